Source: an optimization exercise on an open RTL-to-GDS flow (aim: small area). Production flows keep margins and buffers that such runs may drop.
Where RTL was checked, it was by simulation tests only, not by an equivalence proof against the original.
Order is by start time. A run may have started before the one above it ended, and the first run may already hold edits.
The series may have gaps, and a smaller design here may also do less where the tests do not look.
The RTL of runs 2, 7 and 10 was laid out without a check of its function.
The clock cells of runs 7 to 22 come from the design's own scripts or RTL, not from TritonCTS.
The flow treats the clock pin as an ideal source. Dropping or thinning the clock tree relies on that and would not hold on a real chip.

`flow/design.v`:
```
`timescale 1ns / 1ps
module button_debounce (
    input clk,        
    input rst,        
    input button_in,  
    output reg button_out  
);
    parameter integer DEBOUNCE_TIME = 200; 
    reg [19:0] counter;
    reg button_state;
    always @(posedge clk or posedge rst) begin
        if (rst) begin
            counter <= 0;
            button_state <= 0;
            button_out <= 0;
        end else begin
            if (button_in != button_state) begin
                counter <= counter + 1;
                if (counter >= DEBOUNCE_TIME) begin
                    button_state <= button_in;
                    button_out <= button_in;
                    counter <= 0;
                end
            end else begin
                counter <= 0;
            end
        end
    end
endmodule
`timescale 1ns / 1ps
module operatorremainder(
    input [35:0] n,
    output reg is_multiple
);
	parameter DIVISOR = 20000;
	reg [35:0] temp;
	reg [35:0] quotient;
	reg [35:0] remainder;
	integer i;
	always @(*) begin
        temp = n;
        quotient = 0;
        remainder = 0;
        for (i = 35; i >= 0; i = i - 1) begin
            quotient = (quotient << 1) | (temp[i] ? 1'b1 : 1'b0);
            if (quotient >= DIVISOR) begin
                quotient = quotient - DIVISOR;
                remainder = (remainder << 1) | 1'b1;
            end else begin
                remainder = (remainder << 1);
            end
        end
        is_multiple = (quotient == 0);
    end
endmodule
`timescale 1ns / 1ps
module ClockTest(
	input clk,
	input rst,
	input btn,
	output reg [6:0] seg,  
	output reg [3:0] an,
	output reg buttons_pressed, 
	output reg buttons_released 
);
	wire is_divisible;  
   reg [7:0] counter;  
   reg [35:0] cnt;	 
   wire buttons_out;
	reg buttons_out_prev;
   wire [6:0] segments [15:0];  
	reg [3:0] ones;  
   reg [3:0] tens;  
	reg [3:0] s_ones;  
	reg [3:0] s_tens;  
   reg [6:0] refresh_counter;  
   reg refresh_flag;	 
   reg [7:0] clk_display;  
      assign segments[0] = 7'b1000000;   
      assign segments[1] = 7'b1111001;   
      assign segments[2] = 7'b0100100;   
      assign segments[3] = 7'b0110000;   
      assign segments[4] = 7'b0011001;   
      assign segments[5] = 7'b0010010;   
      assign segments[6] = 7'b0000010;   
      assign segments[7] = 7'b1111000;   
      assign segments[8] = 7'b0000000;   
      assign segments[9] = 7'b0010000;   
      assign segments[10] = 7'b0001000;  
      assign segments[11] = 7'b0000011;  
      assign segments[12] = 7'b1000110;  
      assign segments[13] = 7'b0100001;  
      assign segments[14] = 7'b0000110;  
      assign segments[15] = 7'b0001110;  
   button_debounce debounce (
		.clk(clk),
		.rst(rst),
		.button_in(btn),
		.button_out(buttons_out)
   );
   operatorremainder remainder (
        .n(cnt),
        .is_multiple(is_divisible)
    );
   always @ (posedge clk or posedge rst) begin
      if (rst) begin  
         cnt <= 0;
         counter <= 0;
			ones <= 0;
			tens <= 0;
			s_ones <= 0;
			s_tens <= 0;
			clk_display <= 0;
			buttons_out_prev <= 0;
			buttons_pressed <= 0;
			buttons_released <= 0;
      end else begin
			if(cnt == 1_200_000 -1) begin 
				cnt <= 0;
				ones <= 0;
				tens <= 0;
				s_ones <= 0;
				s_tens <= 0;
				clk_display <= 0;
			end else begin
			if (is_divisible) begin 
				if(clk_display == 60) begin
					s_ones <= 0;
					s_tens <= 0;
				end else begin
					clk_display <= clk_display+1;
					if(s_ones == 9) begin
						s_ones <= 0;
						s_tens <= s_tens + 1;
					end else begin
						s_ones <= s_ones + 1;
					end
				end
			end
			buttons_out_prev <= buttons_out;
			buttons_pressed <= (buttons_out & ~buttons_out_prev);	  
			buttons_released <= (~buttons_out & buttons_out_prev);  
			if (buttons_pressed) begin
				if (ones == 9) begin
					ones <= 0;
					if (tens == 9) begin
						tens <= 0;
					end else begin
						tens <= tens + 1;
					end
				end else begin
				ones <= ones + 1;
				end
			end
			cnt <= cnt + 1;
         end   
      end
   end
	always @(posedge clk or posedge rst) begin
		if (rst) begin
			refresh_counter <= 0;
			refresh_flag <= 0;
		end else begin
		refresh_counter <= refresh_counter + 1;
		if (refresh_counter == 250) begin   
			refresh_counter <= 0;
			refresh_flag <= ~refresh_flag;
		end
		end
	end
	always @(posedge clk or posedge rst) begin
		if (rst) begin
			seg <= 7'b1111111;
			an <= 4'b1111;
		end else
		case (refresh_counter[6:5])
			2'b00: begin
				seg <= segments[ones];
				an <= 4'b1110; 
			end
			2'b01: begin
				seg <= segments[tens];
				an <= 4'b1101; 
			end
				2'b10: begin
				seg <= segments[s_ones];
				an <= 4'b1011; 
			end
				2'b11: begin
				seg <= segments[s_tens];
				an <= 4'b0111; 
			end
		endcase
end
endmodule
```
`flow/constraint.sdc`:
```
create_clock -name core_clock -period 50.0 [get_ports {clk}]
set_input_delay 10.0000 -clock core_clock [delete_from_list [all_inputs] [get_ports {clk}]]
set_output_delay 10.0000 -clock core_clock [all_outputs]
set_load 0.01 [all_outputs]
```
`flow/run.sh`:
```
#!/bin/bash
# synth_recipe.tcl (not shown) runs the flow's synth.tcl, then flattens the netlist and writes it again
# the make line also repeats each setting of config.mk as NAME=value (left out here)
make -C /OpenROAD-flow-scripts/flow DESIGN_CONFIG=/design/flow/config.mk WORK_HOME=/design/flow/orfs CLKGATE_MAP_FILE= SYNTH_SCRIPT=/design/flow/synth_recipe.tcl finish
```
`flow/config.mk`:
```
export PLATFORM = sky130hd
export DESIGN_NAME = ClockTest
export DESIGN_NICKNAME = ClockTest
export VERILOG_FILES = /design/flow/design.v
export SDC_FILE = /design/flow/constraint.sdc
export NUM_CORES = 4
export LEC_CHECK = 0
export CAP_MARGIN = 20
export CORE_MARGIN = 2
export CORE_UTILIZATION = 40
export SLEW_MARGIN = 20
```
==> results of run 1 <==
logic make-up (layout without fill, tap and decap cells):
group,count (synthesis),count (layout)
and+or+nand+nor,1822,1822
xor gates and xnor gates,428,428
AOI/OAI and AO/OA,1394,1394
DFF,102,102
other,1,12
adders and majority gates,37,37
buffers and inverters,349,179
muxes,136,136
placed cells by master (no fill, tap or decap), types with 93 or more instances in the layout:
master	count
nor3_1	147
mux2i_1	93
inv_1	95
nand2_1	389
xor2_1	111
a21oi_1	228
nand3_1	200
o21ai_0	148
nor2_1	348
xnor2_1	309
a31oi_1	112
stage by stage:
stage,worst slack [ns],cell area (sq um)
2_1_floorplan,14.47,30200
3_3_place_gp,6.94,30700
3_5_place_dp,6.21,30700
4_1_cts,6.14,31000
5_1_grt,2.40,31000
6_report,5.17,31000
worst max-delay path by stage:
stage	endpoint	cells after the start	startpoint
global route	clk_display[5]	118	cnt[28]
CTS	s_tens[3]	119	cnt[28]
finish	s_tens[3]	117	cnt[28]
floorplan	s_tens[3]	156	cnt[29]
detailed placement	s_tens[3]	119	cnt[28]
global placement	clk_display[5]	117	cnt[28]
area by class of cell:
type | instances | area (sq um) | share of cell area [%]
Tap cell | 969 | 1210 | 3.91
Clock inverter | 7 | 86.3 | 0.278
Clock buffer | 9 | 225 | 0.726
Multi-Input combinational cell | 3829 | 26100 | 84.0
Timing Repair Buffer | 55 | 450 | 1.45
Inverter | 108 | 408 | 1.32
Sequential cell | 102 | 2570 | 8.27
metal layers:
layer	up-vias	wire length (microns)	GRT usage, %
met5	-	0	0
li1	16300	-	-
met2	1489	47200	41.5
met1	16100	49400	37.1
met3	171	6780	2.38
met4	0	2050	5.09
sequential cells by signal (all words and copies together) (netlist names):
name	cells
buttons_pressed	1
ones	4
debounce.counter	20
tens	4
an	4
s_ones	4
refresh_counter	7
cnt	36
buttons_released	1
seg	7
clk_display	8
s_tens	4
debounce.button_out	1
buttons_out_prev	1
==> impl_metrics.tcl, run 1 <==
set metrics [dict create \
    hold_start "refresh_counter[4]" \
    path_max_fanout 26 \
    yosys.area_share.adder_pct 1.53 \
    grt_pass1_wl_microns 169000 \
    end_kind "register" \
    antenna_found_initial 0 \
    vias 34100 \
    synth_top_family_by_area "compound AO/OA/AOI/OAI gates" \
    cap_viol_max_count 0 \
    crit_path_start_kind "register" \
    die_h_microns 278 \
    synth_cells 4269 \
    synth_most_common_cell "nand2_1" \
    ys_types 147 \
    r2r_setup_slack_ns 5.17 \
    crit_top_cell "xnor2_1" \
    finalNetCount 4144 \
    timing.final.crit_share_pct 89.7 \
    ys_warn_count 3 \
    critPathRequiredTime_ns 50.29 \
    core_region_area_sq_um 74400 \
    netlist_top_cells_count "nand2_1, nor2_1, xnor2_1" \
    cts_max_path_buffers 2 \
    post_cts_resized 0 \
    finalClockSkew_ns 0.0117 \
    port_buffers 15 \
    drc 0 \
    setup_viol 0 \
    cp_num_buf_inv 5 \
    wl_microns 105000 \
    worst_ep_arrival_time_ns 45.12 \
    vias_per_cell 6.71 \
    yosys.area_share.simple_pct 32.5 \
    routedWlPerCell_microns 20.8 \
    min_to "refresh_counter[4]" \
    synthArstFlopShare_pct 100 \
    fillers 7829 \
    synth_compound_area_share_pct 34.8 \
    syn_area_sq_um 30100 \
    synth_edf_count 0 \
    synth-xor-area-share_pct 12.7 \
    root_buffer "clkbuf_16" \
    final_antenna_net_count 0 \
    cts.sinks 102 \
    boundaryPins 16 \
    relSlewSlack_pct 27.2 \
    first_global_vias 30500 \
    r2r_cells 117 \
    worst_r2r_endpoint "s_tens[3]" \
    first_pass_iters 8 \
    maxSlewViolCount 0 \
    fp.dieW_microns 278 \
    dp_cells 5063 \
    tightest_slew_ns 1.08 \
    grt_usage_pct 25.7 \
    path_class "register to register" \
    crit_slowest_cell "a2111oi_0" \
    drt_iter0_drc 3745 \
    grt_max_degree 73 \
    cts_tree "yes" \
    gp_congestion 0.966 \
    yosysTopAreaCell "xnor2_1" \
    dieArea_sq_um 77500 \
    synth_seq_cells 102 \
    h-tree-depth 3 \
    synth_top_area_share_pct 8.99 \
    rsz0062_at_grt "no" \
    drive_gt1_share_pct 7.30 \
    post_cts_buffers 0 \
    totalNegativeSetupSlack_ns 0 \
    cts_buffers 9 \
    ys.flop_type "dfrtp_1" \
    grt.overflow.total 0 \
    syn2layout_area_growth_pct 2.99 \
    status "finished clean" \
    fin_cells 5079 \
    seq_area_frac_synth_pct 8.52 \
    fmax_ghz 0.0223 \
    num_rows 100 \
    synth_mux_area_share_pct 4.76 \
    insertion_delay_ns 0.37 \
    clkTransAtPathRegs_ns 0.08 \
    hold_ws_ns 0.477 \
    min_period_ns 44.83 \
    cp_top_family "compound AO/OA/AOI/OAI gates" \
    start_util_pct 40.4 \
    hold_buffers 0 \
    rr_startpoint "cnt[28]" \
    fin_util_pct 41.7 \
    synth.avg_cell_area_sq_um 7.05 \
    min_path_cells 1 \
    hold_viol_final 0 \
    diodes 0 \
    min_path_type "register to register" \
    synthTopCellsByArea "xnor2_1, dfrtp_1, nand2_1" \
    hpwl_microns 82500 \
    slowest_delay_ns 0.92 \
]
Power of run 1 is not shown: the default activity estimate is doubtful for this run.
==> run 2: changes to the inputs <==
==> flow/design.v (replaced) <==
`timescale 1ns / 1ps
module button_debounce (
    input clk,
    input rst,
    input button_in,
    output reg button_out
);
    localparam [7:0] D0 = 8'd4;
    reg [7:0] counter;
    wire differ = button_in ^ button_out;
    wire full = ~|(counter & 8'hf5);
    always @(posedge clk or posedge rst) begin
        if (rst) begin
            counter <= D0;
            button_out <= 0;
        end else begin
            if (differ & full)
                button_out <= button_in;
            if (differ & ~full)
                counter <= {counter[6:0], counter[7] ^ counter[2]};
            else
                counter <= D0;
        end
    end
endmodule
`timescale 1ns / 1ps
module ClockTest(
	input clk,
	input rst,
	input btn,
	output [6:0] seg,
	output [3:0] an,
	output buttons_pressed,
	output buttons_released
);
	localparam [9:0] J0 = 10'd638;          
	reg [6:0] rl;
	reg [9:0] j;
	reg       tick;                         
	reg [3:0] s_ones;
	reg [2:0] s_tens;
	reg [3:0] ones;
	reg [3:0] tens;
	reg       prev;                         
	reg       pulse;                        
	reg [3:0] dg;                           
	wire btn_lvl;
	button_debounce debounce (
		.clk(clk),
		.rst(rst),
		.button_in(btn),
		.button_out(btn_lvl)
	);
	wire [6:0] rc = {rl[6] ^ (&rl[5:0]), rl[5] ^ (&rl[4:0]), rl[4] ^ (&rl[3:0]),
	                 rl[3] ^ (&rl[2:0]), rl[2] ^ (&rl[1:0]), rl[1] ^ rl[0], ~rl[0]};
	function [3:0] bcd_inc;
		input [3:0] d;
		bcd_inc = {(d[3] & ~d[0]) | (d[2] & d[1] & d[0]),
		           d[2] ^ (d[1] & d[0]),
		           d[1] ^ (d[0] & ~d[3]),
		           ~d[0]};
	endfunction
	wire j_last = (j & 10'b1100011111) == 10'b0100011101;
	wire sec_last = j_last & (rl[4:0] == 5'd30);
	wire min_last = sec_last & s_tens[2] & s_tens[1];
	assign buttons_pressed  = pulse & prev;
	assign buttons_released = pulse & ~prev;
	always @(posedge clk or posedge rst) begin
		if (rst) begin
			rl <= 7'h7f;
			j <= J0;
			tick <= 1'b1;
		end else begin
			rl <= rc;
			j <= {j[8:2], j[1] | j_last, j[0], j[9] ^ j[6]};
			tick <= sec_last;
		end
	end
	always @(posedge clk or posedge rst) begin
		if (rst) begin
			s_ones <= 0;
			s_tens <= 0;
			ones <= 0;
			tens <= 0;
			prev <= 0;
			pulse <= 0;
		end else if (min_last) begin
			s_ones <= 0;
			s_tens <= 0;
			ones <= 0;
			tens <= 0;
		end else begin
			if (tick) begin
				s_ones <= bcd_inc(s_ones);
				if (s_ones[3] & s_ones[0])
					s_tens <= {s_tens[2] ^ (s_tens[1] & s_tens[0]), s_tens[1] ^ s_tens[0], ~s_tens[0]};
			end
			if (buttons_pressed) begin
				ones <= bcd_inc(ones);
				if (ones[3] & ones[0])
					tens <= bcd_inc(tens);
			end
			prev <= btn_lvl;
			pulse <= btn_lvl ^ prev;
		end
	end
	always @(posedge clk or posedge rst) begin
		if (rst)
			dg <= 4'b1111;
		else
			case (rc[6:5])
				2'b00: dg <= ones;
				2'b01: dg <= tens;
				2'b10: dg <= s_ones;
				2'b11: dg <= {1'b0, s_tens};
			endcase
	end
	wire blank = dg[3] & dg[2];
	assign an = blank ? 4'b1111 : ~(4'b0001 << rl[6:5]);
	reg [6:0] pat;
	always @(*) begin
		case (dg)
			4'd0: pat = 7'b1000000;
			4'd1: pat = 7'b1111001;
			4'd2: pat = 7'b0100100;
			4'd3: pat = 7'b0110000;
			4'd4: pat = 7'b0011001;
			4'd5: pat = 7'b0010010;
			4'd6: pat = 7'b0000010;
			4'd7: pat = 7'b1111000;
			4'd8: pat = 7'b0000000;
			4'd9: pat = 7'b0010000;
			default: pat = 7'b1111111;
		endcase
	end
	assign seg = pat;
endmodule
==> impl_metrics.tcl, run 2 <==
set metrics [dict create \
    end_kind "output port" \
    ys_warn_count 2 \
    largest_register_ffs 10 \
    clkTransAtPathRegs_ns 0.09 \
    synthArstFlopShare_pct 100 \
    hold_buffers 0 \
    synthTopCellsByArea "dfrtp_1, dfstp_2, ha_1" \
    rr_startpoint "rl[1]" \
    ys_types 33 \
    gp_congestion 0.835 \
    crit_path_start_kind "register" \
    fin_area_sq_um 2480 \
    diodes 0 \
    drive_gt1_share_pct 19.3 \
    antenna_found_initial 0 \
    synth_top_area_share_pct 32.5 \
    post_cts_buffers 0 \
    fmax_ghz 0.0818 \
    cts_max_path_buffers 2 \
    h-tree-depth 2 \
    hpwl_microns 2570 \
    yosysTopAreaCell "dfrtp_1" \
    path_class "register to output port" \
    first_global_vias 1389 \
    post_cts_resized 0 \
    ys.flop_type "dfrtp_1" \
    mostFrequentLayoutCells "dfrtp_1, nor2_1, dfstp_2" \
    fp.dieW_microns 77.4 \
    worst_ep_arrival_time_ns 2.22 \
    fin_cells 272 \
    rsz0062_at_grt "no" \
    syn2layout_area_growth_pct 15.2 \
    synth_most_common_cell "dfrtp_1" \
    tightest_slew_ns 0.612 \
    synth_seq_cells 48 \
    totalNegativeSetupSlack_ns 0 \
    core_region_area_sq_um 5140 \
    grt_pass1_wl_microns 6270 \
    num_rows 26 \
    seq_area_frac_synth_pct 56.8 \
    insertion_delay_ns 0.30 \
    path_max_fanout 6 \
    hold_start "j[5]" \
    routedWlPerCell_microns 12.8 \
    r2r_cells 5 \
    syn_area_sq_um 2160 \
    largest_register "j" \
    vias 1338 \
    netlist_top_cells_count "dfrtp_1, nor2_1, dfstp_2" \
    cap_viol_max_count 0 \
    die_h_microns 77.4 \
    synth.avg_cell_area_sq_um 11.8 \
    min_path_cells 0 \
    root_buffer "clkbuf_8" \
    first_pass_iters 4 \
    relSlewSlack_pct 59.2 \
    grt_usage_pct 13.0 \
    grt.overflow.total 0 \
    critPathRequiredTime_ns 40.00 \
    placed_cell_area_sq_um 2380 \
    start_util_pct 42.0 \
    synth_cells 183 \
    setup_viol 0 \
    min_path_type "register to register" \
    cts_tree "yes" \
    layout_commonest_cell "dfrtp_1" \
    finalClockSkew_ns 0.00804 \
    hold_viol_final 0 \
    cts_buffers 5 \
    drc 0 \
    r2r_setup_slack_ns 47.96 \
    status "finished clean" \
    min_to "j[6]" \
    min_period_ns 12.22 \
    vias_per_cell 4.92 \
    finalNetCount 214 \
    maxSlewViolCount 0 \
    cts.sinks 48 \
    fillers 482 \
    wl_microns 3490 \
    boundaryPins 16 \
    worst_r2r_endpoint "pulse" \
    top_regs "j (10), debounce.counter (8), rl (7)" \
    final_antenna_net_count 0 \
    port_buffers 15 \
    drt_iter0_drc 69 \
    fin_util_pct 48.3 \
    grt_max_degree 49 \
    timing.final.crit_share_pct 24.4 \
    synth_edf_count 0 \
    dieArea_sq_um 6000 \
    dp_cells 264 \
]
[run 2: worst max-delay path: stages, from the launching register on]
cell and delay (ns):
dfstp_2 0.56, inv_1 0.11, ha_1 0.19, or2_2 0.26, a21oi_1 0.22, a31oi_1 0.09, clkdlybuf4s50_1 0.50
[run 2: cell type report]
class	count	area [sq um]	share of cell area [%]
clock buffer	6	93.8	3.78
clock inverter	2	15.0	0.604
inverter	9	33.8	1.36
multi-input combinational	121	871	35.0
sequential	48	1230	49.3
tap	70	87.6	3.52
timing repair buffer	16	158	6.34
[run 2: logic make-up after synthesis]
kind of cell,share of synthesized area (%)
simple gates,16.1
flops,56.8
compound gates,4.29
xor+xnor,7.60
buf+inv,2.78
mux,6.55
fa+ha+maj,5.80
[run 2: metal layers]
metal	vias to the layer above	part of all wire (%)	GRT usage, %
li1	648	-	-
met1	664	47	16.9
met2	20	49	21.5
met3	6	2.3	3.14
met4	0	1.5	4.29
met5	-	0	0
[run 2: worst max path at each step]
stage          startpoint  endpoint  slack [ns]  depth (start not counted)
2_1_floorplan       dg[1]    seg[0]       38.69                          5
3_3_place_gp        dg[1]    seg[0]       38.23                          6
3_5_place_dp        dg[1]    seg[3]       38.11                          6
4_1_cts             dg[1]    seg[3]       37.78                          6
5_1_grt             dg[1]    seg[3]       37.67                          6
6_report            dg[1]    seg[3]       37.78                          6
[run 2: per-stage QoR]
stage                     hold WS [ns]  setup slack, ns
after detailed placement         0.346            38.11
after global routing             0.366            37.67
final                            0.362            37.78
after floorplan                  0.331            38.69
after CTS                        0.361            37.78
after global placement           0.335            38.23
Power of run 2 is not shown: the default activity estimate is doubtful for this run.
==> run 3: changes to the inputs <==
--- a/flow/design.v
+++ b/flow/design.v
@@ -33,17 +33,17 @@
 	output buttons_pressed,
 	output buttons_released
 );
-	localparam [9:0] J0 = 10'd638;          
+	localparam [9:0] J624 = 10'd317;        
 	reg [6:0] rl;
 	reg [9:0] j;
-	reg       tick;                         
+	reg       tick_d;                       
+	reg       press_d;                      
 	reg [3:0] s_ones;
 	reg [2:0] s_tens;
 	reg [3:0] ones;
 	reg [3:0] tens;
 	reg       prev;                         
 	reg       pulse;                        
-	reg [3:0] dg;                           
 	wire btn_lvl;
 	button_debounce debounce (
 		.clk(clk),
@@ -53,6 +53,15 @@
 	);
 	wire [6:0] rc = {rl[6] ^ (&rl[5:0]), rl[5] ^ (&rl[4:0]), rl[4] ^ (&rl[3:0]),
 	                 rl[3] ^ (&rl[2:0]), rl[2] ^ (&rl[1:0]), rl[1] ^ rl[0], ~rl[0]};
+	wire j_624 = (j & 10'b1100011111) == 10'b0100011101;
+	wire j_623 = (j & 10'b0110111111) == 10'b0010011110;
+	wire sec_first = j_624 & (&rl[4:0]);
+	wire sec_last = j_623 & (rl[4:0] == 5'd30);
+	wire sec60 = s_tens[2] & s_tens[1];
+	wire min_last = sec_last & sec60;
+	wire min_last_d = sec_first & sec60;
+	assign buttons_pressed  = pulse & prev;
+	assign buttons_released = pulse & ~prev;
 	function [3:0] bcd_inc;
 		input [3:0] d;
 		bcd_inc = {(d[3] & ~d[0]) | (d[2] & d[1] & d[0]),
@@ -60,63 +69,63 @@
 		           d[1] ^ (d[0] & ~d[3]),
 		           ~d[0]};
 	endfunction
-	wire j_last = (j & 10'b1100011111) == 10'b0100011101;
-	wire sec_last = j_last & (rl[4:0] == 5'd30);
-	wire min_last = sec_last & s_tens[2] & s_tens[1];
-	assign buttons_pressed  = pulse & prev;
-	assign buttons_released = pulse & ~prev;
 	always @(posedge clk or posedge rst) begin
 		if (rst) begin
 			rl <= 7'h7f;
-			j <= J0;
-			tick <= 1'b1;
+			j <= J624;
+			tick_d <= 1'b0;
+			press_d <= 1'b0;
 		end else begin
 			rl <= rc;
-			j <= {j[8:2], j[1] | j_last, j[0], j[9] ^ j[6]};
-			tick <= sec_last;
+			j <= {j[8:2], j[1] | j_624, j[0], j[9] ^ j[6]};
+			tick_d <= sec_first;
+			press_d <= buttons_pressed;
 		end
 	end
 	always @(posedge clk or posedge rst) begin
 		if (rst) begin
 			s_ones <= 0;
-			s_tens <= 0;
+			s_tens <= 3'd7;
 			ones <= 0;
 			tens <= 0;
-			prev <= 0;
-			pulse <= 0;
-		end else if (min_last) begin
+		end else if (min_last_d) begin
 			s_ones <= 0;
 			s_tens <= 0;
 			ones <= 0;
 			tens <= 0;
 		end else begin
-			if (tick) begin
+			if (tick_d) begin
 				s_ones <= bcd_inc(s_ones);
 				if (s_ones[3] & s_ones[0])
 					s_tens <= {s_tens[2] ^ (s_tens[1] & s_tens[0]), s_tens[1] ^ s_tens[0], ~s_tens[0]};
 			end
-			if (buttons_pressed) begin
+			if (press_d) begin
 				ones <= bcd_inc(ones);
 				if (ones[3] & ones[0])
 					tens <= bcd_inc(tens);
 			end
+		end
+	end
+	always @(posedge clk or posedge rst) begin
+		if (rst) begin
+			prev <= 0;
+			pulse <= 0;
+		end else if (!min_last) begin
 			prev <= btn_lvl;
 			pulse <= btn_lvl ^ prev;
 		end
 	end
-	always @(posedge clk or posedge rst) begin
-		if (rst)
-			dg <= 4'b1111;
-		else
-			case (rc[6:5])
-				2'b00: dg <= ones;
-				2'b01: dg <= tens;
-				2'b10: dg <= s_ones;
-				2'b11: dg <= {1'b0, s_tens};
-			endcase
+	reg [3:0] dg;
+	always @(*) begin
+		case (rl[6:5])
+			2'b00: dg = ones;
+			2'b01: dg = tens;
+			2'b10: dg = s_ones;
+			2'b11: dg = {&s_tens, s_tens};
+		endcase
 	end
-	wire blank = dg[3] & dg[2];
-	assign an = blank ? 4'b1111 : ~(4'b0001 << rl[6:5]);
+	wire blank = &s_tens;
+	assign an = {~(rl[6] & rl[5] & ~blank), ~(rl[6] & ~rl[5]), ~(~rl[6] & rl[5]), ~(~rl[6] & ~rl[5])};
 	reg [6:0] pat;
 	always @(*) begin
 		case (dg)
==> impl_metrics.tcl, run 3 <==
set metrics [dict create \
    status "finished clean" \
    timing.final.crit_share_pct 25.5 \
    slowest_delay_ns 0.65 \
    end_kind "output port" \
    dp_cells 255 \
    synth_most_common_cell "dfrtp_1" \
    path_max_fanout 10 \
    maxSlewViolCount 0 \
    port_buffers 15 \
    gp_congestion 0.790 \
    seq_area_frac_synth_pct 55.1 \
    synthArstFlopShare_pct 100 \
    final_antenna_net_count 0 \
    ys_types 35 \
    hold_buffers 0 \
    antenna_found_initial 0 \
    rsz0062_at_grt "no" \
    r2r_setup_slack_ns 47.85 \
    cap_viol_max_count 0 \
    min_path_type "register to register" \
    setup_viol 0 \
    ys.flop_type "dfrtp_1" \
    insertion_delay_ns 0.29 \
    hold_start "j[4]" \
    synth_mux_area_share_pct 8.59 \
    finalNetCount 204 \
    fp.dieW_microns 76.1 \
    syn_area_sq_um 2080 \
    relSlewSlack_pct 48.4 \
    synth_compound_area_share_pct 3.85 \
    ys_warn_count 2 \
    synth.avg_cell_area_sq_um 11.8 \
    placed_cell_area_sq_um 2310 \
    busiest_layer "met2" \
    critPathRequiredTime_ns 40.00 \
    drive_gt1_share_pct 18.7 \
    top_regs "j (10), debounce.counter (8), rl (7)" \
    dieArea_sq_um 5800 \
    core_region_area_sq_um 5070 \
    num_rows 26 \
    fin_area_sq_um 2420 \
    worst_ep_arrival_time_ns 2.75 \
    r2r_cells 6 \
    fin_util_pct 47.7 \
    h-tree-depth 2 \
    clkTransAtPathRegs_ns 0.08 \
    crit_slowest_cell "dfstp_2" \
    cts.sinks 45 \
    fin_cells 263 \
    vias_per_cell 4.89 \
    post_cts_resized 0 \
    rr_startpoint "rl[0]" \
    synth_top_family_by_area "simple AND/OR/NAND/NOR gates" \
    diodes 0 \
    cp_num_buf_inv 1 \
    grt.overflow.total 0 \
    finalClockSkew_ns 0.00631 \
    cts_max_path_buffers 2 \
    grt_pass1_wl_microns 6240 \
    first_pass_iters 4 \
    synthTopCellsByArea "dfrtp_1, dfstp_2, ha_1" \
    synth_cells 176 \
    tightest_slew_ns 0.768 \
    synth-xor-area-share_pct 6.31 \
    cp_cell_sequence "mux4_2 -> or4b_4 -> nand3_1 -> clkdlybuf4s50_1" \
    boundaryPins 16 \
    cp_top_family "simple AND/OR/NAND/NOR gates" \
    synth_seq_cells 45 \
    use_met2_pct 22.3 \
    post_cts_buffers 0 \
    yosysTopAreaCell "dfrtp_1" \
    grt_use_met3_pct 3.55 \
    first_global_vias 1276 \
    worst_r2r_endpoint "s_ones[1]" \
    grt_max_degree 46 \
    die_h_microns 76.1 \
    syn2layout_area_growth_pct 16.3 \
    synth_edf_count 0 \
    start_util_pct 41.0 \
    fillers 483 \
    routedWlPerCell_microns 13.7 \
    met1_usage_pct 17.9 \
    min_to "j[5]" \
    crit_path_start_kind "register" \
    mostFrequentLayoutCells "dfrtp_1, dfstp_2, clkdlybuf4s50_1" \
    grt_usage_pct 13.6 \
    drt_iter0_drc 55 \
    layout_commonest_cell "dfrtp_1" \
    fmax_ghz 0.0784 \
    yosys.area_share.adder_pct 5.41 \
    cts_tree "yes" \
    synth_top_area_share_pct 33.7 \
    wl_microns 3610 \
    totalNegativeSetupSlack_ns 0 \
    largest_register_ffs 10 \
    min_period_ns 12.75 \
    drc 0 \
    hpwl_microns 2650 \
    largest_register "j" \
    hold_viol_final 0 \
    yosys.area_share.simple_pct 17.2 \
    cts_buffers 5 \
    netlist_top_cells_count "dfrtp_1, dfstp_2, nor2_1" \
    vias 1286 \
    path_class "register to output port" \
    root_buffer "clkbuf_8" \
    min_path_cells 0 \
]
## run 3: area by class of cell
type,count,area (sq um),share of cell area (%)
Sequential cell,45,1150,47.4
Multi-Input combinational cell,114,876,36.2
Timing Repair Buffer,16,158,6.51
Tap cell,70,87.6,3.62
Clock buffer,7,86.3,3.56
Inverter,10,37.5,1.55
Clock inverter,1,30.0,1.24
## run 3: logic make-up (layout without fill, tap and decap cells)
logic type,count (synthesis),count (layout)
AOI/OAI and AO/OA,14,14
buffers and inverters,17,34
adders and majority gates,9,9
and+or+nand+nor,64,64
xor gates and xnor gates,15,15
muxes,12,12
DFF,45,45
## run 3: worst max path at each step
stage               start      to  slack [ns]  depth (start not counted)
floorplan           rl[5]  seg[1]       38.12                          5
global placement    rl[5]  seg[3]       37.61                          4
detailed placement  rl[5]  seg[3]       37.56                          4
CTS                 rl[5]  seg[3]       37.23                          4
global route        rl[5]  seg[3]       37.15                          4
finish              rl[5]  seg[3]       37.25                          4
## run 3: worst reg2reg max path: cells and delay by family (launching register included)
family	cells	cell delay, ns
simple gates	3	1.02
flops	1	0.54
fa+ha+maj	2	0.34
buf+inv	1	0.10
## run 3: layer usage
layer	wire length, microns	part of all wire (%)
met4	47	1.3
met5	0	0
met2	1770	49
met3	125	3.5
met1	1670	46
## run 3: stage by stage
| stage | setup slack, ns | hold WS [ns] |
|---|---|---|
| floorplan | 38.12 | 0.354 |
| global placement | 37.61 | 0.358 |
| detailed placement | 37.56 | 0.360 |
| CTS | 37.23 | 0.369 |
| global route | 37.15 | 0.375 |
| finish | 37.25 | 0.368 |
Power of run 3 is not shown: the default activity estimate is doubtful for this run.
==> run 4: changes to the inputs <==
==> flow/flow/run.sh (new file) <==
#!/bin/bash
# The standard layout (standard.sh, which runs the standard synthesis
# unchanged), with two changes to how the layout is built:
#  - port buffers are the smallest buffer cell, buf_1, instead of the flow's
#    default pick (every input and output port still gets its own buffer);
#  - clock tree synthesis inserts no dummy loads.
set -euo pipefail
export BUFFER_PORTS_ARGS="-buffer_cell sky130_fd_sc_hd__buf_1"
export CTS_ARGS="-sink_clustering_enable -repair_clock_nets -dont_use_dummy_load"
bash standard.sh finish > orfs_make.log 2>&1
==> flow/standard.sh (new file) <==
#!/bin/bash
# synth_recipe.tcl (not shown) runs the flow's synth.tcl, then flattens the netlist and writes it again
# the make line also repeats each setting of config.mk as NAME=value (left out here)
make -C /OpenROAD-flow-scripts/flow DESIGN_CONFIG=/design/flow/config.mk WORK_HOME=/design/flow/orfs CLKGATE_MAP_FILE= SYNTH_SCRIPT=/design/flow/synth_recipe.tcl "${@:-finish}"
removed: flow/run.sh
==> impl_metrics.tcl, run 4 <==
set metrics [dict create \
    status "finished clean" \
    regArea_sq_um 1150 \
    path_class "register to output port" \
    synthArstFlopShare_pct 100 \
    path_max_fanout 10 \
    ys_types 35 \
    synth_top_area_share_pct 33.7 \
    rr_startpoint "rl[0]" \
    post_cts_buffers 0 \
    r2r_cells 7 \
    cts_buffers 5 \
    finalNetCount 205 \
    tightest_slew_ns 0.533 \
    routedWlPerCell_microns 13.1 \
    mostFrequentLayoutCells "dfrtp_1, dfstp_2, buf_1" \
    boundaryPins 16 \
    cap_viol_max_count 0 \
    cp_num_buf_inv 1 \
    maxSlewViolCount 0 \
    timing.final.crit_share_pct 24.7 \
    first_pass_iters 4 \
    rsz0062_at_grt "no" \
    slowest_delay_ns 0.65 \
    cp.depth 4 \
    vias_per_cell 4.95 \
    h-tree-depth 2 \
    r2r_setup_slack_ns 48.17 \
    dieArea_sq_um 5800 \
    seq_area_frac_synth_pct 55.1 \
    cts_tree "yes" \
    synth_edf_count 0 \
    grt_max_degree 46 \
    largest_register_ffs 10 \
    syn2layout_area_growth_pct 9.50 \
    synth_most_common_cell "dfrtp_1" \
    top_regs "j (10), debounce.counter (8), rl (7)" \
    wl_microns 3420 \
    critPathCapture "seg[0]" \
    fp.dieW_microns 76.1 \
    crit_path_start_kind "register" \
    synth_seq_cells 45 \
    clkTransAtPathRegs_ns 0.08 \
    totalNegativeSetupSlack_ns 0 \
    port_buffers 15 \
    root_buffer "clkbuf_8" \
    worst_r2r_endpoint "tens[2]" \
    cts.sinks 45 \
    die_h_microns 76.1 \
    cp_cell_sequence "mux4_2 -> or4b_4 -> nand3_1 -> buf_1" \
    fillers 503 \
    fmax_ghz 0.0809 \
    first_global_vias 1269 \
    hold_viol_final 0 \
    drive_gt1_share_pct 18.3 \
    insertion_delay_ns 0.29 \
    synthTopCellsByArea "dfrtp_1, dfstp_2, ha_1" \
    placed_cell_area_sq_um 2210 \
    hold_buffers 0 \
    ys_warn_count 2 \
    diodes 0 \
    finalClockSkew_ns 0.0159 \
    syn_area_sq_um 2080 \
    min_path_type "register to register" \
    end_kind "output port" \
    grt_pass1_wl_microns 5980 \
    gp_congestion 0.753 \
    post_cts_resized 0 \
    setup_viol 0 \
    cts_max_path_buffers 2 \
    synth.avg_cell_area_sq_um 11.8 \
    antenna_found_initial 0 \
    yosysTopAreaCell "dfrtp_1" \
    hpwl_microns 2550 \
    dp_cells 256 \
    relSlewSlack_pct 64.5 \
    grt_usage_pct 13.1 \
    layout_commonest_cell "dfrtp_1" \
    start_util_pct 41.0 \
    core_region_area_sq_um 5070 \
    worst_ep_arrival_time_ns 2.36 \
    crit_slowest_cell "dfstp_2" \
    cp_top_family "flip-flops" \
    netlist_top_cells_count "dfrtp_1, dfstp_2, nor2_1" \
    final_antenna_net_count 0 \
    largest_register "j" \
    multi_input_area_sq_um 867 \
    grt.overflow.total 0 \
    drc 0 \
    num_rows 26 \
    ys.flop_type "dfrtp_1" \
    synth_cells 176 \
    min_period_ns 12.36 \
    crit_start "rl[5]" \
    drt_iter0_drc 39 \
    critPathRequiredTime_ns 40.00 \
    vias 1291 \
    fin_cells 261 \
    fin_area_sq_um 2280 \
]
run 4: per-stage QoR:
step	worst slack [ns]	util (%)	hold slack [ns]
6_report	37.64	44.9	0.367
5_1_grt	37.52	44.9	0.373
4_1_cts	37.62	44.9	0.368
3_5_place_dp	37.96	43.6	0.356
3_3_place_gp	37.99	43.6	0.358
2_1_floorplan	38.12	-	0.354
run 4: area by class of cell:
| class | count | area share (%) |
|---|---|---|
| multi-input cells | 114 | 38.0 |
| flip-flops and latches | 45 | 50.3 |
| inverters | 10 | 1.65 |
| repair buffers | 17 | 3.13 |
| clock buffers | 5 | 3.02 |
| well taps | 70 | 3.84 |
run 4: cell families (layout without fill, tap and decap cells):
group | Yosys count | after routing | share of synthesized area [%]
simple gates | 64 | 64 | 17.2
compound gates | 14 | 14 | 3.85
fa+ha+maj | 9 | 9 | 5.41
xor+xnor | 15 | 15 | 6.31
flops | 45 | 45 | 55.1
buf+inv | 17 | 32 | 3.55
mux | 12 | 12 | 8.59
run 4: metal layers:
layer	track usage, %	share of wire (%)	up-vias
met5	0	0	-
met4	4.91	1.6	0
met3	3.67	4.1	6
met2	21.4	48	28
met1	16.8	46	631
li1	-	-	626
run 4: how the worst min path moves through the flow:
stage | slack (ns) | cells past startpoint | from | to
final | 0.37 | 0 | j[2] | j[3]
after global routing | 0.37 | 0 | j[2] | j[3]
after CTS | 0.37 | 0 | j[2] | j[3]
after detailed placement | 0.36 | 0 | j[2] | j[3]
after global placement | 0.36 | 0 | j[3] | j[4]
after floorplan | 0.35 | 0 | j[4] | j[5]
run 4: worst register-to-register path, cell delays in order, from the launching register on:
cell and delay, ns:
dfstp_2 0.53, ha_1 0.16, and3_1 0.18, ha_1 0.21
inv_1 0.08, nor4_2 0.25, buf_4 0.24, a21oi_1 0.07
Power of run 4 is not shown: the default activity estimate is doubtful for this run.
==> run 5: changes to the inputs <==
==> flow/flow/run.sh (replaced) <==
#!/bin/bash
# The standard layout (standard.sh, which runs the standard synthesis
# unchanged), with these changes to how the layout is built:
#  - after the standard synthesis, its combinational logic is mapped again
#    with Yosys/ABC for area (resynth.tcl); every flip-flop is kept as the
#    standard synthesis made it (same instance, name and cell type);
#  - port buffers are the smallest buffer cell, buf_1 (every input and output
#    port still gets its own buffer);
#  - clock tree synthesis inserts no dummy loads.
# Each tool's full output goes to a log file of its own in this folder.
set -euo pipefail
here=$(pwd)
res=$here/orfs/results/$FLOW_PLATFORM/ClockTest/base
lib=$FLOW_HOME/platforms/$FLOW_PLATFORM/lib/sky130_fd_sc_hd__tt_025C_1v80.lib
export BUFFER_PORTS_ARGS="-buffer_cell sky130_fd_sc_hd__buf_1"
export CTS_ARGS="-sink_clustering_enable -repair_clock_nets -dont_use_dummy_load"

bash standard.sh synth > log_1_standard_synth.log 2>&1

cp $res/1_2_yosys.v $here/standard_synth.v
python3 flow/mkmodels.py $lib $here/cell_models.v > log_2_mkmodels.log 2>&1
# the platform's DONT_USE_CELLS
args=""
for c in $(cat flow/dont_use.txt); do args="$args -dont_use $c"; done
yosys=$FLOW_HOME/../tools/install/yosys/bin/yosys
LIB_FILE=$lib MODELS_V=$here/cell_models.v IN_V=$here/standard_synth.v OUT_V=$here/resynth.v \
  TOP=$FLOW_TOP ABC_SCRIPT=$here/flow/resynth.abc DONT_USE_ARGS="$args" \
  $yosys -c flow/resynth.tcl > log_3_resynth.log 2>&1

cp $here/resynth.v $res/1_2_yosys.v
rm -f $res/1_synth.odb $res/1_synth.sdc
bash standard.sh finish > log_4_standard_finish.log 2>&1
==> flow/flow/dont_use.txt (new file) <==
sky130_fd_sc_hd__probe_p_8
sky130_fd_sc_hd__probec_p_8
sky130_fd_sc_hd__lpflow_bleeder_1
sky130_fd_sc_hd__lpflow_clkbufkapwr_1
sky130_fd_sc_hd__lpflow_clkbufkapwr_16
sky130_fd_sc_hd__lpflow_clkbufkapwr_2
sky130_fd_sc_hd__lpflow_clkbufkapwr_4
sky130_fd_sc_hd__lpflow_clkbufkapwr_8
sky130_fd_sc_hd__lpflow_clkinvkapwr_1
sky130_fd_sc_hd__lpflow_clkinvkapwr_16
sky130_fd_sc_hd__lpflow_clkinvkapwr_2
sky130_fd_sc_hd__lpflow_clkinvkapwr_4
sky130_fd_sc_hd__lpflow_clkinvkapwr_8
sky130_fd_sc_hd__lpflow_decapkapwr_12
sky130_fd_sc_hd__lpflow_decapkapwr_3
sky130_fd_sc_hd__lpflow_decapkapwr_4
sky130_fd_sc_hd__lpflow_decapkapwr_6
sky130_fd_sc_hd__lpflow_decapkapwr_8
sky130_fd_sc_hd__lpflow_inputiso0n_1
sky130_fd_sc_hd__lpflow_inputiso0p_1
sky130_fd_sc_hd__lpflow_inputiso1n_1
sky130_fd_sc_hd__lpflow_inputiso1p_1
sky130_fd_sc_hd__lpflow_inputisolatch_1
sky130_fd_sc_hd__lpflow_isobufsrc_1
sky130_fd_sc_hd__lpflow_isobufsrc_16
sky130_fd_sc_hd__lpflow_isobufsrc_2
sky130_fd_sc_hd__lpflow_isobufsrc_4
sky130_fd_sc_hd__lpflow_isobufsrc_8
sky130_fd_sc_hd__lpflow_isobufsrckapwr_16
sky130_fd_sc_hd__lpflow_lsbuf_lh_hl_isowell_tap_1
sky130_fd_sc_hd__lpflow_lsbuf_lh_hl_isowell_tap_2
sky130_fd_sc_hd__lpflow_lsbuf_lh_hl_isowell_tap_4
sky130_fd_sc_hd__lpflow_lsbuf_lh_isowell_4
sky130_fd_sc_hd__lpflow_lsbuf_lh_isowell_tap_1
sky130_fd_sc_hd__lpflow_lsbuf_lh_isowell_tap_2
sky130_fd_sc_hd__lpflow_lsbuf_lh_isowell_tap_4
==> flow/flow/mkmodels.py (new file) <==
# Write Verilog models of the combinational cells of a liberty file (one assign per output pin).
import re, sys
lib = open(sys.argv[1]).read()
out = []
cells = [(m.group(1), m.end()) for m in re.finditer(r'\n\s*cell\s*\(\s*"?([A-Za-z0-9_]+)"?\s*\)\s*\{', lib)]
for i, (name, start) in enumerate(cells):
    end = cells[i + 1][1] if i + 1 < len(cells) else len(lib)
    body = lib[start:end]
    if re.search(r'\b(ff|latch|statetable)\s*\(', body):
        continue
    pins = []
    for pm in re.finditer(r'\n\s*pin\s*\(\s*"?([A-Za-z0-9_]+)"?\s*\)\s*\{', body):
        seg = body[pm.end():pm.end() + 3000]
        d = re.search(r'direction\s*:\s*"?(\w+)"?', seg)
        f = re.search(r'\bfunction\s*:\s*"([^"]*)"', seg.split('timing')[0].split('internal_power')[0])
        pins.append((pm.group(1), d.group(1) if d else None, f.group(1) if f else None))
    outs = [p for p in pins if p[1] == 'output']
    ins = [p for p in pins if p[1] == 'input']
    if not outs or any(p[2] is None for p in outs):
        continue
    ports = [p[0] for p in ins] + [p[0] for p in outs]
    out.append(f"module {name}({', '.join(ports)});")
    for p in ins: out.append(f"  input {p[0]};")
    for p in outs:
        expr = p[2].replace('!', '~').replace('+', '|').replace('*', '&')
        out.append(f"  output {p[0]};\n  assign {p[0]} = {expr};")
    out.append("endmodule")
open(sys.argv[2], 'w').write("\n".join(out) + "\n")
==> flow/flow/resynth.abc (new file) <==
&get -n
&deepsyn -T 30
&st
&dch -f
&nf -a -R 1000
&put
==> flow/flow/resynth.tcl (new file) <==
# Re-map the combinational logic of the standard synthesis's netlist for area.
# Flip-flops stay as they are: the same instances, names and cell types.
set lib $::env(LIB_FILE)
yosys read_liberty -lib $lib
yosys read_verilog -overwrite $::env(MODELS_V)
yosys read_verilog $::env(IN_V)
yosys hierarchy -top $::env(TOP)
yosys setattr -set keep 1 t:sky130_fd_sc_hd__df*
yosys flatten
yosys read_liberty -lib -overwrite $lib
yosys opt
yosys techmap
yosys opt
yosys stat
yosys abc -script $::env(ABC_SCRIPT) -liberty $lib {*}$::env(DONT_USE_ARGS)
yosys opt_clean -purge
yosys hilomap -singleton -hicell sky130_fd_sc_hd__conb_1 HI -locell sky130_fd_sc_hd__conb_1 LO
yosys insbuf -buf sky130_fd_sc_hd__buf_4 A X
yosys check
yosys stat -liberty $lib
yosys write_verilog -noattr -nohex -nodec $::env(OUT_V)
==> impl_metrics.tcl, run 5 <==
set metrics [dict create \
    status "finished clean" \
    crit_path_start_kind "register" \
    rr_startpoint "rl[0]" \
    cp_cell_sequence "mux4_2 -> nor2_1 -> xor2_1 -> o21ai_0 -> clkinv_1 -> buf_1" \
    cts_tree "yes" \
    h-tree-depth 2 \
    worst_r2r_endpoint "tens[2]" \
    path_max_fanout 9 \
    drc 0 \
    core_region_area_sq_um 4720 \
    crit_start "rl[5]" \
    syn_area_sq_um 1960 \
    totalNegativeSetupSlack_ns 0 \
    hpwl_microns 2370 \
    largest_register "j" \
    finalNetCount 197 \
    gp_congestion 0.857 \
    diodes 0 \
    layout_commonest_cell "dfrtp_1" \
    post_cts_buffers 0 \
    ys_warn_count 2 \
    first_pass_iters 4 \
    boundaryPins 16 \
    min_period_ns 12.36 \
    grt_usage_pct 14.0 \
    maxSlewViolCount 0 \
    drt_iter0_drc 96 \
    cts.sinks 45 \
    rsz0062_at_grt "no" \
    setup_viol 0 \
    num_rows 25 \
    grt_pass1_wl_microns 5830 \
    synth_cells 181 \
    hold_buffers 0 \
    clkTransAtPathRegs_ns 0.08 \
    start_util_pct 41.5 \
    first_global_vias 1267 \
    syn2layout_area_growth_pct 7.54 \
    drive_gt1_share_pct 14.1 \
    tightest_slew_ns 0.555 \
    dp_cells 254 \
    end_kind "output port" \
    root_buffer "clkbuf_8" \
    top_regs "j (10), debounce.counter (8), rl (7)" \
    antenna_found_initial 0 \
    grt.overflow.total 0 \
    port_buffers 15 \
    relSlewSlack_pct 63.0 \
    critPathRequiredTime_ns 40.00 \
    dieArea_sq_um 5470 \
    min_path_type "register to register" \
    post_cts_resized 0 \
    cts_buffers 5 \
    fp.dieW_microns 74.0 \
    slowest_delay_ns 0.63 \
    crit_slowest_cell "dfstp_2" \
    cts_max_path_buffers 2 \
    vias 1268 \
    cap_viol_max_count 0 \
    die_h_microns 74.0 \
    timing.final.crit_share_pct 24.7 \
    insertion_delay_ns 0.30 \
    mostFrequentLayoutCells "dfrtp_1, nor2_1, dfstp_2" \
    wl_microns 3330 \
    critPathCapture "seg[0]" \
    worst_ep_arrival_time_ns 2.36 \
    fmax_ghz 0.0809 \
    largest_register_ffs 10 \
    grt_max_degree 46 \
    hold_viol_final 0 \
    synth.avg_cell_area_sq_um 10.8 \
    finalClockSkew_ns 0.0222 \
    final_antenna_net_count 0 \
    r2r_cells 6 \
    r2r_setup_slack_ns 48.20 \
    hold_start "j[4]" \
    path_class "register to output port" \
    vias_per_cell 4.90 \
    fin_cells 259 \
    routedWlPerCell_microns 12.8 \
]
-- run 5: area by class of cell --
type	instances	area, sq um
fill	438	2620
tap	67	83.8
sequential	45	1150
timing repair buffer	17	71.3
clock buffer	5	68.8
inverter	9	33.8
multi-input combinational	116	702
-- run 5: layer usage --
metal / track usage (%) / up-vias / share of wire [%]
li1: - / 623 / -
met1: 18.5 / 611 / 46
met2: 21.7 / 29 / 47
met3: 4.20 / 5 / 4.8
met4: 6.06 / 0 / 1.8
met5: 0 / - / 0
-- run 5: worst max-delay path, delay by kind of cell, from the launching register on --
family          cells  cell delay [ns]
mux                 1             0.55
buf+inv             2             0.25
simple gates        1             0.22
flops               1             0.63
xor+xnor            1             0.11
compound gates      1             0.30
-- run 5: worst min path at each step --
stage / to / cells after the start / slack (ns)
4_1_cts: j[5] / 0 / 0.37
3_3_place_gp: j[4] / 0 / 0.36
6_report: j[5] / 0 / 0.37
2_1_floorplan: j[4] / 0 / 0.35
3_5_place_dp: j[3] / 0 / 0.36
5_1_grt: j[5] / 0 / 0.37
-- run 5: per-stage QoR --
stage / cell area, sq um / hold slack, ns / utilization, % / worst slack, ns
floorplan: 1960 / 0.351 / - / 38.08
global placement: 2040 / 0.356 / 43.2 / 38.06
detailed placement: 2040 / 0.356 / 43.2 / 37.96
CTS: 2110 / 0.369 / 44.6 / 37.64
global route: 2110 / 0.375 / 44.6 / 37.47
finish: 2110 / 0.367 / 44.6 / 37.64
Power of run 5 is not shown: the default activity estimate is doubtful for this run.
==> run 6: changes to the inputs <==
==> flow/flow/run.sh (replaced) <==
#!/bin/bash
# The standard layout (standard.sh), with these changes to how the layout
# is built:
#  - the standard synthesis runs unchanged first; then the design is
#    synthesized again for area (rtlsynth.tcl: same passes skipped, flattened
#    and renamed the same way, but its own ABC scripts and no adder cells),
#    and the smallest of a few ABC scripts' netlists replaces the standard
#    one, once regnames.py has checked that its flip-flops are the standard
#    synthesis's (same registers, same cell types) and given them the standard
#    names.  If that check fails, the standard netlist is kept;
#  - port buffers are the smallest buffer cell, buf_1 (every input and output
#    port still gets its own buffer);
#  - clock tree synthesis inserts no dummy loads.
# Each tool's full output goes to a log file of its own in this folder.
set -euo pipefail
here=$(pwd)
res=$here/orfs/results/$FLOW_PLATFORM/ClockTest/base
lib=$FLOW_HOME/platforms/$FLOW_PLATFORM/lib/sky130_fd_sc_hd__tt_025C_1v80.lib
yosys=$FLOW_HOME/../tools/install/yosys/bin/yosys
export BUFFER_PORTS_ARGS="-buffer_cell sky130_fd_sc_hd__buf_1"
export CTS_ARGS="-sink_clustering_enable -repair_clock_nets -dont_use_dummy_load"

bash standard.sh synth > log_1_standard_synth.log 2>&1
cp $res/1_2_yosys.v $here/standard_synth.v

# the platform's DONT_USE_CELLS
args=""
for c in $(cat flow/dont_use.txt); do args="$args -dont_use $c"; done
for k in 1 2 3; do
  LIB_FILE=$lib DESIGN_V=$FLOW_DESIGN OUT_V=$here/synth_$k.v TOP=$FLOW_TOP \
    ABC_SCRIPT=$here/flow/abc_$k.abc DONT_USE_ARGS="$args" \
    $yosys -c flow/rtlsynth.tcl > log_2_synth_$k.log 2>&1 &
done
wait || true

best=""
best_area=""
for k in 1 2 3; do
  if python3 flow/regnames.py $here/standard_synth.v $here/synth_$k.v $here/synth_${k}_named.v > log_3_regnames_$k.log 2>&1; then
    a=$(sed -n "s/.*Chip area for module.*: //p" $here/synth_$k.v.stat | tail -1)
    echo "script $k: area $a" >> log_3_choice.log
    if [[ -n "$a" ]] && { [[ -z "$best_area" ]] || python3 -c "import sys; sys.exit(0 if $a < $best_area else 1)"; }; then
      best=$k; best_area=$a
    fi
  fi
done
if [[ -n "$best" ]]; then
  echo "using script $best" >> log_3_choice.log
  cp $here/synth_${best}_named.v $res/1_2_yosys.v
  rm -f $res/1_synth.odb $res/1_synth.sdc
else
  echo "keeping the standard netlist" >> log_3_choice.log
fi
bash standard.sh finish > log_4_standard_finish.log 2>&1
==> flow/flow/abc_1.abc (new file) <==
&get -n
&deepsyn -T 30
&st
&dch -f
&nf -a -R 1000
&put
==> flow/flow/abc_2.abc (new file) <==
&get -n
&st
&synch2
&dc2
&deepsyn -T 30
&st
&dch -f
&nf -a -R 1000
&put
==> flow/flow/abc_3.abc (new file) <==
&get -n
&deepsyn -T 120
&st
&dch -f
&nf -a -R 1000
&put
==> flow/flow/regnames.py (new file) <==
# Give the flip-flops of a netlist the instance names the standard synthesis gave the
# same registers, pairing them by the net on their Q pin, and check that both netlists
# have the same registers in the same cell types.
# usage: regnames.py standard.v mine.v out.v ; exits 1 if they cannot be paired.
import re, sys

INST = re.compile(r'^\s*(sky130_fd_sc_hd__df\w+)\s+(\\\S+|\S+)\s*\((.*?)\);', re.M | re.S)
PIN = re.compile(r'\.(\w+)\s*\(\s*(\\\S+\s|[^()\s]+(?:\s*\[\s*\d+\s*\])?)\s*\)')

def flops(text):
    out = {}
    for m in INST.finditer(text):
        pins = {p: re.sub(r'[\\\s]', '', n) for p, n in PIN.findall(m.group(3))}
        out[m.group(2)] = (m.group(1), pins.get('Q'), m.start(2), m.end(2))
    return out

std = open(sys.argv[1]).read()
mine = open(sys.argv[2]).read()
fs, fm = flops(std), flops(mine)
by_q = {}
for name, (cell, q, _, _) in fs.items():
    if q is None or q in by_q:
        sys.exit(f"standard netlist: flip-flop {name} has no unique Q net")
    by_q[q] = (name, cell)
if len(fs) != len(fm):
    sys.exit(f"{len(fs)} flip-flops in the standard netlist, {len(fm)} in the new one")
edits = []
used = set()
for name, (cell, q, a, b) in fm.items():
    if q not in by_q:
        sys.exit(f"new netlist: flip-flop {name} drives {q}, which no standard flip-flop drives")
    sname, scell = by_q[q]
    if scell != cell:
        sys.exit(f"register {q}: cell {cell}, standard synthesis has {scell}")
    used.add(sname)
    edits.append((a, b, sname))
if len(used) != len(fs):
    sys.exit("registers do not pair one to one")
existing = set(re.findall(r'^\s*\w+\s+(\\\S+|\S+)\s*\(', mine, re.M))
for a, b, sname in sorted(edits, reverse=True):
    mine = mine[:a] + sname + ' ' + mine[b:]
open(sys.argv[3], 'w').write(mine)
print(f"paired {len(edits)} flip-flops")
==> flow/flow/rtlsynth.tcl (new file) <==
# Synthesis of the design for area: like the standard synthesis (no fsm or share
# passes, design flattened, function-call nets renamed) but with its own ABC
# script and no extraction of half/full adder cells.  regnames.py then checks
# that the flip-flops match the standard synthesis's and gives them its names.
set lib $::env(LIB_FILE)
yosys read_liberty -lib $lib
yosys read_verilog -sv $::env(DESIGN_V)
yosys synth -top $::env(TOP) -flatten -nofsm -noshare
yosys opt -purge
yosys dfflibmap -liberty $lib {*}$::env(DONT_USE_ARGS)
yosys opt
yosys setundef -zero
yosys abc -script $::env(ABC_SCRIPT) -liberty $lib {*}$::env(DONT_USE_ARGS)
yosys splitnets
yosys opt_clean -purge
yosys hilomap -singleton -hicell sky130_fd_sc_hd__conb_1 HI -locell sky130_fd_sc_hd__conb_1 LO
yosys insbuf -buf sky130_fd_sc_hd__buf_4 A X
# left out here: hide names made inside functions
yosys check
yosys tee -o $::env(OUT_V).stat stat -liberty $lib
yosys write_verilog -noattr -nohex -nodec $::env(OUT_V)
removed: flow/flow/mkmodels.py
removed: flow/flow/resynth.abc
removed: flow/flow/resynth.tcl
==> impl_metrics.tcl, run 6 <==
set metrics [dict create \
    status "finished clean" \
    drive_gt1_share_pct 14.4 \
    first_global_vias 1186 \
    core_region_area_sq_um 4410 \
    synth_cells 160 \
    first_pass_iters 4 \
    largest_register "j" \
    syn_area_sq_um 1850 \
    fmax_ghz 0.0794 \
    routedWlPerCell_microns 13.6 \
    port_buffers 15 \
    antenna_found_initial 0 \
    finalNetCount 186 \
    start_util_pct 41.9 \
    slowest_delay_ns 0.63 \
    grt.overflow.total 0 \
    dieArea_sq_um 5190 \
    timing.final.crit_share_pct 25.2 \
    hold_buffers 0 \
    relSlewSlack_pct 63.3 \
    cp_num_buf_inv 1 \
    min_to "j[4]" \
    ys_warn_count 2 \
    crit_slowest_cell "dfstp_2" \
    path_max_fanout 8 \
    fillers 418 \
    layout_commonest_cell "dfrtp_1" \
    root_buffer "clkbuf_8" \
    insertion_delay_ns 0.29 \
    fp.dieW_microns 72.0 \
    rsz0062_at_grt "no" \
    diodes 0 \
    synth.avg_cell_area_sq_um 11.6 \
    hold_start "j[3]" \
    grt_max_degree 46 \
    regArea_sq_um 1150 \
    tightest_slew_ns 0.550 \
    post_cts_buffers 0 \
    grt_usage_pct 13.9 \
    hold_viol_final 0 \
    grt_pass1_wl_microns 5490 \
    boundaryPins 16 \
    num_rows 24 \
    worst_ep_arrival_time_ns 2.60 \
    largest_register_ffs 10 \
    worst_r2r_endpoint "s_tens[2]" \
    cap_viol_max_count 0 \
    cts_tree "yes" \
    multi_input_area_sq_um 684 \
    cp_top_family "flip-flops" \
    final_antenna_net_count 0 \
    hpwl_microns 2250 \
    top_regs "j (10), debounce.counter (8), rl (7)" \
    finalClockSkew_ns 0.0110 \
    min_period_ns 12.60 \
    end_kind "output port" \
    post_cts_resized 0 \
    setup_viol 0 \
    rr_startpoint "rl[0]" \
    cts.sinks 45 \
    r2r_cells 7 \
    vias_per_cell 5.28 \
    maxSlewViolCount 0 \
    syn2layout_area_growth_pct 10.7 \
    gp_congestion 0.799 \
    totalNegativeSetupSlack_ns 0 \
    h-tree-depth 2 \
    drc 0 \
    cts_max_path_buffers 2 \
    r2r_setup_slack_ns 47.93 \
    mostFrequentLayoutCells "dfrtp_1, nor2_1, dfstp_2" \
    critPathRequiredTime_ns 40.00 \
    vias 1230 \
    min_path_type "register to register" \
    wl_microns 3170 \
    min_path_cells 0 \
    cts_buffers 5 \
    die_h_microns 72.0 \
    drt_iter0_drc 35 \
    crit_path_start_kind "register" \
    clkTransAtPathRegs_ns 0.08 \
    path_class "register to output port" \
    cp_cell_sequence "mux4_2 -> nor2_1 -> xnor2_1 -> o21ai_0 -> nand2_1 -> o22ai_1 -> buf_1" \
]
run 6: stage by stage:
step / cell area, sq um / instances / worst slack (ns) / hold WS [ns] / util, %
4_1_cts: 2050 / 233 / 37.40 / 0.377 / 46.4
3_5_place_dp: 1980 / 228 / 37.74 / 0.368 / 44.8
6_report: 2050 / 233 / 37.40 / 0.378 / 46.4
3_3_place_gp: 1980 / 228 / 37.88 / 0.364 / 44.8
5_1_grt: 2050 / 233 / 37.21 / 0.383 / 46.4
2_1_floorplan: 1850 / 160 / 37.90 / 0.355 / -
run 6: final cells by class:
class / count / share of cell area, %
Clock buffer: 5 / 3.36
Tap cell: 52 / 3.18
Sequential cell: 45 / 56.0
Multi-Input combinational cell: 110 / 33.4
Inverter: 5 / 0.916
Timing Repair Buffer: 16 / 3.12
run 6: worst max path at each step:
stage | depth (start not counted) | start | end | slack, ns
after global placement | 7 | rl[6] | seg[1] | 37.88
after CTS | 7 | rl[6] | seg[1] | 37.40
after floorplan | 6 | rl[6] | seg[1] | 37.90
final | 7 | rl[6] | seg[1] | 37.40
after global routing | 7 | rl[6] | seg[1] | 37.21
after detailed placement | 7 | rl[6] | seg[1] | 37.74
run 6: worst reg2reg max path, stage by stage (launching register included):
cell and delay [ns]:
dfstp_2 0.56, and3_1 0.23, nand3_1 0.16, nor3_1 0.24, and3_1 0.53, a21oi_1 0.11, nand2_1 0.09, o21ai_0 0.07
run 6: per-layer routing:
metal / track usage [%] / vias up / share of wire, % / wire [microns]
met1: 18.1 / 602 / 48 / 1530
met5: 0 / - / 0 / 0
li1: - / 596 / - / -
met3: 3.33 / 7 / 4.5 / 144
met2: 20.7 / 25 / 45 / 1420
met4: 9.64 / 0 / 2.6 / 81
Power of run 6 is not shown: the default activity estimate is doubtful for this run.
==> run 7: changes to the inputs <==
--- a/flow/design.v
+++ b/flow/design.v
@@ -73,32 +73,29 @@
 		if (rst) begin
 			rl <= 7'h7f;
 			j <= J624;
-			tick_d <= 1'b0;
-			press_d <= 1'b0;
 		end else begin
 			rl <= rc;
 			j <= {j[8:2], j[1] | j_624, j[0], j[9] ^ j[6]};
-			tick_d <= sec_first;
-			press_d <= buttons_pressed;
 		end
 	end
 	always @(posedge clk or posedge rst) begin
-		if (rst) begin
+		if (rst)
+			s_tens <= 3'd7;
+		else if (min_last_d)
+			s_tens <= 0;
+		else if (tick_d & s_ones[3] & s_ones[0])
+			s_tens <= {s_tens[2] ^ (s_tens[1] & s_tens[0]), s_tens[1] ^ s_tens[0], ~s_tens[0]};
+	end
+	always @(posedge clk) begin
+		tick_d <= sec_first;
+		press_d <= buttons_pressed;
+		if (min_last_d) begin
 			s_ones <= 0;
-			s_tens <= 3'd7;
-			ones <= 0;
-			tens <= 0;
-		end else if (min_last_d) begin
-			s_ones <= 0;
-			s_tens <= 0;
 			ones <= 0;
 			tens <= 0;
 		end else begin
-			if (tick_d) begin
+			if (tick_d)
 				s_ones <= bcd_inc(s_ones);
-				if (s_ones[3] & s_ones[0])
-					s_tens <= {s_tens[2] ^ (s_tens[1] & s_tens[0]), s_tens[1] ^ s_tens[0], ~s_tens[0]};
-			end
 			if (press_d) begin
 				ones <= bcd_inc(ones);
 				if (ones[3] & ones[0])
--- a/flow/flow/run.sh
+++ b/flow/flow/run.sh
@@ -10,7 +10,9 @@
 #    names.  If that check fails, the standard netlist is kept;
 #  - port buffers are the smallest buffer cell, buf_1 (every input and output
 #    port still gets its own buffer);
-#  - clock tree synthesis inserts no dummy loads.
+#  - the clock tree is a small two-level tree built by clock_tree.tcl (a root
+#    buffer driving three leaf buffers, each driving a third of the
+#    flip-flops) in place of clock_tree_synthesis.
 # Each tool's full output goes to a log file of its own in this folder.
 set -euo pipefail
 here=$(pwd)
@@ -18,7 +20,7 @@
 lib=$FLOW_HOME/platforms/$FLOW_PLATFORM/lib/sky130_fd_sc_hd__tt_025C_1v80.lib
 yosys=$FLOW_HOME/../tools/install/yosys/bin/yosys
 export BUFFER_PORTS_ARGS="-buffer_cell sky130_fd_sc_hd__buf_1"
-export CTS_ARGS="-sink_clustering_enable -repair_clock_nets -dont_use_dummy_load"
+export PRE_CTS_TCL=$here/flow/clock_tree.tcl
 
 bash standard.sh synth > log_1_standard_synth.log 2>&1
 cp $res/1_2_yosys.v $here/standard_synth.v
==> flow/flow/clock_tree.tcl (new file) <==
# PRE_CTS_TCL hook: build a small two-level clock tree by hand in place of
# clock_tree_synthesis.  The clock's flip-flops are split by position into
# NLEAF groups of about equal size; each group gets a leaf clock buffer at its
# centre, and one root buffer at the centre of all flip-flops drives the leaf
# buffers, so the clock port drives a single cell.  Every flip-flop is two
# buffers from the clock port.
set leaf_cell sky130_fd_sc_hd__clkbuf_8
set root_cell sky130_fd_sc_hd__clkbuf_2
set nleaf 3
set block [ord::get_db_block]
set clk_net [$block findNet clk]
set sinks {}
foreach it [$clk_net getITerms] {
  if { [$it isInputSignal] } {
    set inst [$it getInst]
    set bb [$inst getBBox]
    set x [expr {([$bb xMin] + [$bb xMax]) / 2}]
    set y [expr {([$bb yMin] + [$bb yMax]) / 2}]
    lappend sinks [list $x $y "[$inst getName]/[[$it getMTerm] getName]"]
  }
}
set n [llength $sinks]
set dbu [$block getDbUnitsPerMicron]
# split into vertical strips of about equal count
set sinks [lsort -integer -index 0 $sinks]
set ax 0; set ay 0
foreach s $sinks { set ax [expr {$ax + [lindex $s 0]}]; set ay [expr {$ay + [lindex $s 1]}] }
set ax [expr {double($ax) / $n / $dbu}]; set ay [expr {double($ay) / $n / $dbu}]
for {set k 0} {$k < $nleaf} {incr k} {
  set lo [expr {($k * $n) / $nleaf}]
  set hi [expr {(($k + 1) * $n) / $nleaf - 1}]
  set grp [lrange $sinks $lo $hi]
  set sx 0; set sy 0; set pins {}
  foreach s $grp {
    set sx [expr {$sx + [lindex $s 0]}]; set sy [expr {$sy + [lindex $s 1]}]
    lappend pins [get_pins [lindex $s 2]]
  }
  set m [llength $grp]
  set cx [expr {double($sx) / $m / $dbu}]; set cy [expr {double($sy) / $m / $dbu}]
  insert_buffer -buffer_cell $leaf_cell -net clk -load_pins $pins \
    -location [list $cx $cy] -buffer_name clkbuf_leaf_$k -net_name clknet_leaf_$k
  puts "clock tree: leaf $k, $m flip-flops, buffer at ($cx, $cy)"
}
insert_buffer -buffer_cell $root_cell -net clk -location [list $ax $ay] \
  -buffer_name clkbuf_root -net_name clknet_root
puts "clock tree: root buffer at ($ax, $ay)"
foreach net [list clknet_root clknet_leaf_0 clknet_leaf_1 clknet_leaf_2] {
  set dn [$block findNet $net]
  if { $dn != "NULL" } { $dn setSigType CLOCK }
}
# the tree is built; nothing is left for clock_tree_synthesis to do
proc clock_tree_synthesis { args } {
  puts "clock_tree_synthesis skipped: the clock tree was built by clock_tree.tcl"
}
==> impl_metrics.tcl, run 7 <==
set metrics [dict create \
    status "finished clean" \
    hold_viol_final 0 \
    insertion_delay_ns 0.33 \
    crit_slowest_cell "dfstp_2" \
    largest_register "j" \
    rsz0062_at_grt "no" \
    maxSlewViolCount 0 \
    rr_startpoint "rl[1]" \
    routedWlPerCell_microns 13.8 \
    grt_usage_pct 13.5 \
    vias_per_cell 5.33 \
    post_cts_resized 0 \
    vias 1284 \
    path_class "register to output port" \
    core_region_area_sq_um 4320 \
    ys_warn_count 2 \
    drive_gt1_share_pct 13.2 \
    relSlewSlack_pct 53.1 \
    grt_pass1_wl_microns 5680 \
    min_period_ns 12.63 \
    crit_top_cell "nor2_1" \
    dp_slack_ns 37.76 \
    finalNetCount 194 \
    first_pass_iters 4 \
    setup_viol 0 \
    post_cts_buffers 0 \
    min_path_cells 0 \
    setup_ws_ns 37.37 \
    grt_max_degree 32 \
    hold_start "j[3]" \
    layout_commonest_cell "nor2_1" \
    timing.final.crit_share_pct 25.3 \
    crit_path_start_kind "register" \
    synth_cells 169 \
    slowest_delay_ns 0.60 \
    top_regs "j (10), debounce.counter (8), rl (7)" \
    drc 0 \
    critPathRequiredTime_ns 40.00 \
    totalNegativeSetupSlack_ns 0 \
    end_kind "output port" \
    num_rows 24 \
    drt_iter0_drc 112 \
    wl_microns 3320 \
    mostFrequentLayoutCells "nor2_1, dfstp_2, buf_1" \
    path_max_fanout 7 \
    syn_area_sq_um 1790 \
    cp_cell_sequence "nand2b_1 -> o22ai_1 -> nor3_1 -> or2_0 -> nor2b_1 -> nor2_1 -> nor2_1 -> a22o_1 -> buf_1" \
    boundaryPins 16 \
    first_global_vias 1191 \
    clkTransAtPathRegs_ns 0.10 \
    final_antenna_net_count 0 \
    die_h_microns 70.9 \
    crit_start "rl[5]" \
    grt.overflow.total 0 \
    dieArea_sq_um 5030 \
    hpwl_microns 2490 \
    finalClockSkew_ns 0.0118 \
    fmax_ghz 0.0792 \
    synth.avg_cell_area_sq_um 10.6 \
    gp_congestion 0.876 \
    diodes 0 \
    largest_register_ffs 10 \
    r2r_cells 6 \
    start_util_pct 41.4 \
    r2r_setup_slack_ns 47.81 \
    cap_viol_max_count 0 \
    min_path_type "register to register" \
    hold_buffers 0 \
    tightest_slew_ns 0.697 \
    fp.dieW_microns 70.9 \
    antenna_found_initial 0 \
    port_buffers 15 \
    worst_ep_arrival_time_ns 2.63 \
    syn2layout_area_growth_pct 9.99 \
    hold_ws_ns 0.372 \
]
[run 7: changes by cell type in the layout (fill, tap and decap cells not counted), sizes merged, moves of 3 or more]
cell   previous run  this run
dfrtp            28        14
dfxtp             0        14
nor2             17        21
nor2b             1         4
[run 7: final cells by class, without the clock buffers]
cell class | instances | area [sq um]
Inverter | 5 | 18.8
Fill cell | 417 | 2350
Sequential cell | 45 | 1080
Timing Repair Buffer | 16 | 61.3
Multi-Input combinational cell | 119 | 701
Tap cell | 52 | 65.1
[run 7: layer usage]
layer | up-vias | track usage [%] | part of all wire (%)
li1 | 623 | - | -
met1 | 625 | 17.7 | 44
met4 | 0 | 1.05 | 0.60
met2 | 34 | 25.1 | 51
met5 | - | 0 | 0
met3 | 2 | 1.42 | 4.8
[run 7: final timing paths]
path / to
min reg2reg: j[4]
max in group asynchronous: j[6]
max reg2reg: tens[2]
max: seg[1]
min in group asynchronous: debounce.button_out
min: j[4]
[run 7: stage by stage]
step	utilization [%]	cell area (sq um)	std cells
finish	45.5	1970	241
global placement	44.4	1920	236
CTS	45.5	1970	241
global route	45.5	1970	241
detailed placement	44.5	1920	237
floorplan	-	1790	169
[run 7: worst max-delay path: cells and delay by family, from the launching register on]
family | cells | cell delay, ns
AOI/OAI and AO/OA | 2 | 0.29
and+or+nand+nor | 6 | 1.28
DFF | 1 | 0.60
buffers and inverters | 1 | 0.12
Power of run 7 is not shown: the default activity estimate is doubtful for this run.
==> run 8: changes to the inputs <==
--- a/flow/design.v
+++ b/flow/design.v
@@ -34,7 +34,8 @@
 	output buttons_released
 );
 	localparam [9:0] J624 = 10'd317;        
-	reg [6:0] rl;
+	reg [4:0] u;
+	reg [1:0] g;
 	reg [9:0] j;
 	reg       tick_d;                       
 	reg       press_d;                      
@@ -51,12 +52,14 @@
 		.button_in(btn),
 		.button_out(btn_lvl)
 	);
-	wire [6:0] rc = {rl[6] ^ (&rl[5:0]), rl[5] ^ (&rl[4:0]), rl[4] ^ (&rl[3:0]),
-	                 rl[3] ^ (&rl[2:0]), rl[2] ^ (&rl[1:0]), rl[1] ^ rl[0], ~rl[0]};
+	wire u_low0 = ~|u[3:0];
+	wire u_31 = u_low0 & ~u[4];             
+	wire u_30 = u_low0 & u[4];              
+	wire [1:0] sel = {g[1], g[1] ^ g[0]};   
 	wire j_624 = (j & 10'b1100011111) == 10'b0100011101;
 	wire j_623 = (j & 10'b0110111111) == 10'b0010011110;
-	wire sec_first = j_624 & (&rl[4:0]);
-	wire sec_last = j_623 & (rl[4:0] == 5'd30);
+	wire sec_first = j_624 & u_31;
+	wire sec_last = j_623 & u_30;
 	wire sec60 = s_tens[2] & s_tens[1];
 	wire min_last = sec_last & sec60;
 	wire min_last_d = sec_first & sec60;
@@ -71,10 +74,13 @@
 	endfunction
 	always @(posedge clk or posedge rst) begin
 		if (rst) begin
-			rl <= 7'h7f;
+			u <= 5'b00000;
+			g <= 2'b10;
 			j <= J624;
 		end else begin
-			rl <= rc;
+			u <= {u[3:0], u[4] ^ u[2] ^ u_low0};
+			if (u_31)
+				g <= {g[0], ~g[1]};
 			j <= {j[8:2], j[1] | j_624, j[0], j[9] ^ j[6]};
 		end
 	end
@@ -114,7 +120,7 @@
 	end
 	reg [3:0] dg;
 	always @(*) begin
-		case (rl[6:5])
+		case (sel)
 			2'b00: dg = ones;
 			2'b01: dg = tens;
 			2'b10: dg = s_ones;
@@ -122,7 +128,7 @@
 		endcase
 	end
 	wire blank = &s_tens;
-	assign an = {~(rl[6] & rl[5] & ~blank), ~(rl[6] & ~rl[5]), ~(~rl[6] & rl[5]), ~(~rl[6] & ~rl[5])};
+	assign an = {~(sel[1] & sel[0] & ~blank), ~(sel[1] & ~sel[0]), ~(~sel[1] & sel[0]), ~(~sel[1] & ~sel[0])};
 	reg [6:0] pat;
 	always @(*) begin
 		case (dg)
==> impl_metrics.tcl, run 8 <==
set metrics [dict create \
    grt_usage_pct 13.2 \
    critPathCapture "seg[0]" \
    first_pass_iters 4 \
    status "finished clean" \
    drive_gt1_share_pct 11.5 \
    fin_util_pct 44.9 \
    final_antenna_net_count 0 \
    relSlewSlack_pct 58.0 \
    timing.final.crit_share_pct 24.7 \
    slowest_delay_ns 0.58 \
    min_period_ns 12.36 \
    r2r_cells 8 \
    rsz0062_at_grt "no" \
    syn2layout_area_growth_pct 9.76 \
    wl_microns 3050 \
    hold_ws_ns 0.370 \
    fmax_ghz 0.0809 \
    hpwl_microns 2230 \
    port_buffers 15 \
    hold_buffers 0 \
    worst_r2r_endpoint "s_tens[2]" \
    critPathRequiredTime_ns 40.00 \
    setup_viol 0 \
    grt_max_degree 32 \
    end_kind "output port" \
    diodes 0 \
    num_rows 24 \
    die_h_microns 70.0 \
    drc 0 \
    start_util_pct 40.9 \
    worst_ep_arrival_time_ns 2.36 \
    maxSlewViolCount 0 \
    top_regs "j (10), debounce.counter (8), u (5)" \
    post_cts_buffers 0 \
    syn_area_sq_um 1740 \
    path_max_fanout 9 \
    mostFrequentLayoutCells "nor2_1, dfrtp_1, buf_1" \
    grt_pass1_wl_microns 5510 \
    crit_path_start_kind "register" \
    grt.overflow.total 0 \
    largest_register_ffs 10 \
    crit_start "g[0]" \
    post_cts_resized 0 \
    boundaryPins 16 \
    ys_warn_count 2 \
    finalNetCount 179 \
    crit_slowest_cell "mux4_2" \
    path_class "register to output port" \
    hold_viol_final 0 \
    antenna_found_initial 0 \
    dp_slack_ns 38.01 \
    synth_cells 155 \
    vias_per_cell 5.15 \
    vias 1163 \
    first_global_vias 1193 \
    gp_congestion 0.800 \
    synth.avg_cell_area_sq_um 11.3 \
    drt_iter0_drc 66 \
    rr_startpoint "u[1]" \
    largest_register "j" \
    tightest_slew_ns 0.627 \
    finalClockSkew_ns 0.0105 \
    dieArea_sq_um 4900 \
    insertion_delay_ns 0.34 \
    core_region_area_sq_um 4260 \
    routedWlPerCell_microns 13.5 \
    fp.dieW_microns 70.0 \
    totalNegativeSetupSlack_ns 0 \
    layout_commonest_cell "nor2_1" \
    cp_cell_sequence "mux4_2 -> nor2_1 -> xnor2_1 -> o21ai_0 -> clkinv_1 -> buf_1" \
    r2r_setup_slack_ns 47.77 \
    cap_viol_max_count 0 \
    min_path_type "register to register" \
    setup_ws_ns 37.64 \
    clkTransAtPathRegs_ns 0.10 \
]
run 8: layout make-up, without the clock buffers:
type | count | area, sq um
Tap cell | 52 | 65.1
Inverter | 2 | 7.51
Timing Repair Buffer | 15 | 56.3
Multi-Input combinational cell | 108 | 669
Sequential cell | 45 | 1070
Fill cell | 408 | 2350
run 8: worst min path at each step:
stage	slack (ns)	startpoint	endpoint	depth (start not counted)
after floorplan	0.35	j[4]	j[5]	0
after global placement	0.36	j[2]	j[3]	0
after detailed placement	0.36	j[2]	j[3]	0
after CTS	0.36	j[2]	j[3]	0
after global routing	0.38	j[2]	j[3]	0
final	0.37	j[2]	j[3]	0
run 8: per-layer routing:
layer,share of wire (%),wire (microns),track usage [%],vias up
li1,-,-,-,576
met3,2.5,77,1.44,2
met1,46,1420,17.2,579
met4,0.82,25,1.28,0
met2,50,1530,24.6,6
met5,0,0,0,-
run 8: critical path, delay by kind of cell (launching register included):
kind / cells / cell delay, ns
mux: 1 / 0.58
compound gates: 1 / 0.32
flops: 1 / 0.53
xor+xnor: 1 / 0.11
simple gates: 1 / 0.23
buf+inv: 2 / 0.25
run 8: through the flow:
stage | std cells | area, sq um
floorplan | 155 | 1740
global placement | 222 | 1870
detailed placement | 222 | 1870
CTS | 226 | 1910
global route | 226 | 1910
finish | 226 | 1910
Power of run 8 is not shown: the default activity estimate is doubtful for this run.
==> run 9: changes to the inputs <==
--- a/flow/flow/run.sh
+++ b/flow/flow/run.sh
@@ -11,7 +11,7 @@
 #  - port buffers are the smallest buffer cell, buf_1 (every input and output
 #    port still gets its own buffer);
 #  - the clock tree is a small two-level tree built by clock_tree.tcl (a root
-#    buffer driving three leaf buffers, each driving a third of the
+#    buffer driving four leaf buffers, each driving a quarter of the
 #    flip-flops) in place of clock_tree_synthesis.
 # Each tool's full output goes to a log file of its own in this folder.
 set -euo pipefail
--- a/flow/flow/clock_tree.tcl
+++ b/flow/flow/clock_tree.tcl
@@ -4,9 +4,9 @@
 # centre, and one root buffer at the centre of all flip-flops drives the leaf
 # buffers, so the clock port drives a single cell.  Every flip-flop is two
 # buffers from the clock port.
-set leaf_cell sky130_fd_sc_hd__clkbuf_8
+set leaf_cell sky130_fd_sc_hd__clkbuf_4
 set root_cell sky130_fd_sc_hd__clkbuf_2
-set nleaf 3
+set nleaf 4
 set block [ord::get_db_block]
 set clk_net [$block findNet clk]
 set sinks {}
@@ -44,7 +44,7 @@
 insert_buffer -buffer_cell $root_cell -net clk -location [list $ax $ay] \
   -buffer_name clkbuf_root -net_name clknet_root
 puts "clock tree: root buffer at ($ax, $ay)"
-foreach net [list clknet_root clknet_leaf_0 clknet_leaf_1 clknet_leaf_2] {
+foreach net [list clknet_root clknet_leaf_0 clknet_leaf_1 clknet_leaf_2 clknet_leaf_3 clknet_leaf_4 clknet_leaf_5] {
   set dn [$block findNet $net]
   if { $dn != "NULL" } { $dn setSigType CLOCK }
 }
==> impl_metrics.tcl, run 9 <==
set metrics [dict create \
    antenna_found_initial 0 \
    busiest_layer "met2" \
    maxSlewViolCount 0 \
    timing.final.crit_share_pct 24.7 \
    routedWlPerCell_microns 13.5 \
    wl_microns 3050 \
    top_regs "j (10), debounce.counter (8), u (5)" \
    insertion_delay_ns 0.34 \
    vias 1179 \
    totalNegativeSetupSlack_ns 0 \
    synth_cells 155 \
    rsz0062_at_grt "no" \
    gp_congestion 0.800 \
    hold_viol_final 0 \
    grt_usage_pct 13.2 \
    syn_area_sq_um 1740 \
    hold_buffers 0 \
    post_cts_resized 0 \
    die_h_microns 70.0 \
    met1_usage_pct 16.5 \
    dieArea_sq_um 4900 \
    cap_viol_max_count 0 \
    finalNetCount 180 \
    largest_register "j" \
    mostFrequentLayoutCells "nor2_1, dfrtp_1, buf_1" \
    fmax_ghz 0.0809 \
    clkTransAtPathRegs_ns 0.11 \
    diodes 0 \
    fin_area_sq_um 1900 \
    grt.overflow.total 0 \
    boundaryPins 16 \
    grt_use_met3_pct 1.44 \
    relSlewSlack_pct 58.5 \
    grt_max_degree 32 \
    hold_ws_ns 0.371 \
    setup_viol 0 \
    fp.dieW_microns 70.0 \
    start_util_pct 40.9 \
    first_pass_iters 4 \
    worst_ep_arrival_time_ns 2.36 \
    first_global_vias 1211 \
    vias_per_cell 5.19 \
    ys_warn_count 2 \
    min_path_type "register to register" \
    final_antenna_net_count 0 \
    tightest_slew_ns 0.619 \
    min_period_ns 12.36 \
    path_max_fanout 9 \
    end_kind "output port" \
    grt_pass1_wl_microns 5480 \
    core_region_area_sq_um 4260 \
    hpwl_microns 2230 \
    critPathRequiredTime_ns 40.00 \
    drive_gt1_share_pct 12.0 \
    path_class "register to output port" \
    use_met2_pct 25.2 \
    crit_path_start_kind "register" \
    drt_iter0_drc 69 \
    status "finished clean" \
    layout_commonest_cell "nor2_1" \
    largest_register_ffs 10 \
    placed_cell_area_sq_um 1870 \
    post_cts_buffers 0 \
    synth.avg_cell_area_sq_um 11.3 \
    port_buffers 15 \
    syn2layout_area_growth_pct 9.11 \
    finalClockSkew_ns 0.0222 \
    num_rows 24 \
    fillers 417 \
    drc 0 \
]
run 9: path summary, 6_finish.rpt:
path | start | endpoint | slack, ns | depth (start not counted)
setup / recovery | g[0] | seg[0] | 37.64 | 6
hold / removal | j[2] | j[3] | 0.37 | 0
setup reg to reg | u[1] | s_tens[2] | 47.79 | 8
hold reg to reg | j[2] | j[3] | 0.37 | 0
max in group asynchronous | rst | u[1] | 39.90 | 2
min in group asynchronous | rst | debounce.counter[5] | 9.69 | 2
run 9: through the flow:
| stage | util [%] | worst slack [ns] | std cells |
|---|---|---|---|
| final | 44.6 | 37.64 | 227 |
| after global routing | 44.6 | 37.40 | 227 |
| after CTS | 44.6 | 38.02 | 227 |
| after detailed placement | 43.8 | 38.01 | 222 |
| after global placement | 43.8 | 38.12 | 222 |
| after floorplan | - | 38.17 | 155 |
run 9: area by class of cell, without the clock buffers:
class	instances	area, sq um	share of cell area, %
sequential	45	1070	56.2
multi-input combinational	108	669	35.2
timing repair buffer	15	56.3	2.96
tap	52	65.1	3.42
inverter	2	7.51	0.394
run 9: layer usage:
| metal | vias up | share of wire [%] |
|---|---|---|
| met3 | 2 | 2.2 |
| met2 | 6 | 51 |
| met5 | - | 0 |
| met4 | 0 | 0.82 |
| met1 | 595 | 46 |
| li1 | 576 | - |
run 9: worst max-delay path, cell delays in order (launching register included):
cell      delay (ns)
dfrtp_1         0.54
mux4_2          0.58
nor2_1          0.23
xnor2_1         0.11
o21ai_0         0.32
clkinv_1        0.11
buf_1           0.14
Power of run 9 is not shown: the default activity estimate is doubtful for this run.
==> run 10: changes to the inputs <==
--- a/flow/design.v
+++ b/flow/design.v
@@ -6,20 +6,22 @@
     output reg button_out
 );
     localparam [7:0] D0 = 8'd4;
-    reg [7:0] counter;
+    localparam [7:0] P = 8'h55;
+    reg [7:0] cs;
+    wire [7:0] counter = cs ^ P;
     wire differ = button_in ^ button_out;
     wire full = ~|(counter & 8'hf5);
     always @(posedge clk or posedge rst) begin
         if (rst) begin
-            counter <= D0;
+            cs <= D0 ^ P;
             button_out <= 0;
         end else begin
             if (differ & full)
                 button_out <= button_in;
             if (differ & ~full)
-                counter <= {counter[6:0], counter[7] ^ counter[2]};
+                cs <= {counter[6:0], counter[7] ^ counter[2]} ^ P;
             else
-                counter <= D0;
+                cs <= D0 ^ P;
         end
     end
 endmodule
--- a/flow/flow/run.sh
+++ b/flow/flow/run.sh
@@ -11,7 +11,7 @@
 #  - port buffers are the smallest buffer cell, buf_1 (every input and output
 #    port still gets its own buffer);
 #  - the clock tree is a small two-level tree built by clock_tree.tcl (a root
-#    buffer driving four leaf buffers, each driving a quarter of the
+#    buffer driving three leaf buffers, each driving a third of the
 #    flip-flops) in place of clock_tree_synthesis.
 # Each tool's full output goes to a log file of its own in this folder.
 set -euo pipefail
--- a/flow/flow/clock_tree.tcl
+++ b/flow/flow/clock_tree.tcl
@@ -4,9 +4,9 @@
 # centre, and one root buffer at the centre of all flip-flops drives the leaf
 # buffers, so the clock port drives a single cell.  Every flip-flop is two
 # buffers from the clock port.
-set leaf_cell sky130_fd_sc_hd__clkbuf_4
+set leaf_cell sky130_fd_sc_hd__clkbuf_8
 set root_cell sky130_fd_sc_hd__clkbuf_2
-set nleaf 4
+set nleaf 3
 set block [ord::get_db_block]
 set clk_net [$block findNet clk]
 set sinks {}
@@ -44,7 +44,7 @@
 insert_buffer -buffer_cell $root_cell -net clk -location [list $ax $ay] \
   -buffer_name clkbuf_root -net_name clknet_root
 puts "clock tree: root buffer at ($ax, $ay)"
-foreach net [list clknet_root clknet_leaf_0 clknet_leaf_1 clknet_leaf_2 clknet_leaf_3 clknet_leaf_4 clknet_leaf_5] {
+foreach net [list clknet_root clknet_leaf_0 clknet_leaf_1 clknet_leaf_2] {
   set dn [$block findNet $net]
   if { $dn != "NULL" } { $dn setSigType CLOCK }
 }
==> impl_metrics.tcl, run 10 <==
set metrics [dict create \
    hold_start "j[3]" \
    grt_max_degree 32 \
    fmax_ghz 0.0762 \
    worst_ep_arrival_time_ns 3.13 \
    path_max_fanout 6 \
    route.met3.wl_microns 150 \
    rsz0062_at_grt "no" \
    finalNetCount 191 \
    critPathRequiredTime_ns 40.00 \
    drive_gt1_share_pct 10.8 \
    first_global_vias 1164 \
    fillers 388 \
    vias_per_cell 5.17 \
    crit_path_start_kind "register" \
    boundaryPins 16 \
    relSlewSlack_pct 58.8 \
    first_pass_iters 4 \
    mostFrequentLayoutCells "nor2_1, dfrtp_1, buf_1" \
    num_rows 23 \
    r2r_setup_slack_ns 48.11 \
    wl_microns 3090 \
    rr_startpoint "u[1]" \
    port_buffers 15 \
    min_period_ns 13.13 \
    timing.final.crit_share_pct 26.3 \
    grt_pass1_wl_microns 5350 \
    dp_slack_ns 37.33 \
    hpwl_microns 2240 \
    start_util_pct 42.3 \
    r2r_cells 7 \
    insertion_delay_ns 0.34 \
    setup_ws_ns 36.87 \
    top_layer_used "met4" \
    grt_usage_pct 12.8 \
    met2_length_microns 1380 \
    dieArea_sq_um 4860 \
    synth.avg_cell_area_sq_um 10.4 \
    setup_viol 0 \
    post_cts_buffers 0 \
    totalNegativeSetupSlack_ns 0 \
    vias 1219 \
    diodes 0 \
    min_path_cells 0 \
    tightest_slew_ns 0.618 \
    dp_cells 232 \
    core_region_area_sq_um 4090 \
    largest_register_ffs 10 \
    drt_iter0_drc 82 \
    die_h_microns 69.7 \
    min_to "j[4]" \
    largest_register "j" \
    routedWlPerCell_microns 13.1 \
    top_regs "j (10), debounce.cs (8), u (5)" \
    gp_congestion 0.920 \
    hold_ws_ns 0.370 \
    status "finished clean" \
    crit_start "g[0]" \
    fin_cells 236 \
    layout_commonest_cell "nor2_1" \
    maxSlewViolCount 0 \
    syn_area_sq_um 1730 \
    final_antenna_net_count 0 \
    cap_viol_max_count 0 \
    end_kind "output port" \
    post_cts_resized 0 \
    syn2layout_area_growth_pct 10.4 \
    hold_viol_final 0 \
    hold_buffers 0 \
    synth_cells 166 \
    fp.dieW_microns 69.7 \
    min_path_type "register to register" \
    clkTransAtPathRegs_ns 0.10 \
    finalClockSkew_ns 0.0119 \
    path_class "register to output port" \
    grt.overflow.total 0 \
    ys_warn_count 2 \
    antenna_found_initial 0 \
    wl_met1_microns 1530 \
    worst_r2r_endpoint "s_tens[2]" \
    drc 0 \
]
==> run 10: changes by cell type in the layout (fill, tap and decap cells not counted), sizes merged, moves of 2 or more <==
cell,previous run,this run
and2,10,6
clkinv,1,3
dfrtp,20,18
dfstp,11,13
mux4,3,0
nand2,9,14
nand2b,4,6
nand3,5,3
nand3b,2,0
nor2,22,24
nor2b,3,1
nor3,10,14
o21ai,1,6
o22ai,1,6
==> run 10: layer usage <==
metal | global-route usage (%) | up-vias
met5 | 0 | -
met3 | 1.74 | 4
met2 | 22.5 | 27
met1 | 17.6 | 571
li1 | - | 617
met4 | 1.07 | 0
==> run 10: layout make-up, without the clock buffers <==
type | count | area (sq um) | share of cell area (%)
tap | 50 | 62.6 | 3.28
sequential | 45 | 1070 | 56.2
timing repair buffer | 16 | 63.8 | 3.35
multi-input combinational | 117 | 647 | 33.9
inverter | 4 | 15.0 | 0.787
==> run 10: how the worst max path moves through the flow <==
stage          slack [ns]      to
3_5_place_dp        37.33  seg[2]
4_1_cts             37.31  seg[2]
6_report            36.87  seg[2]
2_1_floorplan       37.50  seg[2]
3_3_place_gp        37.64  seg[2]
5_1_grt             36.59  seg[2]
==> run 10: through the flow <==
stage               utilization [%]  cell area (sq um)
floorplan                         -               1730
finish                         46.7               1910
detailed placement             45.5               1860
global route                   46.7               1910
CTS                            46.7               1910
global placement               45.5               1860
==> run 10: critical path, stage by stage, from the launching register on <==
cell and delay [ns]:
dfrtp_1 0.43, or2_0 0.32, o22ai_1 0.20, nor2_1 0.11, nor2_1 0.18, or2_0 0.21, nand2_1 0.09, o21ai_0 0.32
and2_0 0.22, clkinv_1 0.10, nor3_1 0.18, o21ai_0 0.13, and2_0 0.17, buf_1 0.12
Power of run 10 is not shown: the default activity estimate is doubtful for this run.
==> run 11: changes to the inputs <==
--- a/flow/design.v
+++ b/flow/design.v
@@ -6,22 +6,20 @@
     output reg button_out
 );
     localparam [7:0] D0 = 8'd4;
-    localparam [7:0] P = 8'h55;
-    reg [7:0] cs;
-    wire [7:0] counter = cs ^ P;
+    reg [7:0] counter;
     wire differ = button_in ^ button_out;
     wire full = ~|(counter & 8'hf5);
     always @(posedge clk or posedge rst) begin
         if (rst) begin
-            cs <= D0 ^ P;
+            counter <= D0;
             button_out <= 0;
         end else begin
             if (differ & full)
                 button_out <= button_in;
             if (differ & ~full)
-                cs <= {counter[6:0], counter[7] ^ counter[2]} ^ P;
+                counter <= {counter[6:0], counter[7] ^ counter[2]};
             else
-                cs <= D0 ^ P;
+                counter <= D0;
         end
     end
 endmodule
--- a/flow/flow/run.sh
+++ b/flow/flow/run.sh
@@ -11,7 +11,7 @@
 #  - port buffers are the smallest buffer cell, buf_1 (every input and output
 #    port still gets its own buffer);
 #  - the clock tree is a small two-level tree built by clock_tree.tcl (a root
-#    buffer driving three leaf buffers, each driving a third of the
+#    buffer driving four leaf buffers, each driving a quarter of the
 #    flip-flops) in place of clock_tree_synthesis.
 # Each tool's full output goes to a log file of its own in this folder.
 set -euo pipefail
==> flow/flow/clock_tree.tcl (replaced) <==
# PRE_CTS_TCL hook: build a small two-level clock tree by hand in place of
# clock_tree_synthesis.  The clock's flip-flops are split by position into
# a grid of NCOL x NROW groups of about equal size; each group gets a leaf clock buffer at its
# centre, and one root buffer at the centre of all flip-flops drives the leaf
# buffers, so the clock port drives a single cell.  Every flip-flop is two
# buffers from the clock port.
set leaf_cell sky130_fd_sc_hd__clkbuf_4
set root_cell sky130_fd_sc_hd__clkbuf_4
set ncol 2
set nrow 2
set block [ord::get_db_block]
set clk_net [$block findNet clk]
set sinks {}
foreach it [$clk_net getITerms] {
  if { [$it isInputSignal] } {
    set inst [$it getInst]
    set bb [$inst getBBox]
    set x [expr {([$bb xMin] + [$bb xMax]) / 2}]
    set y [expr {([$bb yMin] + [$bb yMax]) / 2}]
    lappend sinks [list $x $y "[$inst getName]/[[$it getMTerm] getName]"]
  }
}
set n [llength $sinks]
set dbu [$block getDbUnitsPerMicron]
set ax 0; set ay 0
foreach s $sinks { set ax [expr {$ax + [lindex $s 0]}]; set ay [expr {$ay + [lindex $s 1]}] }
set ax [expr {double($ax) / $n / $dbu}]; set ay [expr {double($ay) / $n / $dbu}]
# split into NCOL columns of about equal count by x, each column into NROW
# groups of about equal count by y
set groups {}
set sinks [lsort -integer -index 0 $sinks]
for {set c 0} {$c < $ncol} {incr c} {
  set col [lrange $sinks [expr {($c * $n) / $ncol}] [expr {(($c + 1) * $n) / $ncol - 1}]]
  set col [lsort -integer -index 1 $col]
  set m [llength $col]
  for {set r 0} {$r < $nrow} {incr r} {
    lappend groups [lrange $col [expr {($r * $m) / $nrow}] [expr {(($r + 1) * $m) / $nrow - 1}]]
  }
}
set k 0
foreach grp $groups {
  set sx 0; set sy 0; set pins {}
  foreach s $grp {
    set sx [expr {$sx + [lindex $s 0]}]; set sy [expr {$sy + [lindex $s 1]}]
    lappend pins [get_pins [lindex $s 2]]
  }
  set m [llength $grp]
  set cx [expr {double($sx) / $m / $dbu}]; set cy [expr {double($sy) / $m / $dbu}]
  insert_buffer -buffer_cell $leaf_cell -net clk -load_pins $pins \
    -location [list $cx $cy] -buffer_name clkbuf_leaf_$k -net_name clknet_leaf_$k
  puts "clock tree: leaf $k, $m flip-flops, buffer at ($cx, $cy)"
  incr k
}
insert_buffer -buffer_cell $root_cell -net clk -location [list $ax $ay] \
  -buffer_name clkbuf_root -net_name clknet_root
puts "clock tree: root buffer at ($ax, $ay)"
foreach net [list clknet_root clknet_leaf_0 clknet_leaf_1 clknet_leaf_2 clknet_leaf_3 clknet_leaf_4 clknet_leaf_5] {
  set dn [$block findNet $net]
  if { $dn != "NULL" } { $dn setSigType CLOCK }
}
# the tree is built; nothing is left for clock_tree_synthesis to do
proc clock_tree_synthesis { args } {
  puts "clock_tree_synthesis skipped: the clock tree was built by clock_tree.tcl"
}
==> impl_metrics.tcl, run 11 <==
set metrics [dict create \
    status "finished clean" \
    worst_r2r_endpoint "s_tens[2]" \
    drive_gt1_share_pct 12.0 \
    finalNetCount 180 \
    multi_input_area_sq_um 669 \
    min_path_type "register to register" \
    hold_viol_final 0 \
    min_period_ns 12.38 \
    post_cts_buffers 0 \
    fillers 411 \
    clkTransAtPathRegs_ns 0.12 \
    core_region_area_sq_um 4260 \
    first_pass_iters 4 \
    crit_path_start_kind "register" \
    regArea_sq_um 1070 \
    relSlewSlack_pct 58.9 \
    grt_usage_pct 13.2 \
    fp.dieW_microns 70.0 \
    final_antenna_net_count 0 \
    start_util_pct 40.9 \
    num_rows 24 \
    maxSlewViolCount 0 \
    grt_max_degree 32 \
    finalClockSkew_ns 0.0239 \
    diodes 0 \
    hold_buffers 0 \
    top_regs "j (10), debounce.counter (8), u (5)" \
    cp_cell_sequence "mux4_2 -> nor2_1 -> xnor2_1 -> o21ai_0 -> clkinv_1 -> buf_1" \
    crit_slowest_cell "mux4_2" \
    critPathRequiredTime_ns 40.00 \
    syn_area_sq_um 1740 \
    hpwl_microns 2230 \
    synth.avg_cell_area_sq_um 11.3 \
    antenna_found_initial 0 \
    synth_cells 155 \
    first_global_vias 1202 \
    mostFrequentLayoutCells "nor2_1, dfrtp_1, buf_1" \
    fmax_ghz 0.0808 \
    insertion_delay_ns 0.36 \
    die_h_microns 70.0 \
    gp_congestion 0.800 \
    port_buffers 15 \
    placed_cell_area_sq_um 1870 \
    rr_startpoint "u[1]" \
    fin_area_sq_um 1910 \
    vias 1170 \
    rsz0062_at_grt "no" \
    r2r_cells 8 \
    slowest_delay_ns 0.58 \
    boundaryPins 16 \
    worst_ep_arrival_time_ns 2.38 \
    path_class "register to output port" \
    ys_warn_count 2 \
    largest_register "j" \
    end_kind "output port" \
    grt.overflow.total 0 \
    post_cts_resized 0 \
    drt_iter0_drc 47 \
    layout_commonest_cell "nor2_1" \
    totalNegativeSetupSlack_ns 0 \
    timing.final.crit_share_pct 24.8 \
    syn2layout_area_growth_pct 9.25 \
    hold_start "j[2]" \
    cap_viol_max_count 0 \
    grt_pass1_wl_microns 5490 \
    routedWlPerCell_microns 13.3 \
    largest_register_ffs 10 \
    vias_per_cell 5.15 \
    min_path_cells 0 \
    drc 0 \
    tightest_slew_ns 0.614 \
    setup_viol 0 \
    path_max_fanout 9 \
    r2r_setup_slack_ns 47.79 \
    dieArea_sq_um 4900 \
    min_to "j[3]" \
    wl_microns 3030 \
]
## run 11: worst max path at each step
stage,cells past startpoint,start,end,slack (ns)
2_1_floorplan,6,g[0],seg[2],38.17
3_3_place_gp,6,g[0],seg[0],38.12
3_5_place_dp,6,g[0],seg[0],38.01
5_1_grt,6,g[0],seg[0],37.39
6_report,6,g[0],seg[0],37.62
4_1_cts,6,g[0],seg[0],38.02
## run 11: metal layers
layer	up-vias	GRT usage, %	share of wire (%)
met1	575	17.6	46
li1	580	-	-
met3	8	1.30	2.6
met4	0	2.35	2.2
met5	-	0	0
met2	7	23.6	49
## run 11: per-stage QoR
stage | hold slack, ns | util [%] | setup slack [ns] | std cells
4_1_cts | 0.359 | 44.6 | 38.02 | 227
5_1_grt | 0.382 | 44.7 | 37.39 | 227
3_5_place_dp | 0.358 | 43.8 | 38.01 | 222
6_report | 0.371 | 44.7 | 37.62 | 227
2_1_floorplan | 0.354 | - | 38.17 | 155
3_3_place_gp | 0.358 | 43.8 | 38.12 | 222
## run 11: critical path: cells and delay by family, from the launching register on
family	cells	cell delay [ns]
multiplexers	1	0.58
buffers and inverters	2	0.25
AO/OA/AOI/OAI	1	0.32
AND/OR/NAND/NOR	1	0.23
XOR/XNOR	1	0.11
flip-flops	1	0.54
## run 11: cell type report, without the clock buffers
cell class                 count  area share [%]
sequential                    45            56.1
multi-input combinational    108            35.1
tap                           52            3.41
timing repair buffer          15            2.95
inverter                       2           0.394
Power of run 11 is not shown: the default activity estimate is doubtful for this run.
==> run 12: changes to the inputs <==
--- a/flow/design.v
+++ b/flow/design.v
@@ -3,23 +3,27 @@
     input clk,
     input rst,
     input button_in,
-    output reg button_out
+    output reg button_out,
+    output toggle           
 );
     localparam [7:0] D0 = 8'd4;
-    reg [7:0] counter;
+    localparam [7:0] P = 8'h55;
+    reg [7:0] cs;
+    wire [7:0] counter = cs ^ P;
     wire differ = button_in ^ button_out;
     wire full = ~|(counter & 8'hf5);
+    assign toggle = differ & full;
     always @(posedge clk or posedge rst) begin
         if (rst) begin
-            counter <= D0;
+            cs <= D0 ^ P;
             button_out <= 0;
         end else begin
-            if (differ & full)
+            if (toggle)
                 button_out <= button_in;
             if (differ & ~full)
-                counter <= {counter[6:0], counter[7] ^ counter[2]};
+                cs <= {counter[6:0], counter[7] ^ counter[2]} ^ P;
             else
-                counter <= D0;
+                cs <= D0 ^ P;
         end
     end
 endmodule
@@ -43,14 +47,16 @@
 	reg [2:0] s_tens;
 	reg [3:0] ones;
 	reg [3:0] tens;
-	reg       prev;                         
+	reg       chg;                          
 	reg       pulse;                        
 	wire btn_lvl;
+	wire btn_toggle;
 	button_debounce debounce (
 		.clk(clk),
 		.rst(rst),
 		.button_in(btn),
-		.button_out(btn_lvl)
+		.button_out(btn_lvl),
+		.toggle(btn_toggle)
 	);
 	wire u_low0 = ~|u[3:0];
 	wire u_31 = u_low0 & ~u[4];             
@@ -63,8 +69,8 @@
 	wire sec60 = s_tens[2] & s_tens[1];
 	wire min_last = sec_last & sec60;
 	wire min_last_d = sec_first & sec60;
-	assign buttons_pressed  = pulse & prev;
-	assign buttons_released = pulse & ~prev;
+	assign buttons_pressed  = pulse & btn_lvl;
+	assign buttons_released = pulse & ~btn_lvl;
 	function [3:0] bcd_inc;
 		input [3:0] d;
 		bcd_inc = {(d[3] & ~d[0]) | (d[2] & d[1] & d[0]),
@@ -111,11 +117,12 @@
 	end
 	always @(posedge clk or posedge rst) begin
 		if (rst) begin
-			prev <= 0;
+			chg <= 0;
 			pulse <= 0;
-		end else if (!min_last) begin
-			prev <= btn_lvl;
-			pulse <= btn_lvl ^ prev;
+		end else begin
+			chg <= btn_toggle | (min_last & chg);
+			if (!min_last)
+				pulse <= chg;
 		end
 	end
 	reg [3:0] dg;
--- a/flow/flow/run.sh
+++ b/flow/flow/run.sh
@@ -11,7 +11,7 @@
 #  - port buffers are the smallest buffer cell, buf_1 (every input and output
 #    port still gets its own buffer);
 #  - the clock tree is a small two-level tree built by clock_tree.tcl (a root
-#    buffer driving four leaf buffers, each driving a quarter of the
+#    buffer driving three leaf buffers, each driving a third of the
 #    flip-flops) in place of clock_tree_synthesis.
 # Each tool's full output goes to a log file of its own in this folder.
 set -euo pipefail
@@ -28,7 +28,7 @@
 # the platform's DONT_USE_CELLS
 args=""
 for c in $(cat flow/dont_use.txt); do args="$args -dont_use $c"; done
-for k in 1 2 3; do
+for k in 1 2 3 4 5; do
   LIB_FILE=$lib DESIGN_V=$FLOW_DESIGN OUT_V=$here/synth_$k.v TOP=$FLOW_TOP \
     ABC_SCRIPT=$here/flow/abc_$k.abc DONT_USE_ARGS="$args" \
     $yosys -c flow/rtlsynth.tcl > log_2_synth_$k.log 2>&1 &
@@ -37,7 +37,7 @@
 
 best=""
 best_area=""
-for k in 1 2 3; do
+for k in 1 2 3 4 5; do
   if python3 flow/regnames.py $here/standard_synth.v $here/synth_$k.v $here/synth_${k}_named.v > log_3_regnames_$k.log 2>&1; then
     a=$(sed -n "s/.*Chip area for module.*: //p" $here/synth_$k.v.stat | tail -1)
     echo "script $k: area $a" >> log_3_choice.log
==> flow/flow/abc_4.abc (new file) <==
&get -n
&deepsyn -T 30 -S 2
&st
&dch -f
&nf -a -R 1000
&put
==> flow/flow/abc_5.abc (new file) <==
&get -n
&deepsyn -T 30 -S 3
&st
&dch -f
&nf -a -R 1000
&put
==> flow/flow/clock_tree.tcl (replaced) <==
# PRE_CTS_TCL hook: build a small two-level clock tree by hand in place of
# clock_tree_synthesis.  The clock's flip-flops are split by position into
# NLEAF groups of about equal size; each group gets a leaf clock buffer at its
# centre, and one root buffer at the centre of all flip-flops drives the leaf
# buffers, so the clock port drives a single cell.  Every flip-flop is two
# buffers from the clock port.
set leaf_cell sky130_fd_sc_hd__clkbuf_8
set root_cell sky130_fd_sc_hd__clkbuf_2
set nleaf 3
set block [ord::get_db_block]
set clk_net [$block findNet clk]
set sinks {}
foreach it [$clk_net getITerms] {
  if { [$it isInputSignal] } {
    set inst [$it getInst]
    set bb [$inst getBBox]
    set x [expr {([$bb xMin] + [$bb xMax]) / 2}]
    set y [expr {([$bb yMin] + [$bb yMax]) / 2}]
    lappend sinks [list $x $y "[$inst getName]/[[$it getMTerm] getName]"]
  }
}
set n [llength $sinks]
set dbu [$block getDbUnitsPerMicron]
# split into vertical strips of about equal count
set sinks [lsort -integer -index 0 $sinks]
set ax 0; set ay 0
foreach s $sinks { set ax [expr {$ax + [lindex $s 0]}]; set ay [expr {$ay + [lindex $s 1]}] }
set ax [expr {double($ax) / $n / $dbu}]; set ay [expr {double($ay) / $n / $dbu}]
for {set k 0} {$k < $nleaf} {incr k} {
  set lo [expr {($k * $n) / $nleaf}]
  set hi [expr {(($k + 1) * $n) / $nleaf - 1}]
  set grp [lrange $sinks $lo $hi]
  set sx 0; set sy 0; set pins {}
  foreach s $grp {
    set sx [expr {$sx + [lindex $s 0]}]; set sy [expr {$sy + [lindex $s 1]}]
    lappend pins [get_pins [lindex $s 2]]
  }
  set m [llength $grp]
  set cx [expr {double($sx) / $m / $dbu}]; set cy [expr {double($sy) / $m / $dbu}]
  insert_buffer -buffer_cell $leaf_cell -net clk -load_pins $pins \
    -location [list $cx $cy] -buffer_name clkbuf_leaf_$k -net_name clknet_leaf_$k
  puts "clock tree: leaf $k, $m flip-flops, buffer at ($cx, $cy)"
}
insert_buffer -buffer_cell $root_cell -net clk -location [list $ax $ay] \
  -buffer_name clkbuf_root -net_name clknet_root
puts "clock tree: root buffer at ($ax, $ay)"
foreach net [list clknet_root clknet_leaf_0 clknet_leaf_1 clknet_leaf_2] {
  set dn [$block findNet $net]
  if { $dn != "NULL" } { $dn setSigType CLOCK }
}
# the tree is built; nothing is left for clock_tree_synthesis to do
proc clock_tree_synthesis { args } {
  puts "clock_tree_synthesis skipped: the clock tree was built by clock_tree.tcl"
}
==> impl_metrics.tcl, run 12 <==
set metrics [dict create \
    status "finished clean" \
    drc 0 \
    largest_register "j" \
    boundaryPins 16 \
    grt.overflow.total 0 \
    first_global_vias 1168 \
    timing.final.crit_share_pct 25.1 \
    top_regs "j (10), debounce.cs (8), u (5)" \
    wl_microns 3090 \
    path_max_fanout 6 \
    min_period_ns 12.55 \
    grt_pass1_wl_microns 5440 \
    largest_register_ffs 10 \
    synth.avg_cell_area_sq_um 10.6 \
    core_region_area_sq_um 4090 \
    slowest_delay_ns 0.58 \
    gp_congestion 0.900 \
    relSlewSlack_pct 37.1 \
    mostFrequentLayoutCells "nor2_1, dfrtp_1, buf_1" \
    grt_max_degree 32 \
    antenna_found_initial 0 \
    first_pass_iters 4 \
    finalNetCount 187 \
    end_kind "output port" \
    ys_warn_count 2 \
    post_cts_buffers 0 \
    drt_iter0_drc 47 \
    worst_r2r_endpoint "s_tens[2]" \
    num_rows 23 \
    grt_usage_pct 13.0 \
    die_h_microns 69.8 \
    fmax_ghz 0.0797 \
    r2r_setup_slack_ns 47.51 \
    diodes 0 \
    syn_area_sq_um 1730 \
    maxSlewViolCount 0 \
    path_class "register to output port" \
    final_antenna_net_count 0 \
    rr_startpoint "j[4]" \
    layout_commonest_cell "nor2_1" \
    syn2layout_area_growth_pct 9.54 \
    multi_input_area_sq_um 647 \
    totalNegativeSetupSlack_ns 0 \
    cap_viol_max_count 0 \
    crit_path_start_kind "register" \
    clkTransAtPathRegs_ns 0.09 \
    vias_per_cell 5.23 \
    crit_slowest_cell "dfstp_2" \
    worst_ep_arrival_time_ns 2.55 \
    dieArea_sq_um 4870 \
    setup_viol 0 \
    min_path_cells 0 \
    r2r_cells 6 \
    drive_gt1_share_pct 9.89 \
    hpwl_microns 2300 \
    rsz0062_at_grt "no" \
    port_buffers 15 \
    fillers 407 \
    min_path_type "register to register" \
    hold_buffers 0 \
    hold_viol_final 0 \
    insertion_delay_ns 0.33 \
    fp.dieW_microns 69.8 \
    critPathRequiredTime_ns 40.00 \
    crit_top_cell "nor2_1" \
    hold_start "j[2]" \
    post_cts_resized 0 \
    regArea_sq_um 1070 \
    tightest_slew_ns 0.941 \
    min_to "j[3]" \
    routedWlPerCell_microns 13.3 \
    synth_cells 163 \
    start_util_pct 42.3 \
    cp_cell_sequence "or2_0 -> o22ai_1 -> nor2_1 -> nor2_1 -> xnor2_1 -> o2bb2ai_1 -> nand3_1 -> o21ai_0 -> buf_1" \
    vias 1213 \
    finalClockSkew_ns 0.00981 \
]
## run 12: cell type report, without the clock buffers
type / count / area share, %
inverters: 3 / 0.594
repair buffers: 15 / 2.97
well taps: 50 / 3.30
flip-flops and latches: 45 / 56.6
multi-input cells: 115 / 34.1
## run 12: worst max-delay path by stage
stage / startpoint / end / slack [ns] / cells past startpoint
2_1_floorplan: g[1] / seg[1] / 38.13 / 8
3_3_place_gp: g[1] / seg[1] / 38.05 / 9
3_5_place_dp: g[1] / seg[1] / 37.85 / 9
4_1_cts: g[1] / seg[1] / 37.84 / 9
5_1_grt: g[1] / seg[1] / 37.21 / 9
6_report: g[1] / seg[1] / 37.45 / 9
## run 12: per-layer routing
| layer | track usage (%) | vias to the layer above | part of all wire [%] |
|---|---|---|---|
| met4 | 0.641 | 0 | 0.49 |
| met3 | 1.89 | 2 | 6.0 |
| met5 | 0 | - | 0 |
| met2 | 22.5 | 38 | 47 |
| met1 | 18.1 | 568 | 46 |
| li1 | - | 605 | - |
## run 12: worst max-delay path: cells and delay by family (launching register included)
| family | cells | cell delay [ns] |
|---|---|---|
| buffers and inverters | 1 | 0.18 |
| and+or+nand+nor | 4 | 0.77 |
| AOI/OAI and AO/OA | 3 | 0.54 |
| DFF | 1 | 0.58 |
| xor gates and xnor gates | 1 | 0.15 |
## run 12: stage by stage
step,std cells,hold slack (ns),setup WS [ns],area [sq um],util [%]
5_1_grt,232,0.380,37.21,1900,46.4
2_1_floorplan,163,0.348,38.13,1730,-
4_1_cts,232,0.361,37.84,1900,46.4
3_5_place_dp,228,0.360,37.85,1850,45.3
3_3_place_gp,228,0.357,38.05,1850,45.3
6_report,232,0.372,37.45,1900,46.4
Power of run 12 is not shown: the default activity estimate is doubtful for this run.
==> run 13: changes to the inputs <==
--- a/flow/config.mk
+++ b/flow/config.mk
@@ -7,5 +7,5 @@
 export LEC_CHECK = 0
 export CAP_MARGIN = 20
 export CORE_MARGIN = 2
-export CORE_UTILIZATION = 40
+export CORE_UTILIZATION = 65
 export SLEW_MARGIN = 20
==> impl_metrics.tcl, run 13 <==
set metrics [dict create \
    status "finished clean" \
    r2r_cells 6 \
    vias 1230 \
    crit_path_start_kind "register" \
    cap_viol_max_count 0 \
    regArea_sq_um 1070 \
    core_region_area_sq_um 2500 \
    critPathRequiredTime_ns 40.00 \
    use_met2_pct 35.2 \
    cp_top_family "simple AND/OR/NAND/NOR gates" \
    fillers 185 \
    tightest_slew_ns 0.922 \
    grt_pass1_wl_microns 5260 \
    gp_congestion 0.871 \
    largest_register_ffs 10 \
    r2r_setup_slack_ns 47.50 \
    layout_commonest_cell "nor2_1" \
    start_util_pct 69.2 \
    clkTransAtPathRegs_ns 0.09 \
    num_rows 18 \
    boundaryPins 16 \
    syn2layout_area_growth_pct 8.10 \
    relSlewSlack_pct 38.3 \
    fmax_ghz 0.0803 \
    post_cts_buffers 0 \
    synth.avg_cell_area_sq_um 10.6 \
    min_path_cells 1 \
    rsz0062_at_grt "no" \
    totalNegativeSetupSlack_ns 0 \
    dp_slack_ns 37.93 \
    timing.final.crit_share_pct 24.9 \
    crit_slowest_cell "dfstp_2" \
    hpwl_microns 2140 \
    cp_cell_sequence "or2_0 -> o22ai_1 -> nor2_1 -> nor2_1 -> xnor2_1 -> o2bb2ai_1 -> nand3_1 -> o21ai_0 -> buf_1" \
    insertion_delay_ns 0.33 \
    multi_input_area_sq_um 647 \
    fin_util_pct 74.8 \
    worst_ep_arrival_time_ns 2.45 \
    crit_top_cell "nor2_1" \
    drc 0 \
    min_path_type "register to register" \
    path_class "register to output port" \
    setup_ws_ns 37.55 \
    finalNetCount 187 \
    final_antenna_net_count 0 \
    first_pass_iters 4 \
    hold_viol_final 0 \
    post_cts_resized 0 \
    port_buffers 15 \
    vias_per_cell 5.80 \
    grt_use_met3_pct 2.33 \
    hold_start "debounce.cs[3]" \
    grt_usage_pct 20.2 \
    min_to "debounce.cs[4]" \
    busiest_layer "met2" \
    grt_max_degree 32 \
    mostFrequentLayoutCells "nor2_1, dfrtp_1, buf_1" \
    finalClockSkew_ns 0.0106 \
    dieArea_sq_um 3090 \
    maxSlewViolCount 0 \
    ys_warn_count 2 \
    routedWlPerCell_microns 13.7 \
    antenna_found_initial 0 \
    worst_r2r_endpoint "s_tens[2]" \
    first_global_vias 1219 \
    largest_register "j" \
    fp.dieW_microns 55.6 \
    path_max_fanout 6 \
    cp_num_buf_inv 1 \
    syn_area_sq_um 1730 \
    met1_usage_pct 27.9 \
    setup_viol 0 \
    die_h_microns 55.6 \
    rr_startpoint "j[4]" \
    hold_buffers 0 \
    drt_iter0_drc 64 \
    synth_cells 163 \
    wl_microns 2910 \
    top_regs "j (10), debounce.cs (8), u (5)" \
    grt.overflow.total 0 \
    drive_gt1_share_pct 9.89 \
    end_kind "output port" \
    slowest_delay_ns 0.57 \
    diodes 0 \
    min_period_ns 12.45 \
]
==> run 13: cell type report, without the clock buffers <==
| class | count | area share, % |
|---|---|---|
| Inverter | 3 | 0.602 |
| Tap cell | 30 | 2.01 |
| Multi-Input combinational cell | 115 | 34.6 |
| Sequential cell | 45 | 57.3 |
| Timing Repair Buffer | 15 | 3.01 |
==> run 13: worst max-delay path by stage <==
stage / startpoint / end / slack, ns / cells after the start
final: g[1] / seg[1] / 37.55 / 9
after global routing: g[1] / seg[1] / 37.33 / 9
after CTS: g[1] / seg[1] / 37.92 / 9
after detailed placement: g[1] / seg[1] / 37.93 / 9
after global placement: g[1] / seg[1] / 38.08 / 9
after floorplan: g[1] / seg[1] / 38.13 / 8
==> run 13: per-layer routing <==
layer / share of wire (%) / routed length, microns / up-vias
met2: 50 / 1440 / 31
met5: 0 / 0 / -
li1: - / - / 601
met3: 5.1 / 147 / 6
met4: 1.1 / 32 / 0
met1: 44 / 1290 / 592
==> run 13: per-stage QoR <==
stage | cells | hold WS [ns] | area (sq um)
global route | 212 | 0.378 | 1870
finish | 212 | 0.368 | 1870
CTS | 212 | 0.359 | 1870
detailed placement | 208 | 0.357 | 1820
global placement | 208 | 0.356 | 1820
floorplan | 163 | 0.348 | 1730
Power of run 13 is not shown: the default activity estimate is doubtful for this run.
==> run 14: changes to the inputs <==
--- a/flow/flow/run.sh
+++ b/flow/flow/run.sh
@@ -10,9 +10,9 @@
 #    names.  If that check fails, the standard netlist is kept;
 #  - port buffers are the smallest buffer cell, buf_1 (every input and output
 #    port still gets its own buffer);
-#  - the clock tree is a small two-level tree built by clock_tree.tcl (a root
-#    buffer driving three leaf buffers, each driving a third of the
-#    flip-flops) in place of clock_tree_synthesis.
+#  - the clock tree is built by clock_tree.tcl in place of
+#    clock_tree_synthesis: four clock buffers, each driving the flip-flops of
+#    one quarter of the layout, driven by the clock port.
 # Each tool's full output goes to a log file of its own in this folder.
 set -euo pipefail
 here=$(pwd)
==> flow/flow/clock_tree.tcl (replaced) <==
set leaf_cell sky130_fd_sc_hd__clkbuf_4
set root_cell ""
set ncol 2
set nrow 2
set block [ord::get_db_block]
set clk_net [$block findNet clk]
set sinks {}
foreach it [$clk_net getITerms] {
  if { [$it isInputSignal] } {
    set inst [$it getInst]
    set bb [$inst getBBox]
    set x [expr {([$bb xMin] + [$bb xMax]) / 2}]
    set y [expr {([$bb yMin] + [$bb yMax]) / 2}]
    lappend sinks [list $x $y "[$inst getName]/[[$it getMTerm] getName]"]
  }
}
set n [llength $sinks]
set dbu [$block getDbUnitsPerMicron]
set ax 0; set ay 0
foreach s $sinks { set ax [expr {$ax + [lindex $s 0]}]; set ay [expr {$ay + [lindex $s 1]}] }
set ax [expr {double($ax) / $n / $dbu}]; set ay [expr {double($ay) / $n / $dbu}]
# split into NCOL columns of about equal count by x, each column into NROW
# groups of about equal count by y
set groups {}
set sinks [lsort -integer -index 0 $sinks]
for {set c 0} {$c < $ncol} {incr c} {
  set col [lrange $sinks [expr {($c * $n) / $ncol}] [expr {(($c + 1) * $n) / $ncol - 1}]]
  set col [lsort -integer -index 1 $col]
  set m [llength $col]
  for {set r 0} {$r < $nrow} {incr r} {
    lappend groups [lrange $col [expr {($r * $m) / $nrow}] [expr {(($r + 1) * $m) / $nrow - 1}]]
  }
}
set k 0
foreach grp $groups {
  set sx 0; set sy 0; set pins {}
  foreach s $grp {
    set sx [expr {$sx + [lindex $s 0]}]; set sy [expr {$sy + [lindex $s 1]}]
    lappend pins [get_pins [lindex $s 2]]
  }
  set m [llength $grp]
  set cx [expr {double($sx) / $m / $dbu}]; set cy [expr {double($sy) / $m / $dbu}]
  insert_buffer -buffer_cell $leaf_cell -net clk -load_pins $pins \
    -location [list $cx $cy] -buffer_name clkbuf_leaf_$k -net_name clknet_leaf_$k
  puts "clock tree: leaf $k, $m flip-flops, buffer at ($cx, $cy)"
  incr k
}
if { $root_cell != "" } {
  insert_buffer -buffer_cell $root_cell -net clk -location [list $ax $ay] \
    -buffer_name clkbuf_root -net_name clknet_root
  puts "clock tree: root buffer at ($ax, $ay)"
}
foreach net [list clknet_root clknet_leaf_0 clknet_leaf_1 clknet_leaf_2 clknet_leaf_3 clknet_leaf_4 clknet_leaf_5] {
  set dn [$block findNet $net]
  if { $dn != "NULL" } { $dn setSigType CLOCK }
}
# the tree is built; nothing is left for clock_tree_synthesis to do
proc clock_tree_synthesis { args } {
  puts "clock_tree_synthesis skipped: the clock tree was built by clock_tree.tcl"
}
--- a/flow/config.mk
+++ b/flow/config.mk
@@ -7,5 +7,5 @@
 export LEC_CHECK = 0
 export CAP_MARGIN = 20
 export CORE_MARGIN = 2
-export CORE_UTILIZATION = 65
+export CORE_UTILIZATION = 80
 export SLEW_MARGIN = 20
==> impl_metrics.tcl, run 14 <==
set metrics [dict create \
    crit_path_start_kind "register" \
    cp_cell_sequence "or2_0 -> o22ai_1 -> nor2_1 -> nor2_1 -> xnor2_1 -> o2bb2ai_1 -> nand3_1 -> o21ai_0 -> buf_1" \
    antenna_found_initial 0 \
    timing.final.crit_share_pct 24.9 \
    drc 0 \
    largest_register "j" \
    crit_top_cell "nor2_1" \
    vias_per_cell 6.34 \
    cap_viol_max_count 0 \
    totalNegativeSetupSlack_ns 0 \
    cp_num_buf_inv 1 \
    drive_gt1_share_pct 9.89 \
    critPathRequiredTime_ns 40.00 \
    min_period_ns 12.46 \
    diodes 0 \
    synth.avg_cell_area_sq_um 10.6 \
    vias 1326 \
    die_h_microns 50.5 \
    crit_slowest_cell "dfstp_2" \
    post_cts_resized 0 \
    core_region_area_sq_um 2000 \
    fillers 70 \
    num_rows 16 \
    largest_register_ffs 10 \
    rsz0062_at_grt "no" \
    fmax_ghz 0.0803 \
    grt_max_degree 32 \
    wl_microns 3750 \
    grt_usage_pct 32.6 \
    hold_ws_ns 0.374 \
    clkTransAtPathRegs_ns 0.10 \
    finalNetCount 187 \
    insertion_delay_ns 0.18 \
    cp_top_family "simple AND/OR/NAND/NOR gates" \
    final_antenna_net_count 0 \
    min_path_type "register to register" \
    end_kind "output port" \
    start_util_pct 86.4 \
    maxSlewViolCount 0 \
    path_max_fanout 6 \
    finalClockSkew_ns 0.0171 \
    dieArea_sq_um 2550 \
    synth_cells 163 \
    tightest_slew_ns 0.955 \
    layout_commonest_cell "nor2_1" \
    worst_ep_arrival_time_ns 2.46 \
    first_global_vias 1349 \
    status "finished clean" \
    boundaryPins 16 \
    hold_viol_final 0 \
    hpwl_microns 2600 \
    relSlewSlack_pct 36.1 \
    grt.overflow.total 0 \
    syn2layout_area_growth_pct 6.94 \
    mostFrequentLayoutCells "nor2_1, dfrtp_1, buf_1" \
    port_buffers 15 \
    post_cts_buffers 0 \
    drt_iter0_drc 76 \
    ys_warn_count 2 \
    gp_congestion 0.778 \
    first_pass_iters 4 \
    routedWlPerCell_microns 17.9 \
    setup_viol 0 \
    syn_area_sq_um 1730 \
    slowest_delay_ns 0.58 \
    path_class "register to output port" \
    hold_buffers 0 \
    top_regs "j (10), debounce.cs (8), u (5)" \
    grt_pass1_wl_microns 6180 \
    fp.dieW_microns 50.5 \
]
## run 14: per-layer routing
metal / GRT usage [%] / vias to the layer above / share of wire, %
li1: - / 609 / -
met1: 41.5 / 634 / 39
met2: 59.2 / 77 / 53
met3: 2.68 / 6 / 6.4
met4: 10.8 / 0 / 1.4
met5: 0 / - / 0
## run 14: worst paths after layout
check	startpoint	to	slack, ns	depth (start not counted)
worst min-delay path	j[4]	j[5]	0.37	0
min in group asynchronous	rst	g[0]	9.86	2
worst max-delay path	g[1]	seg[1]	37.54	9
max in group asynchronous	rst	u[0]	39.72	2
worst min register to register	j[4]	j[5]	0.37	0
worst max register to register	j[3]	s_tens[2]	47.39	6
## run 14: layout make-up, without the clock buffers
class,count,area [sq um],share of cell area (%)
multi-input cells,115,647,35.0
well taps,27,33.8,1.83
inverters,3,11.3,0.609
flip-flops and latches,45,1070,57.9
repair buffers,15,56.3,3.04
## run 14: worst reg2reg max path: stages, from the launching register on
cell and delay, ns:
dfstp_2 0.55, nand3_1 0.09, or3_1 0.40, or4_1 0.42, nor2_1 0.74, nor2_1 0.11
o22a_1 0.24
## run 14: per-stage QoR
stage               utilization [%]  std cells  setup slack [ns]  instance area, sq um
CTS                            92.4        209             37.81                  1850
global placement               90.9        205             38.08                  1820
floorplan                         -        163             38.13                  1730
global route                   92.4        209             37.34                  1850
detailed placement             90.9        205             37.82                  1820
finish                         92.4        209             37.54                  1850
Power of run 14 is not shown: the default activity estimate is doubtful for this run.
==> run 15: changes to the inputs <==
--- a/flow/config.mk
+++ b/flow/config.mk
@@ -7,5 +7,5 @@
 export LEC_CHECK = 0
 export CAP_MARGIN = 20
 export CORE_MARGIN = 2
-export CORE_UTILIZATION = 80
+export CORE_UTILIZATION = 65
 export SLEW_MARGIN = 20
==> impl_metrics.tcl, run 15 <==
set metrics [dict create \
    status "finished clean" \
    fillers 192 \
    regArea_sq_um 1070 \
    rsz0062_at_grt "no" \
    vias_per_cell 5.85 \
    min_path_type "register to register" \
    path_max_fanout 6 \
    fp.dieW_microns 55.6 \
    setup_viol 0 \
    cap_viol_max_count 0 \
    start_util_pct 69.2 \
    synth.avg_cell_area_sq_um 10.6 \
    hpwl_microns 2140 \
    post_cts_buffers 0 \
    port_buffers 15 \
    antenna_found_initial 0 \
    end_kind "output port" \
    first_pass_iters 4 \
    syn_area_sq_um 1730 \
    vias 1241 \
    grt_max_degree 32 \
    largest_register_ffs 10 \
    post_cts_resized 0 \
    ys_warn_count 2 \
    fmax_ghz 0.0813 \
    critPathRequiredTime_ns 40.00 \
    path_class "register to output port" \
    tightest_slew_ns 0.926 \
    timing.final.crit_share_pct 24.6 \
    hold_viol_final 0 \
    placed_cell_area_sq_um 1820 \
    layout_commonest_cell "nor2_1" \
    die_h_microns 55.6 \
    drt_iter0_drc 50 \
    gp_congestion 0.871 \
    top_regs "j (10), debounce.cs (8), u (5)" \
    routedWlPerCell_microns 13.9 \
    first_global_vias 1219 \
    dieArea_sq_um 3090 \
    synth_cells 163 \
    maxSlewViolCount 0 \
    clkTransAtPathRegs_ns 0.12 \
    boundaryPins 16 \
    grt_usage_pct 20.4 \
    mostFrequentLayoutCells "nor2_1, dfrtp_1, buf_1" \
    fin_area_sq_um 1850 \
    largest_register "j" \
    relSlewSlack_pct 38.0 \
    wl_microns 2940 \
    final_antenna_net_count 0 \
    drive_gt1_share_pct 9.89 \
    multi_input_area_sq_um 647 \
    num_rows 18 \
    syn2layout_area_growth_pct 7.16 \
    hold_buffers 0 \
    fin_cells 212 \
    insertion_delay_ns 0.18 \
    drc 0 \
    totalNegativeSetupSlack_ns 0 \
    worst_ep_arrival_time_ns 2.30 \
    diodes 0 \
    grt.overflow.total 0 \
    dp_cells 208 \
    core_region_area_sq_um 2500 \
    min_period_ns 12.30 \
    crit_path_start_kind "register" \
    grt_pass1_wl_microns 5280 \
    finalNetCount 187 \
    finalClockSkew_ns 0.0176 \
]
run 15: area by class of cell, without the clock buffers:
cell class	count	area share (%)
Inverter	3	0.607
Sequential cell	45	57.8
Multi-Input combinational cell	115	34.9
Timing Repair Buffer	15	3.04
Tap cell	30	2.02
run 15: metrics by stage:
| stage | utilization [%] | setup WS [ns] | hold WS [ns] |
|---|---|---|---|
| finish | 74.2 | 37.70 | 0.371 |
| detailed placement | 73.0 | 37.93 | 0.357 |
| floorplan | - | 38.13 | 0.348 |
| CTS | 74.2 | 37.92 | 0.359 |
| global route | 74.2 | 37.49 | 0.382 |
| global placement | 73.0 | 38.08 | 0.356 |
run 15: worst paths after layout:
| path | start | endpoint | slack [ns] | cells after the start |
|---|---|---|---|---|
| max in group asynchronous | rst | j[6] | 39.75 | 2 |
| worst max register to register | j[4] | s_tens[2] | 47.51 | 6 |
| min in group asynchronous | rst | debounce.cs[7] | 9.85 | 2 |
| worst max-delay path | g[1] | seg[1] | 37.70 | 9 |
| worst min-delay path | debounce.cs[3] | debounce.cs[4] | 0.37 | 1 |
| worst min register to register | debounce.cs[3] | debounce.cs[4] | 0.37 | 1 |
run 15: critical path, cell delays in order (launching register included):
cell	delay (ns)
dfstp_2	0.58
or2_0	0.24
o22ai_1	0.13
nor2_1	0.22
nor2_1	0.13
xnor2_1	0.15
o2bb2ai_1	0.29
nand3_1	0.12
o21ai_0	0.09
buf_1	0.17
run 15: layer usage:
layer,vias to the layer above,GRT usage [%],part of all wire (%)
li1,610,-,-
met3,7,2.56,4.8
met5,-,0,0
met4,0,4.53,1.7
met1,595,29.2,46
met2,29,34.0,48
Power of run 15 is not shown: the default activity estimate is doubtful for this run.
==> run 16: changes to the inputs <==
--- a/flow/config.mk
+++ b/flow/config.mk
@@ -7,5 +7,5 @@
 export LEC_CHECK = 0
 export CAP_MARGIN = 20
 export CORE_MARGIN = 2
-export CORE_UTILIZATION = 65
+export CORE_UTILIZATION = 40
 export SLEW_MARGIN = 20
==> impl_metrics.tcl, run 16 <==
set metrics [dict create \
    maxSlewViolCount 0 \
    rr_startpoint "j[4]" \
    crit_start "g[1]" \
    cp_cell_sequence "or2_0 -> o22ai_1 -> nor2_1 -> nor2_1 -> xnor2_1 -> o2bb2ai_1 -> nand3_1 -> o21ai_0 -> buf_1" \
    hpwl_microns 2300 \
    start_util_pct 42.3 \
    crit_path_start_kind "register" \
    min_period_ns 12.40 \
    top_regs "j (10), debounce.cs (8), u (5)" \
    clkTransAtPathRegs_ns 0.11 \
    boundaryPins 16 \
    dieArea_sq_um 4870 \
    min_path_cells 0 \
    rsz0062_at_grt "no" \
    syn_area_sq_um 1730 \
    synth.avg_cell_area_sq_um 10.6 \
    drc 0 \
    insertion_delay_ns 0.17 \
    status "finished clean" \
    post_cts_buffers 0 \
    grt.overflow.total 0 \
    drt_iter0_drc 46 \
    largest_register "j" \
    dp_cells 228 \
    final_antenna_net_count 0 \
    core_region_area_sq_um 4090 \
    gp_congestion 0.900 \
    grt_usage_pct 12.9 \
    fillers 401 \
    relSlewSlack_pct 36.3 \
    routedWlPerCell_microns 13.2 \
    hold_buffers 0 \
    path_class "register to output port" \
    drive_gt1_share_pct 9.89 \
    multi_input_area_sq_um 647 \
    crit_slowest_cell "dfstp_2" \
    r2r_cells 6 \
    regArea_sq_um 1070 \
    cp_num_buf_inv 1 \
    finalClockSkew_ns 0.0132 \
    fp.dieW_microns 69.8 \
    num_rows 23 \
    port_buffers 15 \
    setup_viol 0 \
    mostFrequentLayoutCells "nor2_1, dfrtp_1, buf_1" \
    fin_cells 232 \
    fmax_ghz 0.0807 \
    worst_ep_arrival_time_ns 2.40 \
    vias_per_cell 5.29 \
    wl_microns 3070 \
    synth_cells 163 \
    crit_top_cell "nor2_1" \
    layout_commonest_cell "nor2_1" \
    vias 1228 \
    antenna_found_initial 0 \
    grt_max_degree 32 \
    totalNegativeSetupSlack_ns 0 \
    finalNetCount 187 \
    hold_viol_final 0 \
    hold_start "j[2]" \
    timing.final.crit_share_pct 24.8 \
    path_max_fanout 6 \
    critPathRequiredTime_ns 40.00 \
    cap_viol_max_count 0 \
    syn2layout_area_growth_pct 8.60 \
    die_h_microns 69.8 \
    diodes 0 \
    end_kind "output port" \
    first_global_vias 1187 \
    min_path_type "register to register" \
    cp_top_family "simple AND/OR/NAND/NOR gates" \
    tightest_slew_ns 0.951 \
    slowest_delay_ns 0.58 \
    largest_register_ffs 10 \
    ys_warn_count 2 \
    grt_pass1_wl_microns 5430 \
    post_cts_resized 0 \
    cp.depth 9 \
    first_pass_iters 4 \
    fin_util_pct 46.0 \
]
[run 16: cell counts in the layout (fill, tap and decap cells not counted)]
No cell type changed its count.
[run 16: per-stage QoR]
step / hold slack [ns] / setup slack [ns] / instance area, sq um
global route: 0.387 / 37.39 / 1880
floorplan: 0.348 / 38.13 / 1730
CTS: 0.363 / 37.84 / 1880
global placement: 0.357 / 38.05 / 1850
finish: 0.376 / 37.60 / 1880
detailed placement: 0.360 / 37.85 / 1850
[run 16: path summary, 6_finish.rpt]
check / to / slack, ns
setup / recovery: seg[1] / 37.60
hold / removal: j[3] / 0.38
setup reg to reg: s_tens[2] / 47.50
hold reg to reg: j[3] / 0.38
min in group asynchronous: debounce.cs[7] / 9.86
max in group asynchronous: u[3] / 39.74
[run 16: final cells by class, without the clock buffers]
type	instances	share of cell area (%)
multi-input combinational	115	34.4
sequential	45	57.1
tap	50	3.33
timing repair buffer	15	3.00
inverter	3	0.599
[run 16: metal layers]
layer	GRT usage (%)	share of wire [%]	vias up
li1	-	-	606
met1	17.7	46	580
met2	22.1	47	39
met3	2.03	6.1	3
met4	1.28	1.2	0
met5	0	0	-
Power of run 16 is not shown: the default activity estimate is doubtful for this run.
==> run 17: changes to the inputs <==
--- a/flow/flow/run.sh
+++ b/flow/flow/run.sh
@@ -28,16 +28,18 @@
 # the platform's DONT_USE_CELLS
 args=""
 for c in $(cat flow/dont_use.txt); do args="$args -dont_use $c"; done
-for k in 1 2 3 4 5; do
-  LIB_FILE=$lib DESIGN_V=$FLOW_DESIGN OUT_V=$here/synth_$k.v TOP=$FLOW_TOP \
-    ABC_SCRIPT=$here/flow/abc_$k.abc DONT_USE_ARGS="$args" \
-    $yosys -c flow/rtlsynth.tcl > log_2_synth_$k.log 2>&1 &
+for batch in "1 2 3 4" "5 6 7 8"; do
+  for k in $batch; do
+    LIB_FILE=$lib DESIGN_V=$FLOW_DESIGN OUT_V=$here/synth_$k.v TOP=$FLOW_TOP \
+      ABC_SCRIPT=$here/flow/abc_$k.abc DONT_USE_ARGS="$args" \
+      $yosys -c flow/rtlsynth.tcl > log_2_synth_$k.log 2>&1 &
+  done
+  wait || true
 done
-wait || true
 
 best=""
 best_area=""
-for k in 1 2 3 4 5; do
+for k in 1 2 3 4 5 6 7 8; do
   if python3 flow/regnames.py $here/standard_synth.v $here/synth_$k.v $here/synth_${k}_named.v > log_3_regnames_$k.log 2>&1; then
     a=$(sed -n "s/.*Chip area for module.*: //p" $here/synth_$k.v.stat | tail -1)
     echo "script $k: area $a" >> log_3_choice.log
==> flow/flow/abc_6.abc (new file) <==
&get -n
&st
&synch2
&dc2
&deepsyn -T 30
&st
&dch -f
&nf -a -p -C 32 -F 8 -A 8 -R 1000
&put
==> flow/flow/abc_7.abc (new file) <==
&get -n
&st
&synch2
&dc2
&deepsyn -T 30 -S 1
&st
&dch -f
&nf -a -p -C 32 -F 8 -A 8 -R 1000
&put
==> flow/flow/abc_8.abc (new file) <==
&get -n
&st
&synch2
&dc2
&deepsyn -T 90 -S 5
&st
&dch -f
&nf -a -R 1000
&put
==> impl_metrics.tcl, run 17 <==
set metrics [dict create \
    hold_buffers 0 \
    min_path_type "register to register" \
    relSlewSlack_pct 59.3 \
    dieArea_sq_um 4850 \
    path_max_fanout 7 \
    rr_startpoint "u[1]" \
    first_global_vias 1193 \
    hold_viol_final 0 \
    r2r_setup_slack_ns 47.78 \
    cap_viol_max_count 0 \
    ys_warn_count 2 \
    routedWlPerCell_microns 13.2 \
    r2r_cells 5 \
    vias_per_cell 5.33 \
    post_cts_buffers 0 \
    end_kind "output port" \
    mostFrequentLayoutCells "nor2_1, dfrtp_1, buf_1" \
    crit_start "g[1]" \
    clkTransAtPathRegs_ns 0.11 \
    drc 0 \
    placed_cell_area_sq_um 1840 \
    die_h_microns 69.7 \
    grt_pass1_wl_microns 5320 \
    fmax_ghz 0.0804 \
    fillers 390 \
    largest_register_ffs 10 \
    syn_area_sq_um 1730 \
    wl_microns 3000 \
    tightest_slew_ns 0.609 \
    cp.depth 10 \
    antenna_found_initial 0 \
    layout_commonest_cell "nor2_1" \
    timing.final.crit_share_pct 24.9 \
    synth.avg_cell_area_sq_um 10.9 \
    maxSlewViolCount 0 \
    gp_congestion 0.936 \
    first_pass_iters 4 \
    num_rows 23 \
    rsz0062_at_grt "no" \
    totalNegativeSetupSlack_ns 0 \
    cp_top_family "simple AND/OR/NAND/NOR gates" \
    fp.dieW_microns 69.7 \
    final_antenna_net_count 0 \
    drt_iter0_drc 38 \
    worst_ep_arrival_time_ns 2.44 \
    path_class "register to output port" \
    min_path_cells 0 \
    critPathCapture "seg[1]" \
    grt_usage_pct 12.6 \
    setup_ws_ns 37.56 \
    syn2layout_area_growth_pct 8.63 \
    cp_num_buf_inv 1 \
    grt_max_degree 32 \
    synth_cells 158 \
    fin_area_sq_um 1870 \
    start_util_pct 42.2 \
    worst_r2r_endpoint "tens[2]" \
    fin_cells 227 \
    setup_viol 0 \
    crit_top_cell "or2_0" \
    dp_cells 223 \
    core_region_area_sq_um 4090 \
    vias 1210 \
    finalClockSkew_ns 0.0128 \
    finalNetCount 182 \
    drive_gt1_share_pct 10.7 \
    cp_cell_sequence "or2_0 -> o22ai_1 -> nor2_1 -> o21ai_0 -> nand2_1 -> and2_0 -> a21oi_1 -> or2_0 -> o32ai_1 -> buf_1" \
    slowest_delay_ns 0.59 \
    critPathRequiredTime_ns 40.00 \
    post_cts_resized 0 \
    crit_slowest_cell "dfstp_2" \
    crit_path_start_kind "register" \
    hpwl_microns 2260 \
    port_buffers 15 \
    diodes 0 \
    dp_slack_ns 37.79 \
    top_regs "j (10), debounce.cs (8), u (5)" \
    min_period_ns 12.44 \
    status "finished clean" \
    grt.overflow.total 0 \
    largest_register "j" \
    boundaryPins 16 \
    insertion_delay_ns 0.17 \
]
==> run 17: layout make-up, without the clock buffers <==
cell class                 instances  area [sq um]  share of cell area, %
sequential                        45          1070                   57.2
multi-input combinational        111           646                   34.4
tap                               50          62.6                   3.34
timing repair buffer              15          56.3                   3.00
inverter                           2          7.51                  0.401
==> run 17: worst min path at each step <==
stage               from    to  slack, ns
finish              j[4]  j[5]       0.37
global route        j[4]  j[5]       0.37
CTS                 j[3]  j[4]       0.36
detailed placement  j[3]  j[4]       0.36
global placement    u[3]  u[4]       0.35
floorplan           u[3]  u[4]       0.35
==> run 17: routing by layer <==
layer  part of all wire [%]  wire, microns  vias to the layer above  track usage [%]
met1                     47           1420                      591             17.0
met2                     47           1400                       25             21.8
met3                    4.0            120                        5             1.45
met5                      0              0                        -                0
met4                    1.8             54                        0             2.56
li1                       -              -                      589                -
==> run 17: per-stage QoR <==
stage	hold slack [ns]	util (%)
final	0.372	45.9
after global routing	0.368	45.9
after CTS	0.359	45.9
after detailed placement	0.359	45.1
after global placement	0.351	45.1
after floorplan	0.346	-
Power of run 17 is not shown: the default activity estimate is doubtful for this run.
==> run 18: changes to the inputs <==
==> flow/flow/abc_1.abc (replaced) <==
&get -n
&st
&synch2
&dc2
&deepsyn -T 30 -S 1
&st
&dch -f
&nf -a -p -C 32 -F 8 -A 8 -R 1000 -E 100
&put
strash
dch -f
amap
==> flow/flow/abc_2.abc (replaced) <==
&get -n
&st
&synch2
&dc2
&deepsyn -T 30 -S 2
&st
&dch -f
&nf -a -p -C 32 -F 8 -A 8 -R 1000 -E 100
&put
strash
dch -f
amap
==> flow/flow/abc_3.abc (replaced) <==
&get -n
&st
&synch2
&dc2
&deepsyn -T 30 -S 3
&st
&dch -f
&nf -a -p -C 32 -F 8 -A 8 -R 1000 -E 100
&put
strash
dch -f
amap
==> flow/flow/abc_4.abc (replaced) <==
&get -n
&st
&synch2
&dc2
&deepsyn -T 30 -S 1
&put
strash
dch -f
amap
==> flow/flow/abc_5.abc (replaced) <==
&get -n
&st
&synch2
&dc2
&deepsyn -T 30 -S 1
&st
&dch -f
&nf -a -p -C 32 -F 8 -A 8 -R 1000 -E 100
&put
strash
dch -f
amap
strash
dch -f
amap
==> flow/flow/abc_6.abc (replaced) <==
&get -n
&st
&synch2
&dc2
&deepsyn -T 30 -S 1
&st
&dch -f
&nf -a -p -C 32 -F 8 -A 8 -R 1000
&put
==> flow/flow/abc_7.abc (replaced) <==
&get -n
&st
&synch2
&dc2
&deepsyn -T 30
&st
&dch -f
&nf -a -R 1000
&put
==> flow/flow/abc_8.abc (replaced) <==
&get -n
&st
&synch2
&dc2
&deepsyn -T 60 -S 4
&st
&dch -f
&nf -a -p -C 32 -F 8 -A 8 -R 1000 -E 100
&put
strash
dch -f
amap
--- a/flow/flow/regnames.py
+++ b/flow/flow/regnames.py
@@ -36,8 +36,21 @@
     edits.append((a, b, sname))
 if len(used) != len(fs):
     sys.exit("registers do not pair one to one")
-existing = set(re.findall(r'^\s*\w+\s+(\\\S+|\S+)\s*\(', mine, re.M))
-for a, b, sname in sorted(edits, reverse=True):
-    mine = mine[:a] + sname + ' ' + mine[b:]
+# Other instances of the new netlist may already carry a name the standard
+# synthesis gave a flip-flop (both use Yosys's _NNN_ names); rename those first.
+ANY = re.compile(r'^(\s*sky130_fd_sc_hd__\w+\s+)(\\\S+|\S+)(\s*\()', re.M)
+taken = {m.group(2) for m in ANY.finditer(mine)}
+wanted = {sname for _, _, sname in edits}
+flop_spans = {(a, b) for a, b, _ in edits}
+renames = []
+k = 0
+for m in ANY.finditer(mine):
+    if m.group(2) in wanted and (m.start(2), m.end(2)) not in flop_spans:
+        while f"_comb{k}_" in taken:
+            k += 1
+        renames.append((m.start(2), m.end(2), f"_comb{k}_"))
+        taken.add(f"_comb{k}_")
+for a, b, name in sorted(edits + renames, reverse=True):
+    mine = mine[:a] + name + ' ' + mine[b:]
 open(sys.argv[3], 'w').write(mine)
-print(f"paired {len(edits)} flip-flops")
+print(f"paired {len(edits)} flip-flops, renamed {len(renames)} other instances")
==> impl_metrics.tcl, run 18 <==
set metrics [dict create \
    timing.final.crit_share_pct 25.4 \
    min_period_ns 12.71 \
    totalNegativeSetupSlack_ns 0 \
    path_class "register to output port" \
    worst_ep_arrival_time_ns 2.71 \
    crit_path_start_kind "register" \
    setup_viol 0 \
    fillers 376 \
    die_h_microns 69.3 \
    grt_max_degree 32 \
    num_rows 23 \
    first_pass_iters 4 \
    post_cts_resized 0 \
    relSlewSlack_pct 59.5 \
    insertion_delay_ns 0.18 \
    status "finished clean" \
    dp_cells 239 \
    drc 0 \
    maxSlewViolCount 0 \
    finalNetCount 198 \
    grt_usage_pct 12.9 \
    path_max_fanout 7 \
    port_buffers 15 \
    boundaryPins 16 \
    routedWlPerCell_microns 12.5 \
    fin_cells 243 \
    hpwl_microns 2270 \
    top_regs "j (10), debounce.cs (8), u (5)" \
    core_region_area_sq_um 4060 \
    finalClockSkew_ns 0.0166 \
    syn2layout_area_growth_pct 8.72 \
    ys_warn_count 2 \
    largest_register_ffs 10 \
    fmax_ghz 0.0787 \
    drive_gt1_share_pct 9.33 \
    rsz0062_at_grt "no" \
    drt_iter0_drc 39 \
    multi_input_area_sq_um 571 \
    hold_viol_final 0 \
    grt_pass1_wl_microns 5500 \
    gp_congestion 0.873 \
    dieArea_sq_um 4810 \
    grt.overflow.total 0 \
    tightest_slew_ns 0.607 \
    largest_register "j" \
    layout_commonest_cell "nor2_1" \
    final_antenna_net_count 0 \
    post_cts_buffers 0 \
    clkTransAtPathRegs_ns 0.11 \
    hold_buffers 0 \
    wl_microns 3050 \
    synth_cells 174 \
    start_util_pct 42.1 \
    fp.dieW_microns 69.3 \
    first_global_vias 1239 \
    diodes 0 \
    min_path_type "register to register" \
    synth.avg_cell_area_sq_um 9.81 \
    antenna_found_initial 0 \
    vias 1273 \
    mostFrequentLayoutCells "nor2_1, dfrtp_1, clkinv_1" \
    end_kind "output port" \
    critPathRequiredTime_ns 40.00 \
    vias_per_cell 5.24 \
    syn_area_sq_um 1710 \
    cap_viol_max_count 0 \
    regArea_sq_um 1070 \
]
run 18: cell count changes in the layout (fill, tap and decap cells not counted), sizes merged, moves of 3 or more:
cell / change
and2: -4
a211oi: +7
clkinv: +15
a21oi: -5
and3: -5
a222oi: +3
nor3b: -3
xnor2: -6
o21ai: +8
mux2: -3
nor2: +15
xor2: -3
run 18: path summary, 6_finish.rpt:
path	endpoint	start	depth (start not counted)	slack, ns
setup reg to reg	s_ones[2]	u[1]	7	47.64
max in group asynchronous	u[3]	rst	2	39.73
setup / recovery	seg[1]	g[1]	11	37.29
min in group asynchronous	debounce.cs[1]	rst	2	9.86
hold / removal	u[1]	u[0]	0	0.37
hold reg to reg	u[1]	u[0]	0	0.37
run 18: layout make-up, without the clock buffers:
cell class | count | area share (%)
repair buffers | 15 | 3.03
flip-flops and latches | 45 | 57.8
well taps | 50 | 3.37
inverters | 17 | 3.44
multi-input cells | 112 | 30.7
run 18: per-layer routing:
metal / routed length (microns) / vias up / GRT usage (%)
met5: 0 / - / 0
met2: 1370 / 43 / 21.3
met3: 159 / 4 / 1.45
met1: 1480 / 592 / 18.8
met4: 34 / 0 / 1.96
li1: - / 634 / -
run 18: stage by stage:
step	instance area [sq um]	util [%]	worst slack, ns	hold WS [ns]
global route	1860	45.7	36.98	0.379
floorplan	1710	-	37.82	0.354
detailed placement	1830	45.0	37.51	0.359
CTS	1860	45.7	37.52	0.359
finish	1860	45.7	37.29	0.371
global placement	1830	45.0	37.72	0.358
run 18: critical path, cell delays in order, from the launching register on:
cell      delay (ns)
dfstp_2         0.60
clkinv_1        0.17
nand2_1         0.09
o21ai_0         0.08
a222oi_1        0.44
nand2_1         0.20
nand2_1         0.13
o21ai_0         0.10
a21oi_1         0.24
clkinv_1        0.12
o31ai_1         0.21
buf_1           0.17
Power of run 18 is not shown: the default activity estimate is doubtful for this run.
==> run 19: changes to the inputs <==
--- a/flow/flow/run.sh
+++ b/flow/flow/run.sh
@@ -11,8 +11,8 @@
 #  - port buffers are the smallest buffer cell, buf_1 (every input and output
 #    port still gets its own buffer);
 #  - the clock tree is built by clock_tree.tcl in place of
-#    clock_tree_synthesis: four clock buffers, each driving the flip-flops of
-#    one quarter of the layout, driven by the clock port.
+#    clock_tree_synthesis: three clock buffers, each driving the flip-flops of
+#    one third of the layout (by x), driven by the clock port.
 # Each tool's full output goes to a log file of its own in this folder.
 set -euo pipefail
 here=$(pwd)
--- a/flow/flow/clock_tree.tcl
+++ b/flow/flow/clock_tree.tcl
@@ -1,7 +1,7 @@
-set leaf_cell sky130_fd_sc_hd__clkbuf_4
+set leaf_cell sky130_fd_sc_hd__clkbuf_8
 set root_cell ""
-set ncol 2
-set nrow 2
+set ncol 3
+set nrow 1
 set block [ord::get_db_block]
 set clk_net [$block findNet clk]
 set sinks {}
==> impl_metrics.tcl, run 19 <==
set metrics [dict create \
    grt_usage_pct 12.9 \
    rsz0062_at_grt "no" \
    layout_commonest_cell "nor2_1" \
    clkTransAtPathRegs_ns 0.10 \
    port_buffers 15 \
    top_layer_used "met4" \
    slowest_delay_ns 0.59 \
    vias_per_cell 5.17 \
    tightest_slew_ns 0.601 \
    boundaryPins 16 \
    grt_pass1_wl_microns 5500 \
    fillers 375 \
    r2r_cells 7 \
    insertion_delay_ns 0.16 \
    diodes 0 \
    first_global_vias 1236 \
    end_kind "output port" \
    top_regs "j (10), debounce.cs (8), u (5)" \
    dieArea_sq_um 4810 \
    syn2layout_area_growth_pct 9.38 \
    hold_start "j[4]" \
    crit_top_cell "nand2_1" \
    wl_met1_microns 1460 \
    post_cts_resized 0 \
    grt_max_degree 32 \
    start_util_pct 42.1 \
    vias 1252 \
    gp_congestion 0.873 \
    maxSlewViolCount 0 \
    hold_viol_final 0 \
    min_path_cells 0 \
    multi_input_area_sq_um 571 \
    wl_microns 3040 \
    antenna_found_initial 0 \
    synth_cells 174 \
    drive_gt1_share_pct 8.85 \
    met2_length_microns 1390 \
    fin_area_sq_um 1870 \
    synth.avg_cell_area_sq_um 9.81 \
    drt_iter0_drc 43 \
    finalClockSkew_ns 0.0159 \
    largest_register "j" \
    largest_register_ffs 10 \
    crit_slowest_cell "dfstp_2" \
    post_cts_buffers 0 \
    routedWlPerCell_microns 12.6 \
    num_rows 23 \
    critPathRequiredTime_ns 40.00 \
    core_region_area_sq_um 4060 \
    grt.overflow.total 0 \
    fmax_ghz 0.0788 \
    die_h_microns 69.3 \
    final_antenna_net_count 0 \
    rr_startpoint "u[1]" \
    setup_viol 0 \
    drc 0 \
    worst_r2r_endpoint "s_ones[2]" \
    path_class "register to output port" \
    relSlewSlack_pct 59.9 \
    syn_area_sq_um 1710 \
    r2r_setup_slack_ns 47.67 \
    ys_warn_count 2 \
    fp.dieW_microns 69.3 \
    totalNegativeSetupSlack_ns 0 \
    finalNetCount 197 \
    cap_viol_max_count 0 \
    hpwl_microns 2270 \
    min_path_type "register to register" \
    worst_ep_arrival_time_ns 2.69 \
    route.met3.wl_microns 151 \
    first_pass_iters 4 \
    regArea_sq_um 1070 \
    hold_buffers 0 \
    path_max_fanout 7 \
    cp_cell_sequence "clkinv_1 -> nand2_1 -> o21ai_0 -> a222oi_1 -> nand2_1 -> nand2_1 -> o21ai_0 -> a21oi_1 -> clkinv_1 -> o31ai_1 -> buf_1" \
    placed_cell_area_sq_um 1830 \
    min_period_ns 12.69 \
    status "finished clean" \
    mostFrequentLayoutCells "nor2_1, dfrtp_1, clkinv_1" \
    crit_path_start_kind "register" \
    min_to "j[5]" \
    timing.final.crit_share_pct 25.4 \
]
run 19: cell count changes in the layout (fill, tap and decap cells not counted), sizes merged:
| cell | before | now |
|---|---|---|
| clkbuf | 4 | 3 |
run 19: metal layers:
layer	GRT usage (%)	up-vias
met2	22.0	37
met1	18.5	581
met5	0	-
li1	-	630
met4	1.74	0
met3	1.16	4
run 19: critical path, delay by kind of cell, from the launching register on:
family	cells	cell delay [ns]
DFF	1	0.59
buffers and inverters	3	0.46
and+or+nand+nor	3	0.41
AOI/OAI and AO/OA	5	1.07
run 19: how the worst max path moves through the flow:
stage               endpoint  startpoint
floorplan             seg[1]        g[1]
global placement      seg[1]        g[1]
detailed placement    seg[1]        g[1]
CTS                   seg[1]        g[1]
global route          seg[1]        g[1]
finish                seg[1]        g[1]
run 19: cell type report, without the clock buffers:
cell class,count,share of cell area [%]
Timing Repair Buffer,15,3.02
Tap cell,50,3.35
Sequential cell,45,57.4
Inverter,17,3.42
Multi-Input combinational cell,112,30.6
run 19: stage by stage:
stage | util (%) | hold WS (ns) | cells | setup WS, ns
global placement | 45.0 | 0.358 | 239 | 37.72
detailed placement | 45.0 | 0.359 | 239 | 37.51
CTS | 46.0 | 0.359 | 242 | 37.52
finish | 46.0 | 0.370 | 242 | 37.31
global route | 46.0 | 0.376 | 242 | 37.01
floorplan | - | 0.354 | 174 | 37.82
Power of run 19 is not shown: the default activity estimate is doubtful for this run.
==> run 20: changes to the inputs <==
--- a/flow/flow/run.sh
+++ b/flow/flow/run.sh
@@ -11,8 +11,8 @@
 #  - port buffers are the smallest buffer cell, buf_1 (every input and output
 #    port still gets its own buffer);
 #  - the clock tree is built by clock_tree.tcl in place of
-#    clock_tree_synthesis: three clock buffers, each driving the flip-flops of
-#    one third of the layout (by x), driven by the clock port.
+#    clock_tree_synthesis: four clock buffers, each driving the flip-flops of
+#    one quarter of the layout, driven by the clock port.
 # Each tool's full output goes to a log file of its own in this folder.
 set -euo pipefail
 here=$(pwd)
@@ -28,7 +28,7 @@
 # the platform's DONT_USE_CELLS
 args=""
 for c in $(cat flow/dont_use.txt); do args="$args -dont_use $c"; done
-for batch in "1 2 3 4" "5 6 7 8"; do
+for batch in "1 2 3 4" "5 6 7 8" "9 10 11 12"; do
   for k in $batch; do
     LIB_FILE=$lib DESIGN_V=$FLOW_DESIGN OUT_V=$here/synth_$k.v TOP=$FLOW_TOP \
       ABC_SCRIPT=$here/flow/abc_$k.abc DONT_USE_ARGS="$args" \
@@ -39,7 +39,7 @@
 
 best=""
 best_area=""
-for k in 1 2 3 4 5 6 7 8; do
+for k in 1 2 3 4 5 6 7 8 9 10 11 12; do
   if python3 flow/regnames.py $here/standard_synth.v $here/synth_$k.v $here/synth_${k}_named.v > log_3_regnames_$k.log 2>&1; then
     a=$(sed -n "s/.*Chip area for module.*: //p" $here/synth_$k.v.stat | tail -1)
     echo "script $k: area $a" >> log_3_choice.log
==> flow/flow/abc_10.abc (new file) <==
&get -n
&st
&synch2
&dc2
&deepsyn -T 30 -S 6
&st
&dch -f
&nf -a -p -C 32 -F 8 -A 8 -R 1000 -E 100
&put
strash
dch -f
amap
==> flow/flow/abc_11.abc (new file) <==
&get -n
&st
&synch2
&dc2
&deepsyn -T 30 -S 7
&st
&dch -f
&nf -a -p -C 32 -F 8 -A 8 -R 1000 -E 100
&put
strash
dch -f
amap
==> flow/flow/abc_12.abc (new file) <==
&get -n
&st
&synch2
&dc2
&deepsyn -T 30 -S 8
&st
&dch -f
&nf -a -p -C 32 -F 8 -A 8 -R 1000 -E 100
&put
strash
dch -f
amap
==> flow/flow/abc_9.abc (new file) <==
&get -n
&st
&synch2
&dc2
&deepsyn -T 30 -S 5
&st
&dch -f
&nf -a -p -C 32 -F 8 -A 8 -R 1000 -E 100
&put
strash
dch -f
amap
--- a/flow/flow/clock_tree.tcl
+++ b/flow/flow/clock_tree.tcl
@@ -1,7 +1,7 @@
-set leaf_cell sky130_fd_sc_hd__clkbuf_8
+set leaf_cell sky130_fd_sc_hd__clkbuf_4
 set root_cell ""
-set ncol 3
-set nrow 1
+set ncol 2
+set nrow 2
 set block [ord::get_db_block]
 set clk_net [$block findNet clk]
 set sinks {}
==> impl_metrics.tcl, run 20 <==
set metrics [dict create \
    r2r_cells 7 \
    post_cts_buffers 0 \
    maxSlewViolCount 0 \
    tightest_slew_ns 0.607 \
    insertion_delay_ns 0.18 \
    start_util_pct 42.1 \
    min_path_type "register to register" \
    crit_path_start_kind "register" \
    wl_microns 3050 \
    busiest_layer "met2" \
    finalNetCount 198 \
    fin_area_sq_um 1860 \
    grt_use_met3_pct 1.45 \
    mostFrequentLayoutCells "nor2_1, dfrtp_1, clkinv_1" \
    rr_startpoint "u[1]" \
    port_buffers 15 \
    syn2layout_area_growth_pct 8.72 \
    syn_area_sq_um 1710 \
    die_h_microns 69.3 \
    rsz0062_at_grt "no" \
    use_met2_pct 21.3 \
    first_pass_iters 4 \
    fp.dieW_microns 69.3 \
    min_path_cells 0 \
    status "finished clean" \
    grt.overflow.total 0 \
    synth.avg_cell_area_sq_um 9.81 \
    gp_congestion 0.873 \
    placed_cell_area_sq_um 1830 \
    largest_register_ffs 10 \
    met1_usage_pct 18.8 \
    hpwl_microns 2270 \
    largest_register "j" \
    relSlewSlack_pct 59.5 \
    drc 0 \
    hold_start "u[0]" \
    timing.final.crit_share_pct 25.4 \
    drive_gt1_share_pct 9.33 \
    min_to "u[1]" \
    grt_pass1_wl_microns 5500 \
    drt_iter0_drc 39 \
    grt_usage_pct 12.9 \
    core_region_area_sq_um 4060 \
    synth_cells 174 \
    worst_ep_arrival_time_ns 2.71 \
    grt_max_degree 32 \
    path_max_fanout 7 \
    diodes 0 \
    boundaryPins 16 \
    post_cts_resized 0 \
    r2r_setup_slack_ns 47.64 \
    min_period_ns 12.71 \
    first_global_vias 1239 \
    vias 1273 \
    ys_warn_count 2 \
    final_antenna_net_count 0 \
    routedWlPerCell_microns 12.5 \
    end_kind "output port" \
    cap_viol_max_count 0 \
    setup_viol 0 \
    vias_per_cell 5.24 \
    dieArea_sq_um 4810 \
    hold_buffers 0 \
    fmax_ghz 0.0787 \
    num_rows 23 \
    critPathRequiredTime_ns 40.00 \
    worst_r2r_endpoint "s_ones[2]" \
    finalClockSkew_ns 0.0166 \
    hold_viol_final 0 \
    clkTransAtPathRegs_ns 0.11 \
    layout_commonest_cell "nor2_1" \
    totalNegativeSetupSlack_ns 0 \
    antenna_found_initial 0 \
    path_class "register to output port" \
    top_regs "j (10), debounce.cs (8), u (5)" \
]
run 20: final cells by class, without the clock buffers:
cell class	count	area [sq um]
inverter	17	63.8
timing repair buffer	15	56.3
tap	50	62.6
sequential	45	1070
fill	376	2200
multi-input combinational	112	571
run 20: worst max path at each step:
stage	from	to	slack, ns	depth (start not counted)
finish	g[1]	seg[1]	37.29	11
global route	g[1]	seg[1]	36.98	11
CTS	g[1]	seg[1]	37.52	11
detailed placement	g[1]	seg[1]	37.51	11
global placement	g[1]	seg[1]	37.72	11
floorplan	g[1]	seg[1]	37.82	10
run 20: critical path, stage by stage (launching register included):
cell and delay [ns]:
dfstp_2 0.60, clkinv_1 0.17, nand2_1 0.09, o21ai_0 0.08
a222oi_1 0.44, nand2_1 0.20, nand2_1 0.13, o21ai_0 0.10
a21oi_1 0.24, clkinv_1 0.12, o31ai_1 0.21, buf_1 0.17
run 20: metal layers:
metal	vias to the layer above	part of all wire (%)	routed length, microns
li1	634	-	-
met1	592	49	1480
met2	43	45	1370
met3	4	5.2	159
met4	0	1.1	34
met5	-	0	0
run 20: stage by stage:
step	hold slack (ns)	util, %	worst slack (ns)	cells
floorplan	0.354	-	37.82	174
global placement	0.358	45.0	37.72	239
detailed placement	0.359	45.0	37.51	239
CTS	0.359	45.7	37.52	243
global route	0.379	45.7	36.98	243
finish	0.371	45.7	37.29	243
Power of run 20 is not shown: the default activity estimate is doubtful for this run.
==> run 21: changes to the inputs <==
==> flow/flow/abc_10.abc (replaced) <==
&get -n
&st
&synch2
&dc2
&deepsyn -T 30 -S 13
&st
&dch -f
&nf -a -p -C 32 -F 8 -A 8 -R 1000 -E 100
&put
strash
dch -f
amap
==> flow/flow/abc_9.abc (replaced) <==
&get -n
&st
&synch2
&dc2
&deepsyn -T 30 -S 9
&st
&dch -f
&nf -a -p -C 32 -F 8 -A 8 -R 1000 -E 100
&put
strash
dch -f
amap
==> impl_metrics.tcl, run 21 <==
set metrics [dict create \
    status "finished clean" \
    critPathRequiredTime_ns 40.00 \
    start_util_pct 42.1 \
    core_region_area_sq_um 4060 \
    timing.final.crit_share_pct 25.4 \
    dieArea_sq_um 4810 \
    tightest_slew_ns 0.607 \
    cp_cell_sequence "clkinv_1 -> nand2_1 -> o21ai_0 -> a222oi_1 -> nand2_1 -> nand2_1 -> o21ai_0 -> a21oi_1 -> clkinv_1 -> o31ai_1 -> buf_1" \
    vias_per_cell 5.24 \
    vias 1273 \
    syn_area_sq_um 1710 \
    worst_r2r_endpoint "s_ones[2]" \
    maxSlewViolCount 0 \
    drt_iter0_drc 39 \
    min_path_type "register to register" \
    crit_path_start_kind "register" \
    worst_ep_arrival_time_ns 2.71 \
    post_cts_resized 0 \
    diodes 0 \
    crit_top_cell "nand2_1" \
    r2r_setup_slack_ns 47.64 \
    cap_viol_max_count 0 \
    min_period_ns 12.71 \
    layout_commonest_cell "nor2_1" \
    end_kind "output port" \
    largest_register "j" \
    first_pass_iters 4 \
    finalNetCount 198 \
    synth.avg_cell_area_sq_um 9.81 \
    setup_ws_ns 37.29 \
    grt_usage_pct 12.9 \
    totalNegativeSetupSlack_ns 0 \
    drive_gt1_share_pct 9.33 \
    cp_top_family "compound AO/OA/AOI/OAI gates" \
    slowest_delay_ns 0.60 \
    insertion_delay_ns 0.18 \
    num_rows 23 \
    drc 0 \
    hpwl_microns 2270 \
    hold_buffers 0 \
    wl_microns 3050 \
    hold_start "u[0]" \
    clkTransAtPathRegs_ns 0.11 \
    path_max_fanout 7 \
    r2r_cells 7 \
    grt_pass1_wl_microns 5500 \
    routedWlPerCell_microns 12.5 \
    crit_slowest_cell "dfstp_2" \
    fmax_ghz 0.0787 \
    final_antenna_net_count 0 \
    dp_slack_ns 37.51 \
    syn2layout_area_growth_pct 8.72 \
    boundaryPins 16 \
    grt_max_degree 32 \
    die_h_microns 69.3 \
    min_path_cells 0 \
    synth_cells 174 \
    antenna_found_initial 0 \
    hold_viol_final 0 \
    rsz0062_at_grt "no" \
    setup_viol 0 \
    top_regs "j (10), debounce.cs (8), u (5)" \
    crit_start "g[1]" \
    grt.overflow.total 0 \
    min_to "u[1]" \
    path_class "register to output port" \
    relSlewSlack_pct 59.5 \
    fp.dieW_microns 69.3 \
    finalClockSkew_ns 0.0166 \
    ys_warn_count 2 \
    cp_num_buf_inv 3 \
    rr_startpoint "u[1]" \
    mostFrequentLayoutCells "nor2_1, dfrtp_1, clkinv_1" \
    first_global_vias 1239 \
    largest_register_ffs 10 \
    post_cts_buffers 0 \
    port_buffers 15 \
    gp_congestion 0.873 \
]
## run 21: how the worst max path moves through the flow
stage	endpoint	slack (ns)	cells past startpoint
after global routing	seg[1]	36.98	11
after detailed placement	seg[1]	37.51	11
after CTS	seg[1]	37.52	11
after global placement	seg[1]	37.72	11
final	seg[1]	37.29	11
after floorplan	seg[1]	37.82	10
## run 21: area by class of cell, without the clock buffers
| type | count | area (sq um) |
|---|---|---|
| tap | 50 | 62.6 |
| sequential | 45 | 1070 |
| timing repair buffer | 15 | 56.3 |
| fill | 376 | 2200 |
| multi-input combinational | 112 | 571 |
| inverter | 17 | 63.8 |
## run 21: stage by stage
step	cell area (sq um)	cells	hold slack (ns)	utilization, %
after floorplan	1710	174	0.354	-
after global placement	1830	239	0.358	45.0
after detailed placement	1830	239	0.359	45.0
after CTS	1860	243	0.359	45.7
after global routing	1860	243	0.379	45.7
final	1860	243	0.371	45.7
## run 21: metal layers
layer	global-route usage, %	share of wire, %	routed length, microns
met5	0	0	0
met4	1.96	1.1	34
met3	1.45	5.2	159
met2	21.3	45	1370
met1	18.8	49	1480
Power of run 21 is not shown: the default activity estimate is doubtful for this run.
==> run 22: changes to the inputs <==
--- a/flow/flow/run.sh
+++ b/flow/flow/run.sh
@@ -11,8 +11,8 @@
 #  - port buffers are the smallest buffer cell, buf_1 (every input and output
 #    port still gets its own buffer);
 #  - the clock tree is built by clock_tree.tcl in place of
-#    clock_tree_synthesis: four clock buffers, each driving the flip-flops of
-#    one quarter of the layout, driven by the clock port.
+#    clock_tree_synthesis: three clock buffers, each driving the flip-flops of
+#    one third of the layout (by x), driven by the clock port.
 # Each tool's full output goes to a log file of its own in this folder.
 set -euo pipefail
 here=$(pwd)
--- a/flow/flow/clock_tree.tcl
+++ b/flow/flow/clock_tree.tcl
@@ -1,7 +1,7 @@
-set leaf_cell sky130_fd_sc_hd__clkbuf_4
+set leaf_cell sky130_fd_sc_hd__clkbuf_8
 set root_cell ""
-set ncol 2
-set nrow 2
+set ncol 3
+set nrow 1
 set block [ord::get_db_block]
 set clk_net [$block findNet clk]
 set sinks {}
==> impl_metrics.tcl, run 22 <==
set metrics [dict create \
    status "finished clean" \
    met2_length_microns 1390 \
    cap_viol_max_count 0 \
    die_h_microns 69.3 \
    min_period_ns 12.69 \
    timing.final.crit_share_pct 25.4 \
    drt_iter0_drc 43 \
    num_rows 23 \
    boundaryPins 16 \
    grt_usage_pct 12.9 \
    hold_ws_ns 0.370 \
    core_region_area_sq_um 4060 \
    path_max_fanout 7 \
    post_cts_resized 0 \
    setup_viol 0 \
    final_antenna_net_count 0 \
    hpwl_microns 2270 \
    top_regs "j (10), debounce.cs (8), u (5)" \
    syn_area_sq_um 1710 \
    gp_congestion 0.873 \
    wl_microns 3040 \
    cp_num_buf_inv 3 \
    worst_ep_arrival_time_ns 2.69 \
    cp_top_family "compound AO/OA/AOI/OAI gates" \
    path_class "register to output port" \
    grt.overflow.total 0 \
    finalClockSkew_ns 0.0159 \
    grt_pass1_wl_microns 5500 \
    wl_met1_microns 1460 \
    dp_slack_ns 37.51 \
    cp_cell_sequence "clkinv_1 -> nand2_1 -> o21ai_0 -> a222oi_1 -> nand2_1 -> nand2_1 -> o21ai_0 -> a21oi_1 -> clkinv_1 -> o31ai_1 -> buf_1" \
    insertion_delay_ns 0.16 \
    totalNegativeSetupSlack_ns 0 \
    syn2layout_area_growth_pct 9.38 \
    finalNetCount 197 \
    fp.dieW_microns 69.3 \
    maxSlewViolCount 0 \
    crit_path_start_kind "register" \
    top_layer_used "met4" \
    fillers 375 \
    post_cts_buffers 0 \
    route.met3.wl_microns 151 \
    port_buffers 15 \
    layout_commonest_cell "nor2_1" \
    vias 1252 \
    dieArea_sq_um 4810 \
    start_util_pct 42.1 \
    grt_max_degree 32 \
    hold_start "j[4]" \
    tightest_slew_ns 0.601 \
    synth_cells 174 \
    diodes 0 \
    synth.avg_cell_area_sq_um 9.81 \
    min_path_type "register to register" \
    hold_buffers 0 \
    relSlewSlack_pct 59.9 \
    setup_ws_ns 37.31 \
    mostFrequentLayoutCells "nor2_1, dfrtp_1, clkinv_1" \
    first_pass_iters 4 \
    rsz0062_at_grt "no" \
    clkTransAtPathRegs_ns 0.10 \
    hold_viol_final 0 \
    fin_cells 242 \
    crit_slowest_cell "dfstp_2" \
    first_global_vias 1236 \
    crit_start "g[1]" \
    routedWlPerCell_microns 12.6 \
    vias_per_cell 5.17 \
    rr_startpoint "u[1]" \
    crit_top_cell "nand2_1" \
    largest_register "j" \
    critPathRequiredTime_ns 40.00 \
    slowest_delay_ns 0.59 \
    drive_gt1_share_pct 8.85 \
    antenna_found_initial 0 \
    largest_register_ffs 10 \
    ys_warn_count 2 \
    dp_cells 239 \
    fmax_ghz 0.0788 \
    end_kind "output port" \
    drc 0 \
]
run 22: changes by cell type in the layout (fill, tap and decap cells not counted):
cell,delta
clkbuf_8,+3
clkbuf_4,-4
run 22: path summary, 6_finish.rpt:
path / to / slack, ns / cells past startpoint
min: j[5] / 0.37 / 0
max: seg[1] / 37.31 / 11
min in group asynchronous: g[0] / 9.88 / 2
max in group asynchronous: pulse / 39.71 / 2
min reg2reg: j[5] / 0.37 / 0
max reg2reg: s_ones[2] / 47.67 / 7
run 22: cell type report, without the clock buffers:
cell class | instances | area (sq um) | area share, %
repair buffers | 15 | 56.3 | 3.02
multi-input cells | 112 | 571 | 30.6
flip-flops and latches | 45 | 1070 | 57.4
inverters | 17 | 63.8 | 3.42
well taps | 50 | 62.6 | 3.35
run 22: per-stage QoR:
| stage | util (%) | cell area, sq um |
|---|---|---|
| finish | 46.0 | 1870 |
| global route | 46.0 | 1870 |
| detailed placement | 45.0 | 1830 |
| global placement | 45.0 | 1830 |
| CTS | 46.0 | 1870 |
| floorplan | - | 1710 |
run 22: layer usage:
metal / up-vias / GRT usage (%)
met5: - / 0
met4: 0 / 1.74
met3: 4 / 1.16
met2: 37 / 22.0
met1: 581 / 18.5
li1: 630 / -
Power of run 22 is not shown: the default activity estimate is doubtful for this run.

## port drivers added, routing unchanged
The flow's constraints put no driver on any port. The routed layouts listed below were extracted and timed again, unchanged, in two steps. Step 1, drivers: a clkbuf_16 drives clk and a buf_2 each remaining input, both assumed. Step 2 adds t to the input delays and takes it off the output delays; t is the mean of the earliest and latest rising clock arrival at the registers after step 1. Input paths then give back, and output paths get back, about the clock's delay inside the block. Slacks: ideal ports / drivers / drivers and shift; pairs: ideal ports / drivers.
run	t, ns	setup WS [ns]	pins driven straight from the clock port
run 1	0.417	5.169 / 5.169 / 5.169	1
run 2	0.319	37.780 / 37.758 / 38.077	1
run 3	0.312	37.245 / 37.222 / 37.534	1
run 4	0.310	37.640 / 37.614 / 37.924	1
run 5	0.312	37.639 / 37.613 / 37.925	1
run 6	0.316	37.401 / 37.374 / 37.690	1
run 7	0.348	37.373 / 37.351 / 37.699	1
run 8	0.360	37.641 / 37.617 / 37.977	1
run 9	0.356	37.642 / 37.620 / 37.976	1
run 10	0.357	36.875 / 36.850 / 37.208	1
run 11	0.366	37.620 / 37.599 / 37.965	1
run 12	0.348	37.453 / 37.430 / 37.777	1
run 13	0.349	37.551 / 37.530 / 37.879	1
run 14	0.208	37.542 / 37.504 / 37.711	4
run 15	0.210	37.702 / 37.659 / 37.869	4
run 16	0.210	37.604 / 37.560 / 37.769	4
run 17	0.207	37.558 / 37.515 / 37.722	4
run 18	0.209	37.290 / 37.248 / 37.457	4
run 19	0.188	37.305 / 37.266 / 37.454	3
run 20	0.209	37.290 / 37.248 / 37.457	4
run 21	0.209	37.290 / 37.248 / 37.457	4
run 22	0.188	37.305 / 37.266 / 37.454	3
After both steps every run listed still meets setup and hold.
